What follows belongs to an exercise in optimizing a design on an open flow for small area; a production flow would make more cautious choices. Only simulation tests tie the RTL to the original design; equivalence was not proved. Runs are listed by start time; runs that overlapped did not see each other's results, and the first one shown may already differ from the original design. Some runs may be left out. An edit can pass the tests and still lose a function that they never use.

### run.sh
#!/bin/bash
# synth_recipe.tcl (not shown) runs the flow's synth.tcl, then flattens the netlist and writes it again
# the make line also repeats each setting of config.mk as NAME=value (left out here)
make -C /OpenROAD-flow-scripts/flow DESIGN_CONFIG=/design/flow/config.mk WORK_HOME=/design/flow/orfs CLKGATE_MAP_FILE= SYNTH_SCRIPT=/design/flow/synth_recipe.tcl finish
### constraint.sdc
create_clock -name core_clock -period 8.0 [get_ports {clk}]
set_input_delay 1.6000 -clock core_clock [delete_from_list [all_inputs] [get_ports {clk}]]
set_output_delay 1.6000 -clock core_clock [all_outputs]
set_load 0.01 [all_outputs]
### design.v
`timescale 1ns / 1ps
module fir_coe#(
parameter COE_LOCAL_NUM         = 2,
parameter COE_SEL_WIDTH         = 2, 
parameter COE_WIDTH             = 16,
parameter COE_TAPS              = 3,
parameter COE_SYMMETRY          = 0,
parameter COE_ODD               = COE_TAPS % 2,
parameter COE_TAPS_TRUE         = COE_SYMMETRY ? (COE_TAPS + COE_ODD)/2 : COE_TAPS,
parameter [COE_WIDTH*COE_TAPS*COE_LOCAL_NUM-1:0] COE_FILE = {16'd11,16'd12,16'd13, 
                                                              16'd21,16'd22,16'd33} 
)(
input                                           clk,
input                                           rst_n,
input                                           coe_sel_vld_i,
input            [COE_SEL_WIDTH-1:0]            coe_sel_index_i,
input                                           coe_reload_vld_i,
input            [COE_WIDTH-1:0]                coe_reload_data_i,
output           [COE_WIDTH*COE_TAPS_TRUE-1:0]  coe_o
    );
reg [COE_WIDTH-1:0] coe_local_r [0:COE_TAPS_TRUE-1];
reg [COE_WIDTH-1:0] coe_config_r [0:COE_TAPS_TRUE-1];
reg                 coe_reload_vld_d [0:COE_TAPS_TRUE-1];
integer j;
genvar i;
generate
    for (i=0;i<COE_TAPS_TRUE;i=i+1)begin:local_coe_coe
        always@(posedge clk or negedge rst_n) begin
            if(rst_n == 1'b0)begin
                coe_local_r[i] <= COE_FILE[(((COE_LOCAL_NUM-0)*COE_TAPS-i)*COE_WIDTH-1)-:COE_WIDTH]; 
            end else if(coe_sel_vld_i == 1'b1) begin
                for(j=0;j<COE_LOCAL_NUM;j=j+1)begin
                    if(coe_sel_index_i == j)
                        coe_local_r[i] <= COE_FILE[(((COE_LOCAL_NUM-j)*COE_TAPS-i)*COE_WIDTH-1)-:COE_WIDTH];
                end
                if(coe_sel_index_i == COE_LOCAL_NUM)begin
                    coe_local_r[i] <= coe_config_r[i];
                end
            end
        end
    end
endgenerate
always@(posedge clk or negedge rst_n) begin
    if(rst_n == 1'b0)begin
        for(j=0;j<COE_TAPS_TRUE;j=j+1)begin
            coe_reload_vld_d[j] <= 1'b0;
        end
    end else begin
        for(j=1;j<COE_TAPS_TRUE;j=j+1)begin
            coe_reload_vld_d[j] <= coe_reload_vld_d[j-1];
        end
        coe_reload_vld_d[0] <= coe_reload_vld_i;
    end
end
always@(posedge clk or negedge rst_n) begin
    if(rst_n == 1'b0)begin
        for(j=0;j<COE_TAPS_TRUE;j=j+1)begin
            coe_config_r[j] <= COE_FILE[(((COE_LOCAL_NUM-0)*COE_TAPS-j)*COE_WIDTH-1)-:COE_WIDTH];
        end
    end else begin
        for(j=1;j<COE_TAPS_TRUE;j=j+1)begin
            if(coe_reload_vld_d[j]== 1'b0 && coe_reload_vld_d[j-1] == 1'b1)begin
                coe_config_r[j] <= coe_reload_data_i;
            end
        end
        if(coe_reload_vld_d[0] == 1'b0 && coe_reload_vld_i == 1'b1)begin
            coe_config_r[0] <= coe_reload_data_i;
        end
    end
end
generate
    for (i=0; i < COE_TAPS_TRUE; i=i+1)begin: coe_reg
        assign coe_o[i*COE_WIDTH+:COE_WIDTH] = coe_local_r[i];
    end
endgenerate
endmodule
`timescale 1ns / 1ps
module fir_cal#(
parameter DATA_IN_WIDTH  = 16,
parameter DATA_OUT_WIDTH = 16+16+5,
parameter COE_WIDTH      = 16,
parameter COE_TAPS       = 20,
parameter COE_SYMMETRY   = 0,
parameter SPEED_FAST     = 1,
parameter COE_ODD        = COE_TAPS % 2,
parameter COE_TAPS_TRUE  = COE_SYMMETRY ? (COE_TAPS + COE_ODD)/2 : COE_TAPS
)(
input                                           clk,
input                                           rst_n,
input            [COE_WIDTH*COE_TAPS_TRUE-1:0]  coe_i,
input                                           data_vld_i,
input            [DATA_IN_WIDTH-1:0]            data_i,
output                                          data_vld_o,
output           [DATA_OUT_WIDTH-1:0]           data_o
    );
localparam PIPE_STEP = 2;  
wire signed [COE_WIDTH-1:0] coe[0:COE_TAPS-1];
integer j;
genvar i;
generate
    for (i=0; i < COE_TAPS_TRUE; i=i+1)
    begin: coe_reg
        assign coe[i] = coe_i[i*COE_WIDTH+:COE_WIDTH];
    end
endgenerate
generate
if (COE_SYMMETRY == 0) begin: unsymmetry_gen
    localparam MULT_WIDTH_US = DATA_IN_WIDTH + COE_WIDTH;
    localparam DELAY = 2 + SPEED_FAST + COE_TAPS;
    reg  signed [DATA_IN_WIDTH-1:0] data_r[0:COE_TAPS*PIPE_STEP-1];
    reg                             data_vld_delay[0:DELAY-1];
    reg  signed [MULT_WIDTH_US-1:0] mult_r[0:COE_TAPS-1];
    reg  signed [DATA_OUT_WIDTH-1:0] mult_add_r[0:COE_TAPS-1];
    always@(posedge clk or negedge rst_n) begin
        if(rst_n == 1'b0)begin
            for(j=0;j<DELAY;j=j+1)begin
                data_vld_delay[j] <= 'h0;
            end
        end else begin
            for(j=1;j<DELAY;j=j+1)begin
                data_vld_delay[j] <= data_vld_delay[j-1];
            end
            data_vld_delay[0] <= data_vld_i;
        end
    end
    always@(posedge clk or negedge rst_n) begin
        if(rst_n == 1'b0)begin
            for(j=0;j<COE_TAPS*PIPE_STEP;j=j+1)begin
                data_r[j]  <= 'h0;
            end
        end else begin
            for(j=1;j<COE_TAPS*PIPE_STEP;j=j+1)begin
                data_r[j]  <= data_r[j-1];
            end
            if(data_vld_i == 1'b1)begin
                data_r[0]  <= data_i;
            end else begin
                data_r[0]  <= 'h0;
            end
        end
    end
    if(SPEED_FAST == 0)begin :speed_low
        always@(*) begin
            for(j=0;j<COE_TAPS;j=j+1)begin
                mult_r[j]  = data_r[PIPE_STEP*(j+1)-1] * coe[j];
            end
        end
    end else begin:speed_high
        always@(posedge clk or negedge rst_n) begin
            if(rst_n == 1'b0)begin
                for(j=0;j<COE_TAPS;j=j+1)begin
                    mult_r[j]  <= 'h0;
                end
            end else begin
                for(j=0;j<COE_TAPS;j=j+1)begin
                    mult_r[j]  <= data_r[PIPE_STEP*(j+1)-1] * coe[j];
                end
            end
        end
    end
    always@(posedge clk or negedge rst_n) begin
        if(rst_n == 1'b0)begin
            for(j=0;j<COE_TAPS;j=j+1)begin
                mult_add_r[j]  <= 'h0;
            end
        end else begin
            mult_add_r[0]  <= mult_r[0];
            for(j=1;j<COE_TAPS-1;j=j+1)begin
                mult_add_r[j]  <= mult_r[j] + mult_add_r[j-1];
            end
            if(data_vld_delay[DELAY-2]==1'b1)begin
                mult_add_r[COE_TAPS-1] <= mult_r[COE_TAPS-1] + mult_add_r[COE_TAPS-2];
            end else begin
                mult_add_r[COE_TAPS-1] <= 'h0;
            end
        end
    end
    assign data_o = mult_add_r[COE_TAPS-1];
    assign data_vld_o = data_vld_delay[DELAY-1];
end else begin
    localparam MULT_WIDTH_S  = DATA_IN_WIDTH + COE_WIDTH + 1;
    localparam ADD1_NUM      = COE_TAPS_TRUE;
    localparam MULT_NUM      = ADD1_NUM; 
    localparam ADD2_NUM      = MULT_NUM;  
    localparam DELAY = 3 + SPEED_FAST + MULT_NUM;
    reg  signed [DATA_IN_WIDTH-1:0] data_r[0:COE_TAPS];
    reg                             data_vld_delay[0:DELAY-1];
    reg  signed [DATA_IN_WIDTH:0]   add_step1[0:ADD1_NUM-1];
    wire signed [DATA_IN_WIDTH:0]   add_step1_mid;
    reg  signed [MULT_WIDTH_S-1:0]   mult_r[0:MULT_NUM-1];
    reg  signed [DATA_OUT_WIDTH-1:0] add_step2[0:ADD2_NUM-1];  
    always@(posedge clk or negedge rst_n) begin
        if(rst_n == 1'b0)begin
            for(j=0;j<DELAY;j=j+1)begin
                data_vld_delay[j] <= 'h0;
            end
        end else begin
            for(j=1;j<DELAY;j=j+1)begin
                data_vld_delay[j] <= data_vld_delay[j-1];
            end
            data_vld_delay[0] <= data_vld_i;
        end
    end
    always@(posedge clk or negedge rst_n) begin
        if(rst_n == 1'b0)begin
            for(j=0;j<=COE_TAPS;j=j+1)begin
                data_r[j]  <= 'h0;
            end
        end else begin
            for(j=1;j<=COE_TAPS;j=j+1)begin
                data_r[j]  <= data_r[j-1];
            end
            if(data_vld_i == 1'b1)begin
                data_r[0]  <= data_i;
            end else begin
                data_r[0]  <= 'h0;
            end
        end
    end
    if(COE_ODD == 1)begin
        assign add_step1_mid = data_r[PIPE_STEP*ADD1_NUM-1];
    end else begin
        assign add_step1_mid = data_r[PIPE_STEP*ADD1_NUM-1] +  data_r[COE_TAPS];
    end
    always@(posedge clk or negedge rst_n) begin
        if(rst_n == 1'b0)begin
            for(j=0;j<ADD1_NUM;j=j+1)begin
                add_step1[j]  <= 'h0;
            end
        end else begin
            for(j=0;j<ADD1_NUM-1;j=j+1)begin
                add_step1[j]  <= data_r[PIPE_STEP*(j+1)-1] +  data_r[COE_TAPS];
            end
            add_step1[ADD1_NUM-1] <= add_step1_mid;
        end
    end
    if(SPEED_FAST == 0)begin :speed_low
        always@(*) begin
            for(j=0;j<MULT_NUM;j=j+1)begin
                mult_r[j]  = add_step1[j] * coe[j];
            end
        end
    end else begin:speed_high
        always@(posedge clk or negedge rst_n) begin
            if(rst_n == 1'b0)begin
                for(j=0;j<MULT_NUM;j=j+1)begin
                    mult_r[j]  <= 'h0;
                end
            end else begin
                for(j=0;j<MULT_NUM;j=j+1)begin
                    mult_r[j]  <= add_step1[j] * coe[j];
                end
            end
        end
    end
    always@(posedge clk or negedge rst_n) begin
        if(rst_n == 1'b0)begin
            for(j=0;j<ADD2_NUM;j=j+1)begin
                add_step2[j]  <= 'h0;
            end
        end else begin
            add_step2[0]  <= mult_r[0];
            for(j=1;j<ADD2_NUM-1;j=j+1)begin
                add_step2[j]  <= mult_r[j] + add_step2[j-1];
            end
            if(data_vld_delay[DELAY-2]==1'b1)begin
                add_step2[ADD2_NUM-1] <= mult_r[ADD2_NUM-1] + add_step2[ADD2_NUM-2];
            end else begin
                add_step2[ADD2_NUM-1] <= 'h0;
            end
        end
    end
    assign data_o = add_step2[ADD2_NUM-1];
    assign data_vld_o = data_vld_delay[DELAY-1];
end
endgenerate
endmodule
`timescale 1ns / 1ps
module fir_top #(
parameter SPEED_FAST     = 1,
parameter DATA_IN_WIDTH  = 16,
parameter DATA_OUT_WIDTH = 16+16+5,
parameter COE_WIDTH      = 16,
parameter COE_TAPS       = 22,
parameter COE_SYMMETRY   = 1,
parameter COE_LOCAL_NUM  = 3,
parameter COE_SEL_WIDTH  = 2, 
parameter [COE_WIDTH*COE_TAPS*COE_LOCAL_NUM-1:0] COE_FILE = {-16'd5,16'd0,16'd4,16'd2,-16'd4,-16'd5,16'd5,16'd11,-16'd5,-16'd36,16'd64,16'd64,-16'd36,-16'd5,16'd11,16'd5,-16'd5,-16'd4,16'd2,16'd4,16'd0,-16'd5,
-16'd5,16'd0,16'd4,16'd2,-16'd4,-16'd5,16'd5,16'd11,-16'd5,-16'd36,16'd64,16'd64,-16'd36,-16'd5,16'd11,16'd5,-16'd5,-16'd4,16'd2,16'd4,16'd0,-16'd5,
 16'd5,16'd0,16'd4,16'd2,-16'd4,-16'd5,16'd5,16'd11,-16'd5,-16'd36,16'd16384,16'd16384,-16'd36,-16'd5,16'd11,16'd5,-16'd5,-16'd4,16'd2,16'd4,16'd0,16'd5}
)(
input                                           clk,
input                                           rst_n,
input                                           coe_sel_vld_i,
input            [COE_SEL_WIDTH-1:0]            coe_sel_index_i,
input                                           coe_reload_vld_i,
input            [COE_WIDTH-1:0]                coe_reload_data_i,
input                                           data_vld_i,
input            [DATA_IN_WIDTH-1:0]            data_i,
output                                          data_vld_o,
output           [DATA_OUT_WIDTH-1:0]           data_o
    );
localparam COE_ODD        = COE_TAPS % 2;
localparam COE_TAPS_TRUE  = COE_SYMMETRY ? (COE_TAPS + COE_ODD)/2 : COE_TAPS;
wire  [COE_WIDTH*COE_TAPS_TRUE-1:0]  coe;
fir_coe#(
.COE_LOCAL_NUM      ( COE_LOCAL_NUM     ),
.COE_SEL_WIDTH      ( COE_SEL_WIDTH     ),
.COE_WIDTH          ( COE_WIDTH         ),
.COE_TAPS           ( COE_TAPS          ),
.COE_SYMMETRY       ( COE_SYMMETRY      ),
.COE_ODD            ( COE_ODD           ),
.COE_TAPS_TRUE      ( COE_TAPS_TRUE     ),
.COE_FILE           ( COE_FILE          )
)fir_coe_inst(
.clk                ( clk               ),
.rst_n              ( rst_n             ),
.coe_sel_vld_i      ( coe_sel_vld_i     ),
.coe_sel_index_i    ( coe_sel_index_i   ),
.coe_reload_vld_i   ( coe_reload_vld_i  ),
.coe_reload_data_i  ( coe_reload_data_i ),
.coe_o              ( coe               )
);
fir_cal#(
.DATA_IN_WIDTH      ( DATA_IN_WIDTH     ),
.DATA_OUT_WIDTH     ( DATA_OUT_WIDTH    ),
.COE_WIDTH          ( COE_WIDTH         ),
.COE_TAPS           ( COE_TAPS          ),
.COE_SYMMETRY       ( COE_SYMMETRY      ),
.SPEED_FAST         ( SPEED_FAST        ),
.COE_ODD            ( COE_ODD           ),
.COE_TAPS_TRUE      ( COE_TAPS_TRUE     )
)fir_cal_inst(
.clk                ( clk               ),
.rst_n              ( rst_n             ),
.coe_i              ( coe               ),
.data_vld_i         ( data_vld_i        ),
.data_i             ( data_i            ),
.data_vld_o         ( data_vld_o        ),
.data_o             ( data_o            )
);
endmodule
### config.mk
export PLATFORM = sky130hd
export DESIGN_NAME = fir_top
export DESIGN_NICKNAME = fir_top
export VERILOG_FILES = /design/flow/design.v
export SDC_FILE = /design/flow/constraint.sdc
export NUM_CORES = 4
export LEC_CHECK = 0
export CAP_MARGIN = 20
export CORE_MARGIN = 2
export CORE_UTILIZATION = 40
export SLEW_MARGIN = 20
==> impl_metrics.xml, run 1 <==
<?xml version="1.0" encoding="UTF-8"?>
<metrics>
  <group name="clock_tree">
    <metric name="tritoncts" unit="">done</metric>
    <metric name="cts_hold_repair.buffers" unit="">0</metric>
    <metric name="resized_after_cts" unit="">0</metric>
    <metric name="cts.root.buffer_cell" unit="">clkbuf_16</metric>
    <metric name="cts_post_setup_buffers_inserted" unit="">0</metric>
    <metric name="h-tree-depth" unit="">4</metric>
    <metric name="cts_made_buffers" unit="">198</metric>
    <metric name="cts-root-to-sink-buffers" unit="">4</metric>
    <metric name="cts_num_sinks" unit="">1696</metric>
    <metric name="clkLatencyLatePin" unit="ns">0.93</metric>
    <metric name="clock_transition_at_the_register_clock_pins_on_the_worst_setup_and_hold_paths_after_cts" unit="ns">0.06</metric>
  </group>
  <group name="layout">
    <metric name="nets" unit="">22500</metric>
    <metric name="layout.area.seq" unit="sq um">42600</metric>
    <metric name="proportion_of_layout_cells_with_a_drive_suffix_above_1" unit="%">4.97</metric>
    <metric name="multiInputGateArea" unit="sq um">125000</metric>
    <metric name="fillCellCount" unit="">43700</metric>
    <metric name="area.growth.synth_to_final" unit="%">7.78</metric>
    <metric name="layout.cell_area.non_filler" unit="sq um">197000</metric>
  </group>
  <group name="global_routing">
    <metric name="gr-usage-all-layers" unit="%">21.6</metric>
    <metric name="groute.layer.met2.usage" unit="%">37.9</metric>
    <metric name="global_route_wire_length_before_repair" unit="mm">771</metric>
    <metric name="global_route.usage.met3" unit="%">2.07</metric>
    <metric name="grt.met1_usage" unit="%">27.2</metric>
    <metric name="grt_start_max_net_pins" unit="">178</metric>
    <metric name="grt_pass1_vias" unit="">131000</metric>
    <metric name="grt_antenna_before_repair" unit="">37</metric>
    <metric name="top_usage_layer" unit="">met2</metric>
    <metric name="global_route.overflow_total" unit="">0</metric>
  </group>
  <group name="routing">
    <metric name="total_via_count_after_detailed_routing" unit="">121000</metric>
    <metric name="routed_wirelength" unit="mm">486</metric>
    <metric name="drt-initial-drc-count" unit="">7075</metric>
    <metric name="detailedRoute.firstPassIterationCount" unit="">5</metric>
    <metric name="final_antenna_net_count" unit="">0</metric>
    <metric name="post_drt_via_cell_ratio" unit="">5.02</metric>
    <metric name="avgRoutedWirePerCell" unit="um">20.2</metric>
    <metric name="drc" unit="">0</metric>
  </group>
  <group name="floorplan">
    <metric name="die_area" unit="sq um">463000</metric>
    <metric name="core_area" unit="sq um">456000</metric>
    <metric name="floorplan.rows" unit="">248</metric>
    <metric name="die_height" unit="um">681</metric>
    <metric name="initial_util" unit="%">40.1</metric>
    <metric name="io-pin-count" unit="">77</metric>
    <metric name="die_width" unit="um">681</metric>
  </group>
  <group name="critical_path">
    <metric name="criticalPathCategory" unit="">reg -&gt; reg</metric>
    <metric name="crit_path_end_kind" unit="">register</metric>
    <metric name="worst_r2r_endpoint" unit="">fir_cal_inst.genblk2.mult_r[0][27]</metric>
    <metric name="crit_required" unit="ns">8.77</metric>
    <metric name="worstRegToRegCells" unit="">23</metric>
    <metric name="rr_startpoint" unit="">fir_cal_inst.genblk2.add_step1[0][8]</metric>
    <metric name="startpoint_type_of_the_worst_setup_path" unit="">register</metric>
    <metric name="setup.reg_to_reg.worst_slack" unit="ns">0.86</metric>
    <metric name="path_max_fanout" unit="">16</metric>
    <metric name="worst_ep_arrival_time" unit="ns">7.91</metric>
  </group>
  <group name="flow_run">
    <metric name="drv.max_cap_violation_count" unit="">0</metric>
  </group>
  <group name="yosys">
    <metric name="synthesis.yosys.warnings" unit="">10</metric>
    <metric name="synth-edff-count" unit="">0</metric>
    <metric name="yosysUniqueCellTypes" unit="">97</metric>
    <metric name="synth-async-reset-ratio" unit="%">100</metric>
    <metric name="synth_commonest_cells" unit="">inv_1, fa_1, nand2_1, dfrtp_1, and2_1</metric>
    <metric name="netlist.area_leader.share" unit="%">33.4</metric>
    <metric name="mappedNetlistArea" unit="sq um">183000</metric>
    <metric name="synth_area_leaders" unit="">fa_1, dfrtp_1, ha_1, inv_1, and2_1</metric>
    <metric name="synth-seq-area-share" unit="%">23.3</metric>
    <metric name="synthCells" unit="">18100</metric>
    <metric name="post-synth-top-area-cell" unit="">fa_1</metric>
    <metric name="postSynth.topFlopCell" unit="">dfrtp_1</metric>
    <metric name="syn_avg_cell_area" unit="sq um">10.1</metric>
    <metric name="most_used_standard_cell_by_instance_count_after_synthesis" unit="">inv_1</metric>
    <metric name="synth.ff_latch_count" unit="">1696</metric>
  </group>
  <group name="timing">
    <metric name="timing.final.crit_share" unit="%">89.2</metric>
    <metric name="max_slew_margin" unit="%">31.6</metric>
    <metric name="final_period_minus_worst_setup_slack" unit="ns">7.14</metric>
    <metric name="final-hold-violation-count" unit="">0</metric>
    <metric name="setup_repair_after_global_routing_missed_its_margin" unit="">false</metric>
    <metric name="final-max-slew-violation-count" unit="">0</metric>
    <metric name="setup-violations-final" unit="">0</metric>
    <metric name="finalClockSkew" unit="ns">0.0706</metric>
    <metric name="fin_setup_tns" unit="ns">0</metric>
    <metric name="tightest_slew" unit="ns">1.03</metric>
    <metric name="achievable-frequency" unit="MHz">140</metric>
  </group>
  <group name="worst_hold_path">
    <metric name="hp-start" unit="">fir_cal_inst.genblk2.data_r[6][11]</metric>
    <metric name="hold_path_depth" unit="">0</metric>
    <metric name="whs_endpoint" unit="">fir_cal_inst.genblk2.data_r[7][11]</metric>
    <metric name="timing.hold.worst.class" unit="">reg -&gt; reg</metric>
  </group>
  <group name="placement">
    <metric name="dpl-instance-area" unit="sq um">190000</metric>
    <metric name="io_buffer_count" unit="">76</metric>
    <metric name="detailed_place_hpwl" unit="mm">386</metric>
    <metric name="finalWeightedCongestion" unit="">0.896</metric>
  </group>
  <group name="outcome">
    <metric name="status" unit="">timing/DRC/antenna clean</metric>
  </group>
</metrics>
-- through the flow --
stage | setup WS [ns] | cells | utilization, % | hold slack, ns
floorplan | 1.32 | 18100 | - | 0.331
global placement | 0.917 | 23700 | 41.7 | 0.331
detailed placement | 0.880 | 23700 | 41.7 | 0.335
CTS | 0.855 | 24100 | 43.2 | 0.325
global route | 0.384 | 24100 | 43.3 | 0.331
finish | 0.864 | 24100 | 43.3 | 0.327
-- kinds of logic after synthesis --
family	count (synthesis)	share of synthesized area, %
muxes	179	1.10
DFF	1696	23.3
xor gates and xnor gates	820	3.92
and+or+nand+nor	4614	12.4
AOI/OAI and AO/OA	2063	7.34
adders and majority gates	4512	43.4
buffers and inverters	4172	8.55
-- cell type report --
type / instances / area share (%)
Multi-Input combinational cell: 12200 / 63.3
Timing Repair Buffer: 191 / 0.844
Tap cell: 6000 / 3.80
Antenna cell: 30 / 0.0380
Inverter: 3639 / 6.92
Clock inverter: 108 / 0.704
Clock buffer: 260 / 2.83
Sequential cell: 1696 / 21.6
-- worst max path at each step --
stage	from	endpoint	slack, ns	cells past startpoint
finish	fir_cal_inst.genblk2.add_step1[0][8]	fir_cal_inst.genblk2.mult_r[0][27]	0.86	23
floorplan	fir_coe_inst.coe_local_r[5][7]	fir_cal_inst.genblk2.mult_r[5][31]	1.32	26
global route	fir_cal_inst.genblk2.add_step1[0][11]	fir_cal_inst.genblk2.mult_r[0][27]	0.38	22
detailed placement	fir_coe_inst.coe_local_r[5][7]	fir_cal_inst.genblk2.mult_r[5][31]	0.88	24
CTS	fir_cal_inst.genblk2.add_step1[0][11]	fir_cal_inst.genblk2.mult_r[0][29]	0.86	22
global placement	fir_coe_inst.coe_local_r[5][7]	fir_cal_inst.genblk2.mult_r[5][31]	0.92	24
-- registers in the layout (all words and copies together), names as in the netlist --
name,flops
fir_cal_inst.genblk2.data_r,368
fir_coe_inst.coe_config_r,176
fir_cal_inst.genblk2.add_step1,187
fir_coe_inst.coe_local_r,176
fir_cal_inst.genblk2.data_vld_delay,15
fir_cal_inst.genblk2.mult_r,363
fir_cal_inst.genblk2.add_step2,400
fir_coe_inst.coe_reload_vld_d,11
-- metal layers --
metal / vias to the layer above / share of wire, % / wire [um]
met1: 62400 / 41 / 198000
met3: 720 / 4.3 / 21100
met2: 2666 / 50 / 243000
met5: - / 0.012 / 56
met4: 8 / 5.0 / 24500
li1: 55200 / - / -
-- worst max-delay path: stages (launching register included) --
cell and delay [ns]:
dfrtp_1 0.64, and2_1 0.31, fa_1 0.53, inv_1 0.05
fa_1 0.47, fa_1 0.53, inv_1 0.06, fa_1 0.44
fa_1 0.51, inv_1 0.05, fa_1 0.47, inv_1 0.04
ha_1 0.35, and3_1 0.22, and3_1 0.21, a32oi_1 0.21
a21oi_1 0.11, nor2_1 0.22, o21ai_0 0.21, o311ai_0 0.63
a21oi_1 0.20, a21oi_1 0.28, o21bai_1 0.11, xnor2_1 0.13
-- layout by cell type, fill, tap and decap left out, drive strengths merged, types with 60 or more instances in the layout --
cell type / Yosys / layout
a21boi: 60 / 60
a21o: 292 / 292
a21oi: 582 / 582
a31oi: 66 / 66
and2: 1503 / 1503
and3: 67 / 67
buf: 30 / 134
clkbuf: 503 / 261
dfrtp: 1536 / 1536
dfstp: 160 / 160
fa: 3057 / 3057
ha: 1455 / 1455
inv: 3639 / 3657
mux2: 176 / 176
nand2: 1755 / 1755
nand2b: 151 / 151
nand3: 135 / 135
nor2: 597 / 597
nor2b: 98 / 98
nor3: 132 / 132
o21a: 108 / 108
o21ai: 433 / 433
o21bai: 99 / 99
o22a: 67 / 67
xnor2: 656 / 656
xor2: 164 / 164
Power of run 1 is left out: the tool's default activity adds up to more than one toggle a clock period on the data nets, which glitch-free logic cannot reach.
## Run 2: large edit since run 1, in outline
design.v: 342 -> 5415 lines; modules unchanged: 0
  fir_coe: edited, 75 -> 45 lines
  fir_cal: edited, 200 -> 5331 lines, shown in part
  fir_fa: new, 4 lines
  fir_top: edited, 64 -> 32 lines
==> module fir_coe as of run 2 <==
module fir_coe (
input                clk,
input                rst_n,
input                coe_sel_vld_i,
input       [1:0]    coe_sel_index_i,
input                coe_reload_vld_i,
input       [15:0]   coe_reload_data_i,
output      [175:0]  coe_o
);
localparam [175:0] SET0 = {16'd64, -16'd36, -16'd5, 16'd11, 16'd5, -16'd5, -16'd4, 16'd2, 16'd4, 16'd0, -16'd5};
localparam [175:0] SET2 = {16'd16384, -16'd36, -16'd5, 16'd11, 16'd5, -16'd5, -16'd4, 16'd2, 16'd4, 16'd0, 16'd5};
reg [175:0] cur_r;
reg [175:0] cfg_r;
reg [10:0]  rl_d;
always @(posedge clk or negedge rst_n) begin
    if (!rst_n)
        rl_d <= 11'd0;
    else
        rl_d <= {rl_d[9:0], coe_reload_vld_i};
end
wire [10:0] rl_prev = {rl_d[9:0], coe_reload_vld_i};
genvar k;
generate
    for (k = 0; k < 11; k = k + 1) begin : g_word
        always @(posedge clk or negedge rst_n) begin
            if (!rst_n)
                cfg_r[16*k +: 16] <= SET0[16*k +: 16];
            else if (rl_prev[k] && !rl_d[k])
                cfg_r[16*k +: 16] <= coe_reload_data_i;
        end
    end
endgenerate
always @(posedge clk or negedge rst_n) begin
    if (!rst_n)
        cur_r <= SET0;
    else if (coe_sel_vld_i) begin
        case (coe_sel_index_i)
            2'd3:    cur_r <= cfg_r;
            2'd2:    cur_r <= SET2;
            default: cur_r <= SET0;
        endcase
    end
end
assign coe_o = cur_r;
endmodule
==> module fir_cal as of run 2, first 80 of 5331 lines <==
module fir_cal (
input                clk,
input                rst_n,
input       [175:0]  coe_i,
input                data_vld_i,
input       [15:0]   data_i,
output               data_vld_o,
output      [36:0]   data_o
);
reg  [15:0] x0;
reg  [15:0] x1;
reg  [15:0] x2;
reg  [15:0] x3;
reg  [15:0] x4;
reg  [15:0] x5;
reg  [15:0] x6;
reg  [15:0] x7;
reg  [15:0] x8;
reg  [15:0] x9;
reg  [15:0] x10;
reg  [15:0] x11;
reg  [15:0] x12;
reg  [15:0] x13;
reg  [15:0] x14;
reg  [15:0] x15;
reg  [15:0] x16;
reg  [15:0] x17;
reg  [15:0] x18;
reg  [15:0] x19;
reg  [15:0] x20;
reg  [15:0] x21;
wire [15:0] c0 = coe_i[0 +: 16];
wire [15:0] c1 = coe_i[16 +: 16];
wire [15:0] c2 = coe_i[32 +: 16];
wire [15:0] c3 = coe_i[48 +: 16];
wire [15:0] c4 = coe_i[64 +: 16];
wire [15:0] c5 = coe_i[80 +: 16];
wire [15:0] c6 = coe_i[96 +: 16];
wire [15:0] c7 = coe_i[112 +: 16];
wire [15:0] c8 = coe_i[128 +: 16];
wire [15:0] c9 = coe_i[144 +: 16];
wire [15:0] c10 = coe_i[160 +: 16];
always @(posedge clk or negedge rst_n) begin
    if (!rst_n) begin
        x0 <= 16'd0;
        x1 <= 16'd0;
        x2 <= 16'd0;
        x3 <= 16'd0;
        x4 <= 16'd0;
        x5 <= 16'd0;
        x6 <= 16'd0;
        x7 <= 16'd0;
        x8 <= 16'd0;
        x9 <= 16'd0;
        x10 <= 16'd0;
        x11 <= 16'd0;
        x12 <= 16'd0;
        x13 <= 16'd0;
        x14 <= 16'd0;
        x15 <= 16'd0;
        x16 <= 16'd0;
        x17 <= 16'd0;
        x18 <= 16'd0;
        x19 <= 16'd0;
        x20 <= 16'd0;
        x21 <= 16'd0;
    end else begin
        x0 <= data_vld_i ? data_i : 16'd0;
        x1 <= x0;
        x2 <= x1;
        x3 <= x2;
        x4 <= x3;
        x5 <= x4;
        x6 <= x5;
        x7 <= x6;
        x8 <= x7;
        x9 <= x8;
        x10 <= x9;
        x11 <= x10;
        x12 <= x11;
==> module fir_fa as of run 2 <==
module fir_fa (input a, input b, input ci, output s, output co);
assign s = a ^ b ^ ci;
assign co = (a & b) | (a & ci) | (b & ci);
endmodule
==> module fir_top as of run 2 <==
module fir_top (
input                clk,
input                rst_n,
input                coe_sel_vld_i,
input       [1:0]    coe_sel_index_i,
input                coe_reload_vld_i,
input       [15:0]   coe_reload_data_i,
input                data_vld_i,
input       [15:0]   data_i,
output               data_vld_o,
output      [36:0]   data_o
);
wire [175:0] coe;
fir_coe fir_coe_inst (
.clk                ( clk               ),
.rst_n              ( rst_n             ),
.coe_sel_vld_i      ( coe_sel_vld_i     ),
.coe_sel_index_i    ( coe_sel_index_i   ),
.coe_reload_vld_i   ( coe_reload_vld_i  ),
.coe_reload_data_i  ( coe_reload_data_i ),
.coe_o              ( coe               )
);
fir_cal fir_cal_inst (
.clk                ( clk               ),
.rst_n              ( rst_n             ),
.coe_i              ( coe               ),
.data_vld_i         ( data_vld_i        ),
.data_i             ( data_i            ),
.data_vld_o         ( data_vld_o        ),
.data_o             ( data_o            )
);
endmodule
removed: run.sh
==> flow/run.sh (new file) <==
#!/bin/bash
# Layout flow: the standard flow, except that synthesis maps the logic
# with an area-oriented ABC script (flow/area.abc) instead of ORFS's ABC
# script. Everything else (the synthesis passes, flattening, renaming,
# floorplan, power grid, placement, CTS, routing) is the standard flow.
set -euo pipefail
W=$PWD
# ORFS synthesis with only the ABC call changed
sed 's#^\(\s*\)log_cmd abc {\*}\$abc_args$#\1log_cmd abc {*}$lib_args {*}$lib_dont_use_args -script '"$W"'/flow/area.abc#' \
    "$FLOW_HOME/scripts/synth.tcl" > "$W/flow_synth_core.tcl"
grep -q "flow/area.abc" "$W/flow_synth_core.tcl"
# The standard flow's synthesis script, sourcing the copy above
sed 's#^source \$::env(SCRIPTS_DIR)/synth.tcl$#source '"$W"'/flow_synth_core.tcl#' synth_recipe.tcl > "$W/flow_synth.tcl"
grep -q "flow_synth_core.tcl" "$W/flow_synth.tcl"
# standard.sh with that synthesis script
sed 's#SYNTH_SCRIPT=[^ ]*#SYNTH_SCRIPT='"$W"'/flow_synth.tcl#' standard.sh > "$W/flow_standard.sh"
grep -q "SYNTH_SCRIPT=$W/flow_synth.tcl" "$W/flow_standard.sh"
bash "$W/flow_standard.sh" synth > "$W/flow_synth.log" 2>&1
# the rest of the standard flow
bash standard.sh > "$W/flow_layout.log" 2>&1
test -f out/final.def
==> flow/area.abc (new file) <==
strash; dch; map -a; topo
==> standard.sh (new file) <==
#!/bin/bash
# synth_recipe.tcl (not shown) runs the flow's synth.tcl, then flattens the netlist and writes it again
# the make line also repeats each setting of config.mk as NAME=value (left out here)
make -C /OpenROAD-flow-scripts/flow DESIGN_CONFIG=/design/flow/config.mk WORK_HOME=/design/flow/orfs CLKGATE_MAP_FILE= SYNTH_SCRIPT=/design/flow/synth_recipe.tcl "${@:-finish}"
--- a/config.mk
+++ b/config.mk
@@ -5,7 +5,9 @@
 export SDC_FILE = /design/flow/constraint.sdc
 export NUM_CORES = 4
 export LEC_CHECK = 0
+export ABC_CLOCK_PERIOD_IN_PS = 8000
 export CAP_MARGIN = 20
 export CORE_MARGIN = 2
 export CORE_UTILIZATION = 40
 export SLEW_MARGIN = 20
+export SYNTH_HIERARCHICAL = 1
==> impl_metrics.xml, run 2 <==
<?xml version="1.0" encoding="UTF-8"?>
<metrics>
  <group name="clock_tree">
    <metric name="cts-root-to-sink-buffers" unit="">3</metric>
    <metric name="h-tree-depth" unit="">3</metric>
    <metric name="cts_num_sinks" unit="">787</metric>
    <metric name="clkLatencyLatePin" unit="ns">0.83</metric>
    <metric name="cts_made_buffers" unit="">86</metric>
    <metric name="tritoncts" unit="">done</metric>
    <metric name="clock_transition_at_the_register_clock_pins_on_the_worst_setup_and_hold_paths_after_cts" unit="ns">0.06</metric>
    <metric name="cts_hold_repair.buffers" unit="">0</metric>
    <metric name="cts.root.buffer_cell" unit="">clkbuf_16</metric>
  </group>
  <group name="critical_path">
    <metric name="path_max_fanout" unit="">10</metric>
    <metric name="startpoint_type_of_the_worst_setup_path" unit="">register</metric>
    <metric name="crit_path_end_kind" unit="">register</metric>
    <metric name="crit_required" unit="ns">8.63</metric>
    <metric name="worst_ep_arrival_time" unit="ns">8.66</metric>
    <metric name="criticalPathCategory" unit="">reg -&gt; reg</metric>
  </group>
  <group name="layout">
    <metric name="nets" unit="">11500</metric>
    <metric name="area.growth.synth_to_final" unit="%">20.3</metric>
    <metric name="proportion_of_layout_cells_with_a_drive_suffix_above_1" unit="%">15.9</metric>
    <metric name="biggestRegsByFlops" unit="">fir_coe_inst.cfg_r x176, fir_coe_inst.cur_r x176</metric>
    <metric name="layout.cell_area.non_filler" unit="sq um">111000</metric>
    <metric name="mostFrequentLayoutCell" unit="">xor2_1</metric>
    <metric name="finish.utilization" unit="%">48.3</metric>
    <metric name="most-common-layout-cells" unit="">xor2_1, fa_1, o22ai_1, buf_4, nand2_1</metric>
  </group>
  <group name="floorplan">
    <metric name="initial_util" unit="%">40.2</metric>
    <metric name="die_width" unit="um">484</metric>
    <metric name="floorplan.rows" unit="">176</metric>
    <metric name="die_area" unit="sq um">234000</metric>
    <metric name="die_height" unit="um">484</metric>
    <metric name="core_area" unit="sq um">230000</metric>
    <metric name="io-pin-count" unit="">77</metric>
  </group>
  <group name="timing">
    <metric name="tightest_slew" unit="ns">1.23</metric>
    <metric name="finalClockSkew" unit="ns">0.0880</metric>
    <metric name="final_period_minus_worst_setup_slack" unit="ns">8.03</metric>
    <metric name="setup-violations-final" unit="">2</metric>
    <metric name="achievable-frequency" unit="MHz">125</metric>
    <metric name="fin_ws" unit="ns">-0.0301</metric>
    <metric name="max_slew_margin" unit="%">18.2</metric>
    <metric name="timing.final.crit_share" unit="%">100</metric>
    <metric name="final-hold-violation-count" unit="">0</metric>
    <metric name="finalHoldWorstSlack" unit="ns">0.321</metric>
    <metric name="final-max-slew-violation-count" unit="">0</metric>
  </group>
  <group name="global_routing">
    <metric name="top_usage_layer" unit="">met2</metric>
    <metric name="grt.met1_usage" unit="%">60.3</metric>
    <metric name="grt_start_max_net_pins" unit="">166</metric>
    <metric name="global_route.overflow_total" unit="">0</metric>
    <metric name="grt_pass1_vias" unit="">87000</metric>
    <metric name="gr-usage-all-layers" unit="%">50.2</metric>
    <metric name="groute.layer.met2.usage" unit="%">62.8</metric>
    <metric name="global_route.usage.met3" unit="%">32.9</metric>
    <metric name="grt_antenna_before_repair" unit="">69</metric>
    <metric name="global_route_wire_length_before_repair" unit="mm">785</metric>
  </group>
  <group name="routing">
    <metric name="drc" unit="">0</metric>
    <metric name="total_via_count_after_detailed_routing" unit="">89800</metric>
    <metric name="drt-initial-drc-count" unit="">16100</metric>
    <metric name="post_drt_via_cell_ratio" unit="">7.05</metric>
    <metric name="avgRoutedWirePerCell" unit="um">47.1</metric>
    <metric name="final_antenna_net_count" unit="">0</metric>
    <metric name="detailedRoute.firstPassIterationCount" unit="">15</metric>
    <metric name="routed_wirelength" unit="mm">601</metric>
  </group>
  <group name="worst_hold_path">
    <metric name="timing.hold.worst.class" unit="">reg -&gt; reg</metric>
  </group>
  <group name="flow_run">
    <metric name="drv.max_cap_violation_count" unit="">0</metric>
  </group>
  <group name="yosys">
    <metric name="mappedNetlistArea" unit="sq um">92200</metric>
    <metric name="synth_commonest_cells" unit="">xor2_1, fa_1, o22ai_1, nand2_1, clkinv_1</metric>
    <metric name="netlist.area_leader.share" unit="%">35.2</metric>
    <metric name="synthesis.yosys.warnings" unit="">8</metric>
    <metric name="synth-edff-count" unit="">0</metric>
    <metric name="synth_area_leaders" unit="">fa_1, xor2_1, dfrtp_1, o22ai_1, dfstp_2</metric>
    <metric name="postSynth.topFlopCell" unit="">dfrtp_1</metric>
    <metric name="yosysUniqueCellTypes" unit="">38</metric>
    <metric name="synth-async-reset-ratio" unit="%">91.1</metric>
    <metric name="post-synth-top-area-cell" unit="">fa_1</metric>
    <metric name="most_used_standard_cell_by_instance_count_after_synthesis" unit="">xor2_1</metric>
    <metric name="synth.ff_latch_count" unit="">787</metric>
    <metric name="syn_avg_cell_area" unit="sq um">10.8</metric>
    <metric name="synthCells" unit="">8517</metric>
    <metric name="synth-seq-area-share" unit="%">21.2</metric>
  </group>
  <group name="placement">
    <metric name="io_buffer_count" unit="">76</metric>
    <metric name="finalWeightedCongestion" unit="">1.22</metric>
    <metric name="detailed_place_hpwl" unit="mm">473</metric>
    <metric name="dpl-instance-area" unit="sq um">107000</metric>
  </group>
  <group name="outcome">
    <metric name="check.faults" unit="">setup timing</metric>
    <metric name="status" unit="">failed layout checks</metric>
  </group>
</metrics>
run 2: modules after synthesis (local to each module, per instance), a selection:
| module | flip-flops and latches | area, sq um | copies in the design | cells inside |
|---|---|---|---|---|
| fir_cal | 424 | 46800 | 1 | 5936 |
| fir_coe | 363 | 13300 | 1 | 971 |
| fir_fa | 0 | 20.0 | 1610 | 1 |
run 2: final timing paths:
kind / start / endpoint / slack, ns / cells past startpoint
max: fir_coe_inst.cur_r[105] / fir_cal_inst.opb[13] / -0.03 / 16
min: fir_cal_inst.x20[2] / fir_cal_inst.x21[2] / 0.32 / 0
max reg2reg: fir_coe_inst.cur_r[105] / fir_cal_inst.opb[13] / -0.03 / 16
min reg2reg: fir_cal_inst.x20[2] / fir_cal_inst.x21[2] / 0.32 / 0
max in group asynchronous: rst_n / fir_cal_inst.x21[14] / 5.54 / 3
min in group asynchronous: rst_n / fir_cal_inst.x9[0] / 1.02 / 2
run 2: layout make-up:
| class | count | area, sq um |
|---|---|---|
| repair buffers | 972 | 10400 |
| multi-input cells | 7177 | 71900 |
| fillers | 21200 | 119000 |
| well taps | 3026 | 3790 |
| clock inverters | 40 | 697 |
| flip-flops and latches | 787 | 19500 |
| inverters | 559 | 2100 |
| diodes | 70 | 175 |
| clock buffers | 119 | 2490 |
run 2: timing repair:
action	in CTS	in global routing
pin swaps	0	15
setup endpoints to repair	2	30
resized for setup	2	96
buffers inserted	0	12
run 2: metal layers:
layer  part of all wire (%)  vias up
met5                   0.51        -
met4                    9.6       99
met3                     18     2889
met2                     36     9526
met1                     36    45200
li1                       -    32100
run 2: critical path, cell delays in order, from the launching register on:
cell and delay [ns]:
dfrtp_1 0.47, nand2_1 0.12, clkinv_1 0.07, nor2_1 0.12
clkinv_1 0.92, o22ai_1 0.50, xor2_1 0.15, fa_1 0.92
fa_1 0.51, fa_1 0.55, fa_1 0.45, fa_1 0.68
fa_1 0.62, fa_1 0.44, fa_1 0.42, fa_1 0.52
fa_1 0.41
run 2: kinds of logic (layout without fill, tap and decap cells):
| kind of cell | Yosys count | in the layout | share of synthesized area [%] |
|---|---|---|---|
| XOR/XNOR | 1735 | 1735 | 16.5 |
| flip-flops | 787 | 787 | 21.2 |
| AO/OA/AOI/OAI | 2289 | 2289 | 15.2 |
| multiplexers | 111 | 111 | 1.36 |
| buffers and inverters | 560 | 1690 | 2.28 |
| AND/OR/NAND/NOR | 1166 | 1166 | 4.96 |
| other | 1 | 78 | 0.00407 |
| adder cells (fa/ha/maj) | 1868 | 1868 | 38.5 |
run 2: through the flow:
stage / setup WS (ns) / setup TNS, ns / instances
global placement: -0.0888 / -0.172 / 12500
detailed placement: 0.0104 / 0 / 12500
floorplan: 0.472 / 0 / 8524
finish: -0.0301 / -0.0481 / 12800
global route: -0.00700 / -0.0113 / 12700
CTS: 0.0212 / 0 / 12700
Power of run 2 is left out for the same reason.
==> run 3, diff against run 2 <==
--- a/design.v
+++ b/design.v
@@ -54,89 +54,321 @@
 output               data_vld_o,
 output      [36:0]   data_o
 );
-reg  [15:0] x0;
-reg  [15:0] x1;
-reg  [15:0] x2;
-reg  [15:0] x3;
-reg  [15:0] x4;
-reg  [15:0] x5;
-reg  [15:0] x6;
-reg  [15:0] x7;
-reg  [15:0] x8;
-reg  [15:0] x9;
-reg  [15:0] x10;
-reg  [15:0] x11;
-reg  [15:0] x12;
-reg  [15:0] x13;
-reg  [15:0] x14;
-reg  [15:0] x15;
-reg  [15:0] x16;
-reg  [15:0] x17;
-reg  [15:0] x18;
-reg  [15:0] x19;
-reg  [15:0] x20;
-reg  [15:0] x21;
+reg  [15:0] d1;
+reg  [15:0] d2;
+reg  [15:0] d3;
+reg  [15:0] d4;
+reg  [15:0] d5;
+reg  [15:0] d6;
+reg  [15:0] d7;
+reg  [15:0] d8;
+reg  [15:0] d9;
+reg  [15:0] d10;
+reg  [15:0] d11;
+reg  [15:0] d12;
+reg  [15:0] d13;
+reg  [15:0] d14;
+reg  [15:0] d15;
+reg  [15:0] d16;
+reg  [15:0] d17;
+reg  [15:0] d18;
+reg  [15:0] d19;
+reg  [15:0] d20;
+reg  [15:0] d21;
+wire [15:0] x0 = data_vld_i ? data_i : 16'd0;
+reg  [16:0] s0;
 wire [15:0] c0 = coe_i[0 +: 16];
+reg  [16:0] s1;
 wire [15:0] c1 = coe_i[16 +: 16];
+reg  [16:0] s2;
 wire [15:0] c2 = coe_i[32 +: 16];
+reg  [16:0] s3;
 wire [15:0] c3 = coe_i[48 +: 16];
+reg  [16:0] s4;
 wire [15:0] c4 = coe_i[64 +: 16];
+reg  [16:0] s5;
 wire [15:0] c5 = coe_i[80 +: 16];
+reg  [16:0] s6;
 wire [15:0] c6 = coe_i[96 +: 16];
+reg  [16:0] s7;
 wire [15:0] c7 = coe_i[112 +: 16];
+reg  [16:0] s8;
 wire [15:0] c8 = coe_i[128 +: 16];
+reg  [16:0] s9;
 wire [15:0] c9 = coe_i[144 +: 16];
+reg  [16:0] s10;
 wire [15:0] c10 = coe_i[160 +: 16];
 always @(posedge clk or negedge rst_n) begin
     if (!rst_n) begin
-        x0 <= 16'd0;
-        x1 <= 16'd0;
-        x2 <= 16'd0;
-        x3 <= 16'd0;
-        x4 <= 16'd0;
-        x5 <= 16'd0;
-        x6 <= 16'd0;
-        x7 <= 16'd0;
-        x8 <= 16'd0;
-        x9 <= 16'd0;
-        x10 <= 16'd0;
-        x11 <= 16'd0;
-        x12 <= 16'd0;
-        x13 <= 16'd0;
-        x14 <= 16'd0;
-        x15 <= 16'd0;
-        x16 <= 16'd0;
-        x17 <= 16'd0;
-        x18 <= 16'd0;
-        x19 <= 16'd0;
-        x20 <= 16'd0;
-        x21 <= 16'd0;
+        d1 <= 16'd0;
+        d2 <= 16'd0;
+        d3 <= 16'd0;
+        d4 <= 16'd0;
+        d5 <= 16'd0;
+        d6 <= 16'd0;
+        d7 <= 16'd0;
+        d8 <= 16'd0;
+        d9 <= 16'd0;
+        d10 <= 16'd0;
+        d11 <= 16'd0;
+        d12 <= 16'd0;
+        d13 <= 16'd0;
+        d14 <= 16'd0;
+        d15 <= 16'd0;
+        d16 <= 16'd0;
+        d17 <= 16'd0;
+        d18 <= 16'd0;
+        d19 <= 16'd0;
+        d20 <= 16'd0;
+        d21 <= 16'd0;
     end else begin
-        x0 <= data_vld_i ? data_i : 16'd0;
-        x1 <= x0;
-        x2 <= x1;
-        x3 <= x2;
-        x4 <= x3;
-        x5 <= x4;
-        x6 <= x5;
-        x7 <= x6;
-        x8 <= x7;
-        x9 <= x8;
-        x10 <= x9;
-        x11 <= x10;
-        x12 <= x11;
-        x13 <= x12;
-        x14 <= x13;
-        x15 <= x14;
-        x16 <= x15;
-        x17 <= x16;
-        x18 <= x17;
-        x19 <= x18;
-        x20 <= x19;
-        x21 <= x20;
+        d1 <= x0;
+        d2 <= d1;
+        d3 <= d2;
+        d4 <= d3;
+        d5 <= d4;
+        d6 <= d5;
+        d7 <= d6;
+        d8 <= d7;
+        d9 <= d8;
+        d10 <= d9;
+        d11 <= d10;
+        d12 <= d11;
+        d13 <= d12;
+        d14 <= d13;
+        d15 <= d14;
+        d16 <= d15;
+        d17 <= d16;
+        d18 <= d17;
+        d19 <= d18;
+        d20 <= d19;
+        d21 <= d20;
     end
 end
-wire [16:0] s0 = {x0[15], x0} + {x21[15], x21};
+wire [16:0] sn0 = {x0[15], x0} + {d21[15], d21};
+wire [16:0] sn1;
+wire [16:0] cr1;
+assign sn1[0] = d1[0] ^ d20[0];
+assign cr1[0] = d1[0] & d20[0];
+fir_fa up1_1 (.a(d1[1]), .b(d20[1]), .ci(cr1[0]), .s(sn1[1]), .co(cr1[1]));
+fir_fa up1_2 (.a(d1[2]), .b(d20[2]), .ci(cr1[1]), .s(sn1[2]), .co(cr1[2]));
+fir_fa up1_3 (.a(d1[3]), .b(d20[3]), .ci(cr1[2]), .s(sn1[3]), .co(cr1[3]));
+fir_fa up1_4 (.a(d1[4]), .b(d20[4]), .ci(cr1[3]), .s(sn1[4]), .co(cr1[4]));
+fir_fa up1_5 (.a(d1[5]), .b(d20[5]), .ci(cr1[4]), .s(sn1[5]), .co(cr1[5]));
+fir_fa up1_6 (.a(d1[6]), .b(d20[6]), .ci(cr1[5]), .s(sn1[6]), .co(cr1[6]));
+fir_fa up1_7 (.a(d1[7]), .b(d20[7]), .ci(cr1[6]), .s(sn1[7]), .co(cr1[7]));
+fir_fa up1_8 (.a(d1[8]), .b(d20[8]), .ci(cr1[7]), .s(sn1[8]), .co(cr1[8]));
+fir_fa up1_9 (.a(d1[9]), .b(d20[9]), .ci(cr1[8]), .s(sn1[9]), .co(cr1[9]));
+fir_fa up1_10 (.a(d1[10]), .b(d20[10]), .ci(cr1[9]), .s(sn1[10]), .co(cr1[10]));
+fir_fa up1_11 (.a(d1[11]), .b(d20[11]), .ci(cr1[10]), .s(sn1[11]), .co(cr1[11]));
+fir_fa up1_12 (.a(d1[12]), .b(d20[12]), .ci(cr1[11]), .s(sn1[12]), .co(cr1[12]));
+fir_fa up1_13 (.a(d1[13]), .b(d20[13]), .ci(cr1[12]), .s(sn1[13]), .co(cr1[13]));
+fir_fa up1_14 (.a(d1[14]), .b(d20[14]), .ci(cr1[13]), .s(sn1[14]), .co(cr1[14]));
+fir_fa up1_15 (.a(d1[15]), .b(d20[15]), .ci(cr1[14]), .s(sn1[15]), .co(cr1[15]));
+assign sn1[16] = d1[15] ^ d20[15] ^ cr1[15];
+assign cr1[16] = 1'b0;
+wire [16:0] sn2;
+wire [16:0] cr2;
+assign sn2[0] = d2[0] ^ d19[0];
+assign cr2[0] = d2[0] & d19[0];
+fir_fa up2_1 (.a(d2[1]), .b(d19[1]), .ci(cr2[0]), .s(sn2[1]), .co(cr2[1]));
+fir_fa up2_2 (.a(d2[2]), .b(d19[2]), .ci(cr2[1]), .s(sn2[2]), .co(cr2[2]));
+fir_fa up2_3 (.a(d2[3]), .b(d19[3]), .ci(cr2[2]), .s(sn2[3]), .co(cr2[3]));
+fir_fa up2_4 (.a(d2[4]), .b(d19[4]), .ci(cr2[3]), .s(sn2[4]), .co(cr2[4]));
+fir_fa up2_5 (.a(d2[5]), .b(d19[5]), .ci(cr2[4]), .s(sn2[5]), .co(cr2[5]));
+fir_fa up2_6 (.a(d2[6]), .b(d19[6]), .ci(cr2[5]), .s(sn2[6]), .co(cr2[6]));
+fir_fa up2_7 (.a(d2[7]), .b(d19[7]), .ci(cr2[6]), .s(sn2[7]), .co(cr2[7]));
+fir_fa up2_8 (.a(d2[8]), .b(d19[8]), .ci(cr2[7]), .s(sn2[8]), .co(cr2[8]));
+fir_fa up2_9 (.a(d2[9]), .b(d19[9]), .ci(cr2[8]), .s(sn2[9]), .co(cr2[9]));
+fir_fa up2_10 (.a(d2[10]), .b(d19[10]), .ci(cr2[9]), .s(sn2[10]), .co(cr2[10]));
+fir_fa up2_11 (.a(d2[11]), .b(d19[11]), .ci(cr2[10]), .s(sn2[11]), .co(cr2[11]));
+fir_fa up2_12 (.a(d2[12]), .b(d19[12]), .ci(cr2[11]), .s(sn2[12]), .co(cr2[12]));
+fir_fa up2_13 (.a(d2[13]), .b(d19[13]), .ci(cr2[12]), .s(sn2[13]), .co(cr2[13]));
+fir_fa up2_14 (.a(d2[14]), .b(d19[14]), .ci(cr2[13]), .s(sn2[14]), .co(cr2[14]));
+fir_fa up2_15 (.a(d2[15]), .b(d19[15]), .ci(cr2[14]), .s(sn2[15]), .co(cr2[15]));
+assign sn2[16] = d2[15] ^ d19[15] ^ cr2[15];
+assign cr2[16] = 1'b0;
+wire [16:0] sn3;
+wire [16:0] cr3;
+assign sn3[0] = d3[0] ^ d18[0];
+assign cr3[0] = d3[0] & d18[0];
+fir_fa up3_1 (.a(d3[1]), .b(d18[1]), .ci(cr3[0]), .s(sn3[1]), .co(cr3[1]));
+fir_fa up3_2 (.a(d3[2]), .b(d18[2]), .ci(cr3[1]), .s(sn3[2]), .co(cr3[2]));
+fir_fa up3_3 (.a(d3[3]), .b(d18[3]), .ci(cr3[2]), .s(sn3[3]), .co(cr3[3]));
+fir_fa up3_4 (.a(d3[4]), .b(d18[4]), .ci(cr3[3]), .s(sn3[4]), .co(cr3[4]));
+fir_fa up3_5 (.a(d3[5]), .b(d18[5]), .ci(cr3[4]), .s(sn3[5]), .co(cr3[5]));
+fir_fa up3_6 (.a(d3[6]), .b(d18[6]), .ci(cr3[5]), .s(sn3[6]), .co(cr3[6]));
+fir_fa up3_7 (.a(d3[7]), .b(d18[7]), .ci(cr3[6]), .s(sn3[7]), .co(cr3[7]));
+fir_fa up3_8 (.a(d3[8]), .b(d18[8]), .ci(cr3[7]), .s(sn3[8]), .co(cr3[8]));
+fir_fa up3_9 (.a(d3[9]), .b(d18[9]), .ci(cr3[8]), .s(sn3[9]), .co(cr3[9]));
+fir_fa up3_10 (.a(d3[10]), .b(d18[10]), .ci(cr3[9]), .s(sn3[10]), .co(cr3[10]));
+fir_fa up3_11 (.a(d3[11]), .b(d18[11]), .ci(cr3[10]), .s(sn3[11]), .co(cr3[11]));
+fir_fa up3_12 (.a(d3[12]), .b(d18[12]), .ci(cr3[11]), .s(sn3[12]), .co(cr3[12]));
+fir_fa up3_13 (.a(d3[13]), .b(d18[13]), .ci(cr3[12]), .s(sn3[13]), .co(cr3[13]));
+fir_fa up3_14 (.a(d3[14]), .b(d18[14]), .ci(cr3[13]), .s(sn3[14]), .co(cr3[14]));
+fir_fa up3_15 (.a(d3[15]), .b(d18[15]), .ci(cr3[14]), .s(sn3[15]), .co(cr3[15]));
+assign sn3[16] = d3[15] ^ d18[15] ^ cr3[15];
+assign cr3[16] = 1'b0;
+wire [16:0] sn4;
+wire [16:0] cr4;
+assign sn4[0] = d4[0] ^ d17[0];
+assign cr4[0] = d4[0] & d17[0];
+fir_fa up4_1 (.a(d4[1]), .b(d17[1]), .ci(cr4[0]), .s(sn4[1]), .co(cr4[1]));
+fir_fa up4_2 (.a(d4[2]), .b(d17[2]), .ci(cr4[1]), .s(sn4[2]), .co(cr4[2]));
+fir_fa up4_3 (.a(d4[3]), .b(d17[3]), .ci(cr4[2]), .s(sn4[3]), .co(cr4[3]));
+fir_fa up4_4 (.a(d4[4]), .b(d17[4]), .ci(cr4[3]), .s(sn4[4]), .co(cr4[4]));
+fir_fa up4_5 (.a(d4[5]), .b(d17[5]), .ci(cr4[4]), .s(sn4[5]), .co(cr4[5]));
+fir_fa up4_6 (.a(d4[6]), .b(d17[6]), .ci(cr4[5]), .s(sn4[6]), .co(cr4[6]));
+fir_fa up4_7 (.a(d4[7]), .b(d17[7]), .ci(cr4[6]), .s(sn4[7]), .co(cr4[7]));
+fir_fa up4_8 (.a(d4[8]), .b(d17[8]), .ci(cr4[7]), .s(sn4[8]), .co(cr4[8]));
+fir_fa up4_9 (.a(d4[9]), .b(d17[9]), .ci(cr4[8]), .s(sn4[9]), .co(cr4[9]));
+fir_fa up4_10 (.a(d4[10]), .b(d17[10]), .ci(cr4[9]), .s(sn4[10]), .co(cr4[10]));
+fir_fa up4_11 (.a(d4[11]), .b(d17[11]), .ci(cr4[10]), .s(sn4[11]), .co(cr4[11]));
+fir_fa up4_12 (.a(d4[12]), .b(d17[12]), .ci(cr4[11]), .s(sn4[12]), .co(cr4[12]));
+fir_fa up4_13 (.a(d4[13]), .b(d17[13]), .ci(cr4[12]), .s(sn4[13]), .co(cr4[13]));
+fir_fa up4_14 (.a(d4[14]), .b(d17[14]), .ci(cr4[13]), .s(sn4[14]), .co(cr4[14]));
+fir_fa up4_15 (.a(d4[15]), .b(d17[15]), .ci(cr4[14]), .s(sn4[15]), .co(cr4[15]));
+assign sn4[16] = d4[15] ^ d17[15] ^ cr4[15];
+assign cr4[16] = 1'b0;
+wire [16:0] sn5;
+wire [16:0] cr5;
+assign sn5[0] = d5[0] ^ d16[0];
+assign cr5[0] = d5[0] & d16[0];
+fir_fa up5_1 (.a(d5[1]), .b(d16[1]), .ci(cr5[0]), .s(sn5[1]), .co(cr5[1]));
+fir_fa up5_2 (.a(d5[2]), .b(d16[2]), .ci(cr5[1]), .s(sn5[2]), .co(cr5[2]));
+fir_fa up5_3 (.a(d5[3]), .b(d16[3]), .ci(cr5[2]), .s(sn5[3]), .co(cr5[3]));
+fir_fa up5_4 (.a(d5[4]), .b(d16[4]), .ci(cr5[3]), .s(sn5[4]), .co(cr5[4]));
+fir_fa up5_5 (.a(d5[5]), .b(d16[5]), .ci(cr5[4]), .s(sn5[5]), .co(cr5[5]));
+fir_fa up5_6 (.a(d5[6]), .b(d16[6]), .ci(cr5[5]), .s(sn5[6]), .co(cr5[6]));
+fir_fa up5_7 (.a(d5[7]), .b(d16[7]), .ci(cr5[6]), .s(sn5[7]), .co(cr5[7]));
+fir_fa up5_8 (.a(d5[8]), .b(d16[8]), .ci(cr5[7]), .s(sn5[8]), .co(cr5[8]));
+fir_fa up5_9 (.a(d5[9]), .b(d16[9]), .ci(cr5[8]), .s(sn5[9]), .co(cr5[9]));
+fir_fa up5_10 (.a(d5[10]), .b(d16[10]), .ci(cr5[9]), .s(sn5[10]), .co(cr5[10]));
+fir_fa up5_11 (.a(d5[11]), .b(d16[11]), .ci(cr5[10]), .s(sn5[11]), .co(cr5[11]));
+fir_fa up5_12 (.a(d5[12]), .b(d16[12]), .ci(cr5[11]), .s(sn5[12]), .co(cr5[12]));
+fir_fa up5_13 (.a(d5[13]), .b(d16[13]), .ci(cr5[12]), .s(sn5[13]), .co(cr5[13]));
+fir_fa up5_14 (.a(d5[14]), .b(d16[14]), .ci(cr5[13]), .s(sn5[14]), .co(cr5[14]));
+fir_fa up5_15 (.a(d5[15]), .b(d16[15]), .ci(cr5[14]), .s(sn5[15]), .co(cr5[15]));
+assign sn5[16] = d5[15] ^ d16[15] ^ cr5[15];
+assign cr5[16] = 1'b0;
+wire [16:0] sn6;
+wire [16:0] cr6;
+assign sn6[0] = d6[0] ^ d15[0];
+assign cr6[0] = d6[0] & d15[0];
+fir_fa up6_1 (.a(d6[1]), .b(d15[1]), .ci(cr6[0]), .s(sn6[1]), .co(cr6[1]));
+fir_fa up6_2 (.a(d6[2]), .b(d15[2]), .ci(cr6[1]), .s(sn6[2]), .co(cr6[2]));
+fir_fa up6_3 (.a(d6[3]), .b(d15[3]), .ci(cr6[2]), .s(sn6[3]), .co(cr6[3]));
+fir_fa up6_4 (.a(d6[4]), .b(d15[4]), .ci(cr6[3]), .s(sn6[4]), .co(cr6[4]));
+fir_fa up6_5 (.a(d6[5]), .b(d15[5]), .ci(cr6[4]), .s(sn6[5]), .co(cr6[5]));
+fir_fa up6_6 (.a(d6[6]), .b(d15[6]), .ci(cr6[5]), .s(sn6[6]), .co(cr6[6]));
+fir_fa up6_7 (.a(d6[7]), .b(d15[7]), .ci(cr6[6]), .s(sn6[7]), .co(cr6[7]));
+fir_fa up6_8 (.a(d6[8]), .b(d15[8]), .ci(cr6[7]), .s(sn6[8]), .co(cr6[8]));
+fir_fa up6_9 (.a(d6[9]), .b(d15[9]), .ci(cr6[8]), .s(sn6[9]), .co(cr6[9]));
+fir_fa up6_10 (.a(d6[10]), .b(d15[10]), .ci(cr6[9]), .s(sn6[10]), .co(cr6[10]));
+fir_fa up6_11 (.a(d6[11]), .b(d15[11]), .ci(cr6[10]), .s(sn6[11]), .co(cr6[11]));
+fir_fa up6_12 (.a(d6[12]), .b(d15[12]), .ci(cr6[11]), .s(sn6[12]), .co(cr6[12]));
+fir_fa up6_13 (.a(d6[13]), .b(d15[13]), .ci(cr6[12]), .s(sn6[13]), .co(cr6[13]));
+fir_fa up6_14 (.a(d6[14]), .b(d15[14]), .ci(cr6[13]), .s(sn6[14]), .co(cr6[14]));
+fir_fa up6_15 (.a(d6[15]), .b(d15[15]), .ci(cr6[14]), .s(sn6[15]), .co(cr6[15]));
+assign sn6[16] = d6[15] ^ d15[15] ^ cr6[15];
+assign cr6[16] = 1'b0;
+wire [16:0] sn7;
+wire [16:0] cr7;
+assign sn7[0] = d7[0] ^ d14[0];
+assign cr7[0] = d7[0] & d14[0];
+fir_fa up7_1 (.a(d7[1]), .b(d14[1]), .ci(cr7[0]), .s(sn7[1]), .co(cr7[1]));
+fir_fa up7_2 (.a(d7[2]), .b(d14[2]), .ci(cr7[1]), .s(sn7[2]), .co(cr7[2]));
+fir_fa up7_3 (.a(d7[3]), .b(d14[3]), .ci(cr7[2]), .s(sn7[3]), .co(cr7[3]));
+fir_fa up7_4 (.a(d7[4]), .b(d14[4]), .ci(cr7[3]), .s(sn7[4]), .co(cr7[4]));
+fir_fa up7_5 (.a(d7[5]), .b(d14[5]), .ci(cr7[4]), .s(sn7[5]), .co(cr7[5]));
+fir_fa up7_6 (.a(d7[6]), .b(d14[6]), .ci(cr7[5]), .s(sn7[6]), .co(cr7[6]));
+fir_fa up7_7 (.a(d7[7]), .b(d14[7]), .ci(cr7[6]), .s(sn7[7]), .co(cr7[7]));
+fir_fa up7_8 (.a(d7[8]), .b(d14[8]), .ci(cr7[7]), .s(sn7[8]), .co(cr7[8]));
+fir_fa up7_9 (.a(d7[9]), .b(d14[9]), .ci(cr7[8]), .s(sn7[9]), .co(cr7[9]));
+fir_fa up7_10 (.a(d7[10]), .b(d14[10]), .ci(cr7[9]), .s(sn7[10]), .co(cr7[10]));
+fir_fa up7_11 (.a(d7[11]), .b(d14[11]), .ci(cr7[10]), .s(sn7[11]), .co(cr7[11]));
+fir_fa up7_12 (.a(d7[12]), .b(d14[12]), .ci(cr7[11]), .s(sn7[12]), .co(cr7[12]));
+fir_fa up7_13 (.a(d7[13]), .b(d14[13]), .ci(cr7[12]), .s(sn7[13]), .co(cr7[13]));
+fir_fa up7_14 (.a(d7[14]), .b(d14[14]), .ci(cr7[13]), .s(sn7[14]), .co(cr7[14]));
+fir_fa up7_15 (.a(d7[15]), .b(d14[15]), .ci(cr7[14]), .s(sn7[15]), .co(cr7[15]));
+assign sn7[16] = d7[15] ^ d14[15] ^ cr7[15];
+assign cr7[16] = 1'b0;
+wire [16:0] sn8;
+wire [16:0] cr8;
+assign sn8[0] = d8[0] ^ d13[0];
+assign cr8[0] = d8[0] & d13[0];
+fir_fa up8_1 (.a(d8[1]), .b(d13[1]), .ci(cr8[0]), .s(sn8[1]), .co(cr8[1]));
+fir_fa up8_2 (.a(d8[2]), .b(d13[2]), .ci(cr8[1]), .s(sn8[2]), .co(cr8[2]));
+fir_fa up8_3 (.a(d8[3]), .b(d13[3]), .ci(cr8[2]), .s(sn8[3]), .co(cr8[3]));
+fir_fa up8_4 (.a(d8[4]), .b(d13[4]), .ci(cr8[3]), .s(sn8[4]), .co(cr8[4]));
+fir_fa up8_5 (.a(d8[5]), .b(d13[5]), .ci(cr8[4]), .s(sn8[5]), .co(cr8[5]));
+fir_fa up8_6 (.a(d8[6]), .b(d13[6]), .ci(cr8[5]), .s(sn8[6]), .co(cr8[6]));
+fir_fa up8_7 (.a(d8[7]), .b(d13[7]), .ci(cr8[6]), .s(sn8[7]), .co(cr8[7]));
+fir_fa up8_8 (.a(d8[8]), .b(d13[8]), .ci(cr8[7]), .s(sn8[8]), .co(cr8[8]));
+fir_fa up8_9 (.a(d8[9]), .b(d13[9]), .ci(cr8[8]), .s(sn8[9]), .co(cr8[9]));
+fir_fa up8_10 (.a(d8[10]), .b(d13[10]), .ci(cr8[9]), .s(sn8[10]), .co(cr8[10]));
+fir_fa up8_11 (.a(d8[11]), .b(d13[11]), .ci(cr8[10]), .s(sn8[11]), .co(cr8[11]));
+fir_fa up8_12 (.a(d8[12]), .b(d13[12]), .ci(cr8[11]), .s(sn8[12]), .co(cr8[12]));
+fir_fa up8_13 (.a(d8[13]), .b(d13[13]), .ci(cr8[12]), .s(sn8[13]), .co(cr8[13]));
+fir_fa up8_14 (.a(d8[14]), .b(d13[14]), .ci(cr8[13]), .s(sn8[14]), .co(cr8[14]));
+fir_fa up8_15 (.a(d8[15]), .b(d13[15]), .ci(cr8[14]), .s(sn8[15]), .co(cr8[15]));
+assign sn8[16] = d8[15] ^ d13[15] ^ cr8[15];
+assign cr8[16] = 1'b0;
+wire [16:0] sn9;
+wire [16:0] cr9;
+assign sn9[0] = d9[0] ^ d12[0];
+assign cr9[0] = d9[0] & d12[0];
+fir_fa up9_1 (.a(d9[1]), .b(d12[1]), .ci(cr9[0]), .s(sn9[1]), .co(cr9[1]));
+fir_fa up9_2 (.a(d9[2]), .b(d12[2]), .ci(cr9[1]), .s(sn9[2]), .co(cr9[2]));
+fir_fa up9_3 (.a(d9[3]), .b(d12[3]), .ci(cr9[2]), .s(sn9[3]), .co(cr9[3]));
+fir_fa up9_4 (.a(d9[4]), .b(d12[4]), .ci(cr9[3]), .s(sn9[4]), .co(cr9[4]));
+fir_fa up9_5 (.a(d9[5]), .b(d12[5]), .ci(cr9[4]), .s(sn9[5]), .co(cr9[5]));
+fir_fa up9_6 (.a(d9[6]), .b(d12[6]), .ci(cr9[5]), .s(sn9[6]), .co(cr9[6]));
+fir_fa up9_7 (.a(d9[7]), .b(d12[7]), .ci(cr9[6]), .s(sn9[7]), .co(cr9[7]));
+fir_fa up9_8 (.a(d9[8]), .b(d12[8]), .ci(cr9[7]), .s(sn9[8]), .co(cr9[8]));
+fir_fa up9_9 (.a(d9[9]), .b(d12[9]), .ci(cr9[8]), .s(sn9[9]), .co(cr9[9]));
+fir_fa up9_10 (.a(d9[10]), .b(d12[10]), .ci(cr9[9]), .s(sn9[10]), .co(cr9[10]));
+fir_fa up9_11 (.a(d9[11]), .b(d12[11]), .ci(cr9[10]), .s(sn9[11]), .co(cr9[11]));
+fir_fa up9_12 (.a(d9[12]), .b(d12[12]), .ci(cr9[11]), .s(sn9[12]), .co(cr9[12]));
+fir_fa up9_13 (.a(d9[13]), .b(d12[13]), .ci(cr9[12]), .s(sn9[13]), .co(cr9[13]));
+fir_fa up9_14 (.a(d9[14]), .b(d12[14]), .ci(cr9[13]), .s(sn9[14]), .co(cr9[14]));
+fir_fa up9_15 (.a(d9[15]), .b(d12[15]), .ci(cr9[14]), .s(sn9[15]), .co(cr9[15]));
+assign sn9[16] = d9[15] ^ d12[15] ^ cr9[15];
+assign cr9[16] = 1'b0;
+wire [16:0] sn10;
+wire [16:0] cr10;
+assign sn10[0] = d10[0] ^ d11[0];
+assign cr10[0] = d10[0] & d11[0];
+fir_fa up10_1 (.a(d10[1]), .b(d11[1]), .ci(cr10[0]), .s(sn10[1]), .co(cr10[1]));
+fir_fa up10_2 (.a(d10[2]), .b(d11[2]), .ci(cr10[1]), .s(sn10[2]), .co(cr10[2]));
+fir_fa up10_3 (.a(d10[3]), .b(d11[3]), .ci(cr10[2]), .s(sn10[3]), .co(cr10[3]));
+fir_fa up10_4 (.a(d10[4]), .b(d11[4]), .ci(cr10[3]), .s(sn10[4]), .co(cr10[4]));
+fir_fa up10_5 (.a(d10[5]), .b(d11[5]), .ci(cr10[4]), .s(sn10[5]), .co(cr10[5]));
+fir_fa up10_6 (.a(d10[6]), .b(d11[6]), .ci(cr10[5]), .s(sn10[6]), .co(cr10[6]));
+fir_fa up10_7 (.a(d10[7]), .b(d11[7]), .ci(cr10[6]), .s(sn10[7]), .co(cr10[7]));
+fir_fa up10_8 (.a(d10[8]), .b(d11[8]), .ci(cr10[7]), .s(sn10[8]), .co(cr10[8]));
+fir_fa up10_9 (.a(d10[9]), .b(d11[9]), .ci(cr10[8]), .s(sn10[9]), .co(cr10[9]));
+fir_fa up10_10 (.a(d10[10]), .b(d11[10]), .ci(cr10[9]), .s(sn10[10]), .co(cr10[10]));
+fir_fa up10_11 (.a(d10[11]), .b(d11[11]), .ci(cr10[10]), .s(sn10[11]), .co(cr10[11]));
+fir_fa up10_12 (.a(d10[12]), .b(d11[12]), .ci(cr10[11]), .s(sn10[12]), .co(cr10[12]));
+fir_fa up10_13 (.a(d10[13]), .b(d11[13]), .ci(cr10[12]), .s(sn10[13]), .co(cr10[13]));
+fir_fa up10_14 (.a(d10[14]), .b(d11[14]), .ci(cr10[13]), .s(sn10[14]), .co(cr10[14]));
+fir_fa up10_15 (.a(d10[15]), .b(d11[15]), .ci(cr10[14]), .s(sn10[15]), .co(cr10[15]));
+assign sn10[16] = d10[15] ^ d11[15] ^ cr10[15];
+assign cr10[16] = 1'b0;
+always @(posedge clk) begin
+    s0 <= sn0;
+    s1 <= sn1;
+    s2 <= sn2;
+    s3 <= sn3;
+    s4 <= sn4;
+    s5 <= sn5;
+    s6 <= sn6;
+    s7 <= sn7;
+    s8 <= sn8;
+    s9 <= sn9;
+    s10 <= sn10;
+end
 wire n0_0 = c0[1];
 wire o0_0 = c0[0] ^ 1'b0;
 wire t0_0 = (c0[1] & ~c0[0] & ~1'b0) | (~c0[1] & c0[0] & 1'b0);
@@ -305,7 +537,6 @@
 wire p0_7_15 = ((o0_7 & s0[15]) | (t0_7 & s0[14])) ^ n0_7;
 wire p0_7_16 = ((o0_7 & s0[16]) | (t0_7 & s0[15])) ^ n0_7;
 wire p0_7_17 = ~(((o0_7 & s0[16]) | (t0_7 & s0[16])) ^ n0_7);
-wire [16:0] s1 = {x1[15], x1} + {x20[15], x20};
 wire n1_0 = c1[1];
 wire o1_0 = c1[0] ^ 1'b0;
 wire t1_0 = (c1[1] & ~c1[0] & ~1'b0) | (~c1[1] & c1[0] & 1'b0);
@@ -474,7 +705,6 @@
 wire p1_7_15 = ((o1_7 & s1[15]) | (t1_7 & s1[14])) ^ n1_7;
 wire p1_7_16 = ((o1_7 & s1[16]) | (t1_7 & s1[15])) ^ n1_7;
 wire p1_7_17 = ~(((o1_7 & s1[16]) | (t1_7 & s1[16])) ^ n1_7);
-wire [16:0] s2 = {x2[15], x2} + {x19[15], x19};
 wire n2_0 = c2[1];
 wire o2_0 = c2[0] ^ 1'b0;
 wire t2_0 = (c2[1] & ~c2[0] & ~1'b0) | (~c2[1] & c2[0] & 1'b0);
@@ -643,7 +873,6 @@
 wire p2_7_15 = ((o2_7 & s2[15]) | (t2_7 & s2[14])) ^ n2_7;
 wire p2_7_16 = ((o2_7 & s2[16]) | (t2_7 & s2[15])) ^ n2_7;
 wire p2_7_17 = ~(((o2_7 & s2[16]) | (t2_7 & s2[16])) ^ n2_7);
-wire [16:0] s3 = {x3[15], x3} + {x18[15], x18};
 wire n3_0 = c3[1];
 wire o3_0 = c3[0] ^ 1'b0;
 wire t3_0 = (c3[1] & ~c3[0] & ~1'b0) | (~c3[1] & c3[0] & 1'b0);
@@ -812,7 +1041,6 @@
 wire p3_7_15 = ((o3_7 & s3[15]) | (t3_7 & s3[14])) ^ n3_7;
 wire p3_7_16 = ((o3_7 & s3[16]) | (t3_7 & s3[15])) ^ n3_7;
 wire p3_7_17 = ~(((o3_7 & s3[16]) | (t3_7 & s3[16])) ^ n3_7);
-wire [16:0] s4 = {x4[15], x4} + {x17[15], x17};
 wire n4_0 = c4[1];
 wire o4_0 = c4[0] ^ 1'b0;
 wire t4_0 = (c4[1] & ~c4[0] & ~1'b0) | (~c4[1] & c4[0] & 1'b0);
@@ -981,7 +1209,6 @@
 wire p4_7_15 = ((o4_7 & s4[15]) | (t4_7 & s4[14])) ^ n4_7;
 wire p4_7_16 = ((o4_7 & s4[16]) | (t4_7 & s4[15])) ^ n4_7;
 wire p4_7_17 = ~(((o4_7 & s4[16]) | (t4_7 & s4[16])) ^ n4_7);
-wire [16:0] s5 = {x5[15], x5} + {x16[15], x16};
 wire n5_0 = c5[1];
 wire o5_0 = c5[0] ^ 1'b0;
 wire t5_0 = (c5[1] & ~c5[0] & ~1'b0) | (~c5[1] & c5[0] & 1'b0);
@@ -1150,7 +1377,6 @@
 wire p5_7_15 = ((o5_7 & s5[15]) | (t5_7 & s5[14])) ^ n5_7;
 wire p5_7_16 = ((o5_7 & s5[16]) | (t5_7 & s5[15])) ^ n5_7;
 wire p5_7_17 = ~(((o5_7 & s5[16]) | (t5_7 & s5[16])) ^ n5_7);
-wire [16:0] s6 = {x6[15], x6} + {x15[15], x15};
 wire n6_0 = c6[1];
 wire o6_0 = c6[0] ^ 1'b0;
 wire t6_0 = (c6[1] & ~c6[0] & ~1'b0) | (~c6[1] & c6[0] & 1'b0);
@@ -1319,7 +1545,6 @@
 wire p6_7_15 = ((o6_7 & s6[15]) | (t6_7 & s6[14])) ^ n6_7;
 wire p6_7_16 = ((o6_7 & s6[16]) | (t6_7 & s6[15])) ^ n6_7;
 wire p6_7_17 = ~(((o6_7 & s6[16]) | (t6_7 & s6[16])) ^ n6_7);
-wire [16:0] s7 = {x7[15], x7} + {x14[15], x14};
 wire n7_0 = c7[1];
 wire o7_0 = c7[0] ^ 1'b0;
 wire t7_0 = (c7[1] & ~c7[0] & ~1'b0) | (~c7[1] & c7[0] & 1'b0);
@@ -1488,7 +1713,6 @@
 wire p7_7_15 = ((o7_7 & s7[15]) | (t7_7 & s7[14])) ^ n7_7;
 wire p7_7_16 = ((o7_7 & s7[16]) | (t7_7 & s7[15])) ^ n7_7;
 wire p7_7_17 = ~(((o7_7 & s7[16]) | (t7_7 & s7[16])) ^ n7_7);
-wire [16:0] s8 = {x8[15], x8} + {x13[15], x13};
 wire n8_0 = c8[1];
 wire o8_0 = c8[0] ^ 1'b0;
 wire t8_0 = (c8[1] & ~c8[0] & ~1'b0) | (~c8[1] & c8[0] & 1'b0);
@@ -1657,7 +1881,6 @@
 wire p8_7_15 = ((o8_7 & s8[15]) | (t8_7 & s8[14])) ^ n8_7;
 wire p8_7_16 = ((o8_7 & s8[16]) | (t8_7 & s8[15])) ^ n8_7;
 wire p8_7_17 = ~(((o8_7 & s8[16]) | (t8_7 & s8[16])) ^ n8_7);
-wire [16:0] s9 = {x9[15], x9} + {x12[15], x12};
 wire n9_0 = c9[1];
 wire o9_0 = c9[0] ^ 1'b0;
 wire t9_0 = (c9[1] & ~c9[0] & ~1'b0) | (~c9[1] & c9[0] & 1'b0);
@@ -1826,7 +2049,6 @@
 wire p9_7_15 = ((o9_7 & s9[15]) | (t9_7 & s9[14])) ^ n9_7;
 wire p9_7_16 = ((o9_7 & s9[16]) | (t9_7 & s9[15])) ^ n9_7;
 wire p9_7_17 = ~(((o9_7 & s9[16]) | (t9_7 & s9[16])) ^ n9_7);
-wire [16:0] s10 = {x10[15], x10} + {x11[15], x11};
 wire n10_0 = c10[1];
 wire o10_0 = c10[0] ^ 1'b0;
 wire t10_0 = (c10[1] & ~c10[0] & ~1'b0) | (~c10[1] & c10[0] & 1'b0);
@@ -5285,83 +5507,152 @@
 fir_fa ufs3287 (.a(fc3150), .b(fs3219), .ci(fc3218), .s(fs3287), .co(fc3288));
 wire fs3289, fc3290;
 fir_fa ufs3289 (.a(fc3154), .b(fs3221), .ci(fc3220), .s(fs3289), .co(fc3290));
-reg [35:0] ra_r;
-reg [35:0] rb_r;
+reg r0_0;
+reg r0_1;
+reg r1_0;
+reg r1_1;
+reg r2_0;
+reg r2_1;
+reg r3_0;
+reg r3_1;
+reg r4_0;
+reg r4_1;
+reg r5_0;
+reg r5_1;
+reg r6_0;
+reg r6_1;
+reg r7_0;
+reg r7_1;
+reg r8_0;
+reg r8_1;
+reg r9_0;
+reg r9_1;
+reg r10_0;
+reg r10_1;
+reg r11_0;
+reg r11_1;
+reg r12_0;
+reg r12_1;
+reg r13_0;
+reg r13_1;
+reg r14_0;
+reg r14_1;
+reg r15_0;
+reg r15_1;
+reg r16_0;
+reg r16_1;
+reg r17_0;
+reg r17_1;
+reg r18_0;
+reg r18_1;
+reg r19_0;
+reg r19_1;
+reg r20_0;
+reg r20_1;
+reg r21_0;
+reg r21_1;
+reg r22_0;
+reg r22_1;
+reg r23_0;
+reg r23_1;
+reg r24_0;
+reg r24_1;
+reg r25_0;
+reg r25_1;
+reg r26_0;
+reg r26_1;
+reg r27_0;
+reg r27_1;
+reg r28_0;
+reg r28_1;
+reg r29_0;
+reg r29_1;
+reg r30_0;
+reg r30_1;
+reg r31_0;
+reg r31_1;
+reg r32_0;
+reg r32_1;
+reg r33_0;
+reg r33_1;
+reg r34_0;
+reg r34_1;
+reg r35_0;
 always @(posedge clk) begin
-    ra_r[0] <= hs3223;
-    rb_r[0] <= fs3025;
-    ra_r[1] <= hc3224;
-    rb_r[1] <= fs3225;
-    ra_r[2] <= fc3226;
-    rb_r[2] <= fs3227;
-    ra_r[3] <= fc3228;
-    rb_r[3] <= fs3229;
-    ra_r[4] <= fc3230;
-    rb_r[4] <= fs3231;
-    ra_r[5] <= fc3232;
-    rb_r[5] <= fs3233;
-    ra_r[6] <= fc3234;
-    rb_r[6] <= fs3235;
-    ra_r[7] <= fc3236;
-    rb_r[7] <= fs3237;
-    ra_r[8] <= fc3238;
-    rb_r[8] <= fs3239;
-    ra_r[9] <= fc3240;
-    rb_r[9] <= fs3241;
-    ra_r[10] <= fc3242;
-    rb_r[10] <= fs3243;
-    ra_r[11] <= fc3244;
-    rb_r[11] <= fs3245;
-    ra_r[12] <= fc3246;
-    rb_r[12] <= fs3247;
-    ra_r[13] <= fc3248;
-    rb_r[13] <= fs3249;
-    ra_r[14] <= fc3250;
-    rb_r[14] <= fs3251;
-    ra_r[15] <= fc3252;
-    rb_r[15] <= fs3253;
-    ra_r[16] <= fc3254;
-    rb_r[16] <= fs3255;
-    ra_r[17] <= fc3256;
-    rb_r[17] <= fs3257;
-    ra_r[18] <= fc3258;
-    rb_r[18] <= fs3259;
-    ra_r[19] <= fc3260;
-    rb_r[19] <= fs3261;
-    ra_r[20] <= fc3262;
-    rb_r[20] <= fs3263;
-    ra_r[21] <= fc3264;
-    rb_r[21] <= fs3265;
-    ra_r[22] <= fc3266;
-    rb_r[22] <= fs3267;
-    ra_r[23] <= fc3268;
-    rb_r[23] <= fs3269;
-    ra_r[24] <= fc3270;
-    rb_r[24] <= fs3271;
-    ra_r[25] <= fc3272;
-    rb_r[25] <= fs3273;
-    ra_r[26] <= fc3274;
-    rb_r[26] <= fs3275;
-    ra_r[27] <= fc3276;
-    rb_r[27] <= fs3277;
-    ra_r[28] <= fc3278;
-    rb_r[28] <= fs3279;
-    ra_r[29] <= fc3280;
-    rb_r[29] <= fs3281;
-    ra_r[30] <= fc3282;
-    rb_r[30] <= fs3283;
-    ra_r[31] <= fc3284;
-    rb_r[31] <= fs3285;
-    ra_r[32] <= fc3286;
-    rb_r[32] <= fs3287;
-    ra_r[33] <= fc3288;
-    rb_r[33] <= fs3289;
-    ra_r[34] <= fc3290;
-    rb_r[34] <= fc3222;
-    ra_r[35] <= 1'b1;
+    r0_0 <= hs3223;
+    r0_1 <= fs3025;
+    r1_0 <= hc3224;
+    r1_1 <= fs3225;
+    r2_0 <= fc3226;
+    r2_1 <= fs3227;
+    r3_0 <= fc3228;
+    r3_1 <= fs3229;
+    r4_0 <= fc3230;
+    r4_1 <= fs3231;
+    r5_0 <= fc3232;
+    r5_1 <= fs3233;
+    r6_0 <= fc3234;
+    r6_1 <= fs3235;
+    r7_0 <= fc3236;
+    r7_1 <= fs3237;
+    r8_0 <= fc3238;
+    r8_1 <= fs3239;
+    r9_0 <= fc3240;
+    r9_1 <= fs3241;
+    r10_0 <= fc3242;
+    r10_1 <= fs3243;
+    r11_0 <= fc3244;
+    r11_1 <= fs3245;
+    r12_0 <= fc3246;
+    r12_1 <= fs3247;
+    r13_0 <= fc3248;
+    r13_1 <= fs3249;
+    r14_0 <= fc3250;
+    r14_1 <= fs3251;
+    r15_0 <= fc3252;
+    r15_1 <= fs3253;
+    r16_0 <= fc3254;
+    r16_1 <= fs3255;
+    r17_0 <= fc3256;
+    r17_1 <= fs3257;
+    r18_0 <= fc3258;
+    r18_1 <= fs3259;
+    r19_0 <= fc3260;
+    r19_1 <= fs3261;
+    r20_0 <= fc3262;
+    r20_1 <= fs3263;
+    r21_0 <= fc3264;
+    r21_1 <= fs3265;
+    r22_0 <= fc3266;
+    r22_1 <= fs3267;
+    r23_0 <= fc3268;
+    r23_1 <= fs3269;
+    r24_0 <= fc3270;
+    r24_1 <= fs3271;
+    r25_0 <= fc3272;
+    r25_1 <= fs3273;
+    r26_0 <= fc3274;
+    r26_1 <= fs3275;
+    r27_0 <= fc3276;
+    r27_1 <= fs3277;
+    r28_0 <= fc3278;
+    r28_1 <= fs3279;
+    r29_0 <= fc3280;
+    r29_1 <= fs3281;
+    r30_0 <= fc3282;
+    r30_1 <= fs3283;
+    r31_0 <= fc3284;
+    r31_1 <= fs3285;
+    r32_0 <= fc3286;
+    r32_1 <= fs3287;
+    r33_0 <= fc3288;
+    r33_1 <= fs3289;
+    r34_0 <= fc3290;
+    r34_1 <= fc3222;
+    r35_0 <= 1'b1;
 end
-wire [35:0] opa = {ra_r[35], ra_r[34], ra_r[33], ra_r[32], ra_r[31], ra_r[30], ra_r[29], ra_r[28], ra_r[27], ra_r[26], ra_r[25], ra_r[24], ra_r[23], ra_r[22], ra_r[21], ra_r[20], ra_r[19], ra_r[18], ra_r[17], ra_r[16], ra_r[15], ra_r[14], ra_r[13], ra_r[12], ra_r[11], ra_r[10], ra_r[9], ra_r[8], ra_r[7], ra_r[6], ra_r[5], ra_r[4], ra_r[3], ra_r[2], ra_r[1], ra_r[0]};
-wire [35:0] opb = {1'b0, rb_r[34], rb_r[33], rb_r[32], rb_r[31], rb_r[30], rb_r[29], rb_r[28], rb_r[27], rb_r[26], rb_r[25], rb_r[24], rb_r[23], rb_r[22], rb_r[21], rb_r[20], rb_r[19], rb_r[18], rb_r[17], rb_r[16], rb_r[15], rb_r[14], rb_r[13], rb_r[12], rb_r[11], rb_r[10], rb_r[9], rb_r[8], rb_r[7], rb_r[6], rb_r[5], rb_r[4], rb_r[3], rb_r[2], rb_r[1], rb_r[0]};
+wire [35:0] opa = {r35_0, r34_0, r33_0, r32_0, r31_0, r30_0, r29_0, r28_0, r27_0, r26_0, r25_0, r24_0, r23_0, r22_0, r21_0, r20_0, r19_0, r18_0, r17_0, r16_0, r15_0, r14_0, r13_0, r12_0, r11_0, r10_0, r9_0, r8_0, r7_0, r6_0, r5_0, r4_0, r3_0, r2_0, r1_0, r0_0};
+wire [35:0] opb = {1'b0, r34_1, r33_1, r32_1, r31_1, r30_1, r29_1, r28_1, r27_1, r26_1, r25_1, r24_1, r23_1, r22_1, r21_1, r20_1, r19_1, r18_1, r17_1, r16_1, r15_1, r14_1, r13_1, r12_1, r11_1, r10_1, r9_1, r8_1, r7_1, r6_1, r5_1, r4_1, r3_1, r2_1, r1_1, r0_1};
 wire [35:0] sum = opa + opb;
 reg v1_r, v2_r;
 always @(posedge clk or negedge rst_n) begin
--- a/config.mk
+++ b/config.mk
@@ -5,9 +5,9 @@
 export SDC_FILE = /design/flow/constraint.sdc
 export NUM_CORES = 4
 export LEC_CHECK = 0
-export ABC_CLOCK_PERIOD_IN_PS = 8000
 export CAP_MARGIN = 20
 export CORE_MARGIN = 2
 export CORE_UTILIZATION = 40
+export SETUP_SLACK_MARGIN = 0.2
 export SLEW_MARGIN = 20
 export SYNTH_HIERARCHICAL = 1
==> impl_metrics.xml, run 3 <==
<?xml version="1.0" encoding="UTF-8"?>
<metrics>
  <group name="outcome">
    <metric name="status" unit="">timing/DRC/antenna clean</metric>
  </group>
  <group name="worst_hold_path">
    <metric name="timing.hold.worst.class" unit="">reg -&gt; reg</metric>
    <metric name="whs_endpoint" unit="">fir_cal_inst.d9[12]</metric>
    <metric name="hold_path_depth" unit="">0</metric>
    <metric name="hp-start" unit="">fir_cal_inst.d8[12]</metric>
  </group>
  <group name="timing">
    <metric name="finalClockSkew" unit="ns">0.110</metric>
    <metric name="timing.final.crit_share" unit="%">94.5</metric>
    <metric name="final-hold-violation-count" unit="">0</metric>
    <metric name="achievable-frequency" unit="MHz">132</metric>
    <metric name="tightest_slew" unit="ns">1.40</metric>
    <metric name="setup-violations-final" unit="">0</metric>
    <metric name="fin_setup_tns" unit="ns">0</metric>
    <metric name="max_slew_margin" unit="%">6.88</metric>
    <metric name="final_period_minus_worst_setup_slack" unit="ns">7.56</metric>
    <metric name="finalHoldWorstSlack" unit="ns">0.316</metric>
    <metric name="setup_repair_after_global_routing_missed_its_margin" unit="">false</metric>
    <metric name="final-max-slew-violation-count" unit="">0</metric>
  </group>
  <group name="floorplan">
    <metric name="floorplan.rows" unit="">175</metric>
    <metric name="core_area" unit="sq um">228000</metric>
    <metric name="initial_util" unit="%">40.3</metric>
    <metric name="die_area" unit="sq um">233000</metric>
    <metric name="die_width" unit="um">483</metric>
    <metric name="die_height" unit="um">483</metric>
    <metric name="io-pin-count" unit="">77</metric>
  </group>
  <group name="clock_tree">
    <metric name="cts_made_buffers" unit="">98</metric>
    <metric name="clock_transition_at_the_register_clock_pins_on_the_worst_setup_and_hold_paths_after_cts" unit="ns">0.06</metric>
    <metric name="resized_after_cts" unit="">0</metric>
    <metric name="cts_post_setup_buffers_inserted" unit="">0</metric>
    <metric name="tritoncts" unit="">done</metric>
    <metric name="clkLatencyLatePin" unit="ns">0.84</metric>
    <metric name="cts_hold_repair.buffers" unit="">0</metric>
    <metric name="h-tree-depth" unit="">3</metric>
    <metric name="cts.root.buffer_cell" unit="">clkbuf_16</metric>
    <metric name="cts_num_sinks" unit="">958</metric>
    <metric name="cts-root-to-sink-buffers" unit="">3</metric>
  </group>
  <group name="critical_path">
    <metric name="worst_r2r_endpoint" unit="">fir_cal_inst.r27_1</metric>
    <metric name="worstRegToRegCells" unit="">15</metric>
    <metric name="criticalPathCategory" unit="">reg -&gt; reg</metric>
    <metric name="startpoint_type_of_the_worst_setup_path" unit="">register</metric>
    <metric name="slowest_delay" unit="ns">0.91</metric>
    <metric name="critical_path.slowest_cell" unit="">fa_1</metric>
    <metric name="critical-path-top-cell-by-count" unit="">fa_1</metric>
    <metric name="critical_path.cell_chain" unit="">nor2_1 &gt; clkinv_1 &gt; nand2_1 &gt; o22ai_1 &gt; xor2_1 &gt; fa_1 &gt; fa_1 &gt; fa_1 &gt; fa_1 &gt; fa_1 &gt; fa_1 &gt; fa_1 &gt; fa_1 &gt; fa_1 &gt; fa_1</metric>
    <metric name="rr_startpoint" unit="">fir_coe_inst.cur_r[93]</metric>
    <metric name="worst_ep_arrival_time" unit="ns">8.17</metric>
    <metric name="path_max_fanout" unit="">9</metric>
    <metric name="setup.reg_to_reg.worst_slack" unit="ns">0.44</metric>
    <metric name="crit_path_end_kind" unit="">register</metric>
    <metric name="crit_required" unit="ns">8.61</metric>
  </group>
  <group name="yosys">
    <metric name="postSynth.topFlopCell" unit="">dfrtp_1</metric>
    <metric name="yosysUniqueCellTypes" unit="">36</metric>
    <metric name="synth.ff_latch_count" unit="">958</metric>
    <metric name="synth-async-reset-ratio" unit="%">73.2</metric>
    <metric name="netlist.area_leader.share" unit="%">38.4</metric>
    <metric name="synth_commonest_cells" unit="">fa_1, xor2_1, o22ai_1, dfrtp_1, clkinv_1</metric>
    <metric name="most_used_standard_cell_by_instance_count_after_synthesis" unit="">fa_1</metric>
    <metric name="mappedNetlistArea" unit="sq um">91800</metric>
    <metric name="synthCells" unit="">7885</metric>
    <metric name="syn_avg_cell_area" unit="sq um">11.6</metric>
    <metric name="post-synth-top-area-cell" unit="">fa_1</metric>
    <metric name="synthesis.yosys.warnings" unit="">8</metric>
    <metric name="synth-edff-count" unit="">0</metric>
    <metric name="synth_area_leaders" unit="">fa_1, dfrtp_1, xor2_1, o22ai_1, dfxtp_1</metric>
    <metric name="synth-seq-area-share" unit="%">24.9</metric>
  </group>
  <group name="global_routing">
    <metric name="gr-usage-all-layers" unit="%">44.8</metric>
    <metric name="global_route.usage.met3" unit="%">21.0</metric>
    <metric name="global_route_wire_length_before_repair" unit="mm">709</metric>
    <metric name="grt.met1_usage" unit="%">55.0</metric>
    <metric name="grt_antenna_before_repair" unit="">45</metric>
    <metric name="grt_pass1_vias" unit="">80600</metric>
    <metric name="top_usage_layer" unit="">met2</metric>
    <metric name="global_route.overflow_total" unit="">0</metric>
    <metric name="grt_start_max_net_pins" unit="">185</metric>
    <metric name="groute.layer.met2.usage" unit="%">60.9</metric>
  </group>
  <group name="routing">
    <metric name="detailedRoute.firstPassIterationCount" unit="">8</metric>
    <metric name="post_drt_via_cell_ratio" unit="">6.75</metric>
    <metric name="routed_wirelength" unit="mm">527</metric>
    <metric name="final_antenna_net_count" unit="">0</metric>
    <metric name="drt-initial-drc-count" unit="">12600</metric>
    <metric name="avgRoutedWirePerCell" unit="um">44.3</metric>
    <metric name="drc" unit="">0</metric>
    <metric name="total_via_count_after_detailed_routing" unit="">80300</metric>
  </group>
  <group name="layout">
    <metric name="proportion_of_layout_cells_with_a_drive_suffix_above_1" unit="%">12.7</metric>
    <metric name="area.growth.synth_to_final" unit="%">15.0</metric>
    <metric name="biggestRegsByFlops" unit="">fir_coe_inst.cfg_r x176, fir_coe_inst.cur_r x176</metric>
    <metric name="most-common-layout-cells" unit="">fa_1, xor2_1, o22ai_1, buf_4, dfrtp_1</metric>
    <metric name="mostFrequentLayoutCell" unit="">fa_1</metric>
    <metric name="nets" unit="">10600</metric>
    <metric name="finish.utilization" unit="%">46.4</metric>
  </group>
  <group name="placement">
    <metric name="detailed_place_hpwl" unit="mm">417</metric>
    <metric name="io_buffer_count" unit="">76</metric>
    <metric name="finalWeightedCongestion" unit="">1.11</metric>
  </group>
  <group name="flow_run">
    <metric name="drv.max_cap_violation_count" unit="">0</metric>
  </group>
</metrics>
[run 3: worst max-delay path: cells and delay by family, from the launching register on]
kind | cells | cell delay, ns
and+or+nand+nor | 2 | 0.59
AOI/OAI and AO/OA | 1 | 0.41
adders and majority gates | 10 | 5.56
xor gates and xnor gates | 1 | 0.13
buffers and inverters | 1 | 0.06
DFF | 1 | 0.62
[run 3: cell families (layout without fill, tap and decap cells)]
kind of cell,Yosys count,in the layout,synth area share [%]
AO/OA/AOI/OAI,2098,2098,14.1
buffers and inverters,474,1388,1.94
adder cells (fa/ha/maj),1858,1858,39.7
multiplexers,111,111,1.36
flip-flops,958,958,24.9
AND/OR/NAND/NOR,908,908,3.79
XOR/XNOR,1477,1477,14.1
other,1,95,0.00409
[run 3: layout make-up]
class                   instances  area, sq um
multi-input cells            6460        67200
clock buffers                 138         2860
fillers                     21200       122000
flip-flops and latches        958        22900
clock inverters                47          659
well taps                    3009         3760
repair buffers                730         6180
diodes                         87          218
inverters                     473         1780
[run 3: routing by layer]
metal | wire length (um) | part of all wire, %
met5 | 676 | 0.13
met4 | 52100 | 9.9
met3 | 78400 | 15
met2 | 207000 | 39
met1 | 189000 | 36
[run 3: Yosys stat by module (local to each module, per instance), excerpt]
module | cells inside | times used
fir_fa | 1 | 1760
fir_cal | 5154 | 1
fir_coe | 971 | 1
[run 3: worst max-delay path by stage]
stage	cells after the start	startpoint	to
3_5_place_dp	16	fir_coe_inst.cur_r[77]	fir_cal_inst.r24_1
3_3_place_gp	14	fir_cal_inst.s0[5]	fir_cal_inst.r24_1
6_report	15	fir_coe_inst.cur_r[93]	fir_cal_inst.r27_1
4_1_cts	16	fir_coe_inst.cur_r[77]	fir_cal_inst.r16_1
5_1_grt	15	fir_coe_inst.cur_r[93]	fir_cal_inst.r27_1
2_1_floorplan	4	coe_sel_vld_i	fir_coe_inst.cur_r[174]
[run 3: per-stage QoR]
step,worst slack (ns),area (sq um),cells
floorplan,0.589,91800,7892
global placement,0.647,102000,11600
detailed placement,0.648,102000,11600
CTS,0.621,105000,11800
global route,0.389,105000,11800
finish,0.441,106000,11900
Power of run 3 is left out for the same reason.
==> run 4, diff against run 3 <==
--- a/design.v
+++ b/design.v
@@ -5371,288 +5371,420 @@
 fir_fa ufs3151 (.a(fs3021), .b(fc2830), .ci(fc3016), .s(fs3151), .co(fc3152));
 wire fs3153, fc3154;
 fir_fa ufs3153 (.a(fs3023), .b(fc3018), .ci(fc3020), .s(fs3153), .co(fc3154));
-wire hs3155 = fs2581 ^ fs2583;
-wire hc3156 = fs2581 & fs2583;
-wire fs3157, fc3158;
-fir_fa ufs3157 (.a(fc3026), .b(fs3027), .ci(fs2837), .s(fs3157), .co(fc3158));
-wire fs3159, fc3160;
-fir_fa ufs3159 (.a(fc3028), .b(hc3030), .ci(fs3031), .s(fs3159), .co(fc3160));
-wire fs3161, fc3162;
-fir_fa ufs3161 (.a(fc3032), .b(fs3035), .ci(fc3034), .s(fs3161), .co(fc3162));
-wire fs3163, fc3164;
-fir_fa ufs3163 (.a(fc3036), .b(fs3039), .ci(fc3038), .s(fs3163), .co(fc3164));
-wire fs3165, fc3166;
-fir_fa ufs3165 (.a(fc3040), .b(fs3043), .ci(fc3042), .s(fs3165), .co(fc3166));
-wire fs3167, fc3168;
-fir_fa ufs3167 (.a(fc3044), .b(fs3047), .ci(fc3046), .s(fs3167), .co(fc3168));
-wire fs3169, fc3170;
-fir_fa ufs3169 (.a(fc3048), .b(fs3051), .ci(fc3050), .s(fs3169), .co(fc3170));
-wire fs3171, fc3172;
-fir_fa ufs3171 (.a(fc3052), .b(fs3055), .ci(fc3054), .s(fs3171), .co(fc3172));
-wire fs3173, fc3174;
-fir_fa ufs3173 (.a(fc3056), .b(fs3059), .ci(fc3058), .s(fs3173), .co(fc3174));
-wire fs3175, fc3176;
-fir_fa ufs3175 (.a(fc3060), .b(fs3063), .ci(fc3062), .s(fs3175), .co(fc3176));
-wire fs3177, fc3178;
-fir_fa ufs3177 (.a(fc3064), .b(fs3067), .ci(fc3066), .s(fs3177), .co(fc3178));
-wire fs3179, fc3180;
-fir_fa ufs3179 (.a(fc3068), .b(fs3071), .ci(fc3070), .s(fs3179), .co(fc3180));
-wire fs3181, fc3182;
-fir_fa ufs3181 (.a(fc3072), .b(fs3075), .ci(fc3074), .s(fs3181), .co(fc3182));
-wire fs3183, fc3184;
-fir_fa ufs3183 (.a(fc3076), .b(fs3079), .ci(fc3078), .s(fs3183), .co(fc3184));
-wire fs3185, fc3186;
-fir_fa ufs3185 (.a(fc3080), .b(fs3083), .ci(fc3082), .s(fs3185), .co(fc3186));
-wire fs3187, fc3188;
-fir_fa ufs3187 (.a(fc3084), .b(fs3087), .ci(fc3086), .s(fs3187), .co(fc3188));
-wire fs3189, fc3190;
-fir_fa ufs3189 (.a(fc3088), .b(fs3091), .ci(fc3090), .s(fs3189), .co(fc3190));
-wire fs3191, fc3192;
-fir_fa ufs3191 (.a(fc3092), .b(fs3095), .ci(fc3094), .s(fs3191), .co(fc3192));
-wire fs3193, fc3194;
-fir_fa ufs3193 (.a(fc3096), .b(fs3099), .ci(fc3098), .s(fs3193), .co(fc3194));
-wire fs3195, fc3196;
-fir_fa ufs3195 (.a(fc3100), .b(fs3103), .ci(fc3102), .s(fs3195), .co(fc3196));
-wire fs3197, fc3198;
-fir_fa ufs3197 (.a(fc3104), .b(fs3107), .ci(fc3106), .s(fs3197), .co(fc3198));
-wire fs3199, fc3200;
-fir_fa ufs3199 (.a(fc3108), .b(fs3111), .ci(fc3110), .s(fs3199), .co(fc3200));
-wire fs3201, fc3202;
-fir_fa ufs3201 (.a(fc3112), .b(fs3115), .ci(fs3117), .s(fs3201), .co(fc3202));
-wire fs3203, fc3204;
-fir_fa ufs3203 (.a(fc3116), .b(fs3119), .ci(fs3121), .s(fs3203), .co(fc3204));
-wire fs3205, fc3206;
-fir_fa ufs3205 (.a(fs3123), .b(fc3120), .ci(fc3122), .s(fs3205), .co(fc3206));
-wire fs3207, fc3208;
-fir_fa ufs3207 (.a(fs3127), .b(fc3124), .ci(fs3129), .s(fs3207), .co(fc3208));
-wire fs3209, fc3210;
-fir_fa ufs3209 (.a(fc3128), .b(fs3131), .ci(fs3133), .s(fs3209), .co(fc3210));
-wire fs3211, fc3212;
-fir_fa ufs3211 (.a(fs3135), .b(fc3132), .ci(fs3137), .s(fs3211), .co(fc3212));
-wire fs3213, fc3214;
-fir_fa ufs3213 (.a(fs3139), .b(fc3136), .ci(fs3141), .s(fs3213), .co(fc3214));
-wire fs3215, fc3216;
-fir_fa ufs3215 (.a(fs3143), .b(fc3140), .ci(fs3145), .s(fs3215), .co(fc3216));
-wire fs3217, fc3218;
-fir_fa ufs3217 (.a(fs3147), .b(fc3144), .ci(fs3149), .s(fs3217), .co(fc3218));
-wire fs3219, fc3220;
-fir_fa ufs3219 (.a(fs3151), .b(fc3148), .ci(fs3153), .s(fs3219), .co(fc3220));
-wire fs3221, fc3222;
-fir_fa ufs3221 (.a(fc3022), .b(fc3024), .ci(fc3152), .s(fs3221), .co(fc3222));
-wire hs3223 = fs2227 ^ hs3155;
-wire hc3224 = fs2227 & hs3155;
-wire fs3225, fc3226;
-fir_fa ufs3225 (.a(hc3156), .b(hs3029), .ci(fs3157), .s(fs3225), .co(fc3226));
-wire fs3227, fc3228;
-fir_fa ufs3227 (.a(fc3158), .b(fs3033), .ci(fs3159), .s(fs3227), .co(fc3228));
-wire fs3229, fc3230;
-fir_fa ufs3229 (.a(fc3160), .b(fs3037), .ci(fs3161), .s(fs3229), .co(fc3230));
-wire fs3231, fc3232;
-fir_fa ufs3231 (.a(fc3162), .b(fs3041), .ci(fs3163), .s(fs3231), .co(fc3232));
-wire fs3233, fc3234;
-fir_fa ufs3233 (.a(fc3164), .b(fs3045), .ci(fs3165), .s(fs3233), .co(fc3234));
-wire fs3235, fc3236;
-fir_fa ufs3235 (.a(fs3049), .b(fc3166), .ci(fs3167), .s(fs3235), .co(fc3236));
-wire fs3237, fc3238;
-fir_fa ufs3237 (.a(fs3053), .b(fc3168), .ci(fs3169), .s(fs3237), .co(fc3238));
-wire fs3239, fc3240;
-fir_fa ufs3239 (.a(fc3170), .b(fs3057), .ci(fs3171), .s(fs3239), .co(fc3240));
-wire fs3241, fc3242;
-fir_fa ufs3241 (.a(fs3061), .b(fc3172), .ci(fs3173), .s(fs3241), .co(fc3242));
-wire fs3243, fc3244;
-fir_fa ufs3243 (.a(fs3065), .b(fc3174), .ci(fs3175), .s(fs3243), .co(fc3244));
-wire fs3245, fc3246;
-fir_fa ufs3245 (.a(fs3069), .b(fc3176), .ci(fs3177), .s(fs3245), .co(fc3246));
-wire fs3247, fc3248;
-fir_fa ufs3247 (.a(fs3073), .b(fc3178), .ci(fs3179), .s(fs3247), .co(fc3248));
-wire fs3249, fc3250;
-fir_fa ufs3249 (.a(fs3077), .b(fc3180), .ci(fs3181), .s(fs3249), .co(fc3250));
-wire fs3251, fc3252;
-fir_fa ufs3251 (.a(fs3081), .b(fc3182), .ci(fs3183), .s(fs3251), .co(fc3252));
-wire fs3253, fc3254;
-fir_fa ufs3253 (.a(fs3085), .b(fc3184), .ci(fs3185), .s(fs3253), .co(fc3254));
-wire fs3255, fc3256;
-fir_fa ufs3255 (.a(fs3089), .b(fc3186), .ci(fs3187), .s(fs3255), .co(fc3256));
-wire fs3257, fc3258;
-fir_fa ufs3257 (.a(fs3093), .b(fc3188), .ci(fs3189), .s(fs3257), .co(fc3258));
-wire fs3259, fc3260;
-fir_fa ufs3259 (.a(fs3097), .b(fc3190), .ci(fs3191), .s(fs3259), .co(fc3260));
-wire fs3261, fc3262;
-fir_fa ufs3261 (.a(fs3101), .b(fc3192), .ci(fs3193), .s(fs3261), .co(fc3262));
-wire fs3263, fc3264;
-fir_fa ufs3263 (.a(fs3105), .b(fc3194), .ci(fs3195), .s(fs3263), .co(fc3264));
-wire fs3265, fc3266;
-fir_fa ufs3265 (.a(fs3109), .b(fc3196), .ci(fs3197), .s(fs3265), .co(fc3266));
-wire fs3267, fc3268;
-fir_fa ufs3267 (.a(fs3113), .b(fc3198), .ci(fs3199), .s(fs3267), .co(fc3268));
-wire fs3269, fc3270;
-fir_fa ufs3269 (.a(fc3114), .b(fs3201), .ci(fc3200), .s(fs3269), .co(fc3270));
-wire fs3271, fc3272;
-fir_fa ufs3271 (.a(fc3118), .b(fs3203), .ci(fc3202), .s(fs3271), .co(fc3272));
-wire fs3273, fc3274;
-fir_fa ufs3273 (.a(fs3125), .b(fc3204), .ci(fs3205), .s(fs3273), .co(fc3274));
-wire fs3275, fc3276;
-fir_fa ufs3275 (.a(fc3126), .b(fs3207), .ci(fc3206), .s(fs3275), .co(fc3276));
-wire fs3277, fc3278;
-fir_fa ufs3277 (.a(fc3130), .b(fs3209), .ci(fc3208), .s(fs3277), .co(fc3278));
-wire fs3279, fc3280;
-fir_fa ufs3279 (.a(fc3134), .b(fs3211), .ci(fc3210), .s(fs3279), .co(fc3280));
-wire fs3281, fc3282;
-fir_fa ufs3281 (.a(fc3138), .b(fs3213), .ci(fc3212), .s(fs3281), .co(fc3282));
-wire fs3283, fc3284;
-fir_fa ufs3283 (.a(fc3142), .b(fs3215), .ci(fc3214), .s(fs3283), .co(fc3284));
-wire fs3285, fc3286;
-fir_fa ufs3285 (.a(fc3146), .b(fs3217), .ci(fc3216), .s(fs3285), .co(fc3286));
-wire fs3287, fc3288;
-fir_fa ufs3287 (.a(fc3150), .b(fs3219), .ci(fc3218), .s(fs3287), .co(fc3288));
-wire fs3289, fc3290;
-fir_fa ufs3289 (.a(fc3154), .b(fs3221), .ci(fc3220), .s(fs3289), .co(fc3290));
 reg r0_0;
 reg r0_1;
+reg r0_2;
+reg r0_3;
 reg r1_0;
 reg r1_1;
+reg r1_2;
+reg r1_3;
 reg r2_0;
 reg r2_1;
+reg r2_2;
+reg r2_3;
 reg r3_0;
 reg r3_1;
+reg r3_2;
+reg r3_3;
 reg r4_0;
 reg r4_1;
+reg r4_2;
+reg r4_3;
 reg r5_0;
 reg r5_1;
+reg r5_2;
+reg r5_3;
 reg r6_0;
 reg r6_1;
+reg r6_2;
+reg r6_3;
 reg r7_0;
 reg r7_1;
+reg r7_2;
+reg r7_3;
 reg r8_0;
 reg r8_1;
+reg r8_2;
+reg r8_3;
 reg r9_0;
 reg r9_1;
+reg r9_2;
+reg r9_3;
 reg r10_0;
 reg r10_1;
+reg r10_2;
+reg r10_3;
 reg r11_0;
 reg r11_1;
+reg r11_2;
+reg r11_3;
 reg r12_0;
 reg r12_1;
+reg r12_2;
+reg r12_3;
 reg r13_0;
 reg r13_1;
+reg r13_2;
+reg r13_3;
 reg r14_0;
 reg r14_1;
+reg r14_2;
+reg r14_3;
 reg r15_0;
 reg r15_1;
+reg r15_2;
+reg r15_3;
 reg r16_0;
 reg r16_1;
+reg r16_2;
+reg r16_3;
 reg r17_0;
 reg r17_1;
+reg r17_2;
+reg r17_3;
 reg r18_0;
 reg r18_1;
+reg r18_2;
+reg r18_3;
 reg r19_0;
 reg r19_1;
+reg r19_2;
+reg r19_3;
 reg r20_0;
 reg r20_1;
+reg r20_2;
+reg r20_3;
 reg r21_0;
 reg r21_1;
+reg r21_2;
+reg r21_3;
 reg r22_0;
 reg r22_1;
+reg r22_2;
+reg r22_3;
 reg r23_0;
 reg r23_1;
+reg r23_2;
+reg r23_3;
 reg r24_0;
 reg r24_1;
+reg r24_2;
+reg r24_3;
 reg r25_0;
 reg r25_1;
+reg r25_2;
+reg r25_3;
 reg r26_0;
 reg r26_1;
+reg r26_2;
+reg r26_3;
 reg r27_0;
 reg r27_1;
+reg r27_2;
+reg r27_3;
 reg r28_0;
 reg r28_1;
+reg r28_2;
+reg r28_3;
 reg r29_0;
 reg r29_1;
+reg r29_2;
+reg r29_3;
 reg r30_0;
 reg r30_1;
+reg r30_2;
+reg r30_3;
 reg r31_0;
 reg r31_1;
+reg r31_2;
+reg r31_3;
 reg r32_0;
 reg r32_1;
+reg r32_2;
+reg r32_3;
 reg r33_0;
 reg r33_1;
-reg r34_0;
-reg r34_1;
+reg r33_2;
+reg r33_3;
 reg r35_0;
 always @(posedge clk) begin
-    r0_0 <= hs3223;
-    r0_1 <= fs3025;
-    r1_0 <= hc3224;
-    r1_1 <= fs3225;
-    r2_0 <= fc3226;
-    r2_1 <= fs3227;
-    r3_0 <= fc3228;
-    r3_1 <= fs3229;
-    r4_0 <= fc3230;
-    r4_1 <= fs3231;
-    r5_0 <= fc3232;
-    r5_1 <= fs3233;
-    r6_0 <= fc3234;
-    r6_1 <= fs3235;
-    r7_0 <= fc3236;
-    r7_1 <= fs3237;
-    r8_0 <= fc3238;
-    r8_1 <= fs3239;
-    r9_0 <= fc3240;
-    r9_1 <= fs3241;
-    r10_0 <= fc3242;
-    r10_1 <= fs3243;
-    r11_0 <= fc3244;
-    r11_1 <= fs3245;
-    r12_0 <= fc3246;
-    r12_1 <= fs3247;
-    r13_0 <= fc3248;
-    r13_1 <= fs3249;
-    r14_0 <= fc3250;
-    r14_1 <= fs3251;
-    r15_0 <= fc3252;
-    r15_1 <= fs3253;
-    r16_0 <= fc3254;
-    r16_1 <= fs3255;
-    r17_0 <= fc3256;
-    r17_1 <= fs3257;
-    r18_0 <= fc3258;
-    r18_1 <= fs3259;
-    r19_0 <= fc3260;
-    r19_1 <= fs3261;
-    r20_0 <= fc3262;
-    r20_1 <= fs3263;
-    r21_0 <= fc3264;
-    r21_1 <= fs3265;
-    r22_0 <= fc3266;
-    r22_1 <= fs3267;
-    r23_0 <= fc3268;
-    r23_1 <= fs3269;
-    r24_0 <= fc3270;
-    r24_1 <= fs3271;
-    r25_0 <= fc3272;
-    r25_1 <= fs3273;
-    r26_0 <= fc3274;
-    r26_1 <= fs3275;
-    r27_0 <= fc3276;
-    r27_1 <= fs3277;
-    r28_0 <= fc3278;
-    r28_1 <= fs3279;
-    r29_0 <= fc3280;
-    r29_1 <= fs3281;
-    r30_0 <= fc3282;
-    r30_1 <= fs3283;
-    r31_0 <= fc3284;
-    r31_1 <= fs3285;
-    r32_0 <= fc3286;
-    r32_1 <= fs3287;
-    r33_0 <= fc3288;
-    r33_1 <= fs3289;
-    r34_0 <= fc3290;
-    r34_1 <= fc3222;
+    r0_0 <= fs2581;
+    r0_1 <= fs2583;
+    r0_2 <= fs2227;
+    r0_3 <= fs3025;
+    r1_0 <= fc3026;
+    r1_1 <= fs3027;
+    r1_2 <= fs2837;
+    r1_3 <= hs3029;
+    r2_0 <= fc3028;
+    r2_1 <= hc3030;
+    r2_2 <= fs3031;
+    r2_3 <= fs3033;
+    r3_0 <= fc3032;
+    r3_1 <= fs3035;
+    r3_2 <= fc3034;
+    r3_3 <= fs3037;
+    r4_0 <= fc3036;
+    r4_1 <= fs3039;
+    r4_2 <= fc3038;
+    r4_3 <= fs3041;
+    r5_0 <= fc3040;
+    r5_1 <= fs3043;
+    r5_2 <= fc3042;
+    r5_3 <= fs3045;
+    r6_0 <= fc3044;
+    r6_1 <= fs3047;
+    r6_2 <= fc3046;
+    r6_3 <= fs3049;
+    r7_0 <= fc3048;
+    r7_1 <= fs3051;
+    r7_2 <= fc3050;
+    r7_3 <= fs3053;
+    r8_0 <= fc3052;
+    r8_1 <= fs3055;
+    r8_2 <= fc3054;
+    r8_3 <= fs3057;
+    r9_0 <= fc3056;
+    r9_1 <= fs3059;
+    r9_2 <= fc3058;
+    r9_3 <= fs3061;
+    r10_0 <= fc3060;
+    r10_1 <= fs3063;
+    r10_2 <= fc3062;
+    r10_3 <= fs3065;
+    r11_0 <= fc3064;
+    r11_1 <= fs3067;
+    r11_2 <= fc3066;
+    r11_3 <= fs3069;
+    r12_0 <= fc3068;
+    r12_1 <= fs3071;
+    r12_2 <= fc3070;
+    r12_3 <= fs3073;
+    r13_0 <= fc3072;
+    r13_1 <= fs3075;
+    r13_2 <= fc3074;
+    r13_3 <= fs3077;
+    r14_0 <= fc3076;
+    r14_1 <= fs3079;
+    r14_2 <= fc3078;
+    r14_3 <= fs3081;
+    r15_0 <= fc3080;
+    r15_1 <= fs3083;
+    r15_2 <= fc3082;
+    r15_3 <= fs3085;
+    r16_0 <= fc3084;
+    r16_1 <= fs3087;
+    r16_2 <= fc3086;
+    r16_3 <= fs3089;
+    r17_0 <= fc3088;
+    r17_1 <= fs3091;
+    r17_2 <= fc3090;
+    r17_3 <= fs3093;
+    r18_0 <= fc3092;
+    r18_1 <= fs3095;
+    r18_2 <= fc3094;
+    r18_3 <= fs3097;
+    r19_0 <= fc3096;
+    r19_1 <= fs3099;
+    r19_2 <= fc3098;
+    r19_3 <= fs3101;
+    r20_0 <= fc3100;
+    r20_1 <= fs3103;
+    r20_2 <= fc3102;
+    r20_3 <= fs3105;
+    r21_0 <= fc3104;
+    r21_1 <= fs3107;
+    r21_2 <= fc3106;
+    r21_3 <= fs3109;
+    r22_0 <= fc3108;
+    r22_1 <= fs3111;
+    r22_2 <= fc3110;
+    r22_3 <= fs3113;
+    r23_0 <= fc3112;
+    r23_1 <= fs3115;
+    r23_2 <= fs3117;
+    r23_3 <= fc3114;
+    r24_0 <= fc3116;
+    r24_1 <= fs3119;
+    r24_2 <= fs3121;
+    r24_3 <= fc3118;
+    r25_0 <= fs3123;
+    r25_1 <= fc3120;
+    r25_2 <= fc3122;
+    r25_3 <= fs3125;
+    r26_0 <= fs3127;
+    r26_1 <= fc3124;
+    r26_2 <= fs3129;
+    r26_3 <= fc3126;
+    r27_0 <= fc3128;
+    r27_1 <= fs3131;
+    r27_2 <= fs3133;
+    r27_3 <= fc3130;
+    r28_0 <= fs3135;
+    r28_1 <= fc3132;
+    r28_2 <= fs3137;
+    r28_3 <= fc3134;
+    r29_0 <= fs3139;
+    r29_1 <= fc3136;
+    r29_2 <= fs3141;
+    r29_3 <= fc3138;
+    r30_0 <= fs3143;
+    r30_1 <= fc3140;
+    r30_2 <= fs3145;
+    r30_3 <= fc3142;
+    r31_0 <= fs3147;
+    r31_1 <= fc3144;
+    r31_2 <= fs3149;
+    r31_3 <= fc3146;
+    r32_0 <= fs3151;
+    r32_1 <= fc3148;
+    r32_2 <= fs3153;
+    r32_3 <= fc3150;
+    r33_0 <= fc3022;
+    r33_1 <= fc3024;
+    r33_2 <= fc3152;
+    r33_3 <= fc3154;
     r35_0 <= 1'b1;
 end
-wire [35:0] opa = {r35_0, r34_0, r33_0, r32_0, r31_0, r30_0, r29_0, r28_0, r27_0, r26_0, r25_0, r24_0, r23_0, r22_0, r21_0, r20_0, r19_0, r18_0, r17_0, r16_0, r15_0, r14_0, r13_0, r12_0, r11_0, r10_0, r9_0, r8_0, r7_0, r6_0, r5_0, r4_0, r3_0, r2_0, r1_0, r0_0};
-wire [35:0] opb = {1'b0, r34_1, r33_1, r32_1, r31_1, r30_1, r29_1, r28_1, r27_1, r26_1, r25_1, r24_1, r23_1, r22_1, r21_1, r20_1, r19_1, r18_1, r17_1, r16_1, r15_1, r14_1, r13_1, r12_1, r11_1, r10_1, r9_1, r8_1, r7_1, r6_1, r5_1, r4_1, r3_1, r2_1, r1_1, r0_1};
+wire hs3155 = r0_0 ^ r0_1;
+wire hc3156 = r0_0 & r0_1;
+wire fs3157, fc3158;
+fir_fa ufs3157 (.a(r1_0), .b(r1_1), .ci(r1_2), .s(fs3157), .co(fc3158));
+wire fs3159, fc3160;
+fir_fa ufs3159 (.a(r2_0), .b(r2_1), .ci(r2_2), .s(fs3159), .co(fc3160));
+wire fs3161, fc3162;
+fir_fa ufs3161 (.a(r3_0), .b(r3_1), .ci(r3_2), .s(fs3161), .co(fc3162));
+wire fs3163, fc3164;
+fir_fa ufs3163 (.a(r4_0), .b(r4_1), .ci(r4_2), .s(fs3163), .co(fc3164));
+wire fs3165, fc3166;
+fir_fa ufs3165 (.a(r5_0), .b(r5_1), .ci(r5_2), .s(fs3165), .co(fc3166));
+wire fs3167, fc3168;
+fir_fa ufs3167 (.a(r6_0), .b(r6_1), .ci(r6_2), .s(fs3167), .co(fc3168));
+wire fs3169, fc3170;
+fir_fa ufs3169 (.a(r7_0), .b(r7_1), .ci(r7_2), .s(fs3169), .co(fc3170));
+wire fs3171, fc3172;
+fir_fa ufs3171 (.a(r8_0), .b(r8_1), .ci(r8_2), .s(fs3171), .co(fc3172));
+wire fs3173, fc3174;
+fir_fa ufs3173 (.a(r9_0), .b(r9_1), .ci(r9_2), .s(fs3173), .co(fc3174));
+wire fs3175, fc3176;
+fir_fa ufs3175 (.a(r10_0), .b(r10_1), .ci(r10_2), .s(fs3175), .co(fc3176));
+wire fs3177, fc3178;
+fir_fa ufs3177 (.a(r11_0), .b(r11_1), .ci(r11_2), .s(fs3177), .co(fc3178));
+wire fs3179, fc3180;
+fir_fa ufs3179 (.a(r12_0), .b(r12_1), .ci(r12_2), .s(fs3179), .co(fc3180));
+wire fs3181, fc3182;
+fir_fa ufs3181 (.a(r13_0), .b(r13_1), .ci(r13_2), .s(fs3181), .co(fc3182));
+wire fs3183, fc3184;
+fir_fa ufs3183 (.a(r14_0), .b(r14_1), .ci(r14_2), .s(fs3183), .co(fc3184));
+wire fs3185, fc3186;
+fir_fa ufs3185 (.a(r15_0), .b(r15_1), .ci(r15_2), .s(fs3185), .co(fc3186));
+wire fs3187, fc3188;
+fir_fa ufs3187 (.a(r16_0), .b(r16_1), .ci(r16_2), .s(fs3187), .co(fc3188));
+wire fs3189, fc3190;
+fir_fa ufs3189 (.a(r17_0), .b(r17_1), .ci(r17_2), .s(fs3189), .co(fc3190));
+wire fs3191, fc3192;
+fir_fa ufs3191 (.a(r18_0), .b(r18_1), .ci(r18_2), .s(fs3191), .co(fc3192));
+wire fs3193, fc3194;
+fir_fa ufs3193 (.a(r19_0), .b(r19_1), .ci(r19_2), .s(fs3193), .co(fc3194));
+wire fs3195, fc3196;
+fir_fa ufs3195 (.a(r20_0), .b(r20_1), .ci(r20_2), .s(fs3195), .co(fc3196));
+wire fs3197, fc3198;
+fir_fa ufs3197 (.a(r21_0), .b(r21_1), .ci(r21_2), .s(fs3197), .co(fc3198));
+wire fs3199, fc3200;
+fir_fa ufs3199 (.a(r22_0), .b(r22_1), .ci(r22_2), .s(fs3199), .co(fc3200));
+wire fs3201, fc3202;
+fir_fa ufs3201 (.a(r23_0), .b(r23_1), .ci(r23_2), .s(fs3201), .co(fc3202));
+wire fs3203, fc3204;
+fir_fa ufs3203 (.a(r24_0), .b(r24_1), .ci(r24_2), .s(fs3203), .co(fc3204));
+wire fs3205, fc3206;
+fir_fa ufs3205 (.a(r25_0), .b(r25_1), .ci(r25_2), .s(fs3205), .co(fc3206));
+wire fs3207, fc3208;
+fir_fa ufs3207 (.a(r26_0), .b(r26_1), .ci(r26_2), .s(fs3207), .co(fc3208));
+wire fs3209, fc3210;
+fir_fa ufs3209 (.a(r27_0), .b(r27_1), .ci(r27_2), .s(fs3209), .co(fc3210));
+wire fs3211, fc3212;
+fir_fa ufs3211 (.a(r28_0), .b(r28_1), .ci(r28_2), .s(fs3211), .co(fc3212));
+wire fs3213, fc3214;
+fir_fa ufs3213 (.a(r29_0), .b(r29_1), .ci(r29_2), .s(fs3213), .co(fc3214));
+wire fs3215, fc3216;
+fir_fa ufs3215 (.a(r30_0), .b(r30_1), .ci(r30_2), .s(fs3215), .co(fc3216));
+wire fs3217, fc3218;
+fir_fa ufs3217 (.a(r31_0), .b(r31_1), .ci(r31_2), .s(fs3217), .co(fc3218));
+wire fs3219, fc3220;
+fir_fa ufs3219 (.a(r32_0), .b(r32_1), .ci(r32_2), .s(fs3219), .co(fc3220));
+wire fs3221, fc3222;
+fir_fa ufs3221 (.a(r33_0), .b(r33_1), .ci(r33_2), .s(fs3221), .co(fc3222));
+wire hs3223 = r0_2 ^ r0_3;
+wire hc3224 = r0_2 & r0_3;
+wire fs3225, fc3226;
+fir_fa ufs3225 (.a(r1_3), .b(hc3156), .ci(fs3157), .s(fs3225), .co(fc3226));
+wire fs3227, fc3228;
+fir_fa ufs3227 (.a(r2_3), .b(fc3158), .ci(fs3159), .s(fs3227), .co(fc3228));
+wire fs3229, fc3230;
+fir_fa ufs3229 (.a(r3_3), .b(fc3160), .ci(fs3161), .s(fs3229), .co(fc3230));
+wire fs3231, fc3232;
+fir_fa ufs3231 (.a(r4_3), .b(fc3162), .ci(fs3163), .s(fs3231), .co(fc3232));
+wire fs3233, fc3234;
+fir_fa ufs3233 (.a(r5_3), .b(fc3164), .ci(fs3165), .s(fs3233), .co(fc3234));
+wire fs3235, fc3236;
+fir_fa ufs3235 (.a(r6_3), .b(fc3166), .ci(fs3167), .s(fs3235), .co(fc3236));
+wire fs3237, fc3238;
+fir_fa ufs3237 (.a(r7_3), .b(fc3168), .ci(fs3169), .s(fs3237), .co(fc3238));
+wire fs3239, fc3240;
+fir_fa ufs3239 (.a(r8_3), .b(fc3170), .ci(fs3171), .s(fs3239), .co(fc3240));
+wire fs3241, fc3242;
+fir_fa ufs3241 (.a(r9_3), .b(fc3172), .ci(fs3173), .s(fs3241), .co(fc3242));
+wire fs3243, fc3244;
+fir_fa ufs3243 (.a(r10_3), .b(fc3174), .ci(fs3175), .s(fs3243), .co(fc3244));
+wire fs3245, fc3246;
+fir_fa ufs3245 (.a(r11_3), .b(fc3176), .ci(fs3177), .s(fs3245), .co(fc3246));
+wire fs3247, fc3248;
+fir_fa ufs3247 (.a(r12_3), .b(fc3178), .ci(fs3179), .s(fs3247), .co(fc3248));
+wire fs3249, fc3250;
+fir_fa ufs3249 (.a(r13_3), .b(fc3180), .ci(fs3181), .s(fs3249), .co(fc3250));
+wire fs3251, fc3252;
+fir_fa ufs3251 (.a(r14_3), .b(fc3182), .ci(fs3183), .s(fs3251), .co(fc3252));
+wire fs3253, fc3254;
+fir_fa ufs3253 (.a(r15_3), .b(fc3184), .ci(fs3185), .s(fs3253), .co(fc3254));
+wire fs3255, fc3256;
+fir_fa ufs3255 (.a(r16_3), .b(fc3186), .ci(fs3187), .s(fs3255), .co(fc3256));
+wire fs3257, fc3258;
+fir_fa ufs3257 (.a(r17_3), .b(fc3188), .ci(fs3189), .s(fs3257), .co(fc3258));
+wire fs3259, fc3260;
+fir_fa ufs3259 (.a(r18_3), .b(fc3190), .ci(fs3191), .s(fs3259), .co(fc3260));
+wire fs3261, fc3262;
+fir_fa ufs3261 (.a(r19_3), .b(fc3192), .ci(fs3193), .s(fs3261), .co(fc3262));
+wire fs3263, fc3264;
+fir_fa ufs3263 (.a(r20_3), .b(fc3194), .ci(fs3195), .s(fs3263), .co(fc3264));
+wire fs3265, fc3266;
+fir_fa ufs3265 (.a(r21_3), .b(fc3196), .ci(fs3197), .s(fs3265), .co(fc3266));
+wire fs3267, fc3268;
+fir_fa ufs3267 (.a(r22_3), .b(fc3198), .ci(fs3199), .s(fs3267), .co(fc3268));
+wire fs3269, fc3270;
+fir_fa ufs3269 (.a(r23_3), .b(fc3200), .ci(fs3201), .s(fs3269), .co(fc3270));
+wire fs3271, fc3272;
+fir_fa ufs3271 (.a(r24_3), .b(fc3202), .ci(fs3203), .s(fs3271), .co(fc3272));
+wire fs3273, fc3274;
+fir_fa ufs3273 (.a(r25_3), .b(fc3204), .ci(fs3205), .s(fs3273), .co(fc3274));
+wire fs3275, fc3276;
+fir_fa ufs3275 (.a(r26_3), .b(fc3206), .ci(fs3207), .s(fs3275), .co(fc3276));
+wire fs3277, fc3278;
+fir_fa ufs3277 (.a(r27_3), .b(fc3208), .ci(fs3209), .s(fs3277), .co(fc3278));
+wire fs3279, fc3280;
+fir_fa ufs3279 (.a(r28_3), .b(fc3210), .ci(fs3211), .s(fs3279), .co(fc3280));
+wire fs3281, fc3282;
+fir_fa ufs3281 (.a(r29_3), .b(fc3212), .ci(fs3213), .s(fs3281), .co(fc3282));
+wire fs3283, fc3284;
+fir_fa ufs3283 (.a(r30_3), .b(fc3214), .ci(fs3215), .s(fs3283), .co(fc3284));
+wire fs3285, fc3286;
+fir_fa ufs3285 (.a(r31_3), .b(fc3216), .ci(fs3217), .s(fs3285), .co(fc3286));
+wire fs3287, fc3288;
+fir_fa ufs3287 (.a(r32_3), .b(fc3218), .ci(fs3219), .s(fs3287), .co(fc3288));
+wire fs3289, fc3290;
+fir_fa ufs3289 (.a(r33_3), .b(fc3220), .ci(fs3221), .s(fs3289), .co(fc3290));
+wire [35:0] opa = {r35_0, fc3290, fc3288, fc3286, fc3284, fc3282, fc3280, fc3278, fc3276, fc3274, fc3272, fc3270, fc3268, fc3266, fc3264, fc3262, fc3260, fc3258, fc3256, fc3254, fc3252, fc3250, fc3248, fc3246, fc3244, fc3242, fc3240, fc3238, fc3236, fc3234, fc3232, fc3230, fc3228, fc3226, hc3224, hs3223};
+wire [35:0] opb = {1'b0, fc3222, fs3289, fs3287, fs3285, fs3283, fs3281, fs3279, fs3277, fs3275, fs3273, fs3271, fs3269, fs3267, fs3265, fs3263, fs3261, fs3259, fs3257, fs3255, fs3253, fs3251, fs3249, fs3247, fs3245, fs3243, fs3241, fs3239, fs3237, fs3235, fs3233, fs3231, fs3229, fs3227, fs3225, hs3155};
 wire [35:0] sum = opa + opb;
 reg v1_r, v2_r;
 always @(posedge clk or negedge rst_n) begin
==> impl_metrics.xml, run 4 <==
<?xml version="1.0" encoding="UTF-8"?>
<metrics>
  <group name="routing">
    <metric name="routed_wirelength" unit="mm">532</metric>
    <metric name="avgRoutedWirePerCell" unit="um">45.1</metric>
    <metric name="drc" unit="">0</metric>
    <metric name="final_antenna_net_count" unit="">0</metric>
    <metric name="detailedRoute.firstPassIterationCount" unit="">13</metric>
    <metric name="drt-initial-drc-count" unit="">13700</metric>
    <metric name="total_via_count_after_detailed_routing" unit="">80400</metric>
    <metric name="post_drt_via_cell_ratio" unit="">6.82</metric>
  </group>
  <group name="layout">
    <metric name="nets" unit="">10500</metric>
    <metric name="mostFrequentLayoutCell" unit="">fa_1</metric>
    <metric name="fillCellCount" unit="">21600</metric>
    <metric name="biggestRegsByFlops" unit="">fir_coe_inst.cfg_r x176, fir_coe_inst.cur_r x176</metric>
    <metric name="proportion_of_layout_cells_with_a_drive_suffix_above_1" unit="%">11.5</metric>
    <metric name="most-common-layout-cells" unit="">fa_1, xor2_1, o22ai_1, dfrtp_1, buf_4</metric>
    <metric name="area.growth.synth_to_final" unit="%">13.4</metric>
  </group>
  <group name="global_routing">
    <metric name="global_route.usage.met3" unit="%">21.1</metric>
    <metric name="global_route.overflow_total" unit="">0</metric>
    <metric name="global_route_wire_length_before_repair" unit="mm">716</metric>
    <metric name="grt_start_max_net_pins" unit="">171</metric>
    <metric name="groute.layer.met2.usage" unit="%">60.0</metric>
    <metric name="grt.met1_usage" unit="%">54.8</metric>
    <metric name="grt_antenna_before_repair" unit="">28</metric>
    <metric name="gr-usage-all-layers" unit="%">44.8</metric>
    <metric name="grt_pass1_vias" unit="">81800</metric>
    <metric name="top_usage_layer" unit="">met2</metric>
  </group>
  <group name="timing">
    <metric name="final_period_minus_worst_setup_slack" unit="ns">7.37</metric>
    <metric name="final-hold-violation-count" unit="">0</metric>
    <metric name="achievable-frequency" unit="MHz">136</metric>
    <metric name="final-max-slew-violation-count" unit="">0</metric>
    <metric name="fin_setup_tns" unit="ns">0</metric>
    <metric name="finalClockSkew" unit="ns">0.0762</metric>
    <metric name="setup-violations-final" unit="">0</metric>
    <metric name="max_slew_margin" unit="%">7.39</metric>
    <metric name="setup_repair_after_global_routing_missed_its_margin" unit="">false</metric>
    <metric name="timing.final.crit_share" unit="%">92.1</metric>
    <metric name="tightest_slew" unit="ns">1.38</metric>
  </group>
  <group name="clock_tree">
    <metric name="h-tree-depth" unit="">3</metric>
    <metric name="resized_after_cts" unit="">0</metric>
    <metric name="clock_transition_at_the_register_clock_pins_on_the_worst_setup_and_hold_paths_after_cts" unit="ns">0.08</metric>
    <metric name="cts.root.buffer_cell" unit="">clkbuf_16</metric>
    <metric name="tritoncts" unit="">done</metric>
    <metric name="cts_made_buffers" unit="">109</metric>
    <metric name="cts_num_sinks" unit="">1024</metric>
    <metric name="cts_hold_repair.buffers" unit="">0</metric>
    <metric name="cts-root-to-sink-buffers" unit="">3</metric>
    <metric name="cts_post_setup_buffers_inserted" unit="">0</metric>
    <metric name="clkLatencyLatePin" unit="ns">0.84</metric>
  </group>
  <group name="critical_path">
    <metric name="rr_startpoint" unit="">fir_coe_inst.cur_r[137]</metric>
    <metric name="critPathCapture" unit="">fir_cal_inst.r12_3</metric>
    <metric name="worst_r2r_endpoint" unit="">fir_cal_inst.r12_3</metric>
    <metric name="crit_required" unit="ns">8.62</metric>
    <metric name="path_max_fanout" unit="">4</metric>
    <metric name="crit_path_end_kind" unit="">register</metric>
    <metric name="startpoint_type_of_the_worst_setup_path" unit="">register</metric>
    <metric name="worst_ep_arrival_time" unit="ns">7.99</metric>
    <metric name="criticalPathCategory" unit="">reg -&gt; reg</metric>
    <metric name="worstRegToRegCells" unit="">12</metric>
    <metric name="critical_path.startpoint" unit="">fir_coe_inst.cur_r[137]</metric>
    <metric name="setup.reg_to_reg.worst_slack" unit="ns">0.63</metric>
  </group>
  <group name="yosys">
    <metric name="synth-edff-count" unit="">0</metric>
    <metric name="synth-seq-area-share" unit="%">26.0</metric>
    <metric name="yosysUniqueCellTypes" unit="">35</metric>
    <metric name="synth_commonest_cells" unit="">fa_1, xor2_1, o22ai_1, dfrtp_1, nor2_1</metric>
    <metric name="postSynth.topFlopCell" unit="">dfrtp_1</metric>
    <metric name="post-synth-top-area-cell" unit="">fa_1</metric>
    <metric name="mappedNetlistArea" unit="sq um">93000</metric>
    <metric name="synth-async-reset-ratio" unit="%">68.5</metric>
    <metric name="synthesis.yosys.warnings" unit="">8</metric>
    <metric name="syn_avg_cell_area" unit="sq um">11.7</metric>
    <metric name="synth_area_leaders" unit="">fa_1, dfrtp_1, xor2_1, o22ai_1, dfxtp_1</metric>
    <metric name="netlist.area_leader.share" unit="%">37.9</metric>
    <metric name="most_used_standard_cell_by_instance_count_after_synthesis" unit="">fa_1</metric>
    <metric name="synthCells" unit="">7926</metric>
    <metric name="synth.ff_latch_count" unit="">1024</metric>
  </group>
  <group name="floorplan">
    <metric name="floorplan.rows" unit="">177</metric>
    <metric name="die_width" unit="um">486</metric>
    <metric name="io-pin-count" unit="">77</metric>
    <metric name="die_height" unit="um">486</metric>
    <metric name="core_area" unit="sq um">232000</metric>
    <metric name="die_area" unit="sq um">236000</metric>
    <metric name="initial_util" unit="%">40.1</metric>
  </group>
  <group name="worst_hold_path">
    <metric name="timing.hold.worst.class" unit="">reg -&gt; reg</metric>
  </group>
  <group name="placement">
    <metric name="detailed_place_hpwl" unit="mm">412</metric>
    <metric name="io_buffer_count" unit="">76</metric>
    <metric name="finalWeightedCongestion" unit="">1.14</metric>
  </group>
  <group name="flow_run">
    <metric name="drv.max_cap_violation_count" unit="">0</metric>
  </group>
  <group name="outcome">
    <metric name="status" unit="">timing/DRC/antenna clean</metric>
  </group>
</metrics>
## run 4: cell type report
cell class | count | area (sq um) | area share, %
multi-input combinational | 6454 | 67200 | 63.7
sequential | 1024 | 24200 | 22.9
timing repair buffer | 595 | 4720 | 4.48
tap | 3043 | 3810 | 3.61
clock buffer | 155 | 3080 | 2.92
inverter | 454 | 1710 | 1.62
clock inverter | 51 | 739 | 0.701
antenna | 8 | 20.0 | 0.0190
## run 4: per-layer routing
layer	vias up	routed length [um]
li1	29100	-
met2	7562	205000
met5	-	856
met4	32	56300
met1	41200	188000
met3	2483	81900
## run 4: stage by stage
| stage | setup WS [ns] | instance area [sq um] | cells | util (%) | hold slack [ns] |
|---|---|---|---|---|---|
| 4_1_cts | 0.789 | 105000 | 11800 | 45.5 | 0.356 |
| 2_1_floorplan | 0.589 | 93000 | 7933 | - | 0.331 |
| 3_5_place_dp | 0.867 | 102000 | 11600 | 43.8 | 0.341 |
| 5_1_grt | 0.576 | 105000 | 11800 | 45.5 | 0.367 |
| 6_report | 0.629 | 105000 | 11800 | 45.5 | 0.355 |
| 3_3_place_gp | 0.834 | 102000 | 11600 | 43.8 | 0.333 |
## run 4: how the worst min path moves through the flow
stage / start / end / slack [ns] / cells past startpoint
after floorplan: fir_cal_inst.v1_r / fir_cal_inst.v2_r / 0.33 / 0
after global placement: fir_cal_inst.v1_r / fir_cal_inst.v2_r / 0.33 / 0
after detailed placement: fir_cal_inst.v1_r / fir_cal_inst.v2_r / 0.34 / 0
after CTS: fir_cal_inst.v1_r / fir_cal_inst.v2_r / 0.36 / 0
after global routing: fir_cal_inst.v1_r / fir_cal_inst.v2_r / 0.37 / 0
final: fir_cal_inst.v1_r / fir_cal_inst.v2_r / 0.36 / 0
## run 4: kinds of logic after synthesis
group | after synthesis | share of synthesized area (%)
AOI/OAI and AO/OA | 2097 | 13.9
xor gates and xnor gates | 1478 | 13.9
adders and majority gates | 1858 | 39.2
buffers and inverters | 455 | 1.84
DFF | 1024 | 26.0
muxes | 111 | 1.34
other | 1 | 0.00403
and+or+nand+nor | 902 | 3.71
## run 4: critical path, stage by stage (launching register included)
cell and delay (ns):
dfstp_2 0.56, nor2_1 0.08, nor2_1 0.56, nand2_1 0.40
xor2_1 1.16, fa_1 0.64, fa_1 0.60, fa_1 0.51
fa_1 0.49, fa_1 0.59, fa_1 0.46, fa_1 0.55
fa_1 0.51
## run 4: Yosys stat by module, one instance, submodules excluded, a selection
module | cells | cell area [sq um]
fir_coe | 971 | 13300
fir_fa | 1 | 20.0
fir_cal | 5195 | 44500
Power of run 4 is left out for the same reason.
==> run 5, diff against run 4 <==
--- a/design.v
+++ b/design.v
@@ -54,320 +54,323 @@
 output               data_vld_o,
 output      [36:0]   data_o
 );
-reg  [15:0] d1;
-reg  [15:0] d2;
-reg  [15:0] d3;
-reg  [15:0] d4;
-reg  [15:0] d5;
-reg  [15:0] d6;
-reg  [15:0] d7;
-reg  [15:0] d8;
-reg  [15:0] d9;
-reg  [15:0] d10;
-reg  [15:0] d11;
-reg  [15:0] d12;
-reg  [15:0] d13;
-reg  [15:0] d14;
-reg  [15:0] d15;
-reg  [15:0] d16;
-reg  [15:0] d17;
-reg  [15:0] d18;
-reg  [15:0] d19;
-reg  [15:0] d20;
-reg  [15:0] d21;
+reg  [15:0] dn1;
+reg  [15:0] dn2;
+reg  [15:0] dn3;
+reg  [15:0] dn4;
+reg  [15:0] dn5;
+reg  [15:0] dn6;
+reg  [15:0] dn7;
+reg  [15:0] dn8;
+reg  [15:0] dn9;
+reg  [15:0] dn10;
+reg  [15:0] dn11;
+reg  [15:0] dn12;
+reg  [15:0] dn13;
+reg  [15:0] dn14;
+reg  [15:0] dn15;
+reg  [15:0] dn16;
+reg  [15:0] dn17;
+reg  [15:0] dn18;
+reg  [15:0] dn19;
+reg  [15:0] dn20;
+reg  [15:0] dn21;
 wire [15:0] x0 = data_vld_i ? data_i : 16'd0;
-reg  [16:0] s0;
+reg  [16:0] sq0;
+wire [16:0] s0 = ~sq0;
 wire [15:0] c0 = coe_i[0 +: 16];
-reg  [16:0] s1;
+reg  [16:0] sq1;
+wire [16:0] s1 = ~sq1;
 wire [15:0] c1 = coe_i[16 +: 16];
-reg  [16:0] s2;
+reg  [16:0] sq2;
+wire [16:0] s2 = ~sq2;
 wire [15:0] c2 = coe_i[32 +: 16];
-reg  [16:0] s3;
+reg  [16:0] sq3;
+wire [16:0] s3 = ~sq3;
 wire [15:0] c3 = coe_i[48 +: 16];
-reg  [16:0] s4;
+reg  [16:0] sq4;
+wire [16:0] s4 = ~sq4;
 wire [15:0] c4 = coe_i[64 +: 16];
-reg  [16:0] s5;
+reg  [16:0] sq5;
+wire [16:0] s5 = ~sq5;
 wire [15:0] c5 = coe_i[80 +: 16];
-reg  [16:0] s6;
+reg  [16:0] sq6;
+wire [16:0] s6 = ~sq6;
 wire [15:0] c6 = coe_i[96 +: 16];
-reg  [16:0] s7;
+reg  [16:0] sq7;
+wire [16:0] s7 = ~sq7;
 wire [15:0] c7 = coe_i[112 +: 16];
-reg  [16:0] s8;
+reg  [16:0] sq8;
+wire [16:0] s8 = ~sq8;
 wire [15:0] c8 = coe_i[128 +: 16];
-reg  [16:0] s9;
+reg  [16:0] sq9;
+wire [16:0] s9 = ~sq9;
 wire [15:0] c9 = coe_i[144 +: 16];
-reg  [16:0] s10;
+reg  [16:0] sq10;
+wire [16:0] s10 = ~sq10;
 wire [15:0] c10 = coe_i[160 +: 16];
 always @(posedge clk or negedge rst_n) begin
     if (!rst_n) begin
-        d1 <= 16'd0;
-        d2 <= 16'd0;
-        d3 <= 16'd0;
-        d4 <= 16'd0;
-        d5 <= 16'd0;
-        d6 <= 16'd0;
-        d7 <= 16'd0;
-        d8 <= 16'd0;
-        d9 <= 16'd0;
-        d10 <= 16'd0;
-        d11 <= 16'd0;
-        d12 <= 16'd0;
-        d13 <= 16'd0;
-        d14 <= 16'd0;
-        d15 <= 16'd0;
-        d16 <= 16'd0;
-        d17 <= 16'd0;
-        d18 <= 16'd0;
-        d19 <= 16'd0;
-        d20 <= 16'd0;
-        d21 <= 16'd0;
+        dn1 <= 16'hffff;
+        dn2 <= 16'hffff;
+        dn3 <= 16'hffff;
+        dn4 <= 16'hffff;
+        dn5 <= 16'hffff;
+        dn6 <= 16'hffff;
+        dn7 <= 16'hffff;
+        dn8 <= 16'hffff;
+        dn9 <= 16'hffff;
+        dn10 <= 16'hffff;
+        dn11 <= 16'hffff;
+        dn12 <= 16'hffff;
+        dn13 <= 16'hffff;
+        dn14 <= 16'hffff;
+        dn15 <= 16'hffff;
+        dn16 <= 16'hffff;
+        dn17 <= 16'hffff;
+        dn18 <= 16'hffff;
+        dn19 <= 16'hffff;
+        dn20 <= 16'hffff;
+        dn21 <= 16'hffff;
     end else begin
-        d1 <= x0;
-        d2 <= d1;
-        d3 <= d2;
-        d4 <= d3;
-        d5 <= d4;
-        d6 <= d5;
-        d7 <= d6;
-        d8 <= d7;
-        d9 <= d8;
-        d10 <= d9;
-        d11 <= d10;
-        d12 <= d11;
-        d13 <= d12;
-        d14 <= d13;
-        d15 <= d14;
-        d16 <= d15;
-        d17 <= d16;
-        d18 <= d17;
-        d19 <= d18;
-        d20 <= d19;
-        d21 <= d20;
+        dn1 <= ~x0;
+        dn2 <= dn1;
+        dn3 <= dn2;
+        dn4 <= dn3;
+        dn5 <= dn4;
+        dn6 <= dn5;
+        dn7 <= dn6;
+        dn8 <= dn7;
+        dn9 <= dn8;
+        dn10 <= dn9;
+        dn11 <= dn10;
+        dn12 <= dn11;
+        dn13 <= dn12;
+        dn14 <= dn13;
+        dn15 <= dn14;
+        dn16 <= dn15;
+        dn17 <= dn16;
+        dn18 <= dn17;
+        dn19 <= dn18;
+        dn20 <= dn19;
+        dn21 <= dn20;
     end
 end
-wire [16:0] sn0 = {x0[15], x0} + {d21[15], d21};
-wire [16:0] sn1;
-wire [16:0] cr1;
-assign sn1[0] = d1[0] ^ d20[0];
-assign cr1[0] = d1[0] & d20[0];
-fir_fa up1_1 (.a(d1[1]), .b(d20[1]), .ci(cr1[0]), .s(sn1[1]), .co(cr1[1]));
-fir_fa up1_2 (.a(d1[2]), .b(d20[2]), .ci(cr1[1]), .s(sn1[2]), .co(cr1[2]));
-fir_fa up1_3 (.a(d1[3]), .b(d20[3]), .ci(cr1[2]), .s(sn1[3]), .co(cr1[3]));
-fir_fa up1_4 (.a(d1[4]), .b(d20[4]), .ci(cr1[3]), .s(sn1[4]), .co(cr1[4]));
-fir_fa up1_5 (.a(d1[5]), .b(d20[5]), .ci(cr1[4]), .s(sn1[5]), .co(cr1[5]));
-fir_fa up1_6 (.a(d1[6]), .b(d20[6]), .ci(cr1[5]), .s(sn1[6]), .co(cr1[6]));
-fir_fa up1_7 (.a(d1[7]), .b(d20[7]), .ci(cr1[6]), .s(sn1[7]), .co(cr1[7]));
-fir_fa up1_8 (.a(d1[8]), .b(d20[8]), .ci(cr1[7]), .s(sn1[8]), .co(cr1[8]));
-fir_fa up1_9 (.a(d1[9]), .b(d20[9]), .ci(cr1[8]), .s(sn1[9]), .co(cr1[9]));
-fir_fa up1_10 (.a(d1[10]), .b(d20[10]), .ci(cr1[9]), .s(sn1[10]), .co(cr1[10]));
-fir_fa up1_11 (.a(d1[11]), .b(d20[11]), .ci(cr1[10]), .s(sn1[11]), .co(cr1[11]));
-fir_fa up1_12 (.a(d1[12]), .b(d20[12]), .ci(cr1[11]), .s(sn1[12]), .co(cr1[12]));
-fir_fa up1_13 (.a(d1[13]), .b(d20[13]), .ci(cr1[12]), .s(sn1[13]), .co(cr1[13]));
-fir_fa up1_14 (.a(d1[14]), .b(d20[14]), .ci(cr1[13]), .s(sn1[14]), .co(cr1[14]));
-fir_fa up1_15 (.a(d1[15]), .b(d20[15]), .ci(cr1[14]), .s(sn1[15]), .co(cr1[15]));
-assign sn1[16] = d1[15] ^ d20[15] ^ cr1[15];
-assign cr1[16] = 1'b0;
-wire [16:0] sn2;
-wire [16:0] cr2;
-assign sn2[0] = d2[0] ^ d19[0];
-assign cr2[0] = d2[0] & d19[0];
-fir_fa up2_1 (.a(d2[1]), .b(d19[1]), .ci(cr2[0]), .s(sn2[1]), .co(cr2[1]));
-fir_fa up2_2 (.a(d2[2]), .b(d19[2]), .ci(cr2[1]), .s(sn2[2]), .co(cr2[2]));
-fir_fa up2_3 (.a(d2[3]), .b(d19[3]), .ci(cr2[2]), .s(sn2[3]), .co(cr2[3]));
-fir_fa up2_4 (.a(d2[4]), .b(d19[4]), .ci(cr2[3]), .s(sn2[4]), .co(cr2[4]));
-fir_fa up2_5 (.a(d2[5]), .b(d19[5]), .ci(cr2[4]), .s(sn2[5]), .co(cr2[5]));
-fir_fa up2_6 (.a(d2[6]), .b(d19[6]), .ci(cr2[5]), .s(sn2[6]), .co(cr2[6]));
-fir_fa up2_7 (.a(d2[7]), .b(d19[7]), .ci(cr2[6]), .s(sn2[7]), .co(cr2[7]));
-fir_fa up2_8 (.a(d2[8]), .b(d19[8]), .ci(cr2[7]), .s(sn2[8]), .co(cr2[8]));
-fir_fa up2_9 (.a(d2[9]), .b(d19[9]), .ci(cr2[8]), .s(sn2[9]), .co(cr2[9]));
-fir_fa up2_10 (.a(d2[10]), .b(d19[10]), .ci(cr2[9]), .s(sn2[10]), .co(cr2[10]));
-fir_fa up2_11 (.a(d2[11]), .b(d19[11]), .ci(cr2[10]), .s(sn2[11]), .co(cr2[11]));
-fir_fa up2_12 (.a(d2[12]), .b(d19[12]), .ci(cr2[11]), .s(sn2[12]), .co(cr2[12]));
-fir_fa up2_13 (.a(d2[13]), .b(d19[13]), .ci(cr2[12]), .s(sn2[13]), .co(cr2[13]));
-fir_fa up2_14 (.a(d2[14]), .b(d19[14]), .ci(cr2[13]), .s(sn2[14]), .co(cr2[14]));
-fir_fa up2_15 (.a(d2[15]), .b(d19[15]), .ci(cr2[14]), .s(sn2[15]), .co(cr2[15]));
-assign sn2[16] = d2[15] ^ d19[15] ^ cr2[15];
-assign cr2[16] = 1'b0;
-wire [16:0] sn3;
-wire [16:0] cr3;
-assign sn3[0] = d3[0] ^ d18[0];
-assign cr3[0] = d3[0] & d18[0];
-fir_fa up3_1 (.a(d3[1]), .b(d18[1]), .ci(cr3[0]), .s(sn3[1]), .co(cr3[1]));
-fir_fa up3_2 (.a(d3[2]), .b(d18[2]), .ci(cr3[1]), .s(sn3[2]), .co(cr3[2]));
-fir_fa up3_3 (.a(d3[3]), .b(d18[3]), .ci(cr3[2]), .s(sn3[3]), .co(cr3[3]));
-fir_fa up3_4 (.a(d3[4]), .b(d18[4]), .ci(cr3[3]), .s(sn3[4]), .co(cr3[4]));
-fir_fa up3_5 (.a(d3[5]), .b(d18[5]), .ci(cr3[4]), .s(sn3[5]), .co(cr3[5]));
-fir_fa up3_6 (.a(d3[6]), .b(d18[6]), .ci(cr3[5]), .s(sn3[6]), .co(cr3[6]));
-fir_fa up3_7 (.a(d3[7]), .b(d18[7]), .ci(cr3[6]), .s(sn3[7]), .co(cr3[7]));
-fir_fa up3_8 (.a(d3[8]), .b(d18[8]), .ci(cr3[7]), .s(sn3[8]), .co(cr3[8]));
-fir_fa up3_9 (.a(d3[9]), .b(d18[9]), .ci(cr3[8]), .s(sn3[9]), .co(cr3[9]));
-fir_fa up3_10 (.a(d3[10]), .b(d18[10]), .ci(cr3[9]), .s(sn3[10]), .co(cr3[10]));
-fir_fa up3_11 (.a(d3[11]), .b(d18[11]), .ci(cr3[10]), .s(sn3[11]), .co(cr3[11]));
-fir_fa up3_12 (.a(d3[12]), .b(d18[12]), .ci(cr3[11]), .s(sn3[12]), .co(cr3[12]));
-fir_fa up3_13 (.a(d3[13]), .b(d18[13]), .ci(cr3[12]), .s(sn3[13]), .co(cr3[13]));
-fir_fa up3_14 (.a(d3[14]), .b(d18[14]), .ci(cr3[13]), .s(sn3[14]), .co(cr3[14]));
-fir_fa up3_15 (.a(d3[15]), .b(d18[15]), .ci(cr3[14]), .s(sn3[15]), .co(cr3[15]));
-assign sn3[16] = d3[15] ^ d18[15] ^ cr3[15];
-assign cr3[16] = 1'b0;
-wire [16:0] sn4;
-wire [16:0] cr4;
-assign sn4[0] = d4[0] ^ d17[0];
-assign cr4[0] = d4[0] & d17[0];
-fir_fa up4_1 (.a(d4[1]), .b(d17[1]), .ci(cr4[0]), .s(sn4[1]), .co(cr4[1]));
-fir_fa up4_2 (.a(d4[2]), .b(d17[2]), .ci(cr4[1]), .s(sn4[2]), .co(cr4[2]));
-fir_fa up4_3 (.a(d4[3]), .b(d17[3]), .ci(cr4[2]), .s(sn4[3]), .co(cr4[3]));
-fir_fa up4_4 (.a(d4[4]), .b(d17[4]), .ci(cr4[3]), .s(sn4[4]), .co(cr4[4]));
-fir_fa up4_5 (.a(d4[5]), .b(d17[5]), .ci(cr4[4]), .s(sn4[5]), .co(cr4[5]));
-fir_fa up4_6 (.a(d4[6]), .b(d17[6]), .ci(cr4[5]), .s(sn4[6]), .co(cr4[6]));
-fir_fa up4_7 (.a(d4[7]), .b(d17[7]), .ci(cr4[6]), .s(sn4[7]), .co(cr4[7]));
-fir_fa up4_8 (.a(d4[8]), .b(d17[8]), .ci(cr4[7]), .s(sn4[8]), .co(cr4[8]));
-fir_fa up4_9 (.a(d4[9]), .b(d17[9]), .ci(cr4[8]), .s(sn4[9]), .co(cr4[9]));
-fir_fa up4_10 (.a(d4[10]), .b(d17[10]), .ci(cr4[9]), .s(sn4[10]), .co(cr4[10]));
-fir_fa up4_11 (.a(d4[11]), .b(d17[11]), .ci(cr4[10]), .s(sn4[11]), .co(cr4[11]));
-fir_fa up4_12 (.a(d4[12]), .b(d17[12]), .ci(cr4[11]), .s(sn4[12]), .co(cr4[12]));
-fir_fa up4_13 (.a(d4[13]), .b(d17[13]), .ci(cr4[12]), .s(sn4[13]), .co(cr4[13]));
-fir_fa up4_14 (.a(d4[14]), .b(d17[14]), .ci(cr4[13]), .s(sn4[14]), .co(cr4[14]));
-fir_fa up4_15 (.a(d4[15]), .b(d17[15]), .ci(cr4[14]), .s(sn4[15]), .co(cr4[15]));
-assign sn4[16] = d4[15] ^ d17[15] ^ cr4[15];
-assign cr4[16] = 1'b0;
-wire [16:0] sn5;
-wire [16:0] cr5;
-assign sn5[0] = d5[0] ^ d16[0];
-assign cr5[0] = d5[0] & d16[0];
-fir_fa up5_1 (.a(d5[1]), .b(d16[1]), .ci(cr5[0]), .s(sn5[1]), .co(cr5[1]));
-fir_fa up5_2 (.a(d5[2]), .b(d16[2]), .ci(cr5[1]), .s(sn5[2]), .co(cr5[2]));
-fir_fa up5_3 (.a(d5[3]), .b(d16[3]), .ci(cr5[2]), .s(sn5[3]), .co(cr5[3]));
-fir_fa up5_4 (.a(d5[4]), .b(d16[4]), .ci(cr5[3]), .s(sn5[4]), .co(cr5[4]));
-fir_fa up5_5 (.a(d5[5]), .b(d16[5]), .ci(cr5[4]), .s(sn5[5]), .co(cr5[5]));
-fir_fa up5_6 (.a(d5[6]), .b(d16[6]), .ci(cr5[5]), .s(sn5[6]), .co(cr5[6]));
-fir_fa up5_7 (.a(d5[7]), .b(d16[7]), .ci(cr5[6]), .s(sn5[7]), .co(cr5[7]));
-fir_fa up5_8 (.a(d5[8]), .b(d16[8]), .ci(cr5[7]), .s(sn5[8]), .co(cr5[8]));
-fir_fa up5_9 (.a(d5[9]), .b(d16[9]), .ci(cr5[8]), .s(sn5[9]), .co(cr5[9]));
-fir_fa up5_10 (.a(d5[10]), .b(d16[10]), .ci(cr5[9]), .s(sn5[10]), .co(cr5[10]));
-fir_fa up5_11 (.a(d5[11]), .b(d16[11]), .ci(cr5[10]), .s(sn5[11]), .co(cr5[11]));
-fir_fa up5_12 (.a(d5[12]), .b(d16[12]), .ci(cr5[11]), .s(sn5[12]), .co(cr5[12]));
-fir_fa up5_13 (.a(d5[13]), .b(d16[13]), .ci(cr5[12]), .s(sn5[13]), .co(cr5[13]));
-fir_fa up5_14 (.a(d5[14]), .b(d16[14]), .ci(cr5[13]), .s(sn5[14]), .co(cr5[14]));
-fir_fa up5_15 (.a(d5[15]), .b(d16[15]), .ci(cr5[14]), .s(sn5[15]), .co(cr5[15]));
-assign sn5[16] = d5[15] ^ d16[15] ^ cr5[15];
-assign cr5[16] = 1'b0;
-wire [16:0] sn6;
-wire [16:0] cr6;
-assign sn6[0] = d6[0] ^ d15[0];
-assign cr6[0] = d6[0] & d15[0];
-fir_fa up6_1 (.a(d6[1]), .b(d15[1]), .ci(cr6[0]), .s(sn6[1]), .co(cr6[1]));
-fir_fa up6_2 (.a(d6[2]), .b(d15[2]), .ci(cr6[1]), .s(sn6[2]), .co(cr6[2]));
-fir_fa up6_3 (.a(d6[3]), .b(d15[3]), .ci(cr6[2]), .s(sn6[3]), .co(cr6[3]));
-fir_fa up6_4 (.a(d6[4]), .b(d15[4]), .ci(cr6[3]), .s(sn6[4]), .co(cr6[4]));
-fir_fa up6_5 (.a(d6[5]), .b(d15[5]), .ci(cr6[4]), .s(sn6[5]), .co(cr6[5]));
-fir_fa up6_6 (.a(d6[6]), .b(d15[6]), .ci(cr6[5]), .s(sn6[6]), .co(cr6[6]));
-fir_fa up6_7 (.a(d6[7]), .b(d15[7]), .ci(cr6[6]), .s(sn6[7]), .co(cr6[7]));
-fir_fa up6_8 (.a(d6[8]), .b(d15[8]), .ci(cr6[7]), .s(sn6[8]), .co(cr6[8]));
-fir_fa up6_9 (.a(d6[9]), .b(d15[9]), .ci(cr6[8]), .s(sn6[9]), .co(cr6[9]));
-fir_fa up6_10 (.a(d6[10]), .b(d15[10]), .ci(cr6[9]), .s(sn6[10]), .co(cr6[10]));
-fir_fa up6_11 (.a(d6[11]), .b(d15[11]), .ci(cr6[10]), .s(sn6[11]), .co(cr6[11]));
-fir_fa up6_12 (.a(d6[12]), .b(d15[12]), .ci(cr6[11]), .s(sn6[12]), .co(cr6[12]));
-fir_fa up6_13 (.a(d6[13]), .b(d15[13]), .ci(cr6[12]), .s(sn6[13]), .co(cr6[13]));
-fir_fa up6_14 (.a(d6[14]), .b(d15[14]), .ci(cr6[13]), .s(sn6[14]), .co(cr6[14]));
-fir_fa up6_15 (.a(d6[15]), .b(d15[15]), .ci(cr6[14]), .s(sn6[15]), .co(cr6[15]));
-assign sn6[16] = d6[15] ^ d15[15] ^ cr6[15];
-assign cr6[16] = 1'b0;
-wire [16:0] sn7;
-wire [16:0] cr7;
-assign sn7[0] = d7[0] ^ d14[0];
-assign cr7[0] = d7[0] & d14[0];
-fir_fa up7_1 (.a(d7[1]), .b(d14[1]), .ci(cr7[0]), .s(sn7[1]), .co(cr7[1]));
-fir_fa up7_2 (.a(d7[2]), .b(d14[2]), .ci(cr7[1]), .s(sn7[2]), .co(cr7[2]));
-fir_fa up7_3 (.a(d7[3]), .b(d14[3]), .ci(cr7[2]), .s(sn7[3]), .co(cr7[3]));
-fir_fa up7_4 (.a(d7[4]), .b(d14[4]), .ci(cr7[3]), .s(sn7[4]), .co(cr7[4]));
-fir_fa up7_5 (.a(d7[5]), .b(d14[5]), .ci(cr7[4]), .s(sn7[5]), .co(cr7[5]));
-fir_fa up7_6 (.a(d7[6]), .b(d14[6]), .ci(cr7[5]), .s(sn7[6]), .co(cr7[6]));
-fir_fa up7_7 (.a(d7[7]), .b(d14[7]), .ci(cr7[6]), .s(sn7[7]), .co(cr7[7]));
-fir_fa up7_8 (.a(d7[8]), .b(d14[8]), .ci(cr7[7]), .s(sn7[8]), .co(cr7[8]));
-fir_fa up7_9 (.a(d7[9]), .b(d14[9]), .ci(cr7[8]), .s(sn7[9]), .co(cr7[9]));
-fir_fa up7_10 (.a(d7[10]), .b(d14[10]), .ci(cr7[9]), .s(sn7[10]), .co(cr7[10]));
-fir_fa up7_11 (.a(d7[11]), .b(d14[11]), .ci(cr7[10]), .s(sn7[11]), .co(cr7[11]));
-fir_fa up7_12 (.a(d7[12]), .b(d14[12]), .ci(cr7[11]), .s(sn7[12]), .co(cr7[12]));
-fir_fa up7_13 (.a(d7[13]), .b(d14[13]), .ci(cr7[12]), .s(sn7[13]), .co(cr7[13]));
-fir_fa up7_14 (.a(d7[14]), .b(d14[14]), .ci(cr7[13]), .s(sn7[14]), .co(cr7[14]));
-fir_fa up7_15 (.a(d7[15]), .b(d14[15]), .ci(cr7[14]), .s(sn7[15]), .co(cr7[15]));
-assign sn7[16] = d7[15] ^ d14[15] ^ cr7[15];
-assign cr7[16] = 1'b0;
-wire [16:0] sn8;
-wire [16:0] cr8;
-assign sn8[0] = d8[0] ^ d13[0];
-assign cr8[0] = d8[0] & d13[0];
-fir_fa up8_1 (.a(d8[1]), .b(d13[1]), .ci(cr8[0]), .s(sn8[1]), .co(cr8[1]));
-fir_fa up8_2 (.a(d8[2]), .b(d13[2]), .ci(cr8[1]), .s(sn8[2]), .co(cr8[2]));
-fir_fa up8_3 (.a(d8[3]), .b(d13[3]), .ci(cr8[2]), .s(sn8[3]), .co(cr8[3]));
-fir_fa up8_4 (.a(d8[4]), .b(d13[4]), .ci(cr8[3]), .s(sn8[4]), .co(cr8[4]));
-fir_fa up8_5 (.a(d8[5]), .b(d13[5]), .ci(cr8[4]), .s(sn8[5]), .co(cr8[5]));
-fir_fa up8_6 (.a(d8[6]), .b(d13[6]), .ci(cr8[5]), .s(sn8[6]), .co(cr8[6]));
-fir_fa up8_7 (.a(d8[7]), .b(d13[7]), .ci(cr8[6]), .s(sn8[7]), .co(cr8[7]));
-fir_fa up8_8 (.a(d8[8]), .b(d13[8]), .ci(cr8[7]), .s(sn8[8]), .co(cr8[8]));
-fir_fa up8_9 (.a(d8[9]), .b(d13[9]), .ci(cr8[8]), .s(sn8[9]), .co(cr8[9]));
-fir_fa up8_10 (.a(d8[10]), .b(d13[10]), .ci(cr8[9]), .s(sn8[10]), .co(cr8[10]));
-fir_fa up8_11 (.a(d8[11]), .b(d13[11]), .ci(cr8[10]), .s(sn8[11]), .co(cr8[11]));
-fir_fa up8_12 (.a(d8[12]), .b(d13[12]), .ci(cr8[11]), .s(sn8[12]), .co(cr8[12]));
-fir_fa up8_13 (.a(d8[13]), .b(d13[13]), .ci(cr8[12]), .s(sn8[13]), .co(cr8[13]));
-fir_fa up8_14 (.a(d8[14]), .b(d13[14]), .ci(cr8[13]), .s(sn8[14]), .co(cr8[14]));
-fir_fa up8_15 (.a(d8[15]), .b(d13[15]), .ci(cr8[14]), .s(sn8[15]), .co(cr8[15]));
-assign sn8[16] = d8[15] ^ d13[15] ^ cr8[15];
-assign cr8[16] = 1'b0;
-wire [16:0] sn9;
-wire [16:0] cr9;
-assign sn9[0] = d9[0] ^ d12[0];
-assign cr9[0] = d9[0] & d12[0];
-fir_fa up9_1 (.a(d9[1]), .b(d12[1]), .ci(cr9[0]), .s(sn9[1]), .co(cr9[1]));
-fir_fa up9_2 (.a(d9[2]), .b(d12[2]), .ci(cr9[1]), .s(sn9[2]), .co(cr9[2]));
-fir_fa up9_3 (.a(d9[3]), .b(d12[3]), .ci(cr9[2]), .s(sn9[3]), .co(cr9[3]));
-fir_fa up9_4 (.a(d9[4]), .b(d12[4]), .ci(cr9[3]), .s(sn9[4]), .co(cr9[4]));
-fir_fa up9_5 (.a(d9[5]), .b(d12[5]), .ci(cr9[4]), .s(sn9[5]), .co(cr9[5]));
-fir_fa up9_6 (.a(d9[6]), .b(d12[6]), .ci(cr9[5]), .s(sn9[6]), .co(cr9[6]));
-fir_fa up9_7 (.a(d9[7]), .b(d12[7]), .ci(cr9[6]), .s(sn9[7]), .co(cr9[7]));
-fir_fa up9_8 (.a(d9[8]), .b(d12[8]), .ci(cr9[7]), .s(sn9[8]), .co(cr9[8]));
-fir_fa up9_9 (.a(d9[9]), .b(d12[9]), .ci(cr9[8]), .s(sn9[9]), .co(cr9[9]));
-fir_fa up9_10 (.a(d9[10]), .b(d12[10]), .ci(cr9[9]), .s(sn9[10]), .co(cr9[10]));
-fir_fa up9_11 (.a(d9[11]), .b(d12[11]), .ci(cr9[10]), .s(sn9[11]), .co(cr9[11]));
-fir_fa up9_12 (.a(d9[12]), .b(d12[12]), .ci(cr9[11]), .s(sn9[12]), .co(cr9[12]));
-fir_fa up9_13 (.a(d9[13]), .b(d12[13]), .ci(cr9[12]), .s(sn9[13]), .co(cr9[13]));
-fir_fa up9_14 (.a(d9[14]), .b(d12[14]), .ci(cr9[13]), .s(sn9[14]), .co(cr9[14]));
-fir_fa up9_15 (.a(d9[15]), .b(d12[15]), .ci(cr9[14]), .s(sn9[15]), .co(cr9[15]));
-assign sn9[16] = d9[15] ^ d12[15] ^ cr9[15];
-assign cr9[16] = 1'b0;
-wire [16:0] sn10;
-wire [16:0] cr10;
-assign sn10[0] = d10[0] ^ d11[0];
-assign cr10[0] = d10[0] & d11[0];
-fir_fa up10_1 (.a(d10[1]), .b(d11[1]), .ci(cr10[0]), .s(sn10[1]), .co(cr10[1]));
-fir_fa up10_2 (.a(d10[2]), .b(d11[2]), .ci(cr10[1]), .s(sn10[2]), .co(cr10[2]));
-fir_fa up10_3 (.a(d10[3]), .b(d11[3]), .ci(cr10[2]), .s(sn10[3]), .co(cr10[3]));
-fir_fa up10_4 (.a(d10[4]), .b(d11[4]), .ci(cr10[3]), .s(sn10[4]), .co(cr10[4]));
-fir_fa up10_5 (.a(d10[5]), .b(d11[5]), .ci(cr10[4]), .s(sn10[5]), .co(cr10[5]));
-fir_fa up10_6 (.a(d10[6]), .b(d11[6]), .ci(cr10[5]), .s(sn10[6]), .co(cr10[6]));
-fir_fa up10_7 (.a(d10[7]), .b(d11[7]), .ci(cr10[6]), .s(sn10[7]), .co(cr10[7]));
-fir_fa up10_8 (.a(d10[8]), .b(d11[8]), .ci(cr10[7]), .s(sn10[8]), .co(cr10[8]));
-fir_fa up10_9 (.a(d10[9]), .b(d11[9]), .ci(cr10[8]), .s(sn10[9]), .co(cr10[9]));
-fir_fa up10_10 (.a(d10[10]), .b(d11[10]), .ci(cr10[9]), .s(sn10[10]), .co(cr10[10]));
-fir_fa up10_11 (.a(d10[11]), .b(d11[11]), .ci(cr10[10]), .s(sn10[11]), .co(cr10[11]));
-fir_fa up10_12 (.a(d10[12]), .b(d11[12]), .ci(cr10[11]), .s(sn10[12]), .co(cr10[12]));
-fir_fa up10_13 (.a(d10[13]), .b(d11[13]), .ci(cr10[12]), .s(sn10[13]), .co(cr10[13]));
-fir_fa up10_14 (.a(d10[14]), .b(d11[14]), .ci(cr10[13]), .s(sn10[14]), .co(cr10[14]));
-fir_fa up10_15 (.a(d10[15]), .b(d11[15]), .ci(cr10[14]), .s(sn10[15]), .co(cr10[15]));
-assign sn10[16] = d10[15] ^ d11[15] ^ cr10[15];
-assign cr10[16] = 1'b0;
+wire [15:0] x21 = ~dn21;
+wire [16:0] sn0 = {x0[15], x0} + {x21[15], x21};
+wire [16:0] nsn0 = ~sn0;
+wire [16:0] nsn1;
+wire [15:0] ncr1;
+assign nsn1[0] = ~(dn1[0] ^ dn20[0]);
+assign ncr1[0] = dn1[0] | dn20[0];
+fir_fa up1_1 (.a(dn1[1]), .b(dn20[1]), .ci(ncr1[0]), .s(nsn1[1]), .co(ncr1[1]));
+fir_fa up1_2 (.a(dn1[2]), .b(dn20[2]), .ci(ncr1[1]), .s(nsn1[2]), .co(ncr1[2]));
+fir_fa up1_3 (.a(dn1[3]), .b(dn20[3]), .ci(ncr1[2]), .s(nsn1[3]), .co(ncr1[3]));
+fir_fa up1_4 (.a(dn1[4]), .b(dn20[4]), .ci(ncr1[3]), .s(nsn1[4]), .co(ncr1[4]));
+fir_fa up1_5 (.a(dn1[5]), .b(dn20[5]), .ci(ncr1[4]), .s(nsn1[5]), .co(ncr1[5]));
+fir_fa up1_6 (.a(dn1[6]), .b(dn20[6]), .ci(ncr1[5]), .s(nsn1[6]), .co(ncr1[6]));
+fir_fa up1_7 (.a(dn1[7]), .b(dn20[7]), .ci(ncr1[6]), .s(nsn1[7]), .co(ncr1[7]));
+fir_fa up1_8 (.a(dn1[8]), .b(dn20[8]), .ci(ncr1[7]), .s(nsn1[8]), .co(ncr1[8]));
+fir_fa up1_9 (.a(dn1[9]), .b(dn20[9]), .ci(ncr1[8]), .s(nsn1[9]), .co(ncr1[9]));
+fir_fa up1_10 (.a(dn1[10]), .b(dn20[10]), .ci(ncr1[9]), .s(nsn1[10]), .co(ncr1[10]));
+fir_fa up1_11 (.a(dn1[11]), .b(dn20[11]), .ci(ncr1[10]), .s(nsn1[11]), .co(ncr1[11]));
+fir_fa up1_12 (.a(dn1[12]), .b(dn20[12]), .ci(ncr1[11]), .s(nsn1[12]), .co(ncr1[12]));
+fir_fa up1_13 (.a(dn1[13]), .b(dn20[13]), .ci(ncr1[12]), .s(nsn1[13]), .co(ncr1[13]));
+fir_fa up1_14 (.a(dn1[14]), .b(dn20[14]), .ci(ncr1[13]), .s(nsn1[14]), .co(ncr1[14]));
+fir_fa up1_15 (.a(dn1[15]), .b(dn20[15]), .ci(ncr1[14]), .s(nsn1[15]), .co(ncr1[15]));
+assign nsn1[16] = dn1[15] ^ dn20[15] ^ ncr1[15];
+wire [16:0] nsn2;
+wire [15:0] ncr2;
+assign nsn2[0] = ~(dn2[0] ^ dn19[0]);
+assign ncr2[0] = dn2[0] | dn19[0];
+fir_fa up2_1 (.a(dn2[1]), .b(dn19[1]), .ci(ncr2[0]), .s(nsn2[1]), .co(ncr2[1]));
+fir_fa up2_2 (.a(dn2[2]), .b(dn19[2]), .ci(ncr2[1]), .s(nsn2[2]), .co(ncr2[2]));
+fir_fa up2_3 (.a(dn2[3]), .b(dn19[3]), .ci(ncr2[2]), .s(nsn2[3]), .co(ncr2[3]));
+fir_fa up2_4 (.a(dn2[4]), .b(dn19[4]), .ci(ncr2[3]), .s(nsn2[4]), .co(ncr2[4]));
+fir_fa up2_5 (.a(dn2[5]), .b(dn19[5]), .ci(ncr2[4]), .s(nsn2[5]), .co(ncr2[5]));
+fir_fa up2_6 (.a(dn2[6]), .b(dn19[6]), .ci(ncr2[5]), .s(nsn2[6]), .co(ncr2[6]));
+fir_fa up2_7 (.a(dn2[7]), .b(dn19[7]), .ci(ncr2[6]), .s(nsn2[7]), .co(ncr2[7]));
+fir_fa up2_8 (.a(dn2[8]), .b(dn19[8]), .ci(ncr2[7]), .s(nsn2[8]), .co(ncr2[8]));
+fir_fa up2_9 (.a(dn2[9]), .b(dn19[9]), .ci(ncr2[8]), .s(nsn2[9]), .co(ncr2[9]));
+fir_fa up2_10 (.a(dn2[10]), .b(dn19[10]), .ci(ncr2[9]), .s(nsn2[10]), .co(ncr2[10]));
+fir_fa up2_11 (.a(dn2[11]), .b(dn19[11]), .ci(ncr2[10]), .s(nsn2[11]), .co(ncr2[11]));
+fir_fa up2_12 (.a(dn2[12]), .b(dn19[12]), .ci(ncr2[11]), .s(nsn2[12]), .co(ncr2[12]));
+fir_fa up2_13 (.a(dn2[13]), .b(dn19[13]), .ci(ncr2[12]), .s(nsn2[13]), .co(ncr2[13]));
+fir_fa up2_14 (.a(dn2[14]), .b(dn19[14]), .ci(ncr2[13]), .s(nsn2[14]), .co(ncr2[14]));
+fir_fa up2_15 (.a(dn2[15]), .b(dn19[15]), .ci(ncr2[14]), .s(nsn2[15]), .co(ncr2[15]));
+assign nsn2[16] = dn2[15] ^ dn19[15] ^ ncr2[15];
+wire [16:0] nsn3;
+wire [15:0] ncr3;
+assign nsn3[0] = ~(dn3[0] ^ dn18[0]);
+assign ncr3[0] = dn3[0] | dn18[0];
+fir_fa up3_1 (.a(dn3[1]), .b(dn18[1]), .ci(ncr3[0]), .s(nsn3[1]), .co(ncr3[1]));
+fir_fa up3_2 (.a(dn3[2]), .b(dn18[2]), .ci(ncr3[1]), .s(nsn3[2]), .co(ncr3[2]));
+fir_fa up3_3 (.a(dn3[3]), .b(dn18[3]), .ci(ncr3[2]), .s(nsn3[3]), .co(ncr3[3]));
+fir_fa up3_4 (.a(dn3[4]), .b(dn18[4]), .ci(ncr3[3]), .s(nsn3[4]), .co(ncr3[4]));
+fir_fa up3_5 (.a(dn3[5]), .b(dn18[5]), .ci(ncr3[4]), .s(nsn3[5]), .co(ncr3[5]));
+fir_fa up3_6 (.a(dn3[6]), .b(dn18[6]), .ci(ncr3[5]), .s(nsn3[6]), .co(ncr3[6]));
+fir_fa up3_7 (.a(dn3[7]), .b(dn18[7]), .ci(ncr3[6]), .s(nsn3[7]), .co(ncr3[7]));
+fir_fa up3_8 (.a(dn3[8]), .b(dn18[8]), .ci(ncr3[7]), .s(nsn3[8]), .co(ncr3[8]));
+fir_fa up3_9 (.a(dn3[9]), .b(dn18[9]), .ci(ncr3[8]), .s(nsn3[9]), .co(ncr3[9]));
+fir_fa up3_10 (.a(dn3[10]), .b(dn18[10]), .ci(ncr3[9]), .s(nsn3[10]), .co(ncr3[10]));
+fir_fa up3_11 (.a(dn3[11]), .b(dn18[11]), .ci(ncr3[10]), .s(nsn3[11]), .co(ncr3[11]));
+fir_fa up3_12 (.a(dn3[12]), .b(dn18[12]), .ci(ncr3[11]), .s(nsn3[12]), .co(ncr3[12]));
+fir_fa up3_13 (.a(dn3[13]), .b(dn18[13]), .ci(ncr3[12]), .s(nsn3[13]), .co(ncr3[13]));
+fir_fa up3_14 (.a(dn3[14]), .b(dn18[14]), .ci(ncr3[13]), .s(nsn3[14]), .co(ncr3[14]));
+fir_fa up3_15 (.a(dn3[15]), .b(dn18[15]), .ci(ncr3[14]), .s(nsn3[15]), .co(ncr3[15]));
+assign nsn3[16] = dn3[15] ^ dn18[15] ^ ncr3[15];
+wire [16:0] nsn4;
+wire [15:0] ncr4;
+assign nsn4[0] = ~(dn4[0] ^ dn17[0]);
+assign ncr4[0] = dn4[0] | dn17[0];
+fir_fa up4_1 (.a(dn4[1]), .b(dn17[1]), .ci(ncr4[0]), .s(nsn4[1]), .co(ncr4[1]));
+fir_fa up4_2 (.a(dn4[2]), .b(dn17[2]), .ci(ncr4[1]), .s(nsn4[2]), .co(ncr4[2]));
+fir_fa up4_3 (.a(dn4[3]), .b(dn17[3]), .ci(ncr4[2]), .s(nsn4[3]), .co(ncr4[3]));
+fir_fa up4_4 (.a(dn4[4]), .b(dn17[4]), .ci(ncr4[3]), .s(nsn4[4]), .co(ncr4[4]));
+fir_fa up4_5 (.a(dn4[5]), .b(dn17[5]), .ci(ncr4[4]), .s(nsn4[5]), .co(ncr4[5]));
+fir_fa up4_6 (.a(dn4[6]), .b(dn17[6]), .ci(ncr4[5]), .s(nsn4[6]), .co(ncr4[6]));
+fir_fa up4_7 (.a(dn4[7]), .b(dn17[7]), .ci(ncr4[6]), .s(nsn4[7]), .co(ncr4[7]));
+fir_fa up4_8 (.a(dn4[8]), .b(dn17[8]), .ci(ncr4[7]), .s(nsn4[8]), .co(ncr4[8]));
+fir_fa up4_9 (.a(dn4[9]), .b(dn17[9]), .ci(ncr4[8]), .s(nsn4[9]), .co(ncr4[9]));
+fir_fa up4_10 (.a(dn4[10]), .b(dn17[10]), .ci(ncr4[9]), .s(nsn4[10]), .co(ncr4[10]));
+fir_fa up4_11 (.a(dn4[11]), .b(dn17[11]), .ci(ncr4[10]), .s(nsn4[11]), .co(ncr4[11]));
+fir_fa up4_12 (.a(dn4[12]), .b(dn17[12]), .ci(ncr4[11]), .s(nsn4[12]), .co(ncr4[12]));
+fir_fa up4_13 (.a(dn4[13]), .b(dn17[13]), .ci(ncr4[12]), .s(nsn4[13]), .co(ncr4[13]));
+fir_fa up4_14 (.a(dn4[14]), .b(dn17[14]), .ci(ncr4[13]), .s(nsn4[14]), .co(ncr4[14]));
+fir_fa up4_15 (.a(dn4[15]), .b(dn17[15]), .ci(ncr4[14]), .s(nsn4[15]), .co(ncr4[15]));
+assign nsn4[16] = dn4[15] ^ dn17[15] ^ ncr4[15];
+wire [16:0] nsn5;
+wire [15:0] ncr5;
+assign nsn5[0] = ~(dn5[0] ^ dn16[0]);
+assign ncr5[0] = dn5[0] | dn16[0];
+fir_fa up5_1 (.a(dn5[1]), .b(dn16[1]), .ci(ncr5[0]), .s(nsn5[1]), .co(ncr5[1]));
+fir_fa up5_2 (.a(dn5[2]), .b(dn16[2]), .ci(ncr5[1]), .s(nsn5[2]), .co(ncr5[2]));
+fir_fa up5_3 (.a(dn5[3]), .b(dn16[3]), .ci(ncr5[2]), .s(nsn5[3]), .co(ncr5[3]));
+fir_fa up5_4 (.a(dn5[4]), .b(dn16[4]), .ci(ncr5[3]), .s(nsn5[4]), .co(ncr5[4]));
+fir_fa up5_5 (.a(dn5[5]), .b(dn16[5]), .ci(ncr5[4]), .s(nsn5[5]), .co(ncr5[5]));
+fir_fa up5_6 (.a(dn5[6]), .b(dn16[6]), .ci(ncr5[5]), .s(nsn5[6]), .co(ncr5[6]));
+fir_fa up5_7 (.a(dn5[7]), .b(dn16[7]), .ci(ncr5[6]), .s(nsn5[7]), .co(ncr5[7]));
+fir_fa up5_8 (.a(dn5[8]), .b(dn16[8]), .ci(ncr5[7]), .s(nsn5[8]), .co(ncr5[8]));
+fir_fa up5_9 (.a(dn5[9]), .b(dn16[9]), .ci(ncr5[8]), .s(nsn5[9]), .co(ncr5[9]));
+fir_fa up5_10 (.a(dn5[10]), .b(dn16[10]), .ci(ncr5[9]), .s(nsn5[10]), .co(ncr5[10]));
+fir_fa up5_11 (.a(dn5[11]), .b(dn16[11]), .ci(ncr5[10]), .s(nsn5[11]), .co(ncr5[11]));
+fir_fa up5_12 (.a(dn5[12]), .b(dn16[12]), .ci(ncr5[11]), .s(nsn5[12]), .co(ncr5[12]));
+fir_fa up5_13 (.a(dn5[13]), .b(dn16[13]), .ci(ncr5[12]), .s(nsn5[13]), .co(ncr5[13]));
+fir_fa up5_14 (.a(dn5[14]), .b(dn16[14]), .ci(ncr5[13]), .s(nsn5[14]), .co(ncr5[14]));
+fir_fa up5_15 (.a(dn5[15]), .b(dn16[15]), .ci(ncr5[14]), .s(nsn5[15]), .co(ncr5[15]));
+assign nsn5[16] = dn5[15] ^ dn16[15] ^ ncr5[15];
+wire [16:0] nsn6;
+wire [15:0] ncr6;
+assign nsn6[0] = ~(dn6[0] ^ dn15[0]);
+assign ncr6[0] = dn6[0] | dn15[0];
+fir_fa up6_1 (.a(dn6[1]), .b(dn15[1]), .ci(ncr6[0]), .s(nsn6[1]), .co(ncr6[1]));
+fir_fa up6_2 (.a(dn6[2]), .b(dn15[2]), .ci(ncr6[1]), .s(nsn6[2]), .co(ncr6[2]));
+fir_fa up6_3 (.a(dn6[3]), .b(dn15[3]), .ci(ncr6[2]), .s(nsn6[3]), .co(ncr6[3]));
+fir_fa up6_4 (.a(dn6[4]), .b(dn15[4]), .ci(ncr6[3]), .s(nsn6[4]), .co(ncr6[4]));
+fir_fa up6_5 (.a(dn6[5]), .b(dn15[5]), .ci(ncr6[4]), .s(nsn6[5]), .co(ncr6[5]));
+fir_fa up6_6 (.a(dn6[6]), .b(dn15[6]), .ci(ncr6[5]), .s(nsn6[6]), .co(ncr6[6]));
+fir_fa up6_7 (.a(dn6[7]), .b(dn15[7]), .ci(ncr6[6]), .s(nsn6[7]), .co(ncr6[7]));
+fir_fa up6_8 (.a(dn6[8]), .b(dn15[8]), .ci(ncr6[7]), .s(nsn6[8]), .co(ncr6[8]));
+fir_fa up6_9 (.a(dn6[9]), .b(dn15[9]), .ci(ncr6[8]), .s(nsn6[9]), .co(ncr6[9]));
+fir_fa up6_10 (.a(dn6[10]), .b(dn15[10]), .ci(ncr6[9]), .s(nsn6[10]), .co(ncr6[10]));
+fir_fa up6_11 (.a(dn6[11]), .b(dn15[11]), .ci(ncr6[10]), .s(nsn6[11]), .co(ncr6[11]));
+fir_fa up6_12 (.a(dn6[12]), .b(dn15[12]), .ci(ncr6[11]), .s(nsn6[12]), .co(ncr6[12]));
+fir_fa up6_13 (.a(dn6[13]), .b(dn15[13]), .ci(ncr6[12]), .s(nsn6[13]), .co(ncr6[13]));
+fir_fa up6_14 (.a(dn6[14]), .b(dn15[14]), .ci(ncr6[13]), .s(nsn6[14]), .co(ncr6[14]));
+fir_fa up6_15 (.a(dn6[15]), .b(dn15[15]), .ci(ncr6[14]), .s(nsn6[15]), .co(ncr6[15]));
+assign nsn6[16] = dn6[15] ^ dn15[15] ^ ncr6[15];
+wire [16:0] nsn7;
+wire [15:0] ncr7;
+assign nsn7[0] = ~(dn7[0] ^ dn14[0]);
+assign ncr7[0] = dn7[0] | dn14[0];
+fir_fa up7_1 (.a(dn7[1]), .b(dn14[1]), .ci(ncr7[0]), .s(nsn7[1]), .co(ncr7[1]));
+fir_fa up7_2 (.a(dn7[2]), .b(dn14[2]), .ci(ncr7[1]), .s(nsn7[2]), .co(ncr7[2]));
+fir_fa up7_3 (.a(dn7[3]), .b(dn14[3]), .ci(ncr7[2]), .s(nsn7[3]), .co(ncr7[3]));
+fir_fa up7_4 (.a(dn7[4]), .b(dn14[4]), .ci(ncr7[3]), .s(nsn7[4]), .co(ncr7[4]));
+fir_fa up7_5 (.a(dn7[5]), .b(dn14[5]), .ci(ncr7[4]), .s(nsn7[5]), .co(ncr7[5]));
+fir_fa up7_6 (.a(dn7[6]), .b(dn14[6]), .ci(ncr7[5]), .s(nsn7[6]), .co(ncr7[6]));
+fir_fa up7_7 (.a(dn7[7]), .b(dn14[7]), .ci(ncr7[6]), .s(nsn7[7]), .co(ncr7[7]));
+fir_fa up7_8 (.a(dn7[8]), .b(dn14[8]), .ci(ncr7[7]), .s(nsn7[8]), .co(ncr7[8]));
+fir_fa up7_9 (.a(dn7[9]), .b(dn14[9]), .ci(ncr7[8]), .s(nsn7[9]), .co(ncr7[9]));
+fir_fa up7_10 (.a(dn7[10]), .b(dn14[10]), .ci(ncr7[9]), .s(nsn7[10]), .co(ncr7[10]));
+fir_fa up7_11 (.a(dn7[11]), .b(dn14[11]), .ci(ncr7[10]), .s(nsn7[11]), .co(ncr7[11]));
+fir_fa up7_12 (.a(dn7[12]), .b(dn14[12]), .ci(ncr7[11]), .s(nsn7[12]), .co(ncr7[12]));
+fir_fa up7_13 (.a(dn7[13]), .b(dn14[13]), .ci(ncr7[12]), .s(nsn7[13]), .co(ncr7[13]));
+fir_fa up7_14 (.a(dn7[14]), .b(dn14[14]), .ci(ncr7[13]), .s(nsn7[14]), .co(ncr7[14]));
+fir_fa up7_15 (.a(dn7[15]), .b(dn14[15]), .ci(ncr7[14]), .s(nsn7[15]), .co(ncr7[15]));
+assign nsn7[16] = dn7[15] ^ dn14[15] ^ ncr7[15];
+wire [16:0] nsn8;
+wire [15:0] ncr8;
+assign nsn8[0] = ~(dn8[0] ^ dn13[0]);
+assign ncr8[0] = dn8[0] | dn13[0];
+fir_fa up8_1 (.a(dn8[1]), .b(dn13[1]), .ci(ncr8[0]), .s(nsn8[1]), .co(ncr8[1]));
+fir_fa up8_2 (.a(dn8[2]), .b(dn13[2]), .ci(ncr8[1]), .s(nsn8[2]), .co(ncr8[2]));
+fir_fa up8_3 (.a(dn8[3]), .b(dn13[3]), .ci(ncr8[2]), .s(nsn8[3]), .co(ncr8[3]));
+fir_fa up8_4 (.a(dn8[4]), .b(dn13[4]), .ci(ncr8[3]), .s(nsn8[4]), .co(ncr8[4]));
+fir_fa up8_5 (.a(dn8[5]), .b(dn13[5]), .ci(ncr8[4]), .s(nsn8[5]), .co(ncr8[5]));
+fir_fa up8_6 (.a(dn8[6]), .b(dn13[6]), .ci(ncr8[5]), .s(nsn8[6]), .co(ncr8[6]));
+fir_fa up8_7 (.a(dn8[7]), .b(dn13[7]), .ci(ncr8[6]), .s(nsn8[7]), .co(ncr8[7]));
+fir_fa up8_8 (.a(dn8[8]), .b(dn13[8]), .ci(ncr8[7]), .s(nsn8[8]), .co(ncr8[8]));
+fir_fa up8_9 (.a(dn8[9]), .b(dn13[9]), .ci(ncr8[8]), .s(nsn8[9]), .co(ncr8[9]));
+fir_fa up8_10 (.a(dn8[10]), .b(dn13[10]), .ci(ncr8[9]), .s(nsn8[10]), .co(ncr8[10]));
+fir_fa up8_11 (.a(dn8[11]), .b(dn13[11]), .ci(ncr8[10]), .s(nsn8[11]), .co(ncr8[11]));
+fir_fa up8_12 (.a(dn8[12]), .b(dn13[12]), .ci(ncr8[11]), .s(nsn8[12]), .co(ncr8[12]));
+fir_fa up8_13 (.a(dn8[13]), .b(dn13[13]), .ci(ncr8[12]), .s(nsn8[13]), .co(ncr8[13]));
+fir_fa up8_14 (.a(dn8[14]), .b(dn13[14]), .ci(ncr8[13]), .s(nsn8[14]), .co(ncr8[14]));
+fir_fa up8_15 (.a(dn8[15]), .b(dn13[15]), .ci(ncr8[14]), .s(nsn8[15]), .co(ncr8[15]));
+assign nsn8[16] = dn8[15] ^ dn13[15] ^ ncr8[15];
+wire [16:0] nsn9;
+wire [15:0] ncr9;
+assign nsn9[0] = ~(dn9[0] ^ dn12[0]);
+assign ncr9[0] = dn9[0] | dn12[0];
+fir_fa up9_1 (.a(dn9[1]), .b(dn12[1]), .ci(ncr9[0]), .s(nsn9[1]), .co(ncr9[1]));
+fir_fa up9_2 (.a(dn9[2]), .b(dn12[2]), .ci(ncr9[1]), .s(nsn9[2]), .co(ncr9[2]));
+fir_fa up9_3 (.a(dn9[3]), .b(dn12[3]), .ci(ncr9[2]), .s(nsn9[3]), .co(ncr9[3]));
+fir_fa up9_4 (.a(dn9[4]), .b(dn12[4]), .ci(ncr9[3]), .s(nsn9[4]), .co(ncr9[4]));
+fir_fa up9_5 (.a(dn9[5]), .b(dn12[5]), .ci(ncr9[4]), .s(nsn9[5]), .co(ncr9[5]));
+fir_fa up9_6 (.a(dn9[6]), .b(dn12[6]), .ci(ncr9[5]), .s(nsn9[6]), .co(ncr9[6]));
+fir_fa up9_7 (.a(dn9[7]), .b(dn12[7]), .ci(ncr9[6]), .s(nsn9[7]), .co(ncr9[7]));
+fir_fa up9_8 (.a(dn9[8]), .b(dn12[8]), .ci(ncr9[7]), .s(nsn9[8]), .co(ncr9[8]));
+fir_fa up9_9 (.a(dn9[9]), .b(dn12[9]), .ci(ncr9[8]), .s(nsn9[9]), .co(ncr9[9]));
+fir_fa up9_10 (.a(dn9[10]), .b(dn12[10]), .ci(ncr9[9]), .s(nsn9[10]), .co(ncr9[10]));
+fir_fa up9_11 (.a(dn9[11]), .b(dn12[11]), .ci(ncr9[10]), .s(nsn9[11]), .co(ncr9[11]));
+fir_fa up9_12 (.a(dn9[12]), .b(dn12[12]), .ci(ncr9[11]), .s(nsn9[12]), .co(ncr9[12]));
+fir_fa up9_13 (.a(dn9[13]), .b(dn12[13]), .ci(ncr9[12]), .s(nsn9[13]), .co(ncr9[13]));
+fir_fa up9_14 (.a(dn9[14]), .b(dn12[14]), .ci(ncr9[13]), .s(nsn9[14]), .co(ncr9[14]));
+fir_fa up9_15 (.a(dn9[15]), .b(dn12[15]), .ci(ncr9[14]), .s(nsn9[15]), .co(ncr9[15]));
+assign nsn9[16] = dn9[15] ^ dn12[15] ^ ncr9[15];
+wire [16:0] nsn10;
+wire [15:0] ncr10;
+assign nsn10[0] = ~(dn10[0] ^ dn11[0]);
+assign ncr10[0] = dn10[0] | dn11[0];
+fir_fa up10_1 (.a(dn10[1]), .b(dn11[1]), .ci(ncr10[0]), .s(nsn10[1]), .co(ncr10[1]));
+fir_fa up10_2 (.a(dn10[2]), .b(dn11[2]), .ci(ncr10[1]), .s(nsn10[2]), .co(ncr10[2]));
+fir_fa up10_3 (.a(dn10[3]), .b(dn11[3]), .ci(ncr10[2]), .s(nsn10[3]), .co(ncr10[3]));
+fir_fa up10_4 (.a(dn10[4]), .b(dn11[4]), .ci(ncr10[3]), .s(nsn10[4]), .co(ncr10[4]));
+fir_fa up10_5 (.a(dn10[5]), .b(dn11[5]), .ci(ncr10[4]), .s(nsn10[5]), .co(ncr10[5]));
+fir_fa up10_6 (.a(dn10[6]), .b(dn11[6]), .ci(ncr10[5]), .s(nsn10[6]), .co(ncr10[6]));
+fir_fa up10_7 (.a(dn10[7]), .b(dn11[7]), .ci(ncr10[6]), .s(nsn10[7]), .co(ncr10[7]));
+fir_fa up10_8 (.a(dn10[8]), .b(dn11[8]), .ci(ncr10[7]), .s(nsn10[8]), .co(ncr10[8]));
+fir_fa up10_9 (.a(dn10[9]), .b(dn11[9]), .ci(ncr10[8]), .s(nsn10[9]), .co(ncr10[9]));
+fir_fa up10_10 (.a(dn10[10]), .b(dn11[10]), .ci(ncr10[9]), .s(nsn10[10]), .co(ncr10[10]));
+fir_fa up10_11 (.a(dn10[11]), .b(dn11[11]), .ci(ncr10[10]), .s(nsn10[11]), .co(ncr10[11]));
+fir_fa up10_12 (.a(dn10[12]), .b(dn11[12]), .ci(ncr10[11]), .s(nsn10[12]), .co(ncr10[12]));
+fir_fa up10_13 (.a(dn10[13]), .b(dn11[13]), .ci(ncr10[12]), .s(nsn10[13]), .co(ncr10[13]));
+fir_fa up10_14 (.a(dn10[14]), .b(dn11[14]), .ci(ncr10[13]), .s(nsn10[14]), .co(ncr10[14]));
+fir_fa up10_15 (.a(dn10[15]), .b(dn11[15]), .ci(ncr10[14]), .s(nsn10[15]), .co(ncr10[15]));
+assign nsn10[16] = dn10[15] ^ dn11[15] ^ ncr10[15];
 always @(posedge clk) begin
-    s0 <= sn0;
-    s1 <= sn1;
-    s2 <= sn2;
-    s3 <= sn3;
-    s4 <= sn4;
-    s5 <= sn5;
-    s6 <= sn6;
-    s7 <= sn7;
-    s8 <= sn8;
-    s9 <= sn9;
-    s10 <= sn10;
+    sq0 <= nsn0;
+    sq1 <= nsn1;
+    sq2 <= nsn2;
+    sq3 <= nsn3;
+    sq4 <= nsn4;
+    sq5 <= nsn5;
+    sq6 <= nsn6;
+    sq7 <= nsn7;
+    sq8 <= nsn8;
+    sq9 <= nsn9;
+    sq10 <= nsn10;
 end
 wire n0_0 = c0[1];
 wire o0_0 = c0[0] ^ 1'b0;
==> flow/run.sh (replaced) <==
#!/bin/bash
# Layout flow: the standard flow (standard.sh) with two changes:
#  - synthesis maps the logic with an area-oriented ABC script (flow/area.abc)
#    instead of ORFS's ABC script; the synthesis passes, flattening and
#    renaming are the standard flow's own (synth_recipe.tcl);
#  - the resizer may not use the largest buffers (buf_8/12/16, bufbuf_8/16):
#    for the fanout trees it builds, buf_6 and smaller meet the limits too.
# Floorplan, power grid, placement, CTS and routing are the standard steps.
# Each tool's output goes to its own log file in this folder.
set -euo pipefail
W=$PWD
EXTRA_DONT_USE="sky130_fd_sc_hd__buf_8 sky130_fd_sc_hd__buf_12 sky130_fd_sc_hd__buf_16 sky130_fd_sc_hd__bufbuf_8 sky130_fd_sc_hd__bufbuf_16"

# ORFS synthesis with only the ABC call changed
sed 's#^\(\s*\)log_cmd abc {\*}\$abc_args$#\1log_cmd abc {*}$lib_args {*}$lib_dont_use_args -script '"$W"'/flow/area.abc#' \
    "$FLOW_HOME/scripts/synth.tcl" > "$W/flow_synth_core.tcl"
grep -q "flow/area.abc" "$W/flow_synth_core.tcl"
# The standard flow's synthesis script, sourcing the copy above
sed 's#^source \$::env(SCRIPTS_DIR)/synth.tcl$#source '"$W"'/flow_synth_core.tcl#' synth_recipe.tcl > "$W/flow_synth.tcl"
grep -q "flow_synth_core.tcl" "$W/flow_synth.tcl"

# the platform's dont-use list plus the extra cells
DU=$(make --no-print-directory -s -C "$FLOW_HOME" DESIGN_CONFIG="$W/config.mk" WORK_HOME="$W/orfs" print-DONT_USE_CELLS 2> "$W/flow_dontuse.log" | sed -n 's/^DONT_USE_CELLS: //p')
echo "$DU" | grep -q "lpflow_bleeder_1"
echo "DONT_USE_CELLS=$DU $EXTRA_DONT_USE" >> "$W/flow_dontuse.log"

# standard.sh with that synthesis script and dont-use list
sed -e 's#SYNTH_SCRIPT=[^ ]*#SYNTH_SCRIPT='"$W"'/flow_synth.tcl#' \
    -e 's#CLKGATE_MAP_FILE= #CLKGATE_MAP_FILE= "DONT_USE_CELLS='"$DU $EXTRA_DONT_USE"'" #' \
    standard.sh > "$W/flow_standard.sh"
grep -q "SYNTH_SCRIPT=$W/flow_synth.tcl" "$W/flow_standard.sh"
grep -q "DONT_USE_CELLS=.*bufbuf_16" "$W/flow_standard.sh"

bash "$W/flow_standard.sh" synth > "$W/flow_synth.log" 2>&1
bash "$W/flow_standard.sh" ${FLOW_TARGET:-} > "$W/flow_layout.log" 2>&1
test -f out/final.def
--- a/config.mk
+++ b/config.mk
@@ -8,6 +8,9 @@
 export CAP_MARGIN = 20
 export CORE_MARGIN = 2
 export CORE_UTILIZATION = 40
+export CTS_BUF_LIST = sky130_fd_sc_hd__clkbuf_16
+export CTS_CLUSTER_DIAMETER = 80
+export CTS_CLUSTER_SIZE = 25
 export SETUP_SLACK_MARGIN = 0.2
 export SLEW_MARGIN = 20
 export SYNTH_HIERARCHICAL = 1
==> impl_metrics.xml, run 5 <==
<?xml version="1.0" encoding="UTF-8"?>
<metrics>
  <group name="layout">
    <metric name="mostFrequentLayoutCell" unit="">fa_1</metric>
    <metric name="area.growth.synth_to_final" unit="%">10.8</metric>
    <metric name="most-common-layout-cells" unit="">fa_1, xor2_1, o22ai_1, dfstp_2, buf_2</metric>
    <metric name="nets" unit="">10200</metric>
    <metric name="biggestRegsByFlops" unit="">fir_coe_inst.cfg_r x176, fir_coe_inst.cur_r x176</metric>
    <metric name="finish.cell_count_without_fillers" unit="">11400</metric>
    <metric name="proportion_of_layout_cells_with_a_drive_suffix_above_1" unit="%">17.0</metric>
    <metric name="fillCellCount" unit="">21600</metric>
    <metric name="finish.utilization" unit="%">44.6</metric>
  </group>
  <group name="floorplan">
    <metric name="die_height" unit="um">486</metric>
    <metric name="core_area" unit="sq um">230000</metric>
    <metric name="die_area" unit="sq um">236000</metric>
    <metric name="initial_util" unit="%">40.3</metric>
    <metric name="io-pin-count" unit="">77</metric>
    <metric name="die_width" unit="um">486</metric>
    <metric name="floorplan.rows" unit="">176</metric>
  </group>
  <group name="routing">
    <metric name="post_drt_via_cell_ratio" unit="">6.82</metric>
    <metric name="drt-initial-drc-count" unit="">11700</metric>
    <metric name="detailedRoute.firstPassIterationCount" unit="">9</metric>
    <metric name="avgRoutedWirePerCell" unit="um">50.2</metric>
    <metric name="drc" unit="">0</metric>
    <metric name="routed_wirelength" unit="mm">573</metric>
    <metric name="total_via_count_after_detailed_routing" unit="">77900</metric>
    <metric name="final_antenna_net_count" unit="">0</metric>
  </group>
  <group name="yosys">
    <metric name="synthesis.yosys.warnings" unit="">8</metric>
    <metric name="main_combinational_cell_family_by_area_after_synthesis" unit="">adder cells</metric>
    <metric name="most_used_standard_cell_by_instance_count_after_synthesis" unit="">fa_1</metric>
    <metric name="post-synth-top-area-cell" unit="">fa_1</metric>
    <metric name="netlist.area_leader.share" unit="%">38.0</metric>
    <metric name="synth_fa_ha_area_share" unit="%">39.3</metric>
    <metric name="synth-seq-area-share" unit="%">26.6</metric>
    <metric name="postSynth.topFlopCell" unit="">dfstp_2</metric>
    <metric name="synth.mux.area_fraction" unit="%">1.35</metric>
    <metric name="synth-edff-count" unit="">0</metric>
    <metric name="yosysUniqueCellTypes" unit="">38</metric>
    <metric name="synth_area_leaders" unit="">fa_1, xor2_1, dfstp_2, o22ai_1, dfxtp_1</metric>
    <metric name="synthCells" unit="">7636</metric>
    <metric name="synthXorXnorAreaFrac" unit="%">14.7</metric>
    <metric name="synthSimpleGateAreaFrac" unit="%">3.13</metric>
    <metric name="synth-async-reset-ratio" unit="%">68.5</metric>
    <metric name="mappedNetlistArea" unit="sq um">92800</metric>
    <metric name="synth_compound_area_share" unit="%">13.7</metric>
    <metric name="syn_avg_cell_area" unit="sq um">12.1</metric>
    <metric name="synth_commonest_cells" unit="">fa_1, xor2_1, o22ai_1, dfstp_2, nor2_1</metric>
    <metric name="synth.ff_latch_count" unit="">1024</metric>
  </group>
  <group name="placement">
    <metric name="placed_cells_incl_taps" unit="">11300</metric>
    <metric name="finalWeightedCongestion" unit="">1.10</metric>
    <metric name="io_buffer_count" unit="">76</metric>
    <metric name="detailed_place_hpwl" unit="mm">454</metric>
  </group>
  <group name="critical_path">
    <metric name="critical_path.slowest_cell" unit="">nor2_1</metric>
    <metric name="worstRegToRegCells" unit="">20</metric>
    <metric name="path_max_fanout" unit="">3</metric>
    <metric name="rr_startpoint" unit="">fir_cal_inst.dn8[0]</metric>
    <metric name="worst-path-buf-inv" unit="">1</metric>
    <metric name="worst_r2r_endpoint" unit="">fir_cal_inst.sq8[16]</metric>
    <metric name="crit_path_end_kind" unit="">output port</metric>
    <metric name="startpoint_type_of_the_worst_setup_path" unit="">register</metric>
    <metric name="setup.reg_to_reg.worst_slack" unit="ns">0.64</metric>
    <metric name="criticalPathCategory" unit="">reg -&gt; out</metric>
    <metric name="worst_ep_arrival_time" unit="ns">5.93</metric>
    <metric name="critical_path.cell_chain" unit="">fa_1 &gt; fa_1 &gt; fa_1 &gt; nand3_1 &gt; nand2_1 &gt; a21oi_1 &gt; nor3_1 &gt; nor2_1 &gt; nor3_1 &gt; nand2_1 &gt; nor3_1 &gt; a2111oi_0 &gt; xor2_1 &gt; clkdlybuf4s25_1</metric>
    <metric name="slowest_delay" unit="ns">0.72</metric>
    <metric name="kind_of_cell_with_the_highest_combined_delay_on_the_critical_path" unit="">simple AND/OR/NAND/NOR gates</metric>
    <metric name="crit_required" unit="ns">6.40</metric>
  </group>
  <group name="clock_tree">
    <metric name="cts-root-to-sink-buffers" unit="">3</metric>
    <metric name="resized_after_cts" unit="">0</metric>
    <metric name="cts.root.buffer_cell" unit="">clkbuf_16</metric>
    <metric name="clkLatencyLatePin" unit="ns">0.80</metric>
    <metric name="cts_post_setup_buffers_inserted" unit="">0</metric>
    <metric name="clock_transition_at_the_register_clock_pins_on_the_worst_setup_and_hold_paths_after_cts" unit="ns">0.10</metric>
    <metric name="cts_made_buffers" unit="">56</metric>
    <metric name="h-tree-depth" unit="">2</metric>
    <metric name="cts_hold_repair.buffers" unit="">0</metric>
    <metric name="tritoncts" unit="">done</metric>
    <metric name="cts_num_sinks" unit="">1024</metric>
  </group>
  <group name="worst_hold_path">
    <metric name="timing.hold.worst.class" unit="">reg -&gt; reg</metric>
    <metric name="hold_path_depth" unit="">0</metric>
    <metric name="hp-start" unit="">fir_cal_inst.dn12[7]</metric>
    <metric name="whs_endpoint" unit="">fir_cal_inst.dn13[7]</metric>
  </group>
  <group name="global_routing">
    <metric name="grt_start_max_net_pins" unit="">82</metric>
    <metric name="gr-usage-all-layers" unit="%">48.5</metric>
    <metric name="grt_pass1_vias" unit="">80200</metric>
    <metric name="global_route_wire_length_before_repair" unit="mm">755</metric>
    <metric name="global_route.overflow_total" unit="">0</metric>
    <metric name="grt_antenna_before_repair" unit="">48</metric>
  </group>
  <group name="timing">
    <metric name="tightest_slew" unit="ns">1.31</metric>
    <metric name="final_period_minus_worst_setup_slack" unit="ns">7.53</metric>
    <metric name="finalClockSkew" unit="ns">0.0667</metric>
    <metric name="max_slew_margin" unit="%">12.7</metric>
    <metric name="final-hold-violation-count" unit="">0</metric>
    <metric name="final-max-slew-violation-count" unit="">0</metric>
    <metric name="fin_setup_tns" unit="ns">0</metric>
    <metric name="setup-violations-final" unit="">0</metric>
    <metric name="achievable-frequency" unit="MHz">133</metric>
    <metric name="timing.final.crit_share" unit="%">94.2</metric>
    <metric name="setup_repair_after_global_routing_missed_its_margin" unit="">false</metric>
  </group>
  <group name="outcome">
    <metric name="status" unit="">timing/DRC/antenna clean</metric>
  </group>
  <group name="flow_run">
    <metric name="drv.max_cap_violation_count" unit="">0</metric>
  </group>
</metrics>
-- run 5: changes by cell type after synthesis, sizes merged, moves of 73 or more --
cell / change
dfrtp: -336
clkinv: -142
xor2: +81
o21ai: -89
dfstp: +336
o22ai: +73
nor2: -84
-- run 5: stage by stage --
| step | area [sq um] | hold slack, ns | worst slack [ns] |
|---|---|---|---|
| 6_report | 103000 | 0.326 | 0.466 |
| 5_1_grt | 103000 | 0.334 | 0.362 |
| 4_1_cts | 103000 | 0.334 | 0.611 |
| 3_5_place_dp | 101000 | 0.338 | 0.690 |
| 3_3_place_gp | 101000 | 0.346 | 0.687 |
| 2_1_floorplan | 92800 | 0.331 | 0.589 |
-- run 5: worst max-delay path by stage --
stage,depth (start not counted),to,start
final,14,data_o[28],fir_cal_inst.r1_0
after global routing,20,fir_cal_inst.sq8[16],fir_cal_inst.dn13[0]
after CTS,20,fir_cal_inst.sq8[16],fir_cal_inst.dn8[0]
after detailed placement,20,fir_cal_inst.sq8[16],fir_cal_inst.dn13[0]
after global placement,20,fir_cal_inst.sq10[16],fir_cal_inst.dn10[0]
after floorplan,4,fir_coe_inst.cur_r[174],coe_sel_vld_i
-- run 5: cells by family after synthesis --
| family | Yosys count |
|---|---|
| buf+inv | 313 |
| xor+xnor | 1552 |
| simple gates | 752 |
| mux | 111 |
| compound gates | 2025 |
| other cells | 1 |
| flops | 1024 |
| fa+ha+maj | 1858 |
-- run 5: per-module statistics from Yosys, one instance, submodules excluded, a selection --
module,flip-flops and latches,copies in the design,cell area (sq um),cells inside
fir_cal,661,1,44300,4905
fir_coe,363,1,13300,971
fir_fa,0,1760,20.0,1
-- run 5: final cells by class --
class	count	area (sq um)	share of cell area, %
diodes	19	47.5	0.0463
clock buffers	58	1450	1.41
clock inverters	47	479	0.466
inverters	312	1170	1.14
multi-input cells	6306	67200	65.4
flip-flops and latches	1024	24800	24.1
well taps	3026	3790	3.68
repair buffers	625	3820	3.72
-- run 5: routing by layer --
layer  track usage [%]  wire [um]  up-vias
met4              40.5      62800       26
met2              69.4     236000     6383
met3              17.3      69800     2239
met1              58.3     205000    40900
li1                  -          -    28400
met5            0.0204        260        -
Power of run 5 is left out for the same reason.
==> run 6, diff against run 5 <==
--- a/flow/run.sh
+++ b/flow/run.sh
@@ -1,14 +1,18 @@
 #!/bin/bash
-# Layout flow: the standard flow (standard.sh) with two changes:
+# Layout flow: the standard flow (standard.sh) with these changes:
 #  - synthesis maps the logic with an area-oriented ABC script (flow/area.abc)
 #    instead of ORFS's ABC script; the synthesis passes, flattening and
 #    renaming are the standard flow's own (synth_recipe.tcl);
 #  - the resizer may not use the largest buffers (buf_8/12/16, bufbuf_8/16):
-#    for the fanout trees it builds, buf_6 and smaller meet the limits too.
+#    for the fanout trees it builds, buf_6 and smaller meet the limits too;
+#  - clock tree synthesis clusters up to 25 sinks within 80 um per leaf
+#    buffer, uses clkbuf_16 only and adds no dummy loads;
+#  - the ports are buffered with buf_2 cells.
 # Floorplan, power grid, placement, CTS and routing are the standard steps.
 # Each tool's output goes to its own log file in this folder.
 set -euo pipefail
 W=$PWD
+CTS="-sink_clustering_enable -repair_clock_nets -buf_list sky130_fd_sc_hd__clkbuf_16 -sink_clustering_size 25 -sink_clustering_max_diameter 80 -dont_use_dummy_load"
 EXTRA_DONT_USE="sky130_fd_sc_hd__buf_8 sky130_fd_sc_hd__buf_12 sky130_fd_sc_hd__buf_16 sky130_fd_sc_hd__bufbuf_8 sky130_fd_sc_hd__bufbuf_16"
 
 # ORFS synthesis with only the ABC call changed
@@ -26,10 +30,12 @@
 
 # standard.sh with that synthesis script and dont-use list
 sed -e 's#SYNTH_SCRIPT=[^ ]*#SYNTH_SCRIPT='"$W"'/flow_synth.tcl#' \
-    -e 's#CLKGATE_MAP_FILE= #CLKGATE_MAP_FILE= "DONT_USE_CELLS='"$DU $EXTRA_DONT_USE"'" #' \
+    -e 's#CLKGATE_MAP_FILE= #CLKGATE_MAP_FILE= "DONT_USE_CELLS='"$DU $EXTRA_DONT_USE"'" "CTS_ARGS='"$CTS"'" "BUFFER_PORTS_ARGS=-buffer_cell sky130_fd_sc_hd__buf_2" #' \
     standard.sh > "$W/flow_standard.sh"
 grep -q "SYNTH_SCRIPT=$W/flow_synth.tcl" "$W/flow_standard.sh"
 grep -q "DONT_USE_CELLS=.*bufbuf_16" "$W/flow_standard.sh"
+grep -q "CTS_ARGS=.*dont_use_dummy_load" "$W/flow_standard.sh"
+grep -q "BUFFER_PORTS_ARGS=-buffer_cell" "$W/flow_standard.sh"
 
 bash "$W/flow_standard.sh" synth > "$W/flow_synth.log" 2>&1
 bash "$W/flow_standard.sh" ${FLOW_TARGET:-} > "$W/flow_layout.log" 2>&1
--- a/config.mk
+++ b/config.mk
@@ -7,10 +7,7 @@
 export LEC_CHECK = 0
 export CAP_MARGIN = 20
 export CORE_MARGIN = 2
-export CORE_UTILIZATION = 40
-export CTS_BUF_LIST = sky130_fd_sc_hd__clkbuf_16
-export CTS_CLUSTER_DIAMETER = 80
-export CTS_CLUSTER_SIZE = 25
+export CORE_UTILIZATION = 50
 export SETUP_SLACK_MARGIN = 0.2
 export SLEW_MARGIN = 20
 export SYNTH_HIERARCHICAL = 1
==> impl_metrics.xml, run 6 <==
<?xml version="1.0" encoding="UTF-8"?>
<metrics>
  <group name="outcome">
    <metric name="status" unit="">timing/DRC/antenna clean</metric>
  </group>
  <group name="critical_path">
    <metric name="worst_ep_arrival_time" unit="ns">8.01</metric>
    <metric name="worst-path-buf-inv" unit="">2</metric>
    <metric name="critical_path.slowest_cell" unit="">fa_1</metric>
    <metric name="startpoint_type_of_the_worst_setup_path" unit="">register</metric>
    <metric name="criticalPathCategory" unit="">reg -&gt; reg</metric>
    <metric name="critical-path-top-cell-by-count" unit="">fa_1</metric>
    <metric name="critical_path.cell_chain" unit="">clkinv_1 &gt; ha_1 &gt; clkinv_1 &gt; fa_1 &gt; fa_1 &gt; fa_1 &gt; fa_1 &gt; fa_1 &gt; fa_1 &gt; fa_1 &gt; fa_1 &gt; fa_1 &gt; fa_1 &gt; fa_1 &gt; fa_1 &gt; fa_1 &gt; fa_1 &gt; fa_1 &gt; xnor2_1 &gt; xnor2_1</metric>
    <metric name="crit_required" unit="ns">8.66</metric>
    <metric name="path_max_fanout" unit="">2</metric>
    <metric name="kind_of_cell_with_the_highest_combined_delay_on_the_critical_path" unit="">adder cells</metric>
    <metric name="slowest_delay" unit="ns">0.55</metric>
    <metric name="crit_path_end_kind" unit="">register</metric>
  </group>
  <group name="floorplan">
    <metric name="die_area" unit="sq um">189000</metric>
    <metric name="io-pin-count" unit="">77</metric>
    <metric name="die_width" unit="um">435</metric>
    <metric name="die_height" unit="um">435</metric>
    <metric name="core_area" unit="sq um">185000</metric>
    <metric name="floorplan.rows" unit="">158</metric>
    <metric name="initial_util" unit="%">50.2</metric>
  </group>
  <group name="layout">
    <metric name="most-common-layout-cells" unit="">fa_1, xor2_1, o22ai_1, buf_2, dfstp_2</metric>
    <metric name="multiInputGateArea" unit="sq um">67200</metric>
    <metric name="mostFrequentLayoutCell" unit="">fa_1</metric>
    <metric name="finish.utilization" unit="%">54.5</metric>
    <metric name="area.growth.synth_to_final" unit="%">8.66</metric>
    <metric name="fillCellCount" unit="">16000</metric>
    <metric name="nets" unit="">10200</metric>
    <metric name="finish.cell_count_without_fillers" unit="">10800</metric>
    <metric name="biggestRegsByFlops" unit="">fir_coe_inst.cfg_r x176, fir_coe_inst.cur_r x176</metric>
    <metric name="proportion_of_layout_cells_with_a_drive_suffix_above_1" unit="%">16.4</metric>
    <metric name="layout.area.seq" unit="sq um">24700</metric>
  </group>
  <group name="timing">
    <metric name="final-max-slew-violation-count" unit="">0</metric>
    <metric name="achievable-frequency" unit="MHz">136</metric>
    <metric name="timing.final.crit_share" unit="%">91.9</metric>
    <metric name="final-hold-violation-count" unit="">0</metric>
    <metric name="max_slew_margin" unit="%">12.6</metric>
    <metric name="setup-violations-final" unit="">0</metric>
    <metric name="final_period_minus_worst_setup_slack" unit="ns">7.35</metric>
    <metric name="finalClockSkew" unit="ns">0.0630</metric>
    <metric name="fin_ws" unit="ns">0.652</metric>
    <metric name="tightest_slew" unit="ns">1.31</metric>
    <metric name="setup_repair_after_global_routing_missed_its_margin" unit="">false</metric>
    <metric name="fin_setup_tns" unit="ns">0</metric>
  </group>
  <group name="placement">
    <metric name="detailed_place_hpwl" unit="mm">402</metric>
    <metric name="placed_cells_incl_taps" unit="">10700</metric>
    <metric name="io_buffer_count" unit="">76</metric>
    <metric name="dpl_worst_slack" unit="ns">0.717</metric>
    <metric name="finalWeightedCongestion" unit="">1.16</metric>
  </group>
  <group name="clock_tree">
    <metric name="cts_num_sinks" unit="">1024</metric>
    <metric name="cts_made_buffers" unit="">53</metric>
    <metric name="clkLatencyLatePin" unit="ns">0.75</metric>
    <metric name="cts_post_setup_buffers_inserted" unit="">0</metric>
    <metric name="cts-root-to-sink-buffers" unit="">3</metric>
    <metric name="h-tree-depth" unit="">2</metric>
    <metric name="resized_after_cts" unit="">0</metric>
    <metric name="cts_hold_repair.buffers" unit="">0</metric>
    <metric name="cts.root.buffer_cell" unit="">clkbuf_16</metric>
    <metric name="clock_transition_at_the_register_clock_pins_on_the_worst_setup_and_hold_paths_after_cts" unit="ns">0.09</metric>
    <metric name="tritoncts" unit="">done</metric>
  </group>
  <group name="routing">
    <metric name="final_antenna_net_count" unit="">0</metric>
    <metric name="post_drt_via_cell_ratio" unit="">7.20</metric>
    <metric name="detailedRoute.firstPassIterationCount" unit="">7</metric>
    <metric name="total_via_count_after_detailed_routing" unit="">77800</metric>
    <metric name="drc" unit="">0</metric>
    <metric name="drt-initial-drc-count" unit="">12600</metric>
    <metric name="avgRoutedWirePerCell" unit="um">46.3</metric>
    <metric name="routed_wirelength" unit="mm">500</metric>
  </group>
  <group name="yosys">
    <metric name="syn_avg_cell_area" unit="sq um">12.1</metric>
    <metric name="synthesis.yosys.warnings" unit="">8</metric>
    <metric name="synth-seq-area-share" unit="%">26.6</metric>
    <metric name="synth-edff-count" unit="">0</metric>
    <metric name="synth_area_leaders" unit="">fa_1, xor2_1, dfstp_2, o22ai_1, dfxtp_1</metric>
    <metric name="synth-async-reset-ratio" unit="%">68.5</metric>
    <metric name="synthCells" unit="">7636</metric>
    <metric name="synth.ff_latch_count" unit="">1024</metric>
    <metric name="postSynth.topFlopCell" unit="">dfstp_2</metric>
    <metric name="post-synth-top-area-cell" unit="">fa_1</metric>
    <metric name="yosysUniqueCellTypes" unit="">38</metric>
    <metric name="synth_commonest_cells" unit="">fa_1, xor2_1, o22ai_1, dfstp_2, nor2_1</metric>
    <metric name="mappedNetlistArea" unit="sq um">92800</metric>
    <metric name="most_used_standard_cell_by_instance_count_after_synthesis" unit="">fa_1</metric>
    <metric name="netlist.area_leader.share" unit="%">38.0</metric>
  </group>
  <group name="worst_hold_path">
    <metric name="timing.hold.worst.class" unit="">reg -&gt; reg</metric>
  </group>
  <group name="global_routing">
    <metric name="grt_pass1_vias" unit="">80200</metric>
    <metric name="global_route_wire_length_before_repair" unit="mm">679</metric>
    <metric name="global_route.overflow_total" unit="">0</metric>
    <metric name="gr-usage-all-layers" unit="%">53.0</metric>
    <metric name="grt_start_max_net_pins" unit="">80</metric>
    <metric name="grt_antenna_before_repair" unit="">37</metric>
  </group>
  <group name="flow_run">
    <metric name="drv.max_cap_violation_count" unit="">0</metric>
  </group>
</metrics>
run 6: cell counts after synthesis:
No cell type changed its count.
run 6: area by class of cell:
class	instances	share of cell area, %
Sequential cell	1024	24.5
Clock buffer	53	1.32
Tap cell	2480	3.08
Multi-Input combinational cell	6306	66.6
Antenna cell	22	0.0546
Timing Repair Buffer	610	3.28
Inverter	312	1.16
run 6: cells by family after synthesis:
group | Yosys count | synth area share, %
compound gates | 2025 | 13.7
xor+xnor | 1552 | 14.7
fa+ha+maj | 1858 | 39.3
buf+inv | 313 | 1.27
flops | 1024 | 26.6
mux | 111 | 1.35
other cells | 1 | 0.00404
simple gates | 752 | 3.13
run 6: worst paths after layout:
path,cells past startpoint,start,endpoint,slack (ns)
max reg2reg,20,fir_cal_inst.dn10[0],fir_cal_inst.sq10[16],0.65
max,20,fir_cal_inst.dn10[0],fir_cal_inst.sq10[16],0.65
min reg2reg,0,fir_cal_inst.dn12[2],fir_cal_inst.dn13[2],0.35
max in group asynchronous,3,rst_n,fir_cal_inst.v1_r,5.31
min,0,fir_cal_inst.dn12[2],fir_cal_inst.dn13[2],0.35
min in group asynchronous,1,rst_n,fir_coe_inst.cfg_r[56],0.84
run 6: per-module statistics from Yosys (local to each module, per instance), a selection:
module   flops+latches  cell area, sq um  cells inside
fir_cal            661             44300          4905
fir_coe            363             13300           971
fir_fa               0              20.0             1
run 6: through the flow:
step	cell area, sq um	hold slack, ns
floorplan	92800	0.331
global placement	99300	0.345
detailed placement	99300	0.338
CTS	101000	0.345
global route	101000	0.347
finish	101000	0.350
run 6: metal layers:
layer  up-vias  track usage, %  part of all wire, %
met2      7225            74.5                   41
met5         -           0.756                0.056
met3      2813            22.3                   14
met4        18            50.1                   13
met1     39500            60.7                   33
li1      28300               -                    -
Power of run 6 is left out for the same reason.
==> run 7, diff against run 6 <==
--- a/config.mk
+++ b/config.mk
@@ -7,7 +7,8 @@
 export LEC_CHECK = 0
 export CAP_MARGIN = 20
 export CORE_MARGIN = 2
-export CORE_UTILIZATION = 50
+export CORE_UTILIZATION = 40
+export GPL_ROUTABILITY_DRIVEN = 0
 export SETUP_SLACK_MARGIN = 0.2
 export SLEW_MARGIN = 20
 export SYNTH_HIERARCHICAL = 1
==> impl_metrics.xml, run 7 <==
<?xml version="1.0" encoding="UTF-8"?>
<metrics>
  <group name="critical_path">
    <metric name="criticalPathCategory" unit="">reg -&gt; reg</metric>
    <metric name="slowest_delay" unit="ns">1.10</metric>
    <metric name="critical_path.slowest_cell" unit="">dfstp_2</metric>
    <metric name="crit_required" unit="ns">8.57</metric>
    <metric name="kind_of_cell_with_the_highest_combined_delay_on_the_critical_path" unit="">adder cells</metric>
    <metric name="worst-path-buf-inv" unit="">0</metric>
    <metric name="startpoint_type_of_the_worst_setup_path" unit="">register</metric>
    <metric name="critical-path-top-cell-by-count" unit="">fa_1</metric>
    <metric name="path_max_fanout" unit="">15</metric>
    <metric name="worst_ep_arrival_time" unit="ns">7.84</metric>
    <metric name="crit_path_end_kind" unit="">register</metric>
    <metric name="setup.reg_to_reg.worst_slack" unit="ns">0.73</metric>
    <metric name="critical_path.cell_chain" unit="">nor2_1 &gt; a21oi_1 &gt; o22ai_1 &gt; xor2_1 &gt; fa_1 &gt; fa_1 &gt; fa_1 &gt; fa_1 &gt; fa_1 &gt; fa_1 &gt; fa_1 &gt; fa_1</metric>
  </group>
  <group name="clock_tree">
    <metric name="cts_hold_repair.buffers" unit="">0</metric>
    <metric name="resized_after_cts" unit="">0</metric>
    <metric name="cts_made_buffers" unit="">55</metric>
    <metric name="h-tree-depth" unit="">2</metric>
    <metric name="cts-root-to-sink-buffers" unit="">3</metric>
    <metric name="clkLatencyLatePin" unit="ns">0.72</metric>
    <metric name="cts_num_sinks" unit="">1024</metric>
    <metric name="tritoncts" unit="">done</metric>
    <metric name="clock_transition_at_the_register_clock_pins_on_the_worst_setup_and_hold_paths_after_cts" unit="ns">0.10</metric>
    <metric name="cts.root.buffer_cell" unit="">clkbuf_16</metric>
    <metric name="cts_post_setup_buffers_inserted" unit="">0</metric>
  </group>
  <group name="timing">
    <metric name="finalClockSkew" unit="ns">0.0695</metric>
    <metric name="final-hold-violation-count" unit="">0</metric>
    <metric name="final_period_minus_worst_setup_slack" unit="ns">7.27</metric>
    <metric name="fin_setup_tns" unit="ns">0</metric>
    <metric name="setup_repair_after_global_routing_missed_its_margin" unit="">false</metric>
    <metric name="final-max-slew-violation-count" unit="">0</metric>
    <metric name="max_slew_margin" unit="%">5.27</metric>
    <metric name="tightest_slew" unit="ns">1.42</metric>
    <metric name="setup-violations-final" unit="">0</metric>
    <metric name="achievable-frequency" unit="MHz">138</metric>
    <metric name="timing.final.crit_share" unit="%">90.9</metric>
  </group>
  <group name="placement">
    <metric name="io_buffer_count" unit="">76</metric>
    <metric name="dpl-instance-area" unit="sq um">99200</metric>
    <metric name="placed_cells_incl_taps" unit="">11200</metric>
    <metric name="detailed_place_hpwl" unit="mm">345</metric>
  </group>
  <group name="floorplan">
    <metric name="die_height" unit="um">486</metric>
    <metric name="die_width" unit="um">486</metric>
    <metric name="floorplan.rows" unit="">176</metric>
    <metric name="die_area" unit="sq um">236000</metric>
    <metric name="core_area" unit="sq um">230000</metric>
    <metric name="io-pin-count" unit="">77</metric>
    <metric name="initial_util" unit="%">40.3</metric>
  </group>
  <group name="routing">
    <metric name="final_antenna_net_count" unit="">0</metric>
    <metric name="met2RoutedLength" unit="mm">173</metric>
    <metric name="routed_wirelength" unit="mm">438</metric>
    <metric name="post_drt_via_cell_ratio" unit="">6.90</metric>
    <metric name="total_via_count_after_detailed_routing" unit="">77700</metric>
    <metric name="drt-initial-drc-count" unit="">12900</metric>
    <metric name="routed.top_layer" unit="">met5</metric>
    <metric name="wl_met3" unit="mm">73.0</metric>
    <metric name="detailedRoute.firstPassIterationCount" unit="">15</metric>
    <metric name="met1_length" unit="mm">142</metric>
    <metric name="drc" unit="">0</metric>
    <metric name="avgRoutedWirePerCell" unit="um">39.0</metric>
  </group>
  <group name="layout">
    <metric name="fillCellCount" unit="">21500</metric>
    <metric name="most-common-layout-cells" unit="">fa_1, xor2_1, o22ai_1, dfstp_2, buf_2</metric>
    <metric name="mostFrequentLayoutCell" unit="">fa_1</metric>
    <metric name="finish.cell_count_without_fillers" unit="">11300</metric>
    <metric name="area.growth.synth_to_final" unit="%">8.77</metric>
    <metric name="nets" unit="">10100</metric>
    <metric name="proportion_of_layout_cells_with_a_drive_suffix_above_1" unit="%">15.3</metric>
    <metric name="biggestRegsByFlops" unit="">fir_coe_inst.cfg_r x176, fir_coe_inst.cur_r x176</metric>
    <metric name="layout.cell_area.non_filler" unit="sq um">101000</metric>
  </group>
  <group name="yosys">
    <metric name="mappedNetlistArea" unit="sq um">92800</metric>
    <metric name="syn_avg_cell_area" unit="sq um">12.1</metric>
    <metric name="yosysUniqueCellTypes" unit="">38</metric>
    <metric name="postSynth.topFlopCell" unit="">dfstp_2</metric>
    <metric name="most_used_standard_cell_by_instance_count_after_synthesis" unit="">fa_1</metric>
    <metric name="synth-edff-count" unit="">0</metric>
    <metric name="netlist.area_leader.share" unit="%">38.0</metric>
    <metric name="synthesis.yosys.warnings" unit="">8</metric>
    <metric name="synth-seq-area-share" unit="%">26.6</metric>
    <metric name="synth.ff_latch_count" unit="">1024</metric>
    <metric name="synth_area_leaders" unit="">fa_1, xor2_1, dfstp_2, o22ai_1, dfxtp_1</metric>
    <metric name="synth_commonest_cells" unit="">fa_1, xor2_1, o22ai_1, dfstp_2, nor2_1</metric>
    <metric name="post-synth-top-area-cell" unit="">fa_1</metric>
    <metric name="synth-async-reset-ratio" unit="%">68.5</metric>
    <metric name="synthCells" unit="">7636</metric>
  </group>
  <group name="global_routing">
    <metric name="global_route_wire_length_before_repair" unit="mm">610</metric>
    <metric name="gr-usage-all-layers" unit="%">37.0</metric>
    <metric name="grt_start_max_net_pins" unit="">83</metric>
    <metric name="grt_pass1_vias" unit="">80500</metric>
    <metric name="global_route.overflow_total" unit="">0</metric>
    <metric name="grt_antenna_before_repair" unit="">32</metric>
  </group>
  <group name="flow_run">
    <metric name="drv.max_cap_violation_count" unit="">0</metric>
  </group>
  <group name="outcome">
    <metric name="status" unit="">timing/DRC/antenna clean</metric>
  </group>
  <group name="worst_hold_path">
    <metric name="timing.hold.worst.class" unit="">reg -&gt; reg</metric>
  </group>
</metrics>
==> run 7: cell types whose count changed in the layout (fill, tap and decap cells not counted), sizes merged <==
cell    change
diode       +7
clkbuf      +4
buf       -108
==> run 7: Yosys stat by module (local to each module, per instance), excerpt <==
module,times used,cells,flops+latches,area (sq um)
fir_cal,1,4905,661,44300
fir_coe,1,971,363,13300
fir_fa,1760,1,0,20.0
==> run 7: cells by family after synthesis <==
logic type | Yosys count | share of synthesized area, %
AO/OA/AOI/OAI | 2025 | 13.7
multiplexers | 111 | 1.35
XOR/XNOR | 1552 | 14.7
adder cells (fa/ha/maj) | 1858 | 39.3
AND/OR/NAND/NOR | 752 | 3.13
other | 1 | 0.00404
flip-flops | 1024 | 26.6
buffers and inverters | 313 | 1.27
==> run 7: per-stage QoR <==
step           util [%]  hold slack, ns  setup WS, ns
2_1_floorplan         -           0.331         0.589
3_3_place_gp       43.1           0.344         0.807
3_5_place_dp       43.1           0.338         0.805
4_1_cts            43.7           0.324         0.792
5_1_grt            43.8           0.321         0.590
6_report           43.8           0.325         0.728
==> run 7: area by class of cell <==
type | count | area, sq um | area share (%)
clock buffer | 55 | 1380 | 1.36
multi-input combinational | 6306 | 67100 | 66.5
sequential | 1024 | 24700 | 24.5
inverter | 312 | 1170 | 1.16
antenna | 29 | 72.6 | 0.0719
timing repair buffer | 504 | 2690 | 2.67
tap | 3026 | 3790 | 3.75
==> run 7: worst register-to-register path: cells and delay by family (launching register included) <==
family / cells / cell delay [ns]
compound gates: 2 / 1.16
xor+xnor: 1 / 0.23
fa+ha+maj: 8 / 4.43
flops: 1 / 1.10
simple gates: 1 / 0.22
==> run 7: routing by layer <==
layer  track usage, %  up-vias
met4             30.3       54
met5             4.82        -
met2             50.9     7713
met1             40.7    38700
li1                 -    28000
met3             21.6     3220
==> run 7: final timing paths <==
path | start | endpoint | cells after the start
worst max-delay path | fir_coe_inst.cur_r[69] | fir_cal_inst.r18_3 | 12
worst min-delay path | fir_cal_inst.dn11[11] | fir_cal_inst.dn12[11] | 0
worst max register to register | fir_coe_inst.cur_r[69] | fir_cal_inst.r18_3 | 12
worst min register to register | fir_cal_inst.dn11[11] | fir_cal_inst.dn12[11] | 0
max in group asynchronous | rst_n | fir_coe_inst.cfg_r[53] | 2
min in group asynchronous | rst_n | fir_coe_inst.cur_r[175] | 1
Power of run 7 is left out for the same reason.

[afterwards: timing with drivers on the ports]
The results above use ideal ports. As a check the final layouts listed here were re-extracted and re-timed, cells and wires unchanged. Step 1: set_driving_cell puts a clkbuf_16 on clk and a buf_2 on each other input, an assumption about the parent block. Step 2 times the ports against the registers' clock, not the clock port: input delays grow and output delays shrink by t, the midpoint of the rising clock arrivals with the driver on. Slacks: no drivers / after step 1 / after step 2; pairs: no drivers / after step 1.
run	t (ns)	setup slack, ns	worst hold slack (ns)
run 1	1.007	0.864 / 0.864 / 0.864	0.327 / 0.327 / 0.327
run 2	0.876	-0.030 / -0.030 / -0.030	0.321 / 0.321 / 0.321
run 3	0.898	0.441 / 0.441 / 0.441	0.316 / 0.316 / 0.316
run 4	0.916	0.629 / 0.629 / 0.629	0.355 / 0.355 / 0.355
run 5	0.871	0.466 / 0.361 / 0.639	0.326 / 0.326 / 0.326
run 6	0.811	0.652 / 0.652 / 0.652	0.350 / 0.350 / 0.350
run 7	0.803	0.728 / 0.728 / 0.728	0.325 / 0.325 / 0.325
